From an optimization exercise on the open Yosys and OpenROAD flow, aimed at small area; shortcuts taken in it are not production practice.
RTL that was checked went through simulation tests only; none was proved equivalent to the original.
Order is by start time. A run may have started before the one above it ended, and the first run may already hold edits.
The series may have gaps, and a smaller design here may also do less where the tests do not look.
For runs 1 to 3, 10 and 11, only the layout was checked, not whether the RTL still works.
No activity file was given, so power comes from the tool's default toggle rates.

### flow/design.v
module dly_signal (clk, indata, outdata);
parameter WIDTH = 1;
input clk;
input [WIDTH-1:0] indata;
output [WIDTH-1:0] outdata;
reg [WIDTH-1:0] outdata, next_outdata;
always @(posedge clk) outdata <= next_outdata;
always @*
begin
  next_outdata = indata;
end
endmodule
module pipeline_stall (clk, reset, datain, dataout);
parameter WIDTH = 1;
parameter DELAY = 1;
input clk, reset;
input [WIDTH-1:0] datain;
output [WIDTH-1:0] dataout;
reg [(WIDTH*DELAY)-1:0] dly_datain, next_dly_datain;
assign dataout = dly_datain[(WIDTH*DELAY)-1 : WIDTH*(DELAY-1)];
always @ (posedge clk or posedge reset)
begin
  if (reset)
    dly_datain <= 0;
  else dly_datain <= next_dly_datain;
end
always @*
begin
  next_dly_datain = {dly_datain, datain};
end
endmodule
module full_synchronizer (clk, reset, datain, dataout);
parameter WIDTH = 1;
input clk, reset;
input [WIDTH-1:0] datain;
output [WIDTH-1:0] dataout;
pipeline_stall #(WIDTH,2) sync (clk, reset, datain, dataout);
endmodule
module reset_sync (clk, hardreset, reset);
input clk, hardreset;
output reset;
reg [3:0] reset_reg, next_reset_reg;
assign reset = reset_reg[3];
always @ (posedge clk or posedge hardreset)
begin
  if (hardreset)
    reset_reg <= 4'hF;
  else reset_reg <= next_reset_reg;
end
always @*
begin
  next_reset_reg = {reset_reg,1'b0};
end
endmodule
module SRLC16E (A0,A1,A2,A3,CLK,CE,D,Q15,Q);
input A0,A1,A2,A3,CLK,CE,D;
output Q15,Q;
reg [15:0] mem;
wire [3:0] addr = {A3,A2,A1,A0};
assign Q15 = mem[15];
assign Q = mem[addr];
always @(posedge CLK)
begin
  if (CE) mem <= {mem[14:0],D};
end
endmodule
`timescale 1ns/100ps
module decoder(
  clock, execute, opcode,
  wrtrigmask, wrtrigval, wrtrigcfg, wrtrigedge,
  wrspeed, wrsize, wrfwd, wrbwd, wrFlags,
  wrTrigSelect, wrTrigChain,
  finish_now,
  arm_basic, arm_adv, resetCmd);
input clock;
input execute;
input [7:0] opcode;
output [3:0] wrtrigmask;
output [3:0] wrtrigval;
output [3:0] wrtrigcfg;
output [3:0] wrtrigedge;
output wrspeed;
output wrsize;
output wrfwd;
output wrbwd;
output wrFlags;
output wrTrigSelect;
output wrTrigChain;
output finish_now;
output arm_basic;
output arm_adv;
output resetCmd;
reg resetCmd, next_resetCmd;
reg arm_basic, next_arm_basic;
reg arm_adv, next_arm_adv;
reg [3:0] wrtrigmask, next_wrtrigmask;
reg [3:0] wrtrigval, next_wrtrigval;
reg [3:0] wrtrigcfg, next_wrtrigcfg;
reg [3:0] wrtrigedge, next_wrtrigedge;
reg wrspeed, next_wrspeed;
reg wrsize, next_wrsize;
reg wrfwd, next_wrfwd;
reg wrbwd, next_wrbwd;
reg wrFlags, next_wrFlags;
reg finish_now, next_finish_now;
reg wrTrigSelect, next_wrTrigSelect;
reg wrTrigChain, next_wrTrigChain;
always @(posedge clock) 
begin
  resetCmd <= next_resetCmd;
  arm_basic <= next_arm_basic;
  arm_adv <= next_arm_adv;
  wrtrigmask <= next_wrtrigmask;
  wrtrigval <= next_wrtrigval;
  wrtrigcfg <= next_wrtrigcfg;
  wrtrigedge <= next_wrtrigedge;
  wrspeed <= next_wrspeed;
  wrsize <= next_wrsize;
  wrfwd <= next_wrfwd;
  wrbwd <= next_wrbwd;
  wrFlags <= next_wrFlags;
  finish_now <= next_finish_now;
  wrTrigSelect <= next_wrTrigSelect;
  wrTrigChain <= next_wrTrigChain;
end
always @*
begin
  next_resetCmd = 1'b0;
  next_arm_basic = 1'b0;
  next_arm_adv = 1'b0;
  next_wrtrigmask = 4'b0000;
  next_wrtrigval = 4'b0000;
  next_wrtrigcfg = 4'b0000;
  next_wrtrigedge = 4'b0000;
  next_wrspeed = 1'b0;
  next_wrsize = 1'b0;
  next_wrfwd = 1'b0;
  next_wrbwd = 1'b0;
  next_wrFlags = 1'b0;
  next_finish_now = 1'b0;
  next_wrTrigSelect = 1'b0;
  next_wrTrigChain = 1'b0;
  if (execute)
    case(opcode)
      8'h00 : next_resetCmd = 1'b1;
      8'h01 : next_arm_basic = 1'b1;
      8'h02 :; 
      8'h03 :; 
      8'h04 :; 
      8'h05 : next_finish_now = 1'b1;
      8'h06 :; 
      8'h0F : next_arm_adv = 1'b1;
      8'h11 :; 
      8'h13 :; 
      8'h80 : next_wrspeed = 1'b1;
      8'h81 : next_wrsize = 1'b1;
      8'h82 : next_wrFlags = 1'b1;
      8'h83 : next_wrfwd = 1'b1;
      8'h84 : next_wrbwd = 1'b1;
      8'h9E : next_wrTrigSelect = 1'b1;
      8'h9F : next_wrTrigChain = 1'b1;
      8'hC0 : next_wrtrigmask[0] = 1'b1;
      8'hC1 : next_wrtrigval[0] = 1'b1;
      8'hC2 : next_wrtrigcfg[0] = 1'b1;
      8'hC3 : next_wrtrigedge[0] = 1'b1;
      8'hC4 : next_wrtrigmask[1] = 1'b1;
      8'hC5 : next_wrtrigval[1] = 1'b1;
      8'hC6 : next_wrtrigcfg[1] = 1'b1;
      8'hC7 : next_wrtrigedge[1] = 1'b1;
      8'hC8 : next_wrtrigmask[2] = 1'b1;
      8'hC9 : next_wrtrigval[2] = 1'b1;
      8'hCA : next_wrtrigcfg[2] = 1'b1;
      8'hCB : next_wrtrigedge[2] = 1'b1;
      8'hCC : next_wrtrigmask[3] = 1'b1;
      8'hCD : next_wrtrigval[3] = 1'b1;
      8'hCE : next_wrtrigcfg[3] = 1'b1;
      8'hCF : next_wrtrigedge[3] = 1'b1;
    endcase
end
endmodule
`timescale 1ns/100ps
module flags(
  clock, wrFlags, config_data,
  finish_now,
  flags_reg);
input clock;
input wrFlags;
input [31:0] config_data;
input finish_now;
output [31:0] flags_reg;
reg [31:0] flags_reg, next_flags_reg;
always @(posedge clock) 
begin
  flags_reg <= next_flags_reg;
end
always @*
begin
  next_flags_reg = (wrFlags) ? config_data : flags_reg;
  if (finish_now) next_flags_reg[8] = 1'b0;
end
endmodule
`timescale 1ns/100ps
module demux(clock, indata, indata180, outdata);
input clock;
input [15:0] indata;
input [15:0] indata180;
output [31:0] outdata;
reg [15:0] dly_indata180, next_dly_indata180;
assign outdata = {dly_indata180,indata};
always @(posedge clock) 
begin
  dly_indata180 <= next_dly_indata180;
end
always @*
begin
  next_dly_indata180 = indata180;
end
endmodule
`timescale 1ns/100ps
module filter (clock, indata, indata180, outdata);
input clock;
input [31:0] indata;
input [31:0] indata180;
output [31:0] outdata;
reg [31:0] dly_indata, next_dly_indata; 
reg [31:0] dly_indata180, next_dly_indata180; 
reg [31:0] outdata, next_outdata;
always @(posedge clock) 
begin
  outdata <= next_outdata;
  dly_indata <= next_dly_indata;
  dly_indata180 <= next_dly_indata180;
end
always @*
begin
  next_outdata = (outdata | dly_indata | indata) & dly_indata180;
  next_dly_indata = indata;
  next_dly_indata180 = indata180;
end
endmodule
`timescale 1ns/100ps
module sync (clock, reset, indata, intTestMode, numberScheme, filter_mode, demux_mode, falling_edge, outdata);
input clock;
input reset;
input [31:0] indata;
input intTestMode;
input numberScheme;
input filter_mode;
input demux_mode;
input falling_edge;
output [31:0] outdata;
dly_signal sampled_intTestMode_reg (clock, intTestMode, sampled_intTestMode);
dly_signal sampled_numberScheme_reg (clock, numberScheme, sampled_numberScheme);
wire [31:0] sync_indata, sync_indata180;
dly_signal #(32) inbuf_reg (clock, indata, sync_indata);
dly_signal #(32) inbuf180_reg (clock, indata, sync_indata180);
reg [7:0] testcount, next_testcount;
always @ (posedge clock) testcount <= next_testcount;
always @* begin next_testcount = reset ? 8'h00 : testcount+1'b1; end
wire [7:0] testcount1 = {
  testcount[0],testcount[1],testcount[2],testcount[3],
  testcount[4],testcount[5],testcount[6],testcount[7]};
wire [7:0] testcount2 = {
  testcount[3],testcount[2],testcount[1],testcount[0],
  testcount[4],testcount[5],testcount[6],testcount[7]};
wire [7:0] testcount3 = {
  testcount[3],testcount[2],testcount[1],testcount[0],
  testcount[7],testcount[6],testcount[5],testcount[4]};
wire [31:0] itm_count;
dly_signal #(32) sampled_testcount_reg (clock, {testcount3,testcount2,testcount1,testcount}, itm_count);
wire [31:0] itm_indata = (sampled_intTestMode) ? itm_count : sync_indata;
wire [31:0] itm_indata180 = (sampled_intTestMode) ? ~itm_count : sync_indata180;
wire [31:0] demuxL_indata; 
demux demuxL (
  .clock(clock),
  .indata(itm_indata[15:0]), 
  .indata180(itm_indata180[15:0]), 
  .outdata(demuxL_indata));
wire [31:0] demuxH_indata; 
demux demuxH (
  .clock(clock),
  .indata(itm_indata[31:16]), 
  .indata180(itm_indata180[31:16]), 
  .outdata(demuxH_indata));
wire [31:0] demux_indata = (sampled_numberScheme) ? {demuxH_indata[15:0],demuxH_indata[31:16]} : demuxL_indata;
wire [31:0] filtered_indata; 
filter filter (
  .clock(clock), 
  .indata(itm_indata),
  .indata180(itm_indata180),
  .outdata(filtered_indata));
reg [1:0] select, next_select;
reg [31:0] selectdata, next_selectdata;
reg [31:0] outdata;
always @(posedge clock) 
begin
  select <= next_select;
  selectdata <= next_selectdata;
end
always @*
begin
  if (demux_mode)	    
    next_select = 2'b10;
  else if (filter_mode)
    next_select = 2'b11;
  else next_select = {1'b0,falling_edge};
  case (select) 
    2'b00 : next_selectdata = itm_indata;
    2'b01 : next_selectdata = itm_indata180;
    2'b10 : next_selectdata = demux_indata;
    2'b11 : next_selectdata = filtered_indata;
  endcase
  outdata = (sampled_numberScheme) ? {selectdata[15:0],selectdata[31:16]} : selectdata;
end
endmodule
`timescale 1ns/100ps
module sampler (
  clock, extClock_mode, 
  wrDivider, config_data, 
  validIn, dataIn, 
  validOut, dataOut, ready50);
input clock; 			 
input extClock_mode;		 
input wrDivider; 		 
input [23:0] config_data; 	 
input validIn;			 
input [31:0] dataIn; 		 
output validOut; 		 
output [31:0] dataOut; 		 
output ready50;
parameter TRUE = 1'b1;
parameter FALSE = 1'b0;
reg validOut, next_validOut;
reg [31:0] dataOut, next_dataOut;
reg ready50, next_ready50;  
reg [23:0] divider, next_divider; 
reg [23:0] counter, next_counter;	 
wire counter_zero = ~|counter;
always @ (posedge clock) 
begin
  divider <= next_divider;
  counter <= next_counter;
  validOut <= next_validOut;
  dataOut <= next_dataOut;
end
always @*
begin
  next_divider = divider;
  next_counter = counter;
  next_validOut = FALSE;
  next_dataOut = dataOut;
  if (extClock_mode)
    begin
      next_validOut = validIn;
      next_dataOut = dataIn;
    end
  else if (validIn && counter_zero)
    begin
      next_validOut = TRUE;
      next_dataOut = dataIn;
    end
  if (wrDivider)
    begin
      next_divider = config_data[23:0];
      next_counter = next_divider;
      next_validOut = FALSE;  
    end
  else if (validIn) 
    if (counter_zero)
      next_counter = divider;
    else next_counter = counter-1'b1;
end
always @(posedge clock) 
begin
  ready50 <= next_ready50;
end
always @*
begin
  next_ready50 = ready50;
  if (wrDivider)
    next_ready50 = FALSE;  
  else if (counter_zero)
    next_ready50 = TRUE;
  else if (counter == divider[23:1])
    next_ready50 = FALSE;
end
endmodule
`timescale 1ns/100ps
module stage(
  clock, reset, dataIn, validIn,
  wrMask, wrValue, wrEdge, 
  wrConfig, config_data,
  arm, demux_mode, level,
  run, match);
parameter TRUE = 1'b1;
parameter FALSE = 1'b0;
input clock, reset;
input validIn;
input [31:0] dataIn;		 
input wrMask;			 
input wrValue;		 
input wrEdge;			 
input wrConfig;		 
input [31:0] config_data;	 
input arm;
input demux_mode;
input [1:0] level;
output run;
output match;
reg [31:0] dataIn_dlyd;
reg validIn_dlyd;
reg [31:0] maskRegister, next_maskRegister;
reg [31:0] valueRegister, next_valueRegister;
reg [31:0] edgeRegister, next_edgeRegister;
reg [27:0] configRegister, next_configRegister;
reg [15:0] counter, next_counter; 
reg [31:0] shiftRegister, next_shiftRegister;
reg match32Register, next_match32Register;
reg run, next_run;
reg match, next_match;
wire cfgStart = configRegister[27];
wire cfgSerial = configRegister[26];
wire [4:0] cfgChannel = configRegister[24:20];
wire [1:0] cfgLevel = configRegister[17:16];
wire [15:0] cfgDelay = configRegister[15:0];
always @ (posedge clock)
  if (wrConfig) begin
    dataIn_dlyd <= 0;
    validIn_dlyd <= 0;
  end else begin
    dataIn_dlyd <= validIn ? dataIn : dataIn_dlyd;
    validIn_dlyd <= validIn | validIn_dlyd;
  end
always @ (posedge clock or posedge reset)
  if (reset) begin
    maskRegister <= 0;
    valueRegister <= 0;
    edgeRegister <= 0;
    configRegister <= 0;
  end else begin
    maskRegister <= next_maskRegister;
    valueRegister <= next_valueRegister;
    edgeRegister <= next_edgeRegister;
    configRegister <= next_configRegister;
  end
always @*
begin
  next_maskRegister = (wrMask) ? config_data : maskRegister;
  next_valueRegister = (wrValue) ? config_data : valueRegister;
  next_edgeRegister = (wrEdge) ? config_data : edgeRegister;
  next_configRegister = (wrConfig) ? config_data[27:0] : configRegister;
end
wire [31:0] testValue = (cfgSerial) ? shiftRegister : dataIn;
wire [31:0] edgeMatch, bitMatch;
genvar i;
generate
  for(i = 0 ; i < 32 ; i = i + 1)
    begin
      assign edgeMatch[i] = validIn_dlyd & (valueRegister[i] ? (dataIn[i] & ~dataIn_dlyd[i]) : (~dataIn[i] & dataIn_dlyd[i]));
      assign bitMatch[i] = ~maskRegister[i] | ((edgeRegister[i] & ~cfgSerial) ? edgeMatch[i] : (~testValue[i] ^ valueRegister[i]));
    end
endgenerate
wire matchL16 = &bitMatch[15:0];
wire matchH16 = &bitMatch[31:16];
always @(posedge clock) 
begin
  match32Register <= next_match32Register;
end
always @*
begin
  if (demux_mode) 
    next_match32Register = matchL16 | matchH16;
  else next_match32Register = matchL16 & matchH16;
end
wire serialChannelL16 = dataIn[{1'b0,cfgChannel[3:0]}];
wire serialChannelH16 = dataIn[{1'b1,cfgChannel[3:0]}];
always @(posedge clock) 
begin
  shiftRegister <= next_shiftRegister;
end
always @*
begin
  next_shiftRegister = shiftRegister;
  if (validIn)
    if (demux_mode)  
      next_shiftRegister = {shiftRegister,serialChannelH16,serialChannelL16};
    else next_shiftRegister = {shiftRegister, (cfgChannel[4]) ? serialChannelH16 : serialChannelL16};
end
parameter [1:0]
  OFF = 2'h0,
  ARMED = 2'h1,
  MATCHED = 2'h2;
reg [1:0] state, next_state;
always @(posedge clock or posedge reset) 
begin
  if (reset) 
    begin
      state <= OFF;
      counter <= 0;
      match <= FALSE;
      run <= FALSE;
    end
  else 
    begin
      state <= next_state;
      counter <= next_counter;
      match <= next_match;
      run <= next_run;
    end
end
always @*
begin
  next_state = state;
  next_counter = counter;
  next_match = FALSE;
  next_run = FALSE;
  case (state)  
    OFF : 
      begin
        if (arm) next_state = ARMED;
      end
    ARMED : 
      begin
        next_counter = cfgDelay;
        if (match32Register && (level >= cfgLevel)) 
          next_state = MATCHED;
      end
    MATCHED : 
      begin
        if (validIn)
	  begin
            next_counter = counter-1'b1;
            if (~|counter)
	      begin
                next_run = cfgStart;
                next_match = ~cfgStart;
                next_state = OFF;
              end
	  end
      end
  endcase
end
endmodule
`timescale 1ns/100ps
module trigger(
  clock, reset, 
  dataIn, validIn, 
  wrMask, wrValue,
  wrConfig, wrEdge,
  config_data,
  arm, demux_mode, 
  capture, run);
input clock, reset;
input validIn;
input [31:0] dataIn;		 
input [3:0] wrMask;		 
input [3:0] wrValue;		 
input [3:0] wrConfig;		 
input [3:0] wrEdge;		 
input [31:0] config_data;	 
input arm;
input demux_mode;
output capture;			 
output run;			 
reg capture, next_capture;
reg [1:0] levelReg, next_levelReg;
wire [3:0] stageRun;
wire run = |stageRun;
wire [3:0] stageMatch;
stage stage0 (
  .clock(clock), .reset(reset), .dataIn(dataIn), .validIn(validIn), 
  .wrMask(wrMask[0]), .wrValue(wrValue[0]), .wrEdge(wrEdge[0]), 
  .wrConfig(wrConfig[0]), .config_data(config_data),
  .arm(arm), .level(levelReg), .demux_mode(demux_mode),
  .run(stageRun[0]), .match(stageMatch[0]));
stage stage1 (
  .clock(clock), .reset(reset), .dataIn(dataIn), .validIn(validIn), 
  .wrMask(wrMask[1]), .wrValue(wrValue[1]), .wrEdge(wrEdge[1]), 
  .wrConfig(wrConfig[1]), .config_data(config_data),
  .arm(arm), .level(levelReg), .demux_mode(demux_mode),
  .run(stageRun[1]), .match(stageMatch[1]));
stage stage2 (
  .clock(clock), .reset(reset), .dataIn(dataIn), .validIn(validIn), 
  .wrMask(wrMask[2]), .wrValue(wrValue[2]), .wrEdge(wrEdge[2]), 
  .wrConfig(wrConfig[2]), .config_data(config_data),
  .arm(arm), .level(levelReg), .demux_mode(demux_mode),
  .run(stageRun[2]), .match(stageMatch[2]));
stage stage3 (
  .clock(clock), .reset(reset), .dataIn(dataIn), .validIn(validIn), 
  .wrMask(wrMask[3]), .wrValue(wrValue[3]), .wrEdge(wrEdge[3]), 
  .wrConfig(wrConfig[3]), .config_data(config_data),
  .arm(arm), .level(levelReg), .demux_mode(demux_mode),
  .run(stageRun[3]), .match(stageMatch[3]));
always @(posedge clock or posedge reset) 
begin : P2
  if (reset) 
    begin
      capture <= 1'b0;
      levelReg <= 2'b00;
    end
  else 
    begin
      capture <= next_capture;
      levelReg <= next_levelReg;
    end
end
always @*
begin
  next_capture = arm | capture;
  next_levelReg = levelReg;
  if (|stageMatch) next_levelReg = levelReg + 1;
end
endmodule
module delay_fifo (
  clock, reset,
  validIn, dataIn,
  validOut, dataOut);
parameter DELAY = 3;	 
parameter WIDTH = 32;
input clock, reset;
input validIn;
input [WIDTH-1:0] dataIn;
output validOut;
output [WIDTH-1:0] dataOut;
wire [3:0] dly = DELAY-1;
SRLC16E s(.A0(dly[0]), .A1(dly[1]), .A2(dly[2]), .A3(dly[3]), .CLK(clock), .CE(1'b1), .D(validIn), .Q(validOut));
wire [WIDTH-1:0] dataOut;
genvar i;
generate
  for (i=0; i<WIDTH; i=i+1) 
    begin : shiftgen
      SRLC16E s(.A0(dly[0]), .A1(dly[1]), .A2(dly[2]), .A3(dly[3]), .CLK(clock), .CE(1'b1), .D(dataIn[i]), .Q(dataOut[i]));
    end
endgenerate
endmodule
`timescale 1ns/100ps
module data_align(
  clock, disabledGroups, 
  validIn, dataIn, 
  validOut, dataOut);
input clock;
input [3:0] disabledGroups;
input validIn;
input [31:0] dataIn;
output validOut;
output [31:0] dataOut;
reg [1:0] insel0, next_insel0;
reg [1:0] insel1, next_insel1;
reg insel2, next_insel2;
reg [31:0] dataOut, next_dataOut;
reg validOut, next_validOut;
always @ (posedge clock)
begin
  dataOut <= next_dataOut;
  validOut <= next_validOut;
end
always @*
begin
  next_dataOut = dataIn;
  next_validOut = validIn;
  case (insel0[1:0])
    2'h1 : next_dataOut[7:0] = dataIn[15:8];
    2'h2 : next_dataOut[7:0] = dataIn[23:16];
    2'h3 : next_dataOut[7:0] = dataIn[31:24];
  endcase
  case (insel1[1:0])
    2'h1 : next_dataOut[15:8] = dataIn[23:16];
    2'h2 : next_dataOut[15:8] = dataIn[31:24];
  endcase
  case (insel2)
    1'b1 : next_dataOut[23:16] = dataIn[31:24];
  endcase
end
always @(posedge clock) 
begin
  insel0 <= next_insel0;
  insel1 <= next_insel1;
  insel2 <= next_insel2;
end
always @*
begin
  next_insel0 = 2'h0;
  next_insel1 = 2'h0;
  next_insel2 = 1'b0;
  case (disabledGroups)
    4'b0001 : begin next_insel2 = 1'b1; next_insel1=2'h1; next_insel0=2'h1; end
    4'b0010 : begin next_insel2 = 1'b1; next_insel1=2'h1; end
    4'b0100 : begin next_insel2 = 1'b1; end
    4'b0011 : begin next_insel1=2'h2; next_insel0=2'h2; end
    4'b0101 : begin next_insel1=2'h2; next_insel0=2'h1; end
    4'b1001 : begin next_insel1=2'h1; next_insel0=2'h1; end
    4'b0110 : begin next_insel1=2'h2; end
    4'b1010 : begin next_insel1=2'h1; end
    4'b1100 : begin next_insel1=2'h0; end
    4'b0111 : next_insel0 = 2'h3;
    4'b1011 : next_insel0 = 2'h2;
    4'b1101 : next_insel0 = 2'h1;
  endcase
end
endmodule
`timescale 1ns/100ps
module rle_enc(
  clock, reset, 
  enable, arm, 
  rle_mode, demux_mode,
  disabledGroups, 
  dataIn, validIn, 
  dataOut, validOut);
input clock, reset;
input enable, arm;
input [1:0] rle_mode;
input demux_mode;
input [3:0] disabledGroups;
input [31:0] dataIn;
input validIn;
output [31:0] dataOut;
output validOut;
localparam TRUE = 1'b1;
localparam FALSE = 1'b0;
localparam RLE_COUNT = 1'b1;
reg active, next_active;
reg mask_flag, next_mask_flag;
reg [1:0] mode, next_mode;
reg [30:0] data_mask, next_data_mask;
reg [30:0] last_data, next_last_data;
reg last_valid, next_last_valid;
reg [31:0] dataOut, next_dataOut;
reg validOut, next_validOut;
reg [30:0] count, next_count;		 
reg [8:0] fieldcount, next_fieldcount;	 
reg [1:0] track, next_track;		 
wire [30:0] inc_count = count+1'b1;
wire count_zero = ~|count;
wire count_gt_one = track[1];
wire count_full = (count==data_mask);
reg demux_mismatch;
reg mismatch;
wire [30:0] masked_dataIn = dataIn & data_mask;
wire rle_repeat_mode = 0;  
always @ (posedge clock)
begin
  mode <= next_mode;
  data_mask <= next_data_mask;
end
always @*
begin
  next_mode = 2'h3;  
  case (disabledGroups)
    4'b1110,4'b1101,4'b1011,4'b0111 : next_mode = 2'h0;  
    4'b1100,4'b1010,4'b0110,4'b1001,4'b0101,4'b0011 : next_mode = 2'h1;  
    4'b1000,4'b0100,4'b0010,4'b0001 : next_mode = 2'h2;  
  endcase
  next_data_mask = demux_mode ? 32'h7FFF7FFF : 32'h7FFFFFFF;
  case (mode)
    2'h0 : next_data_mask = 32'h0000007F;
    2'h1 : next_data_mask = demux_mode ? 32'h00007F7F : 32'h00007FFF;
    2'h2 : next_data_mask = 32'h007FFFFF;
  endcase
end
always @ (posedge clock or posedge reset)
begin
  if (reset)
    begin
      active <= 0;
      mask_flag <= 0;
    end
  else 
    begin
      active <= next_active;
      mask_flag <= next_mask_flag;
    end
end
always @ (posedge clock)
begin
  count <= next_count;
  fieldcount <= next_fieldcount;
  track <= next_track;
  dataOut <= next_dataOut;
  validOut <= next_validOut;
  last_data <= next_last_data;
  last_valid <= next_last_valid;
end
always @*
begin
  next_active = active | (enable && arm);
  next_mask_flag = mask_flag | (enable && arm);  
  next_dataOut = (mask_flag) ? masked_dataIn : dataIn;
  next_validOut = validIn;
  next_last_data = (validIn) ? masked_dataIn : last_data; 
  next_last_valid = FALSE;
  next_count = count & {31{active}};
  next_fieldcount = fieldcount & {9{active}};
  next_track = track & {2{active}};
  mismatch = |(masked_dataIn^last_data);  
  if (demux_mode)
    begin
      case (mode)
        2'h0 : demux_mismatch = 0;  
        2'h1 : demux_mismatch = (dataIn[14:8] != dataIn[6:0]);
        2'h2 : demux_mismatch = 0;  
        2'h3 : demux_mismatch = (dataIn[30:16] != dataIn[14:0]);
      endcase
    end
  else
    demux_mismatch = 0;
  if (active)
    begin
      next_validOut = FALSE;
      next_last_valid = last_valid | validIn;
      if (validIn && last_valid)
        if (!enable || mismatch || demux_mismatch || count_full)  
          begin
	    next_active = enable;
            next_validOut = TRUE;
            next_dataOut = {RLE_COUNT,count};
            case (mode)
              2'h0 : next_dataOut = {RLE_COUNT,count[6:0]};
              2'h1 : next_dataOut = {RLE_COUNT,count[14:0]};
              2'h2 : next_dataOut = {RLE_COUNT,count[22:0]};
            endcase
            if (!count_gt_one) next_dataOut = last_data;
	    next_fieldcount = fieldcount+1'b1;  
	    next_count = (mismatch || demux_mismatch || ~rle_mode[1] || ~rle_mode[0] & fieldcount[8]) ? 0 : 1;
	    next_track = next_count[1:0];
          end
        else  
	  begin
            next_count = inc_count;
	    if (count_zero)  
	      begin
		next_fieldcount = 0;
		next_validOut = TRUE;
	      end
	    if (rle_repeat_mode && count_zero) next_count = 2;
	    next_track = {|track,1'b1};
	  end
    end
end
endmodule
`timescale 1ns/100ps
module controller(
  clock, reset, run,
  wrSize, wrFwd, wrBwd, config_data,
  validIn, dataIn, busy, arm, 
  send, memoryWrData, memoryRead, 
  memoryWrite, memoryLastWrite);
input clock;
input reset;
input run;
input wrSize;
input wrFwd;
input wrBwd;
input [31:0] config_data;
input validIn;
input [31:0] dataIn;
input busy;
input arm;
output send;
output [31:0] memoryWrData;
output memoryRead;
output memoryWrite;
output memoryLastWrite;
reg [25:0] fwd, next_fwd;  
reg [25:0] bwd, next_bwd;
reg send, next_send;
reg memoryRead, next_memoryRead;
reg memoryWrite, next_memoryWrite;
reg memoryLastWrite, next_memoryLastWrite;
reg [27:0] counter, next_counter; 
wire [27:0] counter_inc = counter+1'b1;
reg [31:0] memoryWrData, next_memoryWrData;
always @(posedge clock) 
begin
  memoryWrData <= next_memoryWrData;
end
always @*
begin
   next_memoryWrData = dataIn;
end
parameter [2:0]
  IDLE =     3'h0,
  SAMPLE =   3'h1,
  DELAY =    3'h2,
  READ =     3'h3,
  READWAIT = 3'h4;
reg [2:0] state, next_state; 
always @(posedge clock or posedge reset) 
begin
  if (reset)
    begin
      state <= IDLE;
      memoryWrite <= 1'b0;
      memoryLastWrite <= 1'b0;
      memoryRead <= 1'b0;
    end
  else 
    begin
      state <= next_state;
      memoryWrite <= next_memoryWrite;
      memoryLastWrite <= next_memoryLastWrite;
      memoryRead <= next_memoryRead;
    end
end
always @(posedge clock)
begin
  counter <= next_counter;
  send <= next_send;
end
always @*
begin
  next_state = state;
  next_counter = counter;
  next_memoryWrite = 1'b0;
  next_memoryLastWrite = 1'b0;
  next_memoryRead = 1'b0;
  next_send = 1'b0;
  case(state)
    IDLE :
      begin
        next_counter = 0;
        next_memoryWrite = 1;
	if (run) next_state = DELAY;
	else if (arm) next_state = SAMPLE;
      end
    SAMPLE : 
      begin
        next_counter = 0;
        next_memoryWrite = validIn;
        if (run) next_state = DELAY;
      end
    DELAY : 
      begin
	if (validIn)
	  begin
	    next_memoryWrite = 1'b1;
            next_counter = counter_inc;
            if (counter == {fwd,2'b11}) 	 
	      begin				 
		next_memoryLastWrite = 1'b1;	 
		next_counter = 0;
		next_state = READ;
	      end
	  end
      end
    READ : 
      begin
        next_memoryRead = 1'b1;
        next_send = 1'b1;
        if (counter == {bwd,2'b11}) 
	  begin
            next_counter = 0;
            next_state = IDLE;
          end
        else 
	  begin
            next_counter = counter_inc;
            next_state = READWAIT;
          end
      end
    READWAIT : 
      begin
        if (!busy && !send) next_state = READ;
      end
  endcase
end
always @(posedge clock) 
begin
  fwd <= next_fwd;
  bwd <= next_bwd;
end
always @*
begin
  next_fwd = fwd;
  next_bwd = bwd;
  if (wrSize) 
    begin
      next_fwd = {10'd0, config_data[31:16]};
      next_bwd = {10'd0, config_data[15:0]};
    end
  else if (wrFwd)
    next_fwd = config_data[25:0];
  else if (wrBwd)
    next_bwd = config_data[25:0];
end
endmodule
`timescale 1ns/100ps
module core(
  clock, extReset, 
  extTriggerIn, 
  opcode, config_data, execute, indata, outputBusy, 
  sampleReady50, outputSend, stableInput,
  memoryWrData, memoryRead, memoryWrite, memoryLastWrite,
  extTriggerOut, armLED, 
  triggerLED, wrFlags, extTestMode);
input clock;
input extReset;			 
input [7:0] opcode;		 
input [31:0] config_data;
input execute;			 
input [31:0] indata;		 
input outputBusy;
input extTriggerIn;
output sampleReady50;
output outputSend;
output [31:0] stableInput;
output [31:0] memoryWrData;
output memoryRead;
output memoryWrite;
output memoryLastWrite;
output extTriggerOut;
output armLED;
output triggerLED;
output wrFlags;
output extTestMode;
wire [31:0] syncedInput;
wire [3:0] wrtrigmask; 
wire [3:0] wrtrigval; 
wire [3:0] wrtrigcfg;
wire [3:0] wrtrigedge;
wire wrDivider; 
wire wrsize; 
wire wrfwd;
wire wrbwd;
wire sample_valid;
wire [31:0] sample_data; 
wire dly_sample_valid;
wire [31:0] dly_sample_data;
wire aligned_data_valid;
wire [31:0] aligned_data;
wire rle_data_valid; 
wire [31:0] rle_data;
wire arm_basic, arm_adv;
wire arm = arm_basic;		 
wire resetCmd;
wire reset = extReset | resetCmd;
reset_sync reset_sync_core (clock, reset, reset_core); 
wire [31:0] flags_reg;
wire demux_mode = flags_reg[0];                     
wire filter_mode = flags_reg[1];                    
wire [3:0] disabledGroups = flags_reg[5:2];         
wire extClock_mode = flags_reg[6];                  
wire falling_edge = flags_reg[7];                   
wire rleEnable = flags_reg[8];                      
wire numberScheme = flags_reg[9];                   
wire extTestMode = flags_reg[10] && !numberScheme;  
wire intTestMode = flags_reg[11];                   
wire [1:0] rle_mode = flags_reg[15:14];             
wire run_basic, run; 
dly_signal extTriggerIn_reg (clock, extTriggerIn, sampled_extTriggerIn);
dly_signal extTriggerOut_reg (clock, run, extTriggerOut);
assign run = sampled_extTriggerIn | run_basic;
reg armLED, next_armLED;
reg triggerLED, next_triggerLED;
always @(posedge clock or posedge extReset) 
begin
  if (extReset) begin
    triggerLED <= 0;
  end else begin
    triggerLED <= next_triggerLED;
  end
end
always @(posedge clock or posedge reset) 
begin
  if (reset) begin
    armLED <= 0;
  end else begin
    armLED <= next_armLED;
  end
end
always @*
begin
  next_armLED = armLED;
  next_triggerLED = triggerLED;
  if (arm) 
    begin
      next_armLED = 1'b1;
      next_triggerLED = 1'b0;
    end
  else if (run) 
    begin
      next_armLED = 1'b0;
      next_triggerLED = 1'b1;
    end
end
decoder decoder(
  .clock(clock),
  .execute(execute),
  .opcode(opcode),
  .wrtrigmask(wrtrigmask),
  .wrtrigval(wrtrigval),
  .wrtrigcfg(wrtrigcfg),
  .wrtrigedge(wrtrigedge),
  .wrspeed(wrDivider),
  .wrsize(wrsize),
  .wrfwd(wrfwd),
  .wrbwd(wrbwd),
  .wrFlags(wrFlags),
  .wrTrigSelect(wrTrigSelect),
  .wrTrigChain(wrTrigChain),
  .finish_now(finish_now),
  .arm_basic(arm_basic),
  .arm_adv(arm_adv),
  .resetCmd(resetCmd));
flags flags(
  .clock(clock),
  .wrFlags(wrFlags),
  .config_data(config_data),
  .finish_now(finish_now),
  .flags_reg(flags_reg));
sync sync(
  .clock(clock),
  .reset(reset_core),
  .indata(indata),
  .intTestMode(intTestMode),
  .numberScheme(numberScheme),
  .filter_mode(filter_mode),
  .demux_mode(demux_mode),
  .falling_edge(falling_edge),
  .outdata(syncedInput));
reg [31:0] stableInput;
reg stableValid;
always @(posedge clock) stableInput <= syncedInput;
always @(posedge clock or posedge reset_core)
begin
  if (reset_core) stableValid <= 1'b0;
  else stableValid <= 1'b1;
end
sampler sampler(
  .clock(clock),
  .extClock_mode(extClock_mode),
  .wrDivider(wrDivider),
  .config_data(config_data[23:0]),
  .validIn(stableValid),
  .dataIn(stableInput),
  .validOut(sample_valid),
  .dataOut(sample_data),
  .ready50(sampleReady50));
trigger trigger(
  .clock(clock),
  .reset(reset_core),
  .validIn(sample_valid),
  .dataIn(sample_data),
  .wrMask(wrtrigmask),
  .wrValue(wrtrigval),
  .wrConfig(wrtrigcfg),
  .wrEdge(wrtrigedge),
  .config_data(config_data),
  .arm(arm_basic),
  .demux_mode(demux_mode),
  .run(run_basic),
  .capture(capture_basic));
wire capture = capture_basic;
delay_fifo #(.DELAY(2)) delay_fifo (
  .clock(clock),
  .validIn(sample_valid),
  .dataIn(sample_data),
  .validOut(dly_sample_valid),
  .dataOut(dly_sample_data));
data_align data_align (
  .clock(clock),
  .disabledGroups(disabledGroups),
  .validIn(dly_sample_valid && capture),
  .dataIn(dly_sample_data),
  .validOut(aligned_data_valid),
  .dataOut(aligned_data));
rle_enc rle_enc (
  .clock(clock),
  .reset(reset_core),
  .enable(rleEnable),
  .arm(arm),
  .rle_mode(rle_mode),
  .demux_mode(demux_mode),
  .disabledGroups(disabledGroups),
  .validIn(aligned_data_valid),
  .dataIn(aligned_data),
  .validOut(rle_data_valid),
  .dataOut(rle_data));
pipeline_stall #(.DELAY(2)) dly_arm_reg (
  .clk(clock), 
  .reset(reset_core), 
  .datain(arm), 
  .dataout(dly_arm));
pipeline_stall #(.DELAY(1)) dly_run_reg (
  .clk(clock), 
  .reset(reset_core), 
  .datain(run), 
  .dataout(dly_run));
controller controller(
  .clock(clock),
  .reset(reset_core),
  .run(dly_run),
  .wrSize(wrsize),
  .wrFwd(wrfwd),
  .wrBwd(wrbwd),
  .config_data(config_data),
  .validIn(rle_data_valid),
  .dataIn(rle_data),
  .arm(dly_arm),
  .busy(outputBusy),
  .send(outputSend),
  .memoryWrData(memoryWrData),
  .memoryRead(memoryRead),
  .memoryWrite(memoryWrite),
  .memoryLastWrite(memoryLastWrite));
endmodule
### flow/run.sh
#!/bin/bash
# synth_recipe.tcl (not shown) runs the flow's synth.tcl, then flattens the netlist and writes it again
# the make line also repeats each setting of config.mk as NAME=value (left out here)
make -C /OpenROAD-flow-scripts/flow DESIGN_CONFIG=/design/flow/config.mk WORK_HOME=/design/flow/orfs CLKGATE_MAP_FILE= SYNTH_SCRIPT=/design/flow/synth_recipe.tcl finish
### flow/config.mk
export PLATFORM = sky130hd
export DESIGN_NAME = core
export DESIGN_NICKNAME = core
export VERILOG_FILES = /design/flow/design.v
export SDC_FILE = /design/flow/constraint.sdc
export NUM_CORES = 4
export LEC_CHECK = 0
export CAP_MARGIN = 20
export CORE_MARGIN = 2
export CORE_UTILIZATION = 40
export SLEW_MARGIN = 20
### flow/constraint.sdc
create_clock -name core_clock -period 6.0 [get_ports {clock}]
set_input_delay 1.2000 -clock core_clock [delete_from_list [all_inputs] [get_ports {clock}]]
set_output_delay 1.2000 -clock core_clock [all_outputs]
set_load 0.01 [all_outputs]
==> flow_summary.toml, run 1 <==
[critical_path]
worstPathRequired_ns = 4.80
crit_type = "reg -> out"
crit_slowest_cell = "dfxtp_1"
slowest_delay_ns = 0.79
arrival_ns = 2.50
crit_path_end_kind = "output pin"
cp_cell_sequence = "buf_4 -> clkdlybuf4s50_1"
crit_buf_inv = 2
path_max_fanout = 9
cp_top_family = "buffers and inverters"
cp-start-kind = "register"

[layout]
final_area_um2 = 73030
drive_gt1_share_pct = 19.71
syn2layout_area_growth_pct = 14.27
layout.nets = 5734
regMostFlops = "delay_fifo.shiftgen.s.mem"
largest_reg_flops = 64

[timing]
setup_viol = 0
max_freq_mhz = 270.1
rsz0062_at_grt = "false"
min_period_over_period_pct = 61.70
fin_setup_tns_ns = 0
final_hold_viol_count = 0
skew_ns = 0.05416
hold_slack_ns = 0.3194
drv_slew = 0
max-slew-margin-rel_pct = 23.28
post-route-min-period_ns = 3.702
fin_ws_ns = 2.298
worst_pin_slew_ns = 1.151

[power]
ir_drop_v = 0.0003199
powerDensity_nw_per_um2 = 340.4
p_total_mw = 24.86
p_leak_nw = 29.90

[global_route]
grt_overflow = 0
grt_pass1_wl_mm = 282.1
grt_util_all_layers_pct = 22.84
grt_start_max_net_pins = 163
antenna_found_initial = 11
grt_pass1_vias = 43180

[cts]
cts-root-buf = "clkbuf_16"
ctsLongestPathBuffers = 3
cts_hold_buffers = 0
postCtsResizedCells = 0
cts_tree = "done"
cts_made_buffers = 160
clk_latency_ns = 0.83
clk_pin_slew_ns = 0.06
cts_sinks = 1514
postCtsSetupBuffers = 0
htreeDepth = 4

[place]
gp_congestion = 0.8793
dp_slack_ns = 2.541
io_buffers = 150
place_hpwl_mm = 123.4
dpl_cell_area_um2 = 67440

[drt]
drt-pass1-iter-count = 6
final_antenna_net_count = 0
vias_per_cell = 5.695
drc = 0
drt-total-wl_mm = 188.5
via_count = 44580
first_iter_violations = 4677
wl_per_cell_um = 24.08

[die]
io_pins = 151
dieWidth_um = 403.7
core_um2 = 158600
die_h_um = 403.7
dieArea_um2 = 163000
start_util_pct = 40.31
row_count = 146

[logic_synthesis]
synth_nets = 5666
syn_area_per_cell_um2 = 11.52
yosysWarnings = 28
synth-async-reset-ratio_pct = 38.64
yosysTopAreaCellShare_pct = 22.75
synth_cell_type_count = 78
synth_edf_count = 312
yosysTopAreaCell = "dfrtp_1"
synth-seq-cells = 1514
synth_most_common_cell = "mux2_2"
synthCells = 5548
synth.area.top_cells = "dfrtp_1, dfxtp_1, edfxtp_1, mux2_2, nand2_1"
synth.cell_area_um2 = 63910
synthFlopType = "dfxtp_1"
synth_common_cells = "mux2_2, dfxtp_1, nand2_1"
ys_seq_area_share_pct = 56.90

[hold_path]
hold_class = "reg -> async"

[outcome]
status = "no timing/DRC/antenna violations"

[job]
cap_violations = 0
[where the power goes]
group / leakage, nW / internal (mW) / total, mW / switching [mW]
combinational: 11.1 / 1.19 / 2.74 / 1.55
sequential: 16.0 / 11.2 / 11.9 / 0.758
clock: 2.71 / 5.86 / 10.2 / 4.34
[final cells by class]
| cell class | instances | area [um2] |
|---|---|---|
| multi-input cells | 3628 | 26000 |
| flip-flops and latches | 1514 | 36390 |
| clock inverters | 58 | 698.2 |
| well taps | 2072 | 2592 |
| clock buffers | 242 | 4862 |
| inverters | 74 | 284.0 |
| repair buffers | 238 | 2197 |
| fillers | 14320 | 85530 |
| diodes | 3 | 7.507 |
[cell usage in the layout, fill, tap and decap left out, types with 24 or more instances in the layout]
cell type / Yosys / final
mux4_2: 53 / 53
nand3_1: 112 / 112
nand4_1: 56 / 56
nand2_1: 599 / 599
dfxtp_1: 617 / 604
a31oi_1: 141 / 141
buf_4: 2 / 84
a22oi_1: 74 / 74
o21ai_0: 333 / 333
inv_1: 73 / 71
clkbuf_8: 0 / 38
and3_1: 27 / 27
clkbuf_16: 0 / 168
xor2_1: 221 / 221
a211oi_1: 122 / 122
clkinv_2: 0 / 24
mux2i_1: 43 / 43
nand2b_1: 71 / 70
nor2b_1: 61 / 61
and2_1: 28 / 28
dfrtp_1: 581 / 581
or3_1: 26 / 26
nor3_1: 42 / 42
clkdlybuf4s50_1: 0 / 148
nor4_1: 27 / 27
ha_1: 41 / 40
mux2_2: 671 / 671
xnor2_1: 127 / 127
o31a_1: 36 / 36
nor2_1: 235 / 234
o211ai_1: 31 / 31
clkbuf_1: 264 / 36
a21oi_1: 248 / 246
edfxtp_1: 312 / 312
[worst reg2reg max path: stages, from the launching register on]
cell and delay (ns):
dfxtp_1 0.74, nand4_1 0.18, or4_1 0.59, a2111oi_2 0.40
nand4_2 0.29, o211ai_4 0.35, buf_4 0.57, o21ai_0 0.25
[kinds of logic after synthesis]
family | share of synthesized area (%)
AO/OA/AOI/OAI | 10.88
AND/OR/NAND/NOR | 9.714
adder cells (fa/ha/maj) | 0.8810
flip-flops | 56.90
XOR/XNOR | 4.769
other | 0.01175
buffers and inverters | 2.449
multiplexers | 14.40
[per-layer routing]
metal  part of all wire, %  global-route usage [%]
met4                   3.5                   7.921
met5                0.0048                       0
met3                   6.7                   4.091
met2                    45                   35.18
met1                    45                   32.35
[stage by stage]
stage          std cells  utilization (%)
6_report            7829            46.06
5_1_grt             7826            46.05
4_1_cts             7825            46.04
3_5_place_dp        7525            42.53
3_3_place_gp        7525            42.53
2_1_floorplan       5548                -
[path summary, 6_finish.rpt]
kind	start	slack, ns	cells after the start	to
max in group asynchronous	reset_sync_core.reset_reg[3]	3.95	2	trigger.stage1.maskRegister[20]
min in group core_clock	delay_fifo.shiftgen[9].s.mem[0]	0.32	0	delay_fifo.shiftgen[9].s.mem[1]
max	decoder.wrFlags	2.30	2	wrFlags
min	decoder.resetCmd	0.32	1	armLED
max reg2reg	rle_enc.mode[1]	2.46	7	rle_enc.dataOut[22]
min reg2reg	decoder.resetCmd	0.32	1	armLED
==> run 2, diff against run 1 <==
==> flow/design.v (replaced) <==
`timescale 1ns/100ps
module stage(
  clock, reset, dataIn, rise, fall, validIn,
  wrMask, wrValue, wrEdge, wrConfig, config_data,
  arm, demux_mode, level,
  run, match);
input clock, reset;
input validIn;
input [31:0] dataIn;
input [31:0] rise;		 
input [31:0] fall;		 
input wrMask, wrValue, wrEdge, wrConfig;
input [31:0] config_data;
input arm;
input demux_mode;
input [1:0] level;
output run;
output match;
reg [31:0] maskRegister, valueRegister, edgeRegister;
reg [27:0] configRegister;
reg mv, vv, ev, cv;
reg validIn_dlyd;
reg [15:0] counter;
reg [31:0] shiftRegister;
reg match32Register;
reg run, match;
reg [1:0] state;
always @(posedge clock) begin
  if (wrMask) maskRegister <= config_data;
  if (wrValue) valueRegister <= config_data;
  if (wrEdge) edgeRegister <= config_data;
  if (wrConfig) configRegister <= config_data[27:0];
end
always @(posedge clock or posedge reset)
  if (reset) begin
    mv <= 1'b0; vv <= 1'b0; ev <= 1'b0; cv <= 1'b0;
  end else begin
    mv <= mv | wrMask;
    vv <= vv | wrValue;
    ev <= ev | wrEdge;
    cv <= cv | wrConfig;
  end
wire cfgStart = configRegister[27] & cv;
wire cfgSerial = configRegister[26] & cv;
wire [4:0] cfgChannel = configRegister[24:20] & {5{cv}};
wire [1:0] cfgLevel = configRegister[17:16] & {2{cv}};
wire [15:0] cfgDelay = configRegister[15:0] & {16{cv}};
always @(posedge clock)
  validIn_dlyd <= ~wrConfig & (validIn | validIn_dlyd);
wire [31:0] value = valueRegister & {32{vv}};
wire [31:0] edgeSel = edgeRegister & {32{~cfgSerial & ev}};
wire [31:0] testValue = cfgSerial ? shiftRegister : dataIn;
wire [31:0] edgeMatch = {32{validIn_dlyd}} & ((value & rise) | (~value & fall));
wire [31:0] bitMatch = ~maskRegister | (edgeSel & edgeMatch) | (~edgeSel & ~(testValue ^ value));
wire matchL16 = ~mv | (&bitMatch[15:0]);
wire matchH16 = ~mv | (&bitMatch[31:16]);
always @(posedge clock)
  match32Register <= demux_mode ? (matchL16 | matchH16) : (matchL16 & matchH16);
wire serialChannelL16 = dataIn[{1'b0,cfgChannel[3:0]}];
wire serialChannelH16 = dataIn[{1'b1,cfgChannel[3:0]}];
always @(posedge clock)
  if (validIn)
    if (demux_mode)
      shiftRegister <= {shiftRegister[29:0],serialChannelH16,serialChannelL16};
    else shiftRegister <= {shiftRegister[30:0], (cfgChannel[4]) ? serialChannelH16 : serialChannelL16};
localparam [1:0] OFF = 2'h0, ARMED = 2'h1, MATCHED = 2'h2;
always @(posedge clock)
  if (state == ARMED) counter <= cfgDelay;
  else if (state == MATCHED && validIn) counter <= counter - 1'b1;
always @(posedge clock or posedge reset)
  if (reset) begin
    state <= OFF;
    match <= 1'b0;
    run <= 1'b0;
  end else begin
    match <= 1'b0;
    run <= 1'b0;
    case (state)
      OFF : if (arm) state <= ARMED;
      ARMED : if (match32Register && (level >= cfgLevel)) state <= MATCHED;
      MATCHED :
        if (validIn && ~|counter) begin
          run <= cfgStart;
          match <= ~cfgStart;
          state <= OFF;
        end
      default : ;
    endcase
  end
endmodule
`timescale 1ns/100ps
module core(
  clock, extReset,
  extTriggerIn,
  opcode, config_data, execute, indata, outputBusy,
  sampleReady50, outputSend, stableInput,
  memoryWrData, memoryRead, memoryWrite, memoryLastWrite,
  extTriggerOut, armLED,
  triggerLED, wrFlags, extTestMode);
input clock;
input extReset;
input [7:0] opcode;
input [31:0] config_data;
input execute;
input [31:0] indata;
input outputBusy;
input extTriggerIn;
output sampleReady50;
output outputSend;
output [31:0] stableInput;
output [31:0] memoryWrData;
output memoryRead;
output memoryWrite;
output memoryLastWrite;
output extTriggerOut;
output armLED;
output triggerLED;
output wrFlags;
output extTestMode;
reg resetCmd;
reg dec_trig;      
reg dec_long;      
reg dec_short;     
reg [3:0] dec_lo;
always @(posedge clock)
begin
  resetCmd <= execute & (opcode == 8'h00);
  dec_trig <= execute & (opcode[7:4] == 4'hC);
  dec_long <= execute & (opcode[7:3] == 5'b10000);
  dec_short <= execute & (opcode[7:3] == 5'b00000);
  dec_lo <= opcode[3:0];
end
wire arm_basic = dec_short & (dec_lo[2:0] == 3'd1);
wire finish_now = dec_short & (dec_lo[2:0] == 3'd5);
wire wrDivider = dec_long & (dec_lo[2:0] == 3'd0);
wire wrsize = dec_long & (dec_lo[2:0] == 3'd1);
assign wrFlags = dec_long & (dec_lo[2:0] == 3'd2);
wire wrfwd = dec_long & (dec_lo[2:0] == 3'd3);
wire wrbwd = dec_long & (dec_lo[2:0] == 3'd4);
wire [3:0] wrtrigmask, wrtrigval, wrtrigcfg, wrtrigedge;
genvar gs;
generate
  for (gs = 0; gs < 4; gs = gs + 1)
    begin : dec
      assign wrtrigmask[gs] = dec_trig & (dec_lo == 4*gs+0);
      assign wrtrigval[gs] = dec_trig & (dec_lo == 4*gs+1);
      assign wrtrigcfg[gs] = dec_trig & (dec_lo == 4*gs+2);
      assign wrtrigedge[gs] = dec_trig & (dec_lo == 4*gs+3);
    end
endgenerate
wire arm = arm_basic;
wire reset = extReset | resetCmd;
reg [3:0] reset_reg;
always @(posedge clock or posedge reset)
begin
  if (reset) reset_reg <= 4'hF;
  else reset_reg <= {reset_reg[2:0], 1'b0};
end
wire reset_core = reset_reg[3];
reg [15:0] flags_reg;
always @(posedge clock)
begin
  if (wrFlags) flags_reg <= config_data[15:0];
  if (finish_now) flags_reg[8] <= 1'b0;
end
wire demux_mode = flags_reg[0];
wire filter_mode = flags_reg[1];
wire [3:0] disabledGroups = flags_reg[5:2];
wire extClock_mode = flags_reg[6];
wire falling_edge = flags_reg[7];
wire rleEnable = flags_reg[8];
wire numberScheme = flags_reg[9];
assign extTestMode = flags_reg[10] && !numberScheme;
wire intTestMode = flags_reg[11];
wire [1:0] rle_mode = flags_reg[15:14];
wire run_basic, run;
reg sampled_extTriggerIn;
reg extTriggerOut;
always @(posedge clock)
begin
  sampled_extTriggerIn <= extTriggerIn;
  extTriggerOut <= run;
end
assign run = sampled_extTriggerIn | run_basic;
reg armLED, triggerLED;
always @(posedge clock or posedge extReset)
begin
  if (extReset) triggerLED <= 1'b0;
  else if (arm) triggerLED <= 1'b0;
  else if (run) triggerLED <= 1'b1;
end
always @(posedge clock or posedge reset)
begin
  if (reset) armLED <= 1'b0;
  else if (arm) armLED <= 1'b1;
  else if (run) armLED <= 1'b0;
end
reg sampled_intTestMode, sampled_numberScheme, dly_intTestMode;
reg [31:0] sync_indata, dly_sync_indata;
reg [7:0] testcount, cnt1, cnt2;
reg [31:0] filtered;
reg [1:0] select;
reg [31:0] selectdata;
wire [31:0] cnt1w = {cnt1[3],cnt1[2],cnt1[1],cnt1[0],cnt1[7],cnt1[6],cnt1[5],cnt1[4],
                     cnt1[3],cnt1[2],cnt1[1],cnt1[0],cnt1[4],cnt1[5],cnt1[6],cnt1[7],
                     cnt1[0],cnt1[1],cnt1[2],cnt1[3],cnt1[4],cnt1[5],cnt1[6],cnt1[7],
                     cnt1};
wire [31:0] cnt2w = {cnt2[3],cnt2[2],cnt2[1],cnt2[0],cnt2[7],cnt2[6],cnt2[5],cnt2[4],
                     cnt2[3],cnt2[2],cnt2[1],cnt2[0],cnt2[4],cnt2[5],cnt2[6],cnt2[7],
                     cnt2[0],cnt2[1],cnt2[2],cnt2[3],cnt2[4],cnt2[5],cnt2[6],cnt2[7],
                     cnt2};
wire [31:0] itm_indata = sampled_intTestMode ? cnt1w : sync_indata;
wire [31:0] itm_indata180 = sampled_intTestMode ? ~cnt1w : sync_indata;
wire [31:0] dly_itm180 = dly_intTestMode ? ~cnt2w : dly_sync_indata;
wire [31:0] demux_indata = sampled_numberScheme ?
  {itm_indata[31:16], dly_itm180[31:16]} : {dly_itm180[15:0], itm_indata[15:0]};
always @(posedge clock)
begin
  sampled_intTestMode <= intTestMode;
  sampled_numberScheme <= numberScheme;
  dly_intTestMode <= sampled_intTestMode;
  sync_indata <= indata;
  dly_sync_indata <= sync_indata;
  testcount <= reset_core ? 8'h00 : testcount + 1'b1;
  cnt1 <= testcount;
  cnt2 <= cnt1;
  filtered <= dly_intTestMode ? ((filtered | itm_indata) & ~cnt2w) : dly_sync_indata;
  if (demux_mode) select <= 2'b10;
  else if (filter_mode) select <= 2'b11;
  else select <= {1'b0, falling_edge};
  case (select)
    2'b00 : selectdata <= itm_indata;
    2'b01 : selectdata <= itm_indata180;
    2'b10 : selectdata <= demux_indata;
    2'b11 : selectdata <= filtered;
  endcase
end
wire [31:0] syncedInput = sampled_numberScheme ? {selectdata[15:0],selectdata[31:16]} : selectdata;
reg [31:0] stableInput;
reg stableValid;
always @(posedge clock) stableInput <= syncedInput;
always @(posedge clock or posedge reset_core)
begin
  if (reset_core) stableValid <= 1'b0;
  else stableValid <= 1'b1;
end
reg sample_valid;
reg [31:0] sample_data;
reg sampleReady50;
reg [23:0] divider;
reg [23:0] scounter;
wire scounter_zero = ~|scounter;
always @(posedge clock)
begin
  if (wrDivider) begin
    divider <= config_data[23:0];
    scounter <= config_data[23:0];
  end else if (stableValid) begin
    if (scounter_zero) scounter <= divider;
    else scounter <= scounter - 1'b1;
  end
  sample_valid <= ~wrDivider & (extClock_mode ? stableValid : (stableValid & scounter_zero));
  if (extClock_mode | (stableValid & scounter_zero)) sample_data <= stableInput;
  if (wrDivider) sampleReady50 <= 1'b0;
  else if (scounter_zero) sampleReady50 <= 1'b1;
  else if (scounter == {1'b0, divider[23:1]}) sampleReady50 <= 1'b0;
end
reg [31:0] last_sample;
always @(posedge clock) if (sample_valid) last_sample <= sample_data;
wire [31:0] rise = sample_data & ~last_sample;
wire [31:0] fall = ~sample_data & last_sample;
reg capture;
reg [1:0] levelReg;
wire [3:0] stageRun, stageMatch;
assign run_basic = |stageRun;
generate
  for (gs = 0; gs < 4; gs = gs + 1)
    begin : st
      stage stage (
        .clock(clock), .reset(reset_core), .dataIn(sample_data),
        .rise(rise), .fall(fall), .validIn(sample_valid),
        .wrMask(wrtrigmask[gs]), .wrValue(wrtrigval[gs]), .wrEdge(wrtrigedge[gs]),
        .wrConfig(wrtrigcfg[gs]), .config_data(config_data),
        .arm(arm_basic), .level(levelReg), .demux_mode(demux_mode),
        .run(stageRun[gs]), .match(stageMatch[gs]));
    end
endgenerate
always @(posedge clock or posedge reset_core)
begin
  if (reset_core) begin
    capture <= 1'b0;
    levelReg <= 2'b00;
  end else begin
    capture <= arm | capture;
    if (|stageMatch) levelReg <= levelReg + 1'b1;
  end
end
reg [1:0] dly_valid;
reg [31:0] dly_data1, dly_data2;
always @(posedge clock)
begin
  dly_valid <= {dly_valid[0], sample_valid};
  dly_data1 <= sample_data;
  dly_data2 <= dly_data1;
end
reg [1:0] insel0, insel1;
reg insel2;
reg [31:0] aligned_data;
reg aligned_data_valid;
always @(posedge clock)
begin
  aligned_data_valid <= dly_valid[1] & capture;
  aligned_data[31:24] <= dly_data2[31:24];
  aligned_data[23:16] <= insel2 ? dly_data2[31:24] : dly_data2[23:16];
  case (insel1)
    2'h1 : aligned_data[15:8] <= dly_data2[23:16];
    2'h2 : aligned_data[15:8] <= dly_data2[31:24];
    default : aligned_data[15:8] <= dly_data2[15:8];
  endcase
  case (insel0)
    2'h1 : aligned_data[7:0] <= dly_data2[15:8];
    2'h2 : aligned_data[7:0] <= dly_data2[23:16];
    2'h3 : aligned_data[7:0] <= dly_data2[31:24];
    default : aligned_data[7:0] <= dly_data2[7:0];
  endcase
  insel0 <= 2'h0;
  insel1 <= 2'h0;
  insel2 <= 1'b0;
  case (disabledGroups)
    4'b0001 : begin insel2 <= 1'b1; insel1 <= 2'h1; insel0 <= 2'h1; end
    4'b0010 : begin insel2 <= 1'b1; insel1 <= 2'h1; end
    4'b0100 : begin insel2 <= 1'b1; end
    4'b0011 : begin insel1 <= 2'h2; insel0 <= 2'h2; end
    4'b0101 : begin insel1 <= 2'h2; insel0 <= 2'h1; end
    4'b1001 : begin insel1 <= 2'h1; insel0 <= 2'h1; end
    4'b0110 : begin insel1 <= 2'h2; end
    4'b1010 : begin insel1 <= 2'h1; end
    4'b0111 : insel0 <= 2'h3;
    4'b1011 : insel0 <= 2'h2;
    4'b1101 : insel0 <= 2'h1;
    default : ;
  endcase
end
reg [1:0] rmode;
reg [30:0] data_mask;
reg ractive, mask_flag;
reg [30:0] last_data;
reg last_valid;
reg [31:0] rle_data;
reg rle_data_valid;
reg [30:0] count;
reg [8:0] fieldcount;
reg [1:0] track;
wire count_zero = ~|count;
wire count_gt_one = track[1];
wire count_full = (count == data_mask);
wire [30:0] masked_dataIn = aligned_data[30:0] & data_mask;
wire mismatch = |(masked_dataIn ^ last_data);
wire demux_mismatch = demux_mode & (
  (rmode == 2'h1) ? (aligned_data[14:8] != aligned_data[6:0]) :
  (rmode == 2'h3) ? (aligned_data[30:16] != aligned_data[14:0]) : 1'b0);
always @(posedge clock)
begin
  rmode <= 2'h3;
  case (disabledGroups)
    4'b1110,4'b1101,4'b1011,4'b0111 : rmode <= 2'h0;
    4'b1100,4'b1010,4'b0110,4'b1001,4'b0101,4'b0011 : rmode <= 2'h1;
    4'b1000,4'b0100,4'b0010,4'b0001 : rmode <= 2'h2;
    default : ;
  endcase
  case (rmode)
    2'h0 : data_mask <= 31'h0000007F;
    2'h1 : data_mask <= demux_mode ? 31'h00007F7F : 31'h00007FFF;
    2'h2 : data_mask <= 31'h007FFFFF;
    default : data_mask <= demux_mode ? 31'h7FFF7FFF : 31'h7FFFFFFF;
  endcase
end
wire rle_emit = ractive & aligned_data_valid & last_valid &
                (~rleEnable | mismatch | demux_mismatch | count_full);
wire rle_inc = ractive & aligned_data_valid & last_valid & ~rle_emit;
always @(posedge clock or posedge reset_core)
begin
  if (reset_core) begin
    ractive <= 1'b0;
    mask_flag <= 1'b0;
  end else begin
    if (rle_emit) ractive <= rleEnable;
    else ractive <= ractive | (rleEnable & arm);
    mask_flag <= mask_flag | (rleEnable & arm);
  end
end
always @(posedge clock)
begin
  if (aligned_data_valid) last_data <= masked_dataIn;
  last_valid <= ractive & (last_valid | aligned_data_valid);
  if (rle_emit) begin
    if (!count_gt_one) rle_data <= {1'b0, last_data};
    else case (rmode)
      2'h0 : rle_data <= {24'd0, 1'b1, count[6:0]};
      2'h1 : rle_data <= {16'd0, 1'b1, count[14:0]};
      2'h2 : rle_data <= {8'd0, 1'b1, count[22:0]};
      default : rle_data <= {1'b1, count};
    endcase
  end else
    rle_data <= mask_flag ? {1'b0, masked_dataIn} : aligned_data;
  rle_data_valid <= ractive ? (rle_emit | (rle_inc & count_zero)) : aligned_data_valid;
  if (!ractive) begin
    count <= 31'd0;
    fieldcount <= 9'd0;
    track <= 2'd0;
  end else if (rle_emit) begin
    fieldcount <= fieldcount + 1'b1;
    if (mismatch || demux_mismatch || ~rle_mode[1] || (~rle_mode[0] & fieldcount[8])) begin
      count <= 31'd0;
      track <= 2'd0;
    end else begin
      count <= 31'd1;
      track <= 2'd1;
    end
  end else if (rle_inc) begin
    count <= count + 1'b1;
    if (count_zero) fieldcount <= 9'd0;
    track <= {|track, 1'b1};
  end
end
reg [1:0] dly_arm_reg;
reg dly_run;
always @(posedge clock or posedge reset_core)
begin
  if (reset_core) begin
    dly_arm_reg <= 2'b00;
    dly_run <= 1'b0;
  end else begin
    dly_arm_reg <= {dly_arm_reg[0], arm};
    dly_run <= run;
  end
end
wire dly_arm = dly_arm_reg[1];
reg [25:0] fwd, bwd;
reg outputSend;
reg memoryRead, memoryWrite, memoryLastWrite;
reg [27:0] ccounter;
reg [31:0] memoryWrData;
reg [2:0] state;
localparam [2:0] IDLE = 3'h0, SAMPLE = 3'h1, DELAY = 3'h2, READ = 3'h3, READWAIT = 3'h4;
always @(posedge clock) memoryWrData <= rle_data;
always @(posedge clock)
begin
  if (wrsize) begin
    fwd <= {10'd0, config_data[31:16]};
    bwd <= {10'd0, config_data[15:0]};
  end else if (wrfwd)
    fwd <= config_data[25:0];
  else if (wrbwd)
    bwd <= config_data[25:0];
end
always @(posedge clock or posedge reset_core)
begin
  if (reset_core) begin
    state <= IDLE;
    memoryWrite <= 1'b0;
    memoryLastWrite <= 1'b0;
    memoryRead <= 1'b0;
  end else begin
    memoryWrite <= 1'b0;
    memoryLastWrite <= 1'b0;
    memoryRead <= 1'b0;
    case (state)
      IDLE : begin
        memoryWrite <= 1'b1;
        if (dly_run) state <= DELAY;
        else if (dly_arm) state <= SAMPLE;
      end
      SAMPLE : begin
        memoryWrite <= rle_data_valid;
        if (dly_run) state <= DELAY;
      end
      DELAY :
        if (rle_data_valid) begin
          memoryWrite <= 1'b1;
          if (ccounter == {fwd,2'b11}) begin
            memoryLastWrite <= 1'b1;
            state <= READ;
          end
        end
      READ : begin
        memoryRead <= 1'b1;
        if (ccounter == {bwd,2'b11}) state <= IDLE;
        else state <= READWAIT;
      end
      READWAIT :
        if (!outputBusy && !outputSend) state <= READ;
      default : ;
    endcase
  end
end
always @(posedge clock)
begin
  outputSend <= (state == READ);
  case (state)
    IDLE, SAMPLE : ccounter <= 28'd0;
    DELAY :
      if (rle_data_valid) begin
        if (ccounter == {fwd,2'b11}) ccounter <= 28'd0;
        else ccounter <= ccounter + 1'b1;
      end
    READ :
      if (ccounter == {bwd,2'b11}) ccounter <= 28'd0;
      else ccounter <= ccounter + 1'b1;
    default : ;
  endcase
end
endmodule
--- a/flow/config.mk
+++ b/flow/config.mk
@@ -10,2 +10,3 @@
 export CORE_UTILIZATION = 40
+export CTS_BUF_LIST = sky130_fd_sc_hd__clkbuf_4
 export SLEW_MARGIN = 20
==> flow_summary.toml, run 2 <==
[outcome]
status = "no timing/DRC/antenna violations"

[hold_path]
hold_class = "reg -> reg"

[cts]
cts_made_buffers = 379
htreeDepth = 5
clk_pin_slew_ns = 0.06
cts-root-buf = "clkbuf_4"
postCtsResizedCells = 0
postCtsSetupBuffers = 0
cts_tree = "done"
ctsLongestPathBuffers = 4
clk_latency_ns = 1.37
cts_sinks = 1395
cts_hold_buffers = 1

[drt]
first_iter_violations = 4495
drt-pass1-iter-count = 6
via_count = 43260
vias_per_cell = 5.597
wl_per_cell_um = 24.65
final_antenna_net_count = 0
drt-total-wl_mm = 190.5
drc = 0

[layout]
mostFrequentLayoutCell = "edfxtp_1"
drive_gt1_share_pct = 17.76
regArea_um2 = 37140
layout.cells.non_filler = 7730
final_cell_mix = "edfxtp_1, clkbuf_4, nand2_1"
multi_input_area_um2 = 22210
syn2layout_area_growth_pct = 14.27
nFillCells = 13850
final_core_util_pct = 46.18
layout.nets = 5534

[critical_path]
crit_type = "reg -> out"
path_max_fanout = 16
crit_path_end_kind = "output pin"
crit_slowest_cell = "dfxtp_1"
worstPathRequired_ns = 4.80
crit_buf_inv = 1
slowest_delay_ns = 0.68
arrival_ns = 3.27
cp_cell_sequence = "nand2b_1 -> nor2_2 -> clkdlybuf4s50_1"
cp_top_family = "simple AND/OR/NAND/NOR gates"
cp-start-kind = "register"

[die]
dieArea_um2 = 155000
dieWidth_um = 393.7
row_count = 142
core_um2 = 150300
start_util_pct = 40.41
io_pins = 151
die_h_um = 393.7

[logic_synthesis]
synthCells = 5054
synth_edf_count = 892
synth_cell_type_count = 93
ys_seq_area_share_pct = 61.13
synth.area.top_cells = "edfxtp_1, dfxtp_1, xnor2_1, mux2_2, nand2_1"
synth-async-reset-ratio_pct = 3.799
yosysTopAreaCellShare_pct = 44.10
synthFlopType = "edfxtp_1"
yosysTopAreaCell = "edfxtp_1"
syn_area_per_cell_um2 = 12.02
synth.cell_area_um2 = 60740
yosysWarnings = 2
synth_common_cells = "edfxtp_1, nand2_1, dfxtp_1"
synth_most_common_cell = "edfxtp_1"
synth-seq-cells = 1395
synth_nets = 5168

[place]
gp_congestion = 0.9424
place_inst = 7051
io_buffers = 150
place_hpwl_mm = 122.4

[timing]
final_hold_viol_count = 0
hold_slack_ns = 0.2620
skew_ns = 0.1362
fin_setup_tns_ns = 0
max_freq_mhz = 223.6
drv_slew = 0
rsz0062_at_grt = "false"
min_period_over_period_pct = 74.53
post-route-min-period_ns = 4.472
setup_viol = 0
worst_pin_slew_ns = 1.152
max-slew-margin-rel_pct = 23.04

[global_route]
grt_pass1_wl_mm = 277.2
grt_start_max_net_pins = 104
antenna_found_initial = 13
grt_pass1_vias = 42350
grt_util_all_layers_pct = 23.98
grt_overflow = 0

[power]
p_leak_nw = 24.94
ir_drop_v = 0.0001724
powerDensity_nw_per_um2 = 319.9

[job]
cap_violations = 0
run 2: cell count changes after synthesis, sizes merged, moves of 107 or more:
cell	change
dfrtp	-532
mux2i	+107
mux2	-487
dfxtp	-167
xnor2	+144
edfxtp	+580
run 2: cells by family (layout without fill, tap and decap cells):
group	count (synthesis)	in the layout	synth area share (%)
adders and majority gates	40	40	0.8117
buffers and inverters	377	1027	2.530
xor gates and xnor gates	428	428	6.172
muxes	367	367	7.070
other	2	12	0.01237
DFF	1395	1395	61.13
AOI/OAI and AO/OA	993	993	10.48
and+or+nand+nor	1452	1452	11.80
run 2: per-layer routing:
layer  up-vias  share of wire [%]  track usage [%]
met5         -              0.012                0
met4         4                4.7            11.88
met3       432                8.8            5.556
met2      2112                 45            37.28
met1     21180                 41            31.45
li1      19540                  -                -
run 2: final cells by class:
class                      count  share of cell area, %
sequential                  1395                  53.52
multi-input combinational   3282                  32.00
clock buffer                 569                  6.155
tap                         2016                  3.634
timing repair buffer         260                  3.494
clock inverter                96                 0.6129
inverter                     102                 0.5534
antenna                       10                0.03605
run 2: worst reg2reg max path, stage by stage (launching register included):
cell,delay [ns]
dfrtp_1,0.33
buf_4,0.41
a21boi_2,0.68
and2_1,0.55
a31oi_1,0.15
or4_1,0.52
nor3_1,0.66
o2111ai_1,0.27
o211ai_1,0.16
run 2: final timing paths:
check,from,endpoint,slack (ns),depth (start not counted)
worst max-delay path,dec_lo[1],wrFlags,1.53,3
worst min-delay path,rle_data[6],memoryWrData[6],0.26,0
worst max register to register,st[2].stage.ev,st[2].stage.match32Register,2.21,8
worst min register to register,rle_data[6],memoryWrData[6],0.26,0
max in group asynchronous,extReset,reset_reg[3],4.53,3
min in group asynchronous,resetCmd,armLED,0.34,1
run 2: per-stage QoR:
stage	worst slack, ns	power, mW	cell area, um2
2_1_floorplan	0.9073	13.16	60740
3_3_place_gp	2.155	13.95	64520
3_5_place_dp	2.028	14.04	64580
4_1_cts	1.404	22.41	69290
5_1_grt	1.353	23.26	69400
6_report	1.528	22.20	69410
run 2: where the power goes:
part	internal [mW]	switching [mW]	leakage [nW]
combinational	0.942	1.38	9.47
clock	4.39	3.94	2.83
sequential	10.9	0.606	12.6
total	16.3	5.93	24.9
==> run 3, diff against run 2 <==
--- a/flow/design.v
+++ b/flow/design.v
@@ -52,4 +52,5 @@
 wire [31:0] testValue = cfgSerial ? shiftRegister : dataIn;
-wire [31:0] edgeMatch = {32{validIn_dlyd}} & ((value & rise) | (~value & fall));
-wire [31:0] bitMatch = ~maskRegister | (edgeSel & edgeMatch) | (~edgeSel & ~(testValue ^ value));
+wire [31:0] eq = ~(testValue ^ value);
+wire [31:0] prevOk = {32{validIn_dlyd}} & (rise ^ value);
+wire [31:0] bitMatch = ~maskRegister | (eq & (~edgeSel | prevOk));
 wire matchL16 = ~mv | (&bitMatch[15:0]);
@@ -280,3 +281,3 @@
         .clock(clock), .reset(reset_core), .dataIn(sample_data),
-        .rise(rise), .fall(fall), .validIn(sample_valid),
+        .rise(last_sample), .fall(fall), .validIn(sample_valid),
         .wrMask(wrtrigmask[gs]), .wrValue(wrtrigval[gs]), .wrEdge(wrtrigedge[gs]),
==> flow/flow/run.sh (new file) <==
#!/bin/bash
set -e
cp standard.sh flow_standard_copy.sh.txt
cat >> config.mk <<'EOF'
export CTS_ARGS = -sink_clustering_enable -repair_clock_nets -dont_use_dummy_load -buf_list sky130_fd_sc_hd__clkbuf_8 -sink_clustering_size 15 -sink_clustering_max_diameter 50
export BUFFER_PORTS_ARGS = -buffer_cell sky130_fd_sc_hd__buf_1
EOF
bash standard.sh > standard.log 2>&1
==> flow/standard.sh (new file) <==
#!/bin/bash
# synth_recipe.tcl (not shown) runs the flow's synth.tcl, then flattens the netlist and writes it again
# the make line also repeats each setting of config.mk as NAME=value (left out here)
make -C /OpenROAD-flow-scripts/flow DESIGN_CONFIG=/design/flow/config.mk WORK_HOME=/design/flow/orfs CLKGATE_MAP_FILE= SYNTH_SCRIPT=/design/flow/synth_recipe.tcl "${@:-finish}"
--- a/flow/config.mk
+++ b/flow/config.mk
@@ -10,3 +10,4 @@
 export CORE_UTILIZATION = 40
-export CTS_BUF_LIST = sky130_fd_sc_hd__clkbuf_4
 export SLEW_MARGIN = 20
+export CTS_ARGS = -sink_clustering_enable -repair_clock_nets -dont_use_dummy_load -buf_list sky130_fd_sc_hd__clkbuf_8 -sink_clustering_size 15 -sink_clustering_max_diameter 50
+export BUFFER_PORTS_ARGS = -buffer_cell sky130_fd_sc_hd__buf_1
removed: flow/run.sh
==> flow_summary.toml, run 3 <==
[drt]
drt-pass1-iter-count = 6
via_count = 39350
dr.max_layer_used = "met4"
vias_per_cell = 5.657
final_antenna_net_count = 0
drc = 0
wl_met3_mm = 12.59
drt-total-wl_mm = 173.7
first_iter_violations = 4094
met2_length_mm = 81.16
wl_met1_mm = 74.03
wl_per_cell_um = 24.97

[place]
dpl_cell_area_um2 = 62540
place_hpwl_mm = 112.0
dp_slack_ns = 2.176
gp_congestion = 0.9064
io_buffers = 150

[critical_path]
slowest_delay_ns = 0.73
cp_top_family = "simple AND/OR/NAND/NOR gates"
cp_cell_sequence = "nand2b_1 -> nor2_2 -> buf_4 -> buf_1"
arrival_ns = 3.19
crit_buf_inv = 2
cp-start-kind = "register"
crit_slowest_cell = "nor2_2"
crit_path_end_kind = "output pin"
crit_type = "reg -> out"
worstPathRequired_ns = 4.80
path_max_fanout = 16

[layout]
drive_gt1_share_pct = 10.60
final_cell_mix = "edfxtp_1, nand2_1, dfxtp_1"
final_area_um2 = 64620
mostFrequentLayoutCell = "edfxtp_1"
nFillCells = 13600
layout.nets = 5137
syn2layout_area_growth_pct = 8.375

[die]
dieArea_um2 = 152200
dieWidth_um = 390.1
start_util_pct = 40.33
io_pins = 151
die_h_um = 390.1
core_um2 = 147800
row_count = 141

[timing]
hold_slack_ns = 0.1351
max_freq_mhz = 227.8
min_period_over_period_pct = 73.17
max-slew-margin-rel_pct = 21.72
fin_setup_tns_ns = 0
drv_slew = 0
worst_pin_slew_ns = 1.174
post-route-min-period_ns = 4.390
fin_ws_ns = 1.610
rsz0062_at_grt = "false"
setup_viol = 0
final_hold_viol_count = 0
skew_ns = 0.09236

[logic_synthesis]
synth_edf_count = 892
synth-async-reset-ratio_pct = 3.799
synth_most_common_cell = "edfxtp_1"
yosysWarnings = 2
synth.cell_area_um2 = 59630
ys_seq_area_share_pct = 62.26
synthCells = 4882
synthFlopType = "edfxtp_1"
yosysTopAreaCellShare_pct = 44.92
syn_area_per_cell_um2 = 12.21
yosysTopAreaCell = "edfxtp_1"
synth_nets = 4996
synth.area.top_cells = "edfxtp_1, dfxtp_1, mux2i_1, nand2_1, xnor2_1"
synth_common_cells = "edfxtp_1, nand2_1, dfxtp_1"
synth_cell_type_count = 77
synth-seq-cells = 1395

[cts]
clk_latency_ns = 0.91
postCtsResizedCells = 0
htreeDepth = 4
postCtsSetupBuffers = 0
clk_pin_slew_ns = 0.07
ctsLongestPathBuffers = 3
cts_made_buffers = 148
cts_hold_buffers = 0
cts_tree = "done"
cts_sinks = 1395
cts-root-buf = "clkbuf_8"

[job]
cap_violations = 0

[global_route]
grt_util_all_layers_pct = 22.39
antenna_found_initial = 9
grt_overflow = 0
grt_start_max_net_pins = 129
grt_pass1_wl_mm = 251.8
grt_pass1_vias = 37630

[power]
powerDensity_nw_per_um2 = 291.5
p_total_mw = 18.84
p_leak_nw = 23.23
ir_drop_v = 0.0002409

[outcome]
status = "no timing/DRC/antenna violations"

[hold_path]
hold_class = "in -> async"
[run 3: cell types whose count changed in the layout (fill, tap and decap cells not counted), sizes merged, moves of 90 or more]
cell and delta:
buf +123, clkbuf -417, clkdlybuf4s50 -145, mux2i +141, nand2 +106, nor2 -90
o21ai -93
[run 3: worst paths after layout]
check                                from                          end  slack [ns]  depth (start not counted)
hold reg to reg                  resetCmd                       armLED        0.27                          1
max in group asynchronous    reset_reg[3]               st[2].stage.vv        4.51                          2
hold / removal                   extReset                   triggerLED        0.14                          2
min in group core_clock      rle_data[17]             memoryWrData[17]        0.29                          0
setup / recovery                dec_lo[1]                      wrFlags        1.61                          4
setup reg to reg           st[2].stage.cv  st[2].stage.match32Register        2.04                          7
[run 3: cell type report]
type                    count  area (um2)  share of cell area (%)
flip-flops and latches   1395       37150                   57.48
multi-input cells        3149       21320                   33.00
well taps                1930        2415                   3.737
clock buffers             148        2037                   3.152
repair buffers            241        1358                   2.101
inverters                  88       331.6                  0.5131
diodes                      5       12.51                 0.01936
[run 3: routing by layer]
| metal | track usage [%] | vias to the layer above |
|---|---|---|
| met3 | 3.718 | 287 |
| met1 | 30.41 | 19540 |
| met4 | 8.066 | 0 |
| met5 | 0 | - |
| li1 | - | 17960 |
| met2 | 36.14 | 1563 |
[run 3: worst reg2reg max path: stages (launching register included)]
cell       delay, ns
dfrtp_1         0.91
nand2_2         0.84
mux2i_1         0.50
mux2i_1         0.12
a2111oi_0       0.52
nand4_1         0.36
o41ai_1         0.42
a21bo_2         0.17
[run 3: cells by family after synthesis]
family | share of synthesized area [%]
other | 0.01259
AND/OR/NAND/NOR | 12.68
adder cells (fa/ha/maj) | 0.7932
multiplexers | 9.342
XOR/XNOR | 5.317
flip-flops | 62.26
AO/OA/AOI/OAI | 7.407
buffers and inverters | 2.189
[run 3: per-stage QoR]
stage | utilization, % | std cells
after floorplan | - | 4882
after global placement | 42.23 | 6798
after detailed placement | 42.30 | 6802
after CTS | 43.68 | 6950
after global routing | 43.70 | 6952
final | 43.71 | 6956
[run 3: power breakdown]
group	internal [mW]	leakage, nW	switching, mW
Clock	2.19	1.06	3.10
Combinational	0.816	9.54	1.22
Sequential	10.9	12.6	0.589
==> run 4, diff against run 3 <==
--- a/flow/design.v
+++ b/flow/design.v
@@ -199,4 +199,6 @@
 reg sampled_intTestMode, sampled_numberScheme, dly_intTestMode;
-reg [31:0] sync_indata, dly_sync_indata;
-reg [7:0] testcount, cnt1, cnt2;
+reg [31:0] sync_indata;
+reg [31:0] dly_itm180;
+reg cnt_clear;
+reg [7:0] cnt1;
 reg [31:0] filtered;
@@ -208,9 +210,4 @@
                      cnt1};
-wire [31:0] cnt2w = {cnt2[3],cnt2[2],cnt2[1],cnt2[0],cnt2[7],cnt2[6],cnt2[5],cnt2[4],
-                     cnt2[3],cnt2[2],cnt2[1],cnt2[0],cnt2[4],cnt2[5],cnt2[6],cnt2[7],
-                     cnt2[0],cnt2[1],cnt2[2],cnt2[3],cnt2[4],cnt2[5],cnt2[6],cnt2[7],
-                     cnt2};
 wire [31:0] itm_indata = sampled_intTestMode ? cnt1w : sync_indata;
 wire [31:0] itm_indata180 = sampled_intTestMode ? ~cnt1w : sync_indata;
-wire [31:0] dly_itm180 = dly_intTestMode ? ~cnt2w : dly_sync_indata;
 wire [31:0] demux_indata = sampled_numberScheme ?
@@ -223,7 +220,6 @@
   sync_indata <= indata;
-  dly_sync_indata <= sync_indata;
-  testcount <= reset_core ? 8'h00 : testcount + 1'b1;
-  cnt1 <= testcount;
-  cnt2 <= cnt1;
-  filtered <= dly_intTestMode ? ((filtered | itm_indata) & ~cnt2w) : dly_sync_indata;
+  dly_itm180 <= itm_indata180;
+  cnt_clear <= reset_core;
+  cnt1 <= cnt_clear ? 8'h00 : cnt1 + 1'b1;
+  filtered <= dly_itm180 & (filtered | itm_indata | {32{~dly_intTestMode}});
   if (demux_mode) select <= 2'b10;
==> flow_summary.toml, run 4 <==
[power]
powerDensity_nw_per_um2 = 277.4
switchingPower_mw = 4.379
swShare_pct = 24.72
intPower_mw = 13.34
ir_drop_v = 0.0001775
p_seq_share_pct = 62.3
pwr-share-comb_pct = 8.9
pwr-share-clk_pct = 28.8
p_leak_nw = 22.71

[critical_path]
arrival_ns = 2.72
crit_slowest_cell = "dfxtp_1"
path_max_fanout = 16
cp-start-kind = "register"
crit_type = "reg -> out"
cp_cell_sequence = "nand2b_1 -> nor2_2 -> buf_4 -> buf_1"
crit_path_end_kind = "output pin"
worstPathRequired_ns = 4.80
rr_worst_depth = 8
slowest_delay_ns = 0.76

[logic_synthesis]
synth-async-reset-ratio_pct = 3.841
synth-seq-cells = 1380
synth_cell_type_count = 88
syn_area_per_cell_um2 = 12.38
synth_top_family_by_area = "simple AND/OR/NAND/NOR gates"
synth_nets = 4888
synthCells = 4774
synth_edf_count = 892
ys_seq_area_share_pct = 62.31
synth_mux_area_share_pct = 9.402
synth.area.top_cells = "edfxtp_1, dfxtp_1, mux2i_1, nand2_1, mux2_2"
synth_most_common_cell = "edfxtp_1"
synthFlopType = "edfxtp_1"
synth_common_cells = "edfxtp_1, nand2_1, dfxtp_1"
yosysTopAreaCell = "edfxtp_1"
synth_xor_area_share_pct = 5.566
synth_fa_ha_area_share_pct = 0.8172
synth_compound_area_share_pct = 7.399
synth.cell_area_um2 = 59100
yosys.area_share.simple_pct = 12.28
yosysWarnings = 2
yosysTopAreaCellShare_pct = 45.32

[layout]
syn2layout_area_growth_pct = 8.068
multi_input_area_um2 = 21100
final_cell_mix = "edfxtp_1, nand2_1, dfxtp_1"
regArea_um2 = 36840
layout.nets = 5009
nFillCells = 13630
drive_gt1_share_pct = 11.32
layout.cells.non_filler = 6830
mostFrequentLayoutCell = "edfxtp_1"

[timing]
drv_slew = 0
min_period_over_period_pct = 65.38
skew_ns = 0.1269
post-route-min-period_ns = 3.923
hold_slack_ns = 0.1245
max-slew-margin-rel_pct = 23.51
worst_pin_slew_ns = 1.147
setup_viol = 0
rsz0062_at_grt = "false"
max_freq_mhz = 254.9
fin_setup_tns_ns = 0
final_hold_viol_count = 0

[global_route]
grt_pass1_wl_mm = 243.8
grt_pass1_vias = 36680
grt_overflow = 0
grt_util_all_layers_pct = 21.76
antenna_found_initial = 12
grt_start_max_net_pins = 132

[cts]
cts_sinks = 1380
postCtsResizedCells = 0
clk_pin_slew_ns = 0.09
cts_tree = "done"
htreeDepth = 4
cts_hold_buffers = 0
cts-root-buf = "clkbuf_8"
clk_latency_ns = 0.93
cts_made_buffers = 139
ctsLongestPathBuffers = 3
postCtsSetupBuffers = 0

[drt]
final_antenna_net_count = 0
drt-pass1-iter-count = 6
via_count = 38290
drt-total-wl_mm = 167.6
drc = 0
wl_per_cell_um = 24.54
first_iter_violations = 3372
vias_per_cell = 5.606

[hold_path]
hold_class = "in -> async"

[outcome]
status = "no timing/DRC/antenna violations"

[place]
gp_congestion = 0.8616
place_hpwl_mm = 111.2
io_buffers = 150
place_inst = 6682

[die]
io_pins = 151
dieArea_um2 = 150800
row_count = 141
die_h_um = 388.4
core_um2 = 147100
start_util_pct = 40.17
dieWidth_um = 388.4

[job]
cap_violations = 0
run 4: cell count changes after synthesis, sizes merged, moves of 20 or more:
cell / delta
nand2: -31
nand2b: -26
mux2i: -34
and3: -36
buf: +25
a21oi: -49
nor2: +48
clkbuf: -31
nor3: +27
o21ai: -35
xor2: +25
nand3: -20
run 4: path summary, 6_finish.rpt:
kind	startpoint	end	slack (ns)
worst max register to register	st[1].stage.cv	st[1].stage.match32Register	2.21
worst max-delay path	dec_lo[1]	wrFlags	2.08
worst min register to register	reset_reg[3]	st[1].stage.ev	0.30
min in group core_clock	rle_data[17]	memoryWrData[17]	0.32
max in group asynchronous	reset_reg[3]	st[3].stage.vv	4.68
worst min-delay path	extReset	triggerLED	0.12
run 4: layout make-up:
class / count / area share [%]
antenna: 7 / 0.02743
clock buffer: 139 / 2.995
sequential: 1380 / 57.68
inverter: 92 / 0.5426
tap: 1930 / 3.781
multi-input combinational: 3058 / 33.04
timing repair buffer: 224 / 1.932
run 4: critical path, delay by kind of cell, from the launching register on:
kind / cells / cell delay (ns)
buffers and inverters: 2 / 0.51
flip-flops: 1 / 0.76
AND/OR/NAND/NOR: 2 / 0.54
run 4: routing by layer:
layer  track usage [%]  up-vias  part of all wire [%]
li1                  -    17540                     -
met2             35.98     1412                    48
met3             3.833      276                   7.0
met1             28.92    19050                    42
met5                 0        -                 0.018
met4             7.202        4                   3.2
run 4: through the flow:
step / util, % / power, mW / cell area (um2) / worst slack (ns)
floorplan: - / 12.24 / 59100 / 0.9073
CTS: 43.37 / 17.85 / 63820 / 2.003
global route: 43.41 / 18.40 / 63870 / 1.894
detailed placement: 42.07 / 12.82 / 61900 / 2.224
finish: 43.41 / 17.72 / 63870 / 2.077
global placement: 42.02 / 12.77 / 61820 / 2.347
run 4: logic make-up after synthesis:
group	after synthesis
buffers and inverters	336
other	2
multiplexers	490
flip-flops	1380
AND/OR/NAND/NOR	1479
AO/OA/AOI/OAI	675
adder cells (fa/ha/maj)	39
XOR/XNOR	373
run 4: power by group through the flow:
stage	Clock (mW)	Sequential, mW	Combinational (mW)
floorplan	0	11.1	1.14
global placement	0	11.2	1.54
detailed placement	0	11.2	1.57
CTS	5.23	11.0	1.58
global route	5.55	11.1	1.76
finish	5.10	11.0	1.57
==> run 5, diff against run 4 <==
==> flow/flow/run.sh (replaced) <==
#!/bin/bash
set -e
cat >> config.mk <<'EOF'
export CTS_ARGS = -sink_clustering_enable -repair_clock_nets -dont_use_dummy_load -buf_list sky130_fd_sc_hd__clkbuf_8 -sink_clustering_size 16 -sink_clustering_max_diameter 60
export BUFFER_PORTS_ARGS = -buffer_cell sky130_fd_sc_hd__buf_1
EOF
rm -rf scripts_local
cp -r "$FLOW_HOME/scripts" scripts_local
cp flow/abc_speed.script scripts_local/abc_speed.script
bash standard.sh SCRIPTS_DIR="$PWD/scripts_local" > standard.log 2>&1
==> flow/flow/abc_speed.script (new file) <==
&get -n
&st
&dch
&nf -p -R 1000
&st
&syn2
&if -g -K 6
&synch2
&nf -p -R 1000
&st
&syn2
&if -g -K 6
&synch2
&nf -p -R 1000
&st
&syn2
&if -g -K 6
&synch2
&nf -p -R 1000
&st
&syn2
&if -g -K 6
&synch2
&nf -p -R 1000
&st
&syn2
&if -g -K 6
&synch2
&nf -p -R 1000
&put
topo
dnsize -c
stime -c
==> flow/config.mk (replaced) <==
export PLATFORM = sky130hd
export DESIGN_NAME = core
export DESIGN_NICKNAME = core
export VERILOG_FILES = /design/flow/design.v
export SDC_FILE = /design/flow/constraint.sdc
export NUM_CORES = 4
export LEC_CHECK = 0
export CAP_MARGIN = 20
export CORE_MARGIN = 2
export CORE_UTILIZATION = 65
export SLEW_MARGIN = 20
export CTS_ARGS = -sink_clustering_enable -repair_clock_nets -dont_use_dummy_load -buf_list sky130_fd_sc_hd__clkbuf_8 -sink_clustering_size 16 -sink_clustering_max_diameter 60
export BUFFER_PORTS_ARGS = -buffer_cell sky130_fd_sc_hd__buf_1
==> flow_summary.toml, run 5 <==
[critical_path]
reg2reg_slack_ns = 2.11
crit_type = "reg -> out"
startpoint = "dec_lo[1]"
worstPathRequired_ns = 4.80
rr_endpoint = "fieldcount[5]"
crit_path_end = "wrFlags"
cp-start-kind = "register"
crit_path_end_kind = "output pin"
timing.rr.start = "data_mask[29]"
arrival_ns = 2.82
path_max_fanout = 16
rr_worst_depth = 13

[global_route]
antenna_found_initial = 10
grt_pass1_wl_mm = 221.9
grt_util_all_layers_pct = 33.62
grt_overflow = 0
grt_pass1_vias = 35000
grt_start_max_net_pins = 138

[drt]
wl_per_cell_um = 25.97
via_count = 36790
drt-total-wl_mm = 151.6
first_iter_violations = 4332
final_antenna_net_count = 0
drc = 0
vias_per_cell = 6.302
drt-pass1-iter-count = 6

[cts]
postCtsSetupBuffers = 0
clk_pin_slew_ns = 0.10
cts_made_buffers = 109
clk_latency_ns = 0.81
cts-root-buf = "clkbuf_8"
cts_sinks = 1380
htreeDepth = 3
ctsLongestPathBuffers = 3
postCtsResizedCells = 0
cts_hold_buffers = 0
cts_tree = "done"

[timing]
skew_ns = 0.06736
rsz0062_at_grt = "false"
worst_pin_slew_ns = 1.040
post-route-min-period_ns = 4.023
max_freq_mhz = 248.6
drv_slew = 0
fin_setup_tns_ns = 0
setup_viol = 0
max-slew-margin-rel_pct = 30.69
final_hold_viol_count = 0
min_period_over_period_pct = 67.05

[place]
place_inst = 5720
place_hpwl_mm = 97.76
gp_congestion = 0.9258
dpl_cell_area_um2 = 59410
io_buffers = 150

[logic_synthesis]
yosysTopAreaCellShare_pct = 47.27
synth.area.top_cells = "edfxtp_1, dfxtp_1, xnor2_1, nand2_1, xor2_1"
synthFlopType = "edfxtp_1"
syn_area_per_cell_um2 = 13.06
synth_common_cells = "edfxtp_1, nand2_1, dfxtp_1"
synth-seq-cells = 1380
synth_cell_type_count = 61
yosysTopAreaCell = "edfxtp_1"
synth-async-reset-ratio_pct = 3.841
synthCells = 4338
yosysWarnings = 2
synth.cell_area_um2 = 56670
synth_nets = 4452
synth_edf_count = 892
ys_seq_area_share_pct = 64.99
synth_most_common_cell = "edfxtp_1"

[power]
swShare_pct = 24.56
switchingPower_mw = 4.189
pwr-share-comb_pct = 9.2
ir_drop_v = 0.0002466
intPower_mw = 12.87
powerDensity_nw_per_um2 = 279.4
p_seq_share_pct = 64.7
p_total_mw = 17.05
pwr-share-clk_pct = 26.2
p_leak_nw = 21.29

[layout]
syn2layout_area_growth_pct = 7.715
layout.cells.non_filler = 5838
mostFrequentLayoutCell = "edfxtp_1"
drive_gt1_share_pct = 5.686
layout.nets = 4794
final_area_um2 = 61040
final_cell_mix = "edfxtp_1, nand2_1, dfxtp_1"

[die]
row_count = 108
core_um2 = 86620
die_h_um = 299.3
dieArea_um2 = 89560
start_util_pct = 65.42
io_pins = 151
dieWidth_um = 299.3

[outcome]
status = "no timing/DRC/antenna violations"

[job]
cap_violations = 0

[hold_path]
hold_class = "reg -> async"
-- run 5: changes by cell type in the layout (fill, tap and decap cells not counted), sizes merged, moves of 40 or more --
| cell | before | now |
|---|---|---|
| inv | 90 | 2 |
| clkbuf | 156 | 112 |
| nand4b | 42 | 1 |
| clkinv | 2 | 52 |
| o2111ai | 44 | 0 |
| nand2 | 608 | 558 |
| mux2i | 257 | 145 |
| xor2 | 144 | 239 |
| xnor2 | 229 | 274 |
| o21ai | 218 | 260 |
| and2 | 78 | 38 |
-- run 5: area by class of cell --
type / instances / area, um2
Sequential cell: 1380 / 36830
Antenna cell: 5 / 12.51
Multi-Input combinational cell: 2903 / 19770
Clock buffer: 109 / 1500
Fill cell: 6320 / 25580
Timing Repair Buffer: 232 / 1277
Tap cell: 1155 / 1445
Inverter: 54 / 202.7
-- run 5: cell families after synthesis --
logic type	share of synthesized area (%)
flops	64.99
simple gates	10.66
compound gates	7.631
xor+xnor	7.929
mux	7.490
buf+inv	0.3643
fa+ha+maj	0.9229
other cells	0.01325
-- run 5: routing by layer --
metal / vias to the layer above / routed length (um) / GRT usage (%)
li1: 16610 / - / -
met1: 18010 / 62130 / 47.92
met2: 1805 / 67710 / 50.90
met3: 360 / 14520 / 6.335
met4: 2 / 7230 / 14.95
met5: - / 13 / 0
-- run 5: worst min path at each step --
stage / endpoint / slack, ns / depth (start not counted)
final: armLED / 0.23 / 1
after CTS: triggerLED / 0.20 / 2
after global placement: armLED / 0.23 / 1
after detailed placement: armLED / 0.23 / 1
after global routing: triggerLED / 0.23 / 2
after floorplan: armLED / 0.15 / 1
-- run 5: power by group through the flow --
stage	Sequential (mW)	Combinational (mW)	Clock, mW
final	11.0	1.56	4.46
after global routing	11.1	1.74	4.83
after CTS	11.0	1.56	4.53
after detailed placement	11.2	1.55	0
after global placement	11.2	1.50	0
after floorplan	11.1	1.06	0
-- run 5: per-stage QoR --
step	utilization (%)	setup WS [ns]	hold slack, ns
2_1_floorplan	-	0.07900	0.1546
3_3_place_gp	68.58	2.304	0.2321
3_5_place_dp	68.59	2.193	0.2339
4_1_cts	70.32	2.008	0.2045
5_1_grt	70.46	1.699	0.2264
6_report	70.47	1.977	0.2300
-- run 5: worst max-delay path, stage by stage, from the launching register on --
cell and delay [ns]:
dfxtp_1 0.78, nand2b_1 0.33, nor2_2 0.70, buf_1 0.21
==> run 6, diff against run 5 <==
--- a/flow/design.v
+++ b/flow/design.v
@@ -212,4 +212,16 @@
 wire [31:0] itm_indata180 = sampled_intTestMode ? ~cnt1w : sync_indata;
-wire [31:0] demux_indata = sampled_numberScheme ?
-  {itm_indata[31:16], dly_itm180[31:16]} : {dly_itm180[15:0], itm_indata[15:0]};
+wire s00 = (select == 2'b00), s01 = (select == 2'b01);
+wire s10 = (select == 2'b10), s11 = (select == 2'b11);
+wire s0x = ~select[1];
+wire dN = s10 & sampled_numberScheme, dL = s10 & ~sampled_numberScheme;
+wire T = sampled_intTestMode;
+wire aLo = ~T & (s0x | dL);      
+wire aHi = ~T & (s0x | dN);      
+wire [31:0] cLo = {32{T}} & (({32{s00}} & cnt1w) | ({32{s01}} & ~cnt1w) | ({32{dL}} & cnt1w));
+wire [31:0] cHi = {32{T}} & (({32{s00}} & cnt1w) | ({32{s01}} & ~cnt1w) | ({32{dN}} & cnt1w));
+wire [31:0] next_selectdata;
+assign next_selectdata[15:0] = ({16{aLo}} & sync_indata[15:0]) | cLo[15:0] |
+                               ({16{dN}} & dly_itm180[31:16]) | ({16{s11}} & filtered[15:0]);
+assign next_selectdata[31:16] = ({16{aHi}} & sync_indata[31:16]) | cHi[31:16] |
+                                ({16{dL}} & dly_itm180[15:0]) | ({16{s11}} & filtered[31:16]);
 always @(posedge clock)
@@ -227,8 +239,3 @@
   else select <= {1'b0, falling_edge};
-  case (select)
-    2'b00 : selectdata <= itm_indata;
-    2'b01 : selectdata <= itm_indata180;
-    2'b10 : selectdata <= demux_indata;
-    2'b11 : selectdata <= filtered;
-  endcase
+  selectdata <= next_selectdata;
 end
--- a/flow/flow/abc_speed.script
+++ b/flow/flow/abc_speed.script
@@ -30,2 +30,7 @@
 &put
+&get -n
+&st
+&dch
+&nf -p -R 1000 -a
+&put
 topo
==> flow_summary.toml, run 6 <==
[critical_path]
crit_buf_inv = 1
cp_top_family = "simple AND/OR/NAND/NOR gates"
arrival_ns = 4.32
crit_type = "reg -> reg"
rr_worst_depth = 11
slowest_delay_ns = 0.66
worstPathRequired_ns = 6.69
cp.depth = 11
crit_path_end_kind = "register"
crit_slowest_cell = "dfxtp_1"
cp_cell_sequence = "and2_0 -> xnor2_1 -> nand2_1 -> a2111oi_0 -> nand4_1 -> nor4_1 -> nor2b_1 -> nand2b_2 -> buf_4 -> a221oi_1 -> a21oi_1"
reg2reg_slack_ns = 2.37
path_max_fanout = 40
cp-start-kind = "register"

[logic_synthesis]
synthCells = 4314
synth.area.top_cells = "edfxtp_1, dfxtp_1, nand2_1, xnor2_1, mux2_1"
ys_seq_area_share_pct = 65.62
synth_nets = 4428
yosysTopAreaCell = "edfxtp_1"
yosysWarnings = 2
synthFlopType = "edfxtp_1"
yosysTopAreaCellShare_pct = 47.73
syn_area_per_cell_um2 = 13.01
synth-seq-cells = 1380
synth.cell_area_um2 = 56120
synth_edf_count = 892
synth_most_common_cell = "edfxtp_1"
synth_cell_type_count = 61
synth-async-reset-ratio_pct = 3.841
synth_common_cells = "edfxtp_1, nand2_1, dfxtp_1"

[place]
dpl_cell_area_um2 = 58770
dp_slack_ns = 2.012
io_buffers = 150
place_inst = 5673
gp_congestion = 0.9324
place_hpwl_mm = 98.74

[global_route]
grt_pass1_wl_mm = 222.1
grt_pass1_vias = 34810
grt_overflow = 0
grt_start_max_net_pins = 163
antenna_found_initial = 10
grt_util_all_layers_pct = 33.75

[drt]
drt-pass1-iter-count = 7
vias_per_cell = 6.365
first_iter_violations = 4999
via_count = 36840
final_antenna_net_count = 0
drc = 0
wl_per_cell_um = 26.02
drt-total-wl_mm = 150.6

[power]
switchingPower_mw = 4.446
pwr-share-comb_pct = 10.4
p_leak_nw = 21.14
swShare_pct = 25.46
ir_drop_v = 0.0002355
p_total_mw = 17.46
powerDensity_nw_per_um2 = 289.2
p_seq_share_pct = 64.3
pwr-share-clk_pct = 25.2
intPower_mw = 13.01

[outcome]
status = "no timing/DRC/antenna violations"

[layout]
layout.cells.non_filler = 5788
syn2layout_area_growth_pct = 7.587
mostFrequentLayoutCell = "edfxtp_1"
final_core_util_pct = 70.69
final_area_um2 = 60380
layout.nets = 4756
drive_gt1_share_pct = 5.345
final_cell_mix = "edfxtp_1, nand2_1, dfxtp_1"

[timing]
fin_setup_tns_ns = 0
worst_pin_slew_ns = 1.174
fin_ws_ns = 2.371
skew_ns = 0.06165
hold_slack_ns = 0.2468
final_hold_viol_count = 0
max_freq_mhz = 275.6
max-slew-margin-rel_pct = 21.74
post-route-min-period_ns = 3.629
setup_viol = 0
drv_slew = 0
min_period_over_period_pct = 60.48
rsz0062_at_grt = "false"

[cts]
cts_made_buffers = 106
htreeDepth = 3
clk_latency_ns = 0.80
cts_tree = "done"
clk_pin_slew_ns = 0.10
postCtsResizedCells = 0
postCtsSetupBuffers = 0
cts_sinks = 1380
cts-root-buf = "clkbuf_8"
cts_hold_buffers = 0
ctsLongestPathBuffers = 3

[die]
dieArea_um2 = 88710
start_util_pct = 65.70
dieWidth_um = 297.8
core_um2 = 85410
row_count = 107
die_h_um = 297.8
io_pins = 151

[job]
cap_violations = 0

[hold_path]
hold_class = "reg -> async"
-- run 6: cell count changes after synthesis, sizes merged, moves of 24 or more --
cell    change
a221oi     +25
clkinv     +24
nand2      +32
nand2b     -27
nor2       +33
nor2b      -28
nor3       +30
o21ai      -57
xnor2      -31
-- run 6: cell type report --
class / instances / area (um2)
Multi-Input combinational cell: 2855 / 19120
Clock buffer: 106 / 1459
Sequential cell: 1380 / 36830
Tap cell: 1144 / 1431
Inverter: 78 / 292.8
Timing Repair Buffer: 221 / 1231
Fill cell: 6152 / 25040
Antenna cell: 4 / 10.01
-- run 6: layer usage --
layer  GRT usage, %  vias to the layer above  wire length (um)
met1          49.67                    18120             62190
met4          10.96                        4              5498
met3          5.819                      310             15120
met5              0                        -                27
met2          51.60                     1893             67780
li1               -                    16510                 -
-- run 6: final timing paths --
path	startpoint	end
setup / recovery	data_mask[29]	rle_data[21]
hold / removal	resetCmd	armLED
setup reg to reg	data_mask[29]	rle_data[21]
hold reg to reg	resetCmd	armLED
max in group asynchronous	reset_reg[3]	state[0]
min in group core_clock	dly_data1[30]	dly_data2[30]
-- run 6: cell families (layout without fill, tap and decap cells) --
| group | after synthesis | in the layout | share of synthesized area, % |
|---|---|---|---|
| other | 2 | 6 | 0.01338 |
| and+or+nand+nor | 1292 | 1292 | 10.51 |
| buffers and inverters | 79 | 405 | 0.5284 |
| DFF | 1380 | 1380 | 65.62 |
| muxes | 352 | 352 | 7.212 |
| xor gates and xnor gates | 464 | 464 | 7.241 |
| AOI/OAI and AO/OA | 708 | 708 | 8.046 |
| adders and majority gates | 37 | 37 | 0.8249 |
-- run 6: power by group through the flow --
stage | sequential, mW | combinational, mW | clock, mW
after CTS | 11.2 | 1.81 | 4.47
after floorplan | 11.3 | 1.25 | 0
after detailed placement | 11.4 | 1.80 | 0
after global routing | 11.3 | 2.05 | 4.79
final | 11.2 | 1.82 | 4.41
after global placement | 11.4 | 1.75 | 0
==> run 7, diff against run 6 <==
--- a/flow/design.v
+++ b/flow/design.v
@@ -53,3 +53,3 @@
 wire [31:0] eq = ~(testValue ^ value);
-wire [31:0] prevOk = {32{validIn_dlyd}} & (rise ^ value);
+wire [31:0] prevOk = {32{validIn_dlyd}} & rise;
 wire [31:0] bitMatch = ~maskRegister | (eq & (~edgeSel | prevOk));
@@ -284,3 +284,3 @@
         .clock(clock), .reset(reset_core), .dataIn(sample_data),
-        .rise(last_sample), .fall(fall), .validIn(sample_valid),
+        .rise(sample_data ^ last_sample), .fall(fall), .validIn(sample_valid),
         .wrMask(wrtrigmask[gs]), .wrValue(wrtrigval[gs]), .wrEdge(wrtrigedge[gs]),
==> flow_summary.toml, run 7 <==
[critical_path]
cp-start-kind = "register"
crit_buf_inv = 0
rr_worst_depth = 14
rr_endpoint = "fieldcount[5]"
worstPathRequired_ns = 6.72
crit_type = "reg -> reg"
cp.depth = 14
startpoint = "aligned_data[14]"
crit_path_end = "fieldcount[5]"
reg2reg_slack_ns = 1.58
slowest_delay_ns = 1.00
crit_slowest_cell = "a21oi_1"
crit_path_end_kind = "register"
timing.rr.start = "aligned_data[14]"
path_max_fanout = 30
cp_cell_sequence = "xor2_1 -> nor4_1 -> nand3_1 -> o311ai_0 -> a21oi_1 -> nor3_1 -> nand4_1 -> or3_1 -> or2_0 -> nand2_1 -> nand2_1 -> a21oi_1 -> o21ai_0 -> o21ai_0"
arrival_ns = 5.14
cp_top_family = "simple AND/OR/NAND/NOR gates"

[logic_synthesis]
synth_common_cells = "edfxtp_1, nand2_1, dfxtp_1"
yosysWarnings = 2
syn_area_per_cell_um2 = 13.20
synth.area.top_cells = "edfxtp_1, dfxtp_1, xor2_1, mux2_1, nand2_1"
synth-seq-cells = 1380
synthFlopType = "edfxtp_1"
synth_most_common_cell = "edfxtp_1"
synth_nets = 4325
synth.cell_area_um2 = 55580
synthCells = 4211
yosysTopAreaCellShare_pct = 48.20
yosysTopAreaCell = "edfxtp_1"
synth-async-reset-ratio_pct = 3.841
ys_seq_area_share_pct = 66.26
synth_edf_count = 892
synth_cell_type_count = 65

[job]
cap_violations = 0

[layout]
drive_gt1_share_pct = 6.073
layout.nets = 4677
syn2layout_area_growth_pct = 7.936
layout.cells.non_filler = 5714
mostFrequentLayoutCell = "edfxtp_1"
multi_input_area_um2 = 18600
regArea_um2 = 36830
final_cell_mix = "edfxtp_1, nand2_1, dfxtp_1"
nFillCells = 6090

[place]
io_buffers = 150
gp_congestion = 0.9423
place_inst = 5598
place_hpwl_mm = 99.08

[timing]
fin_setup_tns_ns = 0
final_hold_viol_count = 0
min_period_over_period_pct = 73.74
drv_slew = 0
max_freq_mhz = 226.0
rsz0062_at_grt = "false"
worst_pin_slew_ns = 1.174
max-slew-margin-rel_pct = 21.10
skew_ns = 0.09285
setup_viol = 0
post-route-min-period_ns = 4.424

[drt]
via_count = 36820
drt-total-wl_mm = 152.4
wl_per_cell_um = 26.67
drc = 0
final_antenna_net_count = 0
vias_per_cell = 6.444
drt-pass1-iter-count = 8
first_iter_violations = 5002

[cts]
postCtsResizedCells = 0
cts_sinks = 1380
clk_pin_slew_ns = 0.10
cts_made_buffers = 104
cts_tree = "done"
clk_latency_ns = 0.81
ctsLongestPathBuffers = 3
htreeDepth = 3
cts_hold_buffers = 0
cts-root-buf = "clkbuf_8"
postCtsSetupBuffers = 0

[power]
powerDensity_nw_per_um2 = 278.6
p_total_mw = 16.71
ir_drop_v = 0.0002209
p_leak_nw = 20.92

[die]
start_util_pct = 65.37
dieWidth_um = 296.4
row_count = 107
dieArea_um2 = 87860
io_pins = 151
die_h_um = 296.4
core_um2 = 85010

[global_route]
grt_overflow = 0
grt_pass1_wl_mm = 222.4
antenna_found_initial = 7
grt_pass1_vias = 34550
grt_util_all_layers_pct = 34.75
grt_start_max_net_pins = 127

[hold_path]
hold_class = "reg -> async"

[outcome]
status = "no timing/DRC/antenna violations"
## run 7: cell count changes after synthesis, sizes merged, moves of 12 or more
cell,change
nor3,+14
a31oi,-33
xnor2,-122
nand2,-82
nand3,+37
and2,+12
xor2,+23
a22oi,+14
a21oi,-33
## run 7: worst reg2reg max path, cell delays in order, from the launching register on
cell,delay (ns)
dfxtp_1,0.50
xor2_1,0.11
nor4_1,0.29
nand3_1,0.11
o311ai_0,0.28
a21oi_1,0.09
nor3_1,0.20
nand4_1,0.12
or3_1,0.34
or2_0,0.32
nand2_1,0.10
nand2_1,0.58
a21oi_1,1.00
o21ai_0,0.21
o21ai_0,0.11
## run 7: how the worst min path moves through the flow
stage | slack [ns] | from | endpoint | cells past startpoint
final | 0.21 | resetCmd | armLED | 1
after CTS | 0.21 | extReset | triggerLED | 2
after detailed placement | 0.25 | resetCmd | armLED | 1
after floorplan | 0.15 | resetCmd | armLED | 1
after global routing | 0.23 | extReset | triggerLED | 2
after global placement | 0.24 | resetCmd | armLED | 1
## run 7: final cells by class
| class | instances | area share, % |
|---|---|---|
| clock buffers | 104 | 2.386 |
| repair buffers | 247 | 2.336 |
| inverters | 71 | 0.4464 |
| multi-input cells | 2759 | 31.01 |
| well taps | 1144 | 2.386 |
| diodes | 9 | 0.03754 |
| flip-flops and latches | 1380 | 61.40 |
## run 7: stage by stage
step | util, % | setup WS [ns] | area [um2] | hold WS, ns
floorplan | - | 0.07791 | 55580 | 0.1546
global placement | 68.70 | 1.664 | 58410 | 0.2358
detailed placement | 68.75 | 1.630 | 58440 | 0.2491
CTS | 70.43 | 1.662 | 59870 | 0.2099
global route | 70.54 | 1.237 | 59970 | 0.2311
finish | 70.56 | 1.576 | 59990 | 0.2104
## run 7: cell families after synthesis
| family | synth area share (%) |
|---|---|
| compound gates | 8.510 |
| buf+inv | 0.4863 |
| fa+ha+maj | 0.8330 |
| simple gates | 10.87 |
| xor+xnor | 5.752 |
| flops | 66.26 |
| mux | 7.272 |
| other cells | 0.01351 |
## run 7: routing by layer
| metal | wire length, um | GRT usage [%] | vias up |
|---|---|---|---|
| met5 | 13 | 0 | - |
| met4 | 6372 | 13.41 | 2 |
| met3 | 14920 | 5.723 | 380 |
| met2 | 68600 | 53.41 | 2001 |
| met1 | 62470 | 50.17 | 18000 |
| li1 | - | - | 16440 |
## run 7: where the power goes
group          internal, mW  leakage (nW)  switching, mW
clock                  1.55         0.748           2.81
sequential             10.6          12.4          0.312
combinational         0.532          7.76          0.907
==> run 8, diff against run 7 <==
--- a/flow/design.v
+++ b/flow/design.v
@@ -449,2 +449,3 @@
 localparam [2:0] IDLE = 3'h0, SAMPLE = 3'h1, DELAY = 3'h2, READ = 3'h3, READWAIT = 3'h4;
+wire ccounter_hit = (ccounter == {(state == READ) ? bwd : fwd, 2'b11});
 always @(posedge clock) memoryWrData <= rle_data;
@@ -484,3 +485,3 @@
           memoryWrite <= 1'b1;
-          if (ccounter == {fwd,2'b11}) begin
+          if (ccounter_hit) begin
             memoryLastWrite <= 1'b1;
@@ -491,3 +492,3 @@
         memoryRead <= 1'b1;
-        if (ccounter == {bwd,2'b11}) state <= IDLE;
+        if (ccounter_hit) state <= IDLE;
         else state <= READWAIT;
@@ -507,3 +508,3 @@
       if (rle_data_valid) begin
-        if (ccounter == {fwd,2'b11}) ccounter <= 28'd0;
+        if (ccounter_hit) ccounter <= 28'd0;
         else ccounter <= ccounter + 1'b1;
@@ -511,3 +512,3 @@
     READ :
-      if (ccounter == {bwd,2'b11}) ccounter <= 28'd0;
+      if (ccounter_hit) ccounter <= 28'd0;
       else ccounter <= ccounter + 1'b1;
==> flow/flow/abc_speed.script (replaced) <==
&get -n
&st
&dch
&nf -p -R 1000 -a
&st
&syn2
&if -g -K 6
&synch2
&nf -p -R 1000 -a
&st
&dch
&nf -p -R 1000 -a
&put
topo
dnsize -c
stime -c
==> flow_summary.toml, run 8 <==
[drt]
final_antenna_net_count = 0
first_iter_violations = 4635
drt-total-wl_mm = 149.1
drt-pass1-iter-count = 7
drc = 0
vias_per_cell = 6.305
via_count = 36760
wl_per_cell_um = 25.58

[timing]
skew_ns = 0.07451
max-slew-margin-rel_pct = 21.87
fin_ws_ns = 1.594
max_freq_mhz = 227.0
post-route-min-period_ns = 4.406
fin_setup_tns_ns = 0
min_period_over_period_pct = 73.44
rsz0062_at_grt = "false"
final_hold_viol_count = 0
worst_pin_slew_ns = 1.169
setup_viol = 0
drv_slew = 0

[cts]
clk_latency_ns = 0.77
cts_made_buffers = 104
cts_tree = "done"
ctsLongestPathBuffers = 3
htreeDepth = 3
cts-root-buf = "clkbuf_8"
cts_sinks = 1380
postCtsSetupBuffers = 0
cts_hold_buffers = 0
clk_pin_slew_ns = 0.09
postCtsResizedCells = 0

[critical_path]
path_max_fanout = 45
crit_path_end_kind = "register"
worstPathRequired_ns = 6.64
crit_type = "reg -> reg"
arrival_ns = 5.05
cp-start-kind = "register"

[place]
gp_congestion = 0.9236
dp_slack_ns = 1.728
io_buffers = 150
place_hpwl_mm = 95.15

[global_route]
grt_overflow = 0
grt_pass1_vias = 34240
grt_start_max_net_pins = 73
grt_util_all_layers_pct = 33.79
antenna_found_initial = 10
grt_pass1_wl_mm = 217.3

[logic_synthesis]
yosysTopAreaCell = "edfxtp_1"
synth_common_cells = "edfxtp_1, nand2_1, dfxtp_1"
synth-async-reset-ratio_pct = 3.841
syn_area_per_cell_um2 = 12.85
synth.cell_area_um2 = 55490
ys_seq_area_share_pct = 66.36
synthCells = 4317
synth_nets = 4431
synth_edf_count = 892
synthFlopType = "edfxtp_1"
synth.area.top_cells = "edfxtp_1, dfxtp_1, nand2_1, xor2_1, mux2_1"
synth_most_common_cell = "edfxtp_1"
synth_cell_type_count = 62
yosysTopAreaCellShare_pct = 48.27
yosysWarnings = 2
synth-seq-cells = 1380

[outcome]
status = "no timing/DRC/antenna violations"

[power]
powerDensity_nw_per_um2 = 280.1
p_leak_nw = 20.90
ir_drop_v = 0.0002575

[die]
start_util_pct = 65.38
dieArea_um2 = 87720
io_pins = 151
dieWidth_um = 296.2
row_count = 107
die_h_um = 296.2
core_um2 = 84880

[layout]
regArea_um2 = 36830
nFillCells = 6084
final_cell_mix = "edfxtp_1, nand2_1, dfxtp_1"
syn2layout_area_growth_pct = 8.255
multi_input_area_um2 = 18510
layout.nets = 4800
mostFrequentLayoutCell = "edfxtp_1"
drive_gt1_share_pct = 5.871

[hold_path]
hold_class = "in -> async"

[job]
cap_violations = 0
-- run 8: cell count changes in the layout (fill, tap and decap cells not counted), moves of 21 or more --
| cell | delta |
|---|---|
| a21oi_1 | +119 |
| a221oi_1 | -26 |
| a222oi_1 | -21 |
| a22oi_1 | -44 |
| a31oi_1 | -22 |
| mux2i_1 | +37 |
| nand2_1 | +73 |
| nand3_1 | -51 |
| o21ai_0 | +105 |
-- run 8: per-layer routing --
layer	part of all wire (%)	track usage [%]	vias up
met5	0.0087	0	-
met4	3.6	11.67	2
met3	10	5.966	308
met2	45	51.91	1945
met1	41	49.02	17920
li1	-	-	16590
-- run 8: stage by stage --
step	hold WS (ns)	instances	total power, mW	util (%)	cell area [um2]
6_report	0.3089	5831	16.82	70.77	60070
2_1_floorplan	0.1546	4317	12.06	-	55490
4_1_cts	0.2432	5821	16.86	70.54	59870
3_5_place_dp	0.3121	5717	12.65	68.85	58440
5_1_grt	0.2955	5829	17.42	70.77	60070
3_3_place_gp	0.3096	5716	12.58	68.82	58410
-- run 8: power by group --
part           switching, mW  internal (mW)  leakage [nW]
Sequential             0.335           10.6          12.5
Combinational          0.949          0.553          7.66
Clock                   2.83           1.55         0.748
-- run 8: path summary, 6_finish.rpt --
kind                                       endpoint          start  slack (ns)  cells after the start
max in group asynchronous           memoryLastWrite   reset_reg[3]        4.57                      2
worst min register to register  sampled_intTestMode  flags_reg[11]        0.31                      0
min in group core_clock         sampled_intTestMode  flags_reg[11]        0.31                      0
worst min-delay path                     triggerLED       extReset        0.31                      2
worst max register to register        fieldcount[7]  data_mask[14]        1.59                     13
worst max-delay path                  fieldcount[7]  data_mask[14]        1.59                     13
-- run 8: cells by family after synthesis --
| group | count (synthesis) | share of synthesized area, % |
|---|---|---|
| AO/OA/AOI/OAI | 809 | 8.602 |
| buffers and inverters | 75 | 0.5073 |
| multiplexers | 373 | 7.463 |
| flip-flops | 1380 | 66.36 |
| adder cells (fa/ha/maj) | 41 | 0.9064 |
| AND/OR/NAND/NOR | 1298 | 10.79 |
| XOR/XNOR | 339 | 5.351 |
| other | 2 | 0.01353 |
-- run 8: critical path: stages (launching register included) --
cell	delay, ns
dfxtp_1	0.54
nand2_1	0.17
a221oi_1	0.39
o2111ai_1	0.18
nor3_1	0.27
nand3_1	0.12
nor4b_1	0.72
nor2b_1	0.30
nor2_1	0.11
nand2_2	0.39
buf_4	0.49
and3_1	0.41
nand2_1	0.10
o21ai_0	0.09
-- run 8: area by class of cell --
| type | count | share of cell area, % |
|---|---|---|
| diodes | 3 | 0.01250 |
| clock buffers | 104 | 2.383 |
| inverters | 74 | 0.4624 |
| multi-input cells | 2862 | 30.82 |
| flip-flops and latches | 1380 | 61.31 |
| well taps | 1144 | 2.383 |
| repair buffers | 264 | 2.631 |
==> run 9, diff against run 8 <==
--- a/flow/design.v
+++ b/flow/design.v
@@ -61,11 +61,17 @@
 wire serialChannelH16 = dataIn[{1'b1,cfgChannel[3:0]}];
-always @(posedge clock)
-  if (validIn)
-    if (demux_mode)
-      shiftRegister <= {shiftRegister[29:0],serialChannelH16,serialChannelL16};
-    else shiftRegister <= {shiftRegister[30:0], (cfgChannel[4]) ? serialChannelH16 : serialChannelL16};
+wire shHold = ~validIn;
+wire shTwo = validIn & demux_mode;
+wire shOne = validIn & ~demux_mode;
+always @(posedge clock)
+  shiftRegister <= ({32{shHold}} & shiftRegister) |
+                   ({32{shTwo}} & {shiftRegister[29:0], serialChannelH16, serialChannelL16}) |
+                   ({32{shOne}} & {shiftRegister[30:0], (cfgChannel[4]) ? serialChannelH16 : serialChannelL16});
 localparam [1:0] OFF = 2'h0, ARMED = 2'h1, MATCHED = 2'h2;
+wire [15:0] borrow = {~|counter[14:0], ~|counter[13:0], ~|counter[12:0], ~|counter[11:0],
+                      ~|counter[10:0], ~|counter[9:0], ~|counter[8:0], ~|counter[7:0],
+                      ~|counter[6:0], ~|counter[5:0], ~|counter[4:0], ~|counter[3:0],
+                      ~|counter[2:0], ~|counter[1:0], ~counter[0], 1'b1};
+wire countDown = (state == MATCHED) & validIn;
 always @(posedge clock)
-  if (state == ARMED) counter <= cfgDelay;
-  else if (state == MATCHED && validIn) counter <= counter - 1'b1;
+  counter <= (state == ARMED) ? cfgDelay : counter ^ (borrow & {16{countDown}});
 always @(posedge clock or posedge reset)
@@ -256,11 +262,15 @@
 wire scounter_zero = ~|scounter;
+reg [23:0] sborrow;
+integer k;
+always @*
+begin
+  sborrow[0] = 1'b1;
+  for (k = 1; k < 24; k = k + 1) sborrow[k] = sborrow[k-1] & ~scounter[k-1];
+end
 always @(posedge clock)
 begin
-  if (wrDivider) begin
-    divider <= config_data[23:0];
-    scounter <= config_data[23:0];
-  end else if (stableValid) begin
-    if (scounter_zero) scounter <= divider;
-    else scounter <= scounter - 1'b1;
-  end
+  if (wrDivider) divider <= config_data[23:0];
+  if (wrDivider) scounter <= config_data[23:0];
+  else if (stableValid & scounter_zero) scounter <= divider;
+  else scounter <= scounter ^ (sborrow & {24{stableValid}});
   sample_valid <= ~wrDivider & (extClock_mode ? stableValid : (stableValid & scounter_zero));
@@ -384,2 +394,13 @@
 wire rle_inc = ractive & aligned_data_valid & last_valid & ~rle_emit;
+wire rle_keep1 = ~(mismatch | demux_mismatch | ~rle_mode[1] | (~rle_mode[0] & fieldcount[8]));
+reg [30:0] ccarry;
+reg [8:0] fcarry;
+integer kr;
+always @*
+begin
+  ccarry[0] = 1'b1;
+  for (kr = 1; kr < 31; kr = kr + 1) ccarry[kr] = ccarry[kr-1] & count[kr-1];
+  fcarry[0] = 1'b1;
+  for (kr = 1; kr < 9; kr = kr + 1) fcarry[kr] = fcarry[kr-1] & fieldcount[kr-1];
+end
 always @(posedge clock or posedge reset_core)
@@ -410,20 +431,8 @@
   rle_data_valid <= ractive ? (rle_emit | (rle_inc & count_zero)) : aligned_data_valid;
-  if (!ractive) begin
-    count <= 31'd0;
-    fieldcount <= 9'd0;
-    track <= 2'd0;
-  end else if (rle_emit) begin
-    fieldcount <= fieldcount + 1'b1;
-    if (mismatch || demux_mismatch || ~rle_mode[1] || (~rle_mode[0] & fieldcount[8])) begin
-      count <= 31'd0;
-      track <= 2'd0;
-    end else begin
-      count <= 31'd1;
-      track <= 2'd1;
-    end
-  end else if (rle_inc) begin
-    count <= count + 1'b1;
-    if (count_zero) fieldcount <= 9'd0;
-    track <= {|track, 1'b1};
-  end
+  if (!ractive) track <= 2'd0;
+  else if (rle_emit) track <= {1'b0, rle_keep1};
+  else if (rle_inc) track <= {|track, 1'b1};
+  if (~ractive | rle_emit) count <= {30'd0, rle_emit & rle_keep1};
+  else count <= count ^ (ccarry & {31{rle_inc}});
+  fieldcount <= {9{~(~ractive | (rle_inc & count_zero))}} & (fieldcount ^ (fcarry & {9{rle_emit}}));
 end
@@ -501,2 +510,11 @@
 end
+wire cc_en = ((state == DELAY) & rle_data_valid) | (state == READ);
+wire cc_clr = (state == IDLE) | (state == SAMPLE) | (cc_en & ccounter_hit);
+reg [27:0] cccarry;
+integer kc;
+always @*
+begin
+  cccarry[0] = 1'b1;
+  for (kc = 1; kc < 28; kc = kc + 1) cccarry[kc] = cccarry[kc-1] & ccounter[kc-1];
+end
 always @(posedge clock)
@@ -504,14 +522,3 @@
   outputSend <= (state == READ);
-  case (state)
-    IDLE, SAMPLE : ccounter <= 28'd0;
-    DELAY :
-      if (rle_data_valid) begin
-        if (ccounter_hit) ccounter <= 28'd0;
-        else ccounter <= ccounter + 1'b1;
-      end
-    READ :
-      if (ccounter_hit) ccounter <= 28'd0;
-      else ccounter <= ccounter + 1'b1;
-    default : ;
-  endcase
+  ccounter <= {28{~cc_clr}} & (ccounter ^ (cccarry & {28{cc_en}}));
 end
==> flow_summary.toml, run 9 <==
[place]
dpl_cell_area_um2 = 55900
place_hpwl_mm = 96.19
io_buffers = 150
gp_congestion = 0.9049
place_inst = 5884

[cts]
cts-root-buf = "clkbuf_8"
cts_made_buffers = 104
clk_pin_slew_ns = 0.09
clk_latency_ns = 0.75
cts_tree = "done"
ctsLongestPathBuffers = 3
cts_sinks = 1380
postCtsResizedCells = 0
postCtsSetupBuffers = 0
cts_hold_buffers = 0
htreeDepth = 3

[layout]
final_cell_mix = "nand2_1, dfxtp_1, edfxtp_1"
mostFrequentLayoutCell = "nand2_1"
multi_input_area_um2 = 18740
drive_gt1_share_pct = 4.948
syn2layout_area_growth_pct = 7.907
final_area_um2 = 57410
layout.cells.non_filler = 5993
layout.nets = 5045
regArea_um2 = 34390
nFillCells = 5910
final_core_util_pct = 71.04

[power]
switchingPower_mw = 3.820
powerDensity_nw_per_um2 = 278.0
intPower_mw = 12.14
p_total_mw = 15.96
swShare_pct = 23.93
pwr-share-clk_pct = 27.2
pwr-share-comb_pct = 7.1
p_seq_share_pct = 65.7
ir_drop_v = 0.0002256
p_leak_nw = 20.89

[timing]
setup_viol = 0
final_hold_viol_count = 0
post-route-min-period_ns = 4.419
worst_pin_slew_ns = 1.140
drv_slew = 0
max-slew-margin-rel_pct = 24.02
min_period_over_period_pct = 73.66
skew_ns = 0.05278
max_freq_mhz = 226.3
rsz0062_at_grt = "false"

[die]
core_um2 = 80810
dieWidth_um = 290.1
start_util_pct = 65.84
dieArea_um2 = 84150
row_count = 104
io_pins = 151
die_h_um = 290.1

[logic_synthesis]
synth.cell_area_um2 = 53200
yosysTopAreaCell = "edfxtp_1"
yosysTopAreaCellShare_pct = 36.58
synth.area.top_cells = "edfxtp_1, dfxtp_1, nand2_1, xor2_1, mux2i_1"
synthCells = 4588
ys_seq_area_share_pct = 64.63
synth_edf_count = 648
synth_common_cells = "nand2_1, dfxtp_1, edfxtp_1"
synth_nets = 4700
synth_cell_type_count = 61
syn_area_per_cell_um2 = 11.60
synth-async-reset-ratio_pct = 3.841
synth-seq-cells = 1380
yosysWarnings = 2
synthFlopType = "dfxtp_1"
synth_most_common_cell = "nand2_1"

[critical_path]
arrival_ns = 5.03
reg2reg_slack_ns = 1.58
crit_path_end = "ccounter[17]"
cp-start-kind = "register"
crit_type = "reg -> reg"
startpoint = "state[1]"
rr_worst_depth = 12
worstPathRequired_ns = 6.61
path_max_fanout = 28
rr_endpoint = "ccounter[17]"
crit_path_end_kind = "register"
timing.rr.start = "state[1]"

[drt]
first_iter_violations = 4289
drt-total-wl_mm = 144.3
wl_per_cell_um = 24.08
via_count = 37240
drt-pass1-iter-count = 6
final_antenna_net_count = 0
drc = 0
vias_per_cell = 6.214

[global_route]
met1_usage_pct = 46.02
met2_usage_pct = 55.19
busiest_layer = "met2"
grt_pass1_vias = 35370
use_met3_pct = 4.971
grt_util_all_layers_pct = 33.85
grt_start_max_net_pins = 203
antenna_found_initial = 6
grt_overflow = 0
grt_pass1_wl_mm = 216.2

[job]
cap_violations = 0

[outcome]
status = "no timing/DRC/antenna violations"

[hold_path]
hold_class = "in -> async"
-- run 9: changes by cell type after synthesis, moves of 119 or more --
cell,change
nor2_1,+127
nand2_1,+189
edfxtp_1,-244
mux2_1,-120
dfxtp_1,+244
a31oi_1,+119
-- run 9: critical path, stage by stage (launching register included) --
cell	delay [ns]
dfrtp_1	0.50
nor2b_1	0.20
nand2_1	0.52
clkinv_1	0.92
mux2i_1	0.47
xor2_1	0.19
nand3_1	0.09
a2111oi_0	0.43
nand4_1	0.20
nor2_1	0.14
o21ai_0	0.15
o21ai_4	0.30
nor3_1	0.14
-- run 9: worst min path at each step --
stage | from | slack (ns) | end | depth (start not counted)
2_1_floorplan | resetCmd | 0.15 | armLED | 1
6_report | extReset | 0.28 | triggerLED | 2
3_5_place_dp | resetCmd | 0.30 | armLED | 1
5_1_grt | extReset | 0.27 | triggerLED | 2
4_1_cts | extReset | 0.21 | triggerLED | 2
3_3_place_gp | resetCmd | 0.29 | armLED | 1
-- run 9: routing by layer --
| metal | up-vias | wire length (um) |
|---|---|---|
| li1 | 17230 | - |
| met5 | - | 0 |
| met2 | 1678 | 67700 |
| met3 | 294 | 11840 |
| met4 | 0 | 6177 |
| met1 | 18040 | 58610 |
-- run 9: layout make-up --
class                   instances  area share (%)
well taps                    1060           2.310
inverters                      55          0.3640
diodes                          2        0.008718
clock buffers                 104           2.493
repair buffers                240           2.280
flip-flops and latches       1380           59.90
multi-input cells            3152           32.64
-- run 9: kinds of logic after synthesis --
group	after synthesis	synth area share (%)
compound gates	935	10.39
xor+xnor	303	4.988
fa+ha+maj	39	0.8984
buf+inv	56	0.3951
flops	1380	64.63
mux	249	5.052
other cells	2	0.01412
simple gates	1624	13.63
-- run 9: power groups by stage --
stage,clock network (mW),logic (mW),registers (mW)
2_1_floorplan,0,0.715,10.6
3_3_place_gp,0,1.09,10.7
3_5_place_dp,0,1.13,10.7
4_1_cts,4.41,1.13,10.5
5_1_grt,4.72,1.26,10.5
6_report,4.34,1.14,10.5
-- run 9: stage by stage --
step,setup TNS (ns),hold WS [ns],worst slack [ns]
floorplan,-1.717,0.1546,-0.2879
global placement,0,0.2861,1.672
detailed placement,0,0.2996,1.529
CTS,0,0.2141,1.539
global route,0,0.2730,1.244
finish,0,0.2770,1.581
==> run 10, diff against run 9 <==
--- a/flow/design.v
+++ b/flow/design.v
@@ -317,3 +317,2 @@
   dly_data1 <= sample_data;
-  dly_data2 <= dly_data1;
 end
@@ -323,2 +322,22 @@
 reg aligned_data_valid;
+always @*
+begin
+  insel0 = 2'h0;
+  insel1 = 2'h0;
+  insel2 = 1'b0;
+  case (disabledGroups)
+    4'b0001 : begin insel2 = 1'b1; insel1 = 2'h1; insel0 = 2'h1; end
+    4'b0010 : begin insel2 = 1'b1; insel1 = 2'h1; end
+    4'b0100 : begin insel2 = 1'b1; end
+    4'b0011 : begin insel1 = 2'h2; insel0 = 2'h2; end
+    4'b0101 : begin insel1 = 2'h2; insel0 = 2'h1; end
+    4'b1001 : begin insel1 = 2'h1; insel0 = 2'h1; end
+    4'b0110 : begin insel1 = 2'h2; end
+    4'b1010 : begin insel1 = 2'h1; end
+    4'b0111 : insel0 = 2'h3;
+    4'b1011 : insel0 = 2'h2;
+    4'b1101 : insel0 = 2'h1;
+    default : ;
+  endcase
+end
 always @(posedge clock)
@@ -326,31 +345,15 @@
   aligned_data_valid <= dly_valid[1] & capture;
-  aligned_data[31:24] <= dly_data2[31:24];
-  aligned_data[23:16] <= insel2 ? dly_data2[31:24] : dly_data2[23:16];
+  aligned_data <= dly_data2;
+  dly_data2[31:24] <= dly_data1[31:24];
+  dly_data2[23:16] <= insel2 ? dly_data1[31:24] : dly_data1[23:16];
   case (insel1)
-    2'h1 : aligned_data[15:8] <= dly_data2[23:16];
-    2'h2 : aligned_data[15:8] <= dly_data2[31:24];
-    default : aligned_data[15:8] <= dly_data2[15:8];
+    2'h1 : dly_data2[15:8] <= dly_data1[23:16];
+    2'h2 : dly_data2[15:8] <= dly_data1[31:24];
+    default : dly_data2[15:8] <= dly_data1[15:8];
   endcase
   case (insel0)
-    2'h1 : aligned_data[7:0] <= dly_data2[15:8];
-    2'h2 : aligned_data[7:0] <= dly_data2[23:16];
-    2'h3 : aligned_data[7:0] <= dly_data2[31:24];
-    default : aligned_data[7:0] <= dly_data2[7:0];
-  endcase
-  insel0 <= 2'h0;
-  insel1 <= 2'h0;
-  insel2 <= 1'b0;
-  case (disabledGroups)
-    4'b0001 : begin insel2 <= 1'b1; insel1 <= 2'h1; insel0 <= 2'h1; end
-    4'b0010 : begin insel2 <= 1'b1; insel1 <= 2'h1; end
-    4'b0100 : begin insel2 <= 1'b1; end
-    4'b0011 : begin insel1 <= 2'h2; insel0 <= 2'h2; end
-    4'b0101 : begin insel1 <= 2'h2; insel0 <= 2'h1; end
-    4'b1001 : begin insel1 <= 2'h1; insel0 <= 2'h1; end
-    4'b0110 : begin insel1 <= 2'h2; end
-    4'b1010 : begin insel1 <= 2'h1; end
-    4'b0111 : insel0 <= 2'h3;
-    4'b1011 : insel0 <= 2'h2;
-    4'b1101 : insel0 <= 2'h1;
-    default : ;
+    2'h1 : dly_data2[7:0] <= dly_data1[15:8];
+    2'h2 : dly_data2[7:0] <= dly_data1[23:16];
+    2'h3 : dly_data2[7:0] <= dly_data1[31:24];
+    default : dly_data2[7:0] <= dly_data1[7:0];
   endcase
==> flow_summary.toml, run 10 <==
[outcome]
status = "no timing/DRC/antenna violations"

[power]
p_leak_nw = 21.02
ir_drop_v = 0.0002901
p_total_mw = 15.71
powerDensity_nw_per_um2 = 271.7

[timing]
final_hold_viol_count = 0
skew_ns = 0.06187
max_freq_mhz = 217.6
drv_slew = 0
min_period_over_period_pct = 76.59
fin_ws_ns = 1.405
post-route-min-period_ns = 4.595
hold_slack_ns = 0.1930
rsz0062_at_grt = "false"
max-slew-margin-rel_pct = 22.07
fin_setup_tns_ns = 0
setup_viol = 0
worst_pin_slew_ns = 1.166

[global_route]
grt_start_max_net_pins = 91
grt_util_all_layers_pct = 34.49
grt_pass1_vias = 35770
grt_pass1_wl_mm = 219.4
antenna_found_initial = 6
grt_overflow = 0

[critical_path]
worstPathRequired_ns = 6.63
crit_path_end_kind = "register"
cp-start-kind = "register"
path_max_fanout = 28
crit_type = "reg -> reg"
arrival_ns = 5.22

[logic_synthesis]
synth_edf_count = 648
synth.area.top_cells = "edfxtp_1, dfxtp_1, nand2_1, xor2_1, mux2i_1"
syn_area_per_cell_um2 = 11.49
synth_most_common_cell = "nand2_1"
synth-async-reset-ratio_pct = 3.841
synthCells = 4652
synth_mux_area_share_pct = 5.034
synth_top_family_by_area = "simple AND/OR/NAND/NOR gates"
synth_fa_ha_area_share_pct = 0.9642
ys_seq_area_share_pct = 64.31
yosysTopAreaCellShare_pct = 36.40
synth-seq-cells = 1380
synth_compound_area_share_pct = 10.60
yosys.area_share.simple_pct = 13.74
yosysWarnings = 2
synthFlopType = "dfxtp_1"
synth_xor_area_share_pct = 4.784
synth.cell_area_um2 = 53460
synth_cell_type_count = 64
synth_nets = 4767
yosysTopAreaCell = "edfxtp_1"
synth_common_cells = "nand2_1, dfxtp_1, edfxtp_1"

[cts]
htreeDepth = 3
clk_pin_slew_ns = 0.10
cts_hold_buffers = 0
ctsLongestPathBuffers = 3
cts_sinks = 1380
cts_tree = "done"
postCtsResizedCells = 0
clk_latency_ns = 0.76
cts_made_buffers = 103
cts-root-buf = "clkbuf_8"
postCtsSetupBuffers = 0

[job]
cap_violations = 0

[drt]
final_antenna_net_count = 0
drc = 0
wl_per_cell_um = 24.20
first_iter_violations = 4806
vias_per_cell = 6.207
via_count = 37740
drt-total-wl_mm = 147.1
drt-pass1-iter-count = 6

[die]
dieWidth_um = 290.8
core_um2 = 81720
io_pins = 151
dieArea_um2 = 84560
start_util_pct = 65.42
die_h_um = 290.8
row_count = 105

[layout]
final_cell_mix = "nand2_1, dfxtp_1, edfxtp_1"
nFillCells = 6046
final_core_util_pct = 70.75
final_area_um2 = 57810
mostFrequentLayoutCell = "nand2_1"
layout.cells.non_filler = 6080
syn2layout_area_growth_pct = 8.135
multi_input_area_um2 = 18940
layout.nets = 5124
drive_gt1_share_pct = 5.452
regArea_um2 = 34390

[hold_path]
hold_class = "reg -> async"

[place]
place_hpwl_mm = 96.00
dpl_cell_area_um2 = 56300
place_inst = 5971
dp_slack_ns = 1.300
gp_congestion = 0.8992
io_buffers = 150
run 10: kinds of logic after synthesis:
family	Yosys count
buf+inv	79
other cells	2
fa+ha+maj	42
simple gates	1645
flops	1380
compound gates	963
mux	249
xor+xnor	292
run 10: path summary, 6_finish.rpt:
kind	from	to	slack, ns	depth (start not counted)
max	state[1]	ccounter[21]	1.40	13
min	resetCmd	armLED	0.19	1
max reg2reg	state[1]	ccounter[21]	1.40	13
min reg2reg	resetCmd	armLED	0.19	1
max in group asynchronous	reset_reg[3]	st[3].stage.mv	4.72	2
min in group core_clock	rle_data[23]	memoryWrData[23]	0.32	0
run 10: critical path, cell delays in order (launching register included):
cell	delay (ns)
dfrtp_1	0.49
nor2b_1	0.18
nand2_1	0.44
clkinv_1	0.61
buf_4	0.38
mux2i_1	0.26
o22ai_1	0.12
nor3_1	0.22
nand4_1	0.12
nor4_1	0.58
nand2b_1	0.21
o22ai_4	0.61
o21bai_1	0.21
a21oi_1	0.05
run 10: area by class of cell:
type | instances | area share (%)
Timing Repair Buffer | 253 | 2.456
Clock buffer | 103 | 2.452
Inverter | 78 | 0.5129
Multi-Input combinational cell | 3193 | 32.77
Sequential cell | 1380 | 59.48
Antenna cell | 3 | 0.01299
Tap cell | 1070 | 2.316
run 10: where the power goes:
group	internal (mW)	switching, mW	total, mW
sequential	10.1	0.273	10.4
combinational	0.367	0.623	0.989
clock	1.53	2.79	4.32
total	12.0	3.69	15.7
run 10: routing by layer:
metal	track usage (%)	vias to the layer above	part of all wire, %
met1	48.03	18220	40
met5	0	-	0.0088
met2	55.00	1805	46
met3	5.904	290	9.7
li1	-	17420	-
met4	12.40	2	3.8
==> run 11, diff against run 10 <==
==> flow/flow/run.sh (replaced) <==
#!/bin/bash
set -e
cat >> config.mk <<'EOF'
export CTS_ARGS = -sink_clustering_enable -repair_clock_nets -dont_use_dummy_load -buf_list sky130_fd_sc_hd__clkbuf_4 -sink_clustering_size 10 -sink_clustering_max_diameter 40
export BUFFER_PORTS_ARGS = -buffer_cell sky130_fd_sc_hd__buf_1
EOF
rm -rf scripts_local
cp -r "$FLOW_HOME/scripts" scripts_local
cp flow/abc_speed.script scripts_local/abc_speed.script
bash standard.sh SCRIPTS_DIR="$PWD/scripts_local" > standard.log 2>&1
--- a/flow/config.mk
+++ b/flow/config.mk
@@ -11,3 +11,3 @@
 export SLEW_MARGIN = 20
-export CTS_ARGS = -sink_clustering_enable -repair_clock_nets -dont_use_dummy_load -buf_list sky130_fd_sc_hd__clkbuf_8 -sink_clustering_size 16 -sink_clustering_max_diameter 60
+export CTS_ARGS = -sink_clustering_enable -repair_clock_nets -dont_use_dummy_load -buf_list sky130_fd_sc_hd__clkbuf_4 -sink_clustering_size 10 -sink_clustering_max_diameter 40
 export BUFFER_PORTS_ARGS = -buffer_cell sky130_fd_sc_hd__buf_1
==> flow_summary.toml, run 11 <==
[cts]
htreeDepth = 4
postCtsResizedCells = 0
cts_tree = "done"
clk_pin_slew_ns = 0.11
cts_sinks = 1380
cts_made_buffers = 171
postCtsSetupBuffers = 0
clk_latency_ns = 1.14
cts_hold_buffers = 1
ctsLongestPathBuffers = 3
cts-root-buf = "clkbuf_4"

[logic_synthesis]
synth_nets = 4767
synth_mux_area_share_pct = 5.034
yosys.area_share.simple_pct = 13.74
synthFlopType = "dfxtp_1"
synth_common_cells = "nand2_1, dfxtp_1, edfxtp_1"
synthCells = 4652
ys_seq_area_share_pct = 64.31
synth_most_common_cell = "nand2_1"
synth_compound_area_share_pct = 10.60
synth.area.top_cells = "edfxtp_1, dfxtp_1, nand2_1, xor2_1, mux2i_1"
synth_top_family_by_area = "simple AND/OR/NAND/NOR gates"
syn_area_per_cell_um2 = 11.49
synth-async-reset-ratio_pct = 3.841
yosysWarnings = 2
synth_xor_area_share_pct = 4.784
yosysTopAreaCellShare_pct = 36.40
synth_cell_type_count = 64
synth_edf_count = 648
synth-seq-cells = 1380
synth_fa_ha_area_share_pct = 0.9642
yosysTopAreaCell = "edfxtp_1"
synth.cell_area_um2 = 53460

[power]
powerDensity_nw_per_um2 = 269.4
p_leak_nw = 21.08
p_total_mw = 15.55
ir_drop_v = 0.0001973

[timing]
min_period_over_period_pct = 77.14
skew_ns = 0.1239
max_freq_mhz = 216.1
hold_slack_ns = 0.1750
worst_pin_slew_ns = 1.250
final_hold_viol_count = 0
rsz0062_at_grt = "false"
drv_slew = 0
max-slew-margin-rel_pct = 16.35
setup_viol = 0
post-route-min-period_ns = 4.628
fin_ws_ns = 1.372

[critical_path]
slowest_delay_ns = 0.61
cp-start-kind = "register"
crit_type = "reg -> reg"
arrival_ns = 5.60
crit_path_end_kind = "register"
crit_slowest_cell = "clkinv_1"
reg2reg_slack_ns = 1.37
path_max_fanout = 28
timing.rr.start = "state[1]"
cp_top_family = "simple AND/OR/NAND/NOR gates"
rr_worst_depth = 13
cp_cell_sequence = "nor2b_1 -> nand2_1 -> clkinv_1 -> buf_4 -> mux2i_1 -> o22ai_1 -> nor3_1 -> nand4_1 -> nor4_1 -> nand2b_1 -> o22ai_4 -> o21bai_1 -> a21oi_1"
rr_endpoint = "ccounter[21]"
crit_buf_inv = 2
worstPathRequired_ns = 6.97

[layout]
final_core_util_pct = 70.62
final_cell_mix = "nand2_1, dfxtp_1, edfxtp_1"
layout.nets = 5193
mostFrequentLayoutCell = "nand2_1"
syn2layout_area_growth_pct = 7.946
drive_gt1_share_pct = 6.718

[drt]
wl_per_cell_um = 24.09
drc = 0
vias_per_cell = 6.210
drt-pass1-iter-count = 6
final_antenna_net_count = 0
via_count = 38240
drt-total-wl_mm = 148.4
first_iter_violations = 4744

[place]
io_buffers = 150
dp_slack_ns = 1.300
gp_congestion = 0.8992
place_hpwl_mm = 96.00

[hold_path]
min_path_cells = 1
hold-path-endpoint = "sync_indata[1]"
hold_class = "in -> reg"
min_from = "indata[1]"

[die]
die_h_um = 290.8
io_pins = 151
start_util_pct = 65.42
core_um2 = 81720
dieWidth_um = 290.8
row_count = 105
dieArea_um2 = 84560

[global_route]
grt_overflow = 0
grt_pass1_wl_mm = 220.9
grt_start_max_net_pins = 91
grt_pass1_vias = 36310
antenna_found_initial = 5
grt_util_all_layers_pct = 34.88

[outcome]
status = "no timing/DRC/antenna violations"

[job]
cap_violations = 0
-- run 11: cell counts after synthesis --
Identical to the previous run, type by type.
-- run 11: logic make-up (layout without fill, tap and decap cells) --
family	count (synthesis)	count (layout)
adders and majority gates	42	42
xor gates and xnor gates	292	292
AOI/OAI and AO/OA	963	963
other	2	14
buffers and inverters	79	503
muxes	249	249
and+or+nand+nor	1645	1645
DFF	1380	1380
-- run 11: cell type report --
class | instances | area, um2
Fill cell | 6081 | 24010
Timing Repair Buffer | 254 | 1430
Inverter | 78 | 296.5
Sequential cell | 1380 | 34390
Tap cell | 1070 | 1339
Multi-Input combinational cell | 3193 | 18940
Antenna cell | 12 | 30.03
Clock buffer | 171 | 1284
-- run 11: per-stage QoR --
step           TNS (ns)  std cells  cell area [um2]
2_1_floorplan   -102.52       4652            53490
5_1_grt               0       6147            57680
4_1_cts               0       6143            57590
3_5_place_dp          0       5971            56300
6_report              0       6158            57710
3_3_place_gp          0       5970            56280
-- run 11: per-layer routing --
layer  GRT usage (%)  up-vias  wire length, um
li1                -    17630                -
met1           47.90    18380            60000
met2           54.70     1870            67820
met3           7.074      355            14500
met4           14.31        2             6031
met5               0        -               10
-- run 11: worst max-delay path by stage --
stage	from	cells past startpoint	endpoint	slack, ns
floorplan	flags_reg[0]	11	fieldcount[8]	-1.86
global placement	state[1]	13	ccounter[21]	1.40
detailed placement	state[1]	13	ccounter[21]	1.30
CTS	state[1]	13	ccounter[21]	1.27
global route	state[1]	13	ccounter[21]	1.01
finish	state[1]	13	ccounter[21]	1.37
-- run 11: worst register-to-register path, delay by kind of cell, from the launching register on --
kind | cells | cell delay [ns]
AO/OA/AOI/OAI | 4 | 0.99
buffers and inverters | 2 | 0.99
flip-flops | 1 | 0.49
multiplexers | 1 | 0.26
AND/OR/NAND/NOR | 6 | 1.77
-- run 11: where the power goes --
part	switching, mW	total (mW)	internal [mW]
registers	0.273	10.4	10.1
clock network	2.86	4.17	1.31
logic	0.622	0.989	0.367
==> run 12, diff against run 11 <==
==> flow/design.v: back to that of run 9 <==
==> flow/flow/run.sh (replaced) <==
#!/bin/bash
set -e
cat >> config.mk <<'EOF'
export CTS_ARGS = -sink_clustering_enable -repair_clock_nets -dont_use_dummy_load -buf_list sky130_fd_sc_hd__clkbuf_8 -sink_clustering_size 16 -sink_clustering_max_diameter 60
export BUFFER_PORTS_ARGS = -buffer_cell sky130_fd_sc_hd__buf_1
EOF
rm -rf scripts_local
cp -r "$FLOW_HOME/scripts" scripts_local
cp flow/abc_speed.script scripts_local/abc_speed.script
bash standard.sh SCRIPTS_DIR="$PWD/scripts_local" > standard.log 2>&1
==> flow/flow/abc_speed.script (replaced) <==
strash
dc2
dch -f
amap -m
topo
stime -c
--- a/flow/config.mk
+++ b/flow/config.mk
@@ -11,3 +11,3 @@
 export SLEW_MARGIN = 20
-export CTS_ARGS = -sink_clustering_enable -repair_clock_nets -dont_use_dummy_load -buf_list sky130_fd_sc_hd__clkbuf_4 -sink_clustering_size 10 -sink_clustering_max_diameter 40
+export CTS_ARGS = -sink_clustering_enable -repair_clock_nets -dont_use_dummy_load -buf_list sky130_fd_sc_hd__clkbuf_8 -sink_clustering_size 16 -sink_clustering_max_diameter 60
 export BUFFER_PORTS_ARGS = -buffer_cell sky130_fd_sc_hd__buf_1
==> flow_summary.toml, run 12 <==
[global_route]
grt_pass1_wl_mm = 225.7
grt_overflow = 0
antenna_found_initial = 4
grt_pass1_vias = 36600
grt_start_max_net_pins = 96
grt_util_all_layers_pct = 36.31

[place]
place_inst = 6031
io_buffers = 150
dpl_cell_area_um2 = 55970
gp_congestion = 0.9437
place_hpwl_mm = 102.1

[logic_synthesis]
synth_nets = 4774
synth-seq-cells = 1380
synthCells = 4662
synth_edf_count = 648
ys_seq_area_share_pct = 65.25
yosysTopAreaCellShare_pct = 36.93
syn_area_per_cell_um2 = 11.30
synth.cell_area_um2 = 52690
synth_common_cells = "dfxtp_1, edfxtp_1, clkinv_1"
synth.area.top_cells = "edfxtp_1, dfxtp_1, clkinv_1, o22ai_1, nor2_1"
synth_cell_type_count = 55
yosysTopAreaCell = "edfxtp_1"
synth_most_common_cell = "dfxtp_1"
yosysWarnings = 2
synthFlopType = "dfxtp_1"
synth-async-reset-ratio_pct = 3.841

[drt]
vias_per_cell = 6.523
drc = 0
wl_per_cell_um = 24.93
drt-pass1-iter-count = 9
drt-total-wl_mm = 153.2
final_antenna_net_count = 0
via_count = 40090
first_iter_violations = 5800

[critical_path]
slowest_delay_ns = 0.43
crit_slowest_cell = "edfxtp_1"
worstPathRequired_ns = 6.68
crit_type = "reg -> reg"
timing.rr.start = "last_data[5]"
cp_top_family = "simple AND/OR/NAND/NOR gates"
arrival_ns = 6.46
crit_buf_inv = 3
crit_path_end_kind = "register"
cp-start-kind = "register"
startpoint = "last_data[5]"
path_max_fanout = 3
cpMostUsedCell = "nor2_2"

[power]
pwr-share-comb_pct = 6.2
p_seq_share_pct = 65.7
powerDensity_nw_per_um2 = 269.8
pwr-share-clk_pct = 28.1
switchingPower_mw = 3.643
p_total_mw = 15.55
swShare_pct = 23.43
intPower_mw = 11.91
p_leak_nw = 20.33
ir_drop_v = 0.0002413

[cts]
htreeDepth = 3
cts-root-buf = "clkbuf_8"
cts_hold_buffers = 0
clk_latency_ns = 0.77
cts_made_buffers = 104
cts_tree = "done"
clk_pin_slew_ns = 0.11
cts_sinks = 1380
ctsLongestPathBuffers = 3

[timing]
max_freq_mhz = 173.0
worst_pin_slew_ns = 1.306
hold_slack_ns = 0.2340
drv_slew = 0
setup_viol = 0
min_period_over_period_pct = 96.33
rsz0062_at_grt = "true"
final_hold_viol_count = 0
post-route-min-period_ns = 5.780
skew_ns = 0.05275
max-slew-margin-rel_pct = 12.00

[layout]
final_area_um2 = 57630
layout.cells.non_filler = 6146
drive_gt1_share_pct = 6.806
final_core_util_pct = 71.66
final_cell_mix = "dfxtp_1, edfxtp_1, clkinv_1"
syn2layout_area_growth_pct = 9.367
layout.nets = 5198
nFillCells = 5851
mostFrequentLayoutCell = "dfxtp_1"

[die]
row_count = 104
io_pins = 151
die_h_um = 288.7
start_util_pct = 65.52
core_um2 = 80420
dieWidth_um = 288.7
dieArea_um2 = 83360

[hold_path]
hold_class = "reg -> async"

[job]
cap_violations = 0

[outcome]
status = "no timing/DRC/antenna violations"
-- run 12: power by group through the flow --
stage                     logic (mW)  registers [mW]  clock network (mW)
after floorplan                0.556            10.4                   0
after global placement         0.917            10.4                   0
after detailed placement       0.943            10.4                   0
after CTS                      0.947            10.2                4.39
after global routing            1.06            10.2                4.72
final                          0.967            10.2                4.37
-- run 12: cells by family (layout without fill, tap and decap cells) --
family | after synthesis | in the layout | share of synthesized area (%)
xor gates and xnor gates | 4 | 4 | 0.06650
DFF | 1380 | 1380 | 65.25
and+or+nand+nor | 1034 | 1034 | 8.446
buffers and inverters | 632 | 1054 | 4.502
other | 2 | 4 | 0.01425
AOI/OAI and AO/OA | 1575 | 1575 | 20.89
adders and majority gates | 35 | 35 | 0.8311
-- run 12: path summary, 6_finish.rpt --
kind / to / slack (ns) / cells past startpoint
setup / recovery: count[30] / 0.22 / 38
hold / removal: armLED / 0.23 / 1
setup reg to reg: count[30] / 0.22 / 38
hold reg to reg: armLED / 0.23 / 1
max in group asynchronous: st[0].stage.state[0] / 4.70 / 2
min in group core_clock: dly_valid[1] / 0.31 / 0
-- run 12: timing repair --
item	4_1_cts	5_1_grt
gates resized for setup	2	35
pin swaps	0	24
setup buffers	0	7
setup endpoints to repair	2	6
-- run 12: worst register-to-register path: cells and delay by family (launching register included) --
family	cells	cell delay, ns
buffers and inverters	3	0.30
AO/OA/AOI/OAI	5	1.28
flip-flops	1	0.43
AND/OR/NAND/NOR	30	3.73
-- run 12: per-layer routing --
layer,share of wire [%],up-vias,GRT usage (%),routed length (um)
li1,-,18360,-,-
met1,40,19060,51.78,60870
met2,44,2303,54.93,67490
met3,11,367,6.777,17610
met4,4.7,2,15.55,7229
met5,0.0098,-,0,15
-- run 12: area by class of cell --
| class | count | area, um2 | area share, % |
|---|---|---|---|
| multi-input combinational | 2650 | 16190 | 28.09 |
| clock buffer | 104 | 1431 | 2.484 |
| antenna | 2 | 5.005 | 0.008685 |
| inverter | 631 | 2374 | 4.119 |
| timing repair buffer | 319 | 1919 | 3.331 |
| tap | 1060 | 1326 | 2.301 |
| sequential | 1380 | 34390 | 59.67 |
-- run 12: stage by stage --
stage | setup WS [ns] | setup TNS [ns]
final | 0.2205 | 0
after global routing | -0.2453 | -0.7166
after CTS | 0.008798 | 0
after detailed placement | -0.05162 | -0.05162
after global placement | 0.1045 | 0
after floorplan | 0.02377 | 0
==> run 13, diff against run 12 <==
==> flow/flow/run.sh (replaced) <==
#!/bin/bash
set -e
cat >> config.mk <<'EOF'
export CTS_ARGS = -sink_clustering_enable -repair_clock_nets -dont_use_dummy_load -buf_list sky130_fd_sc_hd__clkbuf_4 -sink_clustering_size 10 -sink_clustering_max_diameter 40
export BUFFER_PORTS_ARGS = -buffer_cell sky130_fd_sc_hd__buf_1
EOF
rm -rf scripts_local
cp -r "$FLOW_HOME/scripts" scripts_local
cp flow/abc_speed.script scripts_local/abc_speed.script
bash standard.sh SCRIPTS_DIR="$PWD/scripts_local" > standard.log 2>&1
==> flow/flow/abc_speed.script (replaced) <==
&get -n
&st
&dch
&nf -p -R 1000 -a
&st
&syn2
&if -g -K 6
&synch2
&nf -p -R 1000 -a
&st
&dch
&nf -p -R 1000 -a
&put
topo
dnsize -c
stime -c
==> flow/config.mk (replaced) <==
export PLATFORM = sky130hd
export DESIGN_NAME = core
export DESIGN_NICKNAME = core
export VERILOG_FILES = /design/flow/design.v
export SDC_FILE = /design/flow/constraint.sdc
export NUM_CORES = 4
export LEC_CHECK = 0
export CAP_MARGIN = 20
export CORE_MARGIN = 2
export CORE_UTILIZATION = 78
export SLEW_MARGIN = 20
export CTS_ARGS = -sink_clustering_enable -repair_clock_nets -dont_use_dummy_load -buf_list sky130_fd_sc_hd__clkbuf_4 -sink_clustering_size 10 -sink_clustering_max_diameter 40
export BUFFER_PORTS_ARGS = -buffer_cell sky130_fd_sc_hd__buf_1
==> flow_summary.toml, run 13 <==
[die]
core_um2 = 67400
die_h_um = 265.2
start_util_pct = 78.94
dieWidth_um = 265.2
dieArea_um2 = 70310
io_pins = 151
row_count = 95

[global_route]
grt_pass1_wl_mm = 218.5
grt_overflow = 0
grt_start_max_net_pins = 200
grt_util_all_layers_pct = 41.82
antenna_found_initial = 9
grt_pass1_vias = 37220

[place]
gp_congestion = 0.9658
place_hpwl_mm = 96.30
io_buffers = 150
place_inst = 5691
dp_slack_ns = 1.847

[timing]
min_period_over_period_pct = 69.37
max-slew-margin-rel_pct = 20.11
post-route-min-period_ns = 4.162
final_hold_viol_count = 0
drv_slew = 0
fin_ws_ns = 1.838
worst_pin_slew_ns = 1.194
skew_ns = 0.08392
max_freq_mhz = 240.3
setup_viol = 0
fin_setup_tns_ns = 0
rsz0062_at_grt = "false"

[drt]
via_count = 39370
vias_per_cell = 6.712
final_antenna_net_count = 0
first_iter_violations = 6160
wl_per_cell_um = 25.11
drt-total-wl_mm = 147.3
drt-pass1-iter-count = 9
drc = 0

[job]
cap_violations = 0

[outcome]
status = "no timing/DRC/antenna violations"

[critical_path]
timing.rr.start = "data_mask[29]"
crit_path_end_kind = "register"
rr_endpoint = "count[28]"
crit_type = "reg -> reg"
reg2reg_slack_ns = 1.84
cp-start-kind = "register"
rr_worst_depth = 13
worstPathRequired_ns = 6.88
path_max_fanout = 13
arrival_ns = 5.04

[logic_synthesis]
synth_mux_area_share_pct = 5.052
synthFlopType = "dfxtp_1"
synth.area.top_cells = "edfxtp_1, dfxtp_1, nand2_1, xor2_1, mux2i_1"
synth.cell_area_um2 = 53200
synth_edf_count = 648
yosysTopAreaCell = "edfxtp_1"
synth_compound_area_share_pct = 10.39
synth_fa_ha_area_share_pct = 0.8984
yosysTopAreaCellShare_pct = 36.58
yosysWarnings = 2
synth_most_common_cell = "nand2_1"
synth-async-reset-ratio_pct = 3.841
synthCells = 4588
synth_common_cells = "nand2_1, dfxtp_1, edfxtp_1"
synth_cell_type_count = 61
yosys.area_share.simple_pct = 13.63
synth-seq-cells = 1380
synth_top_family_by_area = "simple AND/OR/NAND/NOR gates"
syn_area_per_cell_um2 = 11.60
synth_xor_area_share_pct = 4.988
ys_seq_area_share_pct = 64.63
synth_nets = 4700

[layout]
layout.cells.non_filler = 5866
nFillCells = 3730
layout.nets = 5103
drive_gt1_share_pct = 6.133
final_cell_mix = "nand2_1, dfxtp_1, edfxtp_1"
mostFrequentLayoutCell = "nand2_1"
syn2layout_area_growth_pct = 7.037

[cts]
cts_sinks = 1380
cts_made_buffers = 168
htreeDepth = 4
postCtsResizedCells = 0
clk_pin_slew_ns = 0.10
clk_latency_ns = 1.06
ctsLongestPathBuffers = 3
cts_tree = "done"
cts-root-buf = "clkbuf_4"

[power]
powerDensity_nw_per_um2 = 277.1
ir_drop_v = 0.0002331
p_leak_nw = 20.90

[hold_path]
hold_class = "reg -> async"
## run 13: area by class of cell
cell class | count | area (um2) | share of cell area, %
well taps | 873 | 1092 | 1.918
flip-flops and latches | 1380 | 34390 | 60.39
inverters | 55 | 209.0 | 0.3669
repair buffers | 234 | 1255 | 2.204
clock buffers | 168 | 1261 | 2.215
multi-input cells | 3152 | 18730 | 32.89
diodes | 4 | 10.01 | 0.01758
## run 13: routing by layer
| metal | up-vias | part of all wire, % | global-route usage, % |
|---|---|---|---|
| li1 | 17410 | - | - |
| met4 | 2 | 6.1 | 24.34 |
| met1 | 18480 | 36 | 56.51 |
| met2 | 2963 | 44 | 62.99 |
| met3 | 514 | 14 | 9.628 |
| met5 | - | 0.036 | 0 |
## run 13: critical path, stage by stage, from the launching register on
cell,delay (ns)
dfxtp_1,0.61
nand2_1,0.18
a2111oi_0,0.43
nand4_1,0.16
nor3_1,0.14
and4_1,0.20
o311ai_0,0.20
nand3b_1,0.30
nor3_1,0.86
and4_1,0.43
and3_1,0.24
nand2_1,0.09
xor2_1,0.15
nor2_1,0.06
## run 13: how the worst max path moves through the flow
stage                             start                            to  slack [ns]
final                     data_mask[29]                     count[28]        1.84
after global routing      data_mask[29]                     count[28]        1.40
after CTS                 data_mask[29]                     count[28]        1.83
after detailed placement  data_mask[29]                     count[28]        1.85
after global placement    data_mask[29]                     count[28]        1.98
after floorplan            flags_reg[0]  st[2].stage.shiftRegister[0]       -0.29
## run 13: cells by family after synthesis
family          after synthesis
xor+xnor                    303
fa+ha+maj                    39
compound gates              935
buf+inv                      56
mux                         249
flops                      1380
simple gates               1624
other cells                   2
## run 13: timing repair
item	in CTS	in global routing
buffers inserted	0	0
endpoints found under the hold margin	1	0
hold buffers	1	0
## run 13: power by group
part / leakage, nW / switching, mW / internal (mW) / total [mW]
clock: 0.773 / 2.83 / 1.29 / 4.12
combinational: 7.92 / 0.725 / 0.445 / 1.17
sequential: 12.2 / 0.342 / 10.1 / 10.5
## run 13: through the flow
step                      hold WS (ns)  utilization (%)  cell area (um2)  total power [mW]
after global placement          0.1912            82.51            55610             11.76
after global routing            0.1930            84.49            56940             16.25
final                           0.1689            84.49            56940             15.78
after detailed placement        0.1923            82.51            55610             11.83
after floorplan                 0.1546                -            53200             11.33
after CTS                       0.1697            84.40            56880             15.72
==> run 14, diff against run 13 <==
--- a/flow/design.v
+++ b/flow/design.v
@@ -462,9 +462,6 @@
 begin
-  if (wrsize) begin
-    fwd <= {10'd0, config_data[31:16]};
-    bwd <= {10'd0, config_data[15:0]};
-  end else if (wrfwd)
-    fwd <= config_data[25:0];
-  else if (wrbwd)
-    bwd <= config_data[25:0];
+  fwd <= ({26{~(wrsize | wrfwd)}} & fwd) | ({26{wrsize}} & {10'd0, config_data[31:16]}) |
+         ({26{wrfwd}} & config_data[25:0]);
+  if (wrsize | wrbwd) bwd[15:0] <= config_data[15:0];
+  bwd[25:16] <= ({10{~(wrsize | wrbwd)}} & bwd[25:16]) | ({10{wrbwd}} & config_data[25:16]);
 end
==> flow/flow/run.sh (replaced) <==
#!/bin/bash
set -e
cat >> config.mk <<'EOF'
export CTS_ARGS = -sink_clustering_enable -repair_clock_nets -dont_use_dummy_load -buf_list sky130_fd_sc_hd__clkbuf_8 -sink_clustering_size 16 -sink_clustering_max_diameter 60
export BUFFER_PORTS_ARGS = -buffer_cell sky130_fd_sc_hd__buf_1
EOF
rm -rf scripts_local
cp -r "$FLOW_HOME/scripts" scripts_local
cp flow/abc_speed.script scripts_local/abc_speed.script
bash standard.sh SCRIPTS_DIR="$PWD/scripts_local" > standard.log 2>&1
--- a/flow/config.mk
+++ b/flow/config.mk
@@ -11,3 +11,3 @@
 export SLEW_MARGIN = 20
-export CTS_ARGS = -sink_clustering_enable -repair_clock_nets -dont_use_dummy_load -buf_list sky130_fd_sc_hd__clkbuf_4 -sink_clustering_size 10 -sink_clustering_max_diameter 40
+export CTS_ARGS = -sink_clustering_enable -repair_clock_nets -dont_use_dummy_load -buf_list sky130_fd_sc_hd__clkbuf_8 -sink_clustering_size 16 -sink_clustering_max_diameter 60
 export BUFFER_PORTS_ARGS = -buffer_cell sky130_fd_sc_hd__buf_1
==> flow_summary.toml, run 14 <==
[critical_path]
worstPathRequired_ns = 6.63
crit_path_end_kind = "register"
arrival_ns = 4.99
crit_slowest_cell = "nor2b_4"
crit_type = "reg -> reg"
cp_cell_sequence = "nand2b_1 -> nor2b_4 -> mux2i_1 -> xor2_1 -> nand4_1 -> nor3_1 -> nand3_1 -> or4_1 -> nor2_1 -> o21ai_0 -> o21ai_1 -> buf_4 -> nor3_1"
cp-start-kind = "register"
cpMostUsedCell = "nor3_1"
slowest_delay_ns = 0.82
reg2reg_slack_ns = 1.64
path_max_fanout = 30

[logic_synthesis]
synth_most_common_cell = "nand2_1"
yosysTopAreaCellShare_pct = 35.80
synth.area.top_cells = "edfxtp_1, dfxtp_1, nand2_1, xor2_1, mux2i_1"
syn_area_per_cell_um2 = 11.54
synth_common_cells = "nand2_1, dfxtp_1, edfxtp_1"
synthCells = 4595
synth_nets = 4707
synth.cell_area_um2 = 53010
synth_cell_type_count = 61
synth-async-reset-ratio_pct = 3.841
synth_edf_count = 632
synth-seq-cells = 1380
yosysTopAreaCell = "edfxtp_1"
synthFlopType = "dfxtp_1"
yosysWarnings = 2
ys_seq_area_share_pct = 64.56

[die]
dieArea_um2 = 70060
core_um2 = 67280
die_h_um = 264.7
io_pins = 151
start_util_pct = 78.79
row_count = 95
dieWidth_um = 264.7

[layout]
drive_gt1_share_pct = 4.847
final_area_um2 = 56920
mostFrequentLayoutCell = "nand2_1"
syn2layout_area_growth_pct = 7.384
final_core_util_pct = 84.60
layout.cells.non_filler = 5805
layout.nets = 5045
final_cell_mix = "nand2_1, dfxtp_1, edfxtp_1"

[drt]
vias_per_cell = 6.791
via_count = 39420
final_antenna_net_count = 0
drc = 0
first_iter_violations = 5904
wl_per_cell_um = 25.74
drt-total-wl_mm = 149.4
drt-pass1-iter-count = 9

[outcome]
status = "no timing/DRC/antenna violations"

[place]
gp_congestion = 0.9451
dpl_cell_area_um2 = 55440
io_buffers = 150
place_inst = 5701
dp_slack_ns = 1.742
place_hpwl_mm = 97.92

[timing]
skew_ns = 0.04948
fin_ws_ns = 1.637
post-route-min-period_ns = 4.363
worst_pin_slew_ns = 1.167
drv_slew = 0
setup_viol = 0
rsz0062_at_grt = "false"
max_freq_mhz = 229.2
max-slew-margin-rel_pct = 22.21
min_period_over_period_pct = 72.72
final_hold_viol_count = 0

[power]
ir_drop_v = 0.0002549
switchingPower_mw = 3.815
pwr-share-comb_pct = 7.1
swShare_pct = 24.10
p_leak_nw = 20.65
pwr-share-clk_pct = 26.7
intPower_mw = 12.02
powerDensity_nw_per_um2 = 278.2
p_seq_share_pct = 66.2

[global_route]
grt_start_max_net_pins = 93
met2_usage_pct = 64.97
met1_usage_pct = 56.82
grt_pass1_vias = 37950
antenna_found_initial = 5
use_met3_pct = 9.438
busiest_layer = "met2"
grt_util_all_layers_pct = 42.28
grt_pass1_wl_mm = 223.2
grt_overflow = 0

[hold_path]
hold_class = "reg -> async"

[cts]
postCtsResizedCells = 0
cts_hold_buffers = 0
clk_pin_slew_ns = 0.10
htreeDepth = 3
cts_sinks = 1380
cts_tree = "done"
cts-root-buf = "clkbuf_8"
postCtsSetupBuffers = 0
clk_latency_ns = 0.78
cts_made_buffers = 98
ctsLongestPathBuffers = 3

[job]
cap_violations = 0
run 14: changes by cell type after synthesis, moves of 9 or more:
cell and change:
a21o_1 -9, a222oi_1 +16, a22o_1 +11, clkinv_1 +25, dfxtp_1 +16, edfxtp_1 -16, mux2_1 -16, nand2_1 +13
nand2b_1 -11, nand3_1 +14, nor2_1 -22, nor3_1 -18, o21a_1 -9, o21ai_0 +12
run 14: worst paths after layout:
kind / endpoint / startpoint / cells after the start
hold / removal: armLED / resetCmd / 1
hold reg to reg: armLED / resetCmd / 1
min in group core_clock: dly_data2[2] / dly_data1[2] / 0
setup reg to reg: ccounter[2] / state[2] / 13
setup / recovery: ccounter[2] / state[2] / 13
max in group asynchronous: st[3].stage.vv / reset_reg[3] / 2
run 14: stage by stage:
step | hold slack (ns) | TNS, ns | power, mW
after floorplan | 0.1546 | -1.450 | 11.27
after global placement | 0.2055 | 0 | 11.68
after global routing | 0.2668 | 0 | 16.24
after detailed placement | 0.2140 | 0 | 11.76
final | 0.2355 | 0 | 15.83
after CTS | 0.2434 | 0 | 15.76
run 14: logic make-up after synthesis:
| logic type | count (synthesis) | share of synthesized area (%) |
|---|---|---|
| other | 2 | 0.01417 |
| and+or+nand+nor | 1602 | 13.47 |
| xor gates and xnor gates | 301 | 4.974 |
| DFF | 1380 | 64.56 |
| muxes | 229 | 4.655 |
| adders and majority gates | 39 | 0.9017 |
| buffers and inverters | 81 | 0.5736 |
| AOI/OAI and AO/OA | 961 | 10.85 |
run 14: power groups by stage:
stage	clock network, mW	registers (mW)	logic [mW]
after floorplan	0	10.6	0.703
after global placement	0	10.7	1.03
after detailed placement	0	10.7	1.09
after CTS	4.20	10.5	1.10
after global routing	4.51	10.5	1.22
final	4.23	10.5	1.13
run 14: worst max-delay path: cells and delay by family (launching register included):
family	cells	cell delay, ns
AND/OR/NAND/NOR	8	2.27
buffers and inverters	1	0.36
AO/OA/AOI/OAI	2	0.64
XOR/XNOR	1	0.16
flip-flops	1	0.47
multiplexers	1	0.31
run 14: final cells by class:
| cell class | instances | area [um2] |
|---|---|---|
| sequential | 1380 | 34230 |
| timing repair buffer | 239 | 1326 |
| clock buffer | 98 | 1349 |
| tap | 873 | 1092 |
| fill | 3620 | 10360 |
| inverter | 80 | 302.8 |
| multi-input combinational | 3134 | 18620 |
| antenna | 1 | 2.502 |
run 14: metal layers:
layer  routed length [um]  vias to the layer above
met3                20160                      604
met5                   25                        -
li1                     -                    17220
met2                66720                     2821
met4                 9160                        4
met1                53330                    18770
==> run 15, diff against run 14 <==
--- a/flow/flow/run.sh
+++ b/flow/flow/run.sh
@@ -5,2 +5,3 @@
 export BUFFER_PORTS_ARGS = -buffer_cell sky130_fd_sc_hd__buf_1
+export RECOVER_POWER = 100
 EOF
--- a/flow/config.mk
+++ b/flow/config.mk
@@ -13 +13,2 @@
 export BUFFER_PORTS_ARGS = -buffer_cell sky130_fd_sc_hd__buf_1
+export RECOVER_POWER = 100
==> flow_summary.toml, run 15 <==
[power]
p_seq_share_pct = 66.3
pwr-share-clk_pct = 26.7
powerDensity_nw_per_um2 = 279.9
swShare_pct = 24.08
switchingPower_mw = 3.810
p_leak_nw = 20.37
intPower_mw = 12.01
ir_drop_v = 0.0002559
pwr-share-comb_pct = 7.0

[logic_synthesis]
synth_cell_type_count = 61
yosysTopAreaCell = "edfxtp_1"
synth-async-reset-ratio_pct = 3.841
ys_seq_area_share_pct = 64.56
yosysTopAreaCellShare_pct = 35.80
synth_edf_count = 632
synth.cell_area_um2 = 53010
synth_common_cells = "nand2_1, dfxtp_1, edfxtp_1"
yosysWarnings = 2
synth-seq-cells = 1380
synth.area.top_cells = "edfxtp_1, dfxtp_1, nand2_1, xor2_1, mux2i_1"
synthFlopType = "dfxtp_1"
synth_most_common_cell = "nand2_1"
syn_area_per_cell_um2 = 11.54
synthCells = 4595
synth_nets = 4707

[cts]
htreeDepth = 3
clk_latency_ns = 0.78
postCtsSetupBuffers = 0
cts_tree = "done"
ctsLongestPathBuffers = 3
cts_made_buffers = 98
cts-root-buf = "clkbuf_8"
cts_hold_buffers = 0
clk_pin_slew_ns = 0.10
cts_sinks = 1380
postCtsResizedCells = 0

[timing]
max_freq_mhz = 198.1
skew_ns = 0.04786
post-route-min-period_ns = 5.047
drv_slew = 1361
max-slew-margin-rel_pct = -185.9
rsz0062_at_grt = "false"
setup_viol = 0
fin_ws_ns = 0.9530
min_period_over_period_pct = 84.12
final_hold_viol_count = 0
worst_pin_slew_ns = 4.288

[drt]
drt-total-wl_mm = 149.2
drt-pass1-iter-count = 10
first_iter_violations = 5628
vias_per_cell = 6.789
wl_per_cell_um = 25.71
final_antenna_net_count = 0
drc = 0
via_count = 39410

[critical_path]
rr_worst_depth = 4
cp-start-kind = "register"
crit_path_end_kind = "register"
rr_endpoint = "st[2].stage.shiftRegister[19]"
crit_type = "reg -> reg"
reg2reg_slack_ns = 0.95
worstPathRequired_ns = 6.69
timing.rr.start = "flags_reg[0]"
arrival_ns = 5.74
path_max_fanout = 87

[place]
io_buffers = 150
gp_congestion = 0.9451
place_hpwl_mm = 97.92
dp_slack_ns = 1.742

[die]
row_count = 95
dieArea_um2 = 70060
start_util_pct = 78.79
dieWidth_um = 264.7
die_h_um = 264.7
core_um2 = 67280
io_pins = 151

[layout]
layout.nets = 5045
final_core_util_pct = 84.02
syn2layout_area_growth_pct = 6.635
drive_gt1_share_pct = 3.204
mostFrequentLayoutCell = "nand2_1"
final_cell_mix = "nand2_1, dfxtp_1, edfxtp_1"

[outcome]
so.violations = "capacitance limit, slew limit"
status = "failed layout checks"

[global_route]
grt_pass1_vias = 37950
grt_overflow = 0
antenna_found_initial = 6
grt_util_all_layers_pct = 42.28
grt_start_max_net_pins = 93
grt_pass1_wl_mm = 223.2

[job]
cap_violations = 46

[hold_path]
hold_class = "reg -> async"
==> run 15: cell counts after synthesis <==
Identical to the previous run, type by type.
==> run 15: how the worst max path moves through the flow <==
stage / startpoint / endpoint / slack (ns) / cells after the start
2_1_floorplan: flags_reg[0] / st[1].stage.shiftRegister[0] / -0.25 / 4
3_3_place_gp: state[2] / ccounter[26] / 1.85 / 13
3_5_place_dp: state[2] / ccounter[3] / 1.74 / 13
4_1_cts: state[2] / ccounter[3] / 1.71 / 13
5_1_grt: flags_reg[0] / st[1].stage.shiftRegister[17] / 0.86 / 4
6_report: flags_reg[0] / st[2].stage.shiftRegister[19] / 0.95 / 4
==> run 15: logic make-up (layout without fill, tap and decap cells) <==
family	count (synthesis)	count (layout)	synth area share, %
muxes	229	229	4.655
buffers and inverters	81	417	0.5736
other	2	3	0.01417
AOI/OAI and AO/OA	961	961	10.85
adders and majority gates	39	39	0.9017
and+or+nand+nor	1602	1602	13.47
xor gates and xnor gates	301	301	4.974
DFF	1380	1380	64.56
==> run 15: metrics by stage <==
stage	hold WS (ns)	power [mW]	setup TNS (ns)	area, um2	cells
after floorplan	0.1546	11.27	-1.450	53010	4595
after global placement	0.2055	11.68	0	55440	5701
after detailed placement	0.2140	11.76	0	55440	5701
after CTS	0.2434	15.76	0	56790	5799
after global routing	0.2668	16.23	0	56520	5805
final	0.2351	15.82	0	56520	5805
==> run 15: per-layer routing <==
metal  wire length, um  up-vias  GRT usage, %  share of wire [%]
met1             52540    18640         56.82                 35
met2             66690     2936         64.97                 45
met3             20410      604         9.438                 14
met4              9565        4         23.04                6.4
met5                27        -             0              0.018
li1                  -    17230             -                  -
==> run 15: cell type report <==
class / instances / area [um2]
inverter: 80 / 302.8
antenna: 1 / 2.502
multi-input combinational: 3134 / 18560
timing repair buffer: 239 / 988.4
fill: 3732 / 10750
sequential: 1380 / 34230
clock buffer: 98 / 1349
tap: 873 / 1092
==> run 15: power groups by stage <==
| stage | Clock, mW | Sequential [mW] | Combinational, mW |
|---|---|---|---|
| after floorplan | 0 | 10.6 | 0.703 |
| after detailed placement | 0 | 10.7 | 1.09 |
| after CTS | 4.20 | 10.5 | 1.10 |
| after global placement | 0 | 10.7 | 1.03 |
| after global routing | 4.51 | 10.5 | 1.21 |
| final | 4.22 | 10.5 | 1.12 |
==> run 15: critical path, cell delays in order (launching register included) <==
cell and delay (ns):
edfxtp_1 0.48, buf_4 0.52, clkbuf_1 3.04, nand2_1 0.53
a31oi_1 0.33

==> re-timing with driven ports <==
The flow's constraints put no driver on any port. The routed layouts listed below were extracted and timed again, unchanged, in two steps.
Step 1: set_driving_cell puts a clkbuf_16 on clock and a buf_2 on each other input, an assumption about the parent block.
Step 2 adds t to the input delays and takes it off the output delays; t is the mean of the earliest and latest rising clock arrival at the registers after step 1. Input paths then give back, and output paths get back, about the clock's delay inside the block.
Three values: ideal ports, drivers, drivers and shift; two values: the first two.
| run | shift t [ns] | setup slack, ns | hold WS [ns] | worst setup path at the end | cell pins on the clock port's net |
|---|---|---|---|---|---|
| run 1 | 0.877 | 2.298 / 2.219 / 2.457 | 0.319 / 0.319 / 0.319 | register to register | 1 |
| run 2 | 1.369 | 1.528 / 1.461 / 2.209 | 0.262 / 0.262 / 0.262 | register to register | 1 |
| run 3 | 0.949 | 1.610 / 1.535 / 2.035 | 0.135 / 0.084 / 0.274 | register to register | 1 |
| run 4 | 0.934 | 2.077 / 1.999 / 2.214 | 0.124 / 0.066 / 0.299 | register to register | 1 |
| run 5 | 0.843 | 1.977 / 1.908 / 2.110 | 0.230 / 0.210 / 0.230 | register to register | 1 |
| run 6 | 0.839 | 2.371 / 2.371 / 2.371 | 0.247 / 0.208 / 0.247 | register to register | 1 |
| run 7 | 0.837 | 1.576 / 1.576 / 1.576 | 0.210 / 0.195 / 0.210 | register to register | 1 |
| run 8 | 0.806 | 1.594 / 1.594 / 1.594 | 0.309 / 0.258 / 0.309 | register to register | 1 |
| run 9 | 0.803 | 1.581 / 1.581 / 1.581 | 0.277 / 0.227 / 0.288 | register to register | 1 |
| run 10 | 0.796 | 1.405 / 1.405 / 1.405 | 0.193 / 0.193 / 0.193 | register to register | 1 |
| run 11 | 1.146 | 1.372 / 1.372 / 1.372 | 0.175 / 0.124 / 0.193 | register to register | 1 |
| run 12 | 0.821 | 0.220 / 0.220 / 0.220 | 0.234 / 0.230 / 0.234 | register to register | 1 |
| run 13 | 1.067 | 1.838 / 1.838 / 1.838 | 0.169 / 0.169 / 0.169 | register to register | 1 |
| run 14 | 0.820 | 1.637 / 1.637 / 1.637 | 0.235 / 0.235 / 0.235 | register to register | 1 |
| run 15 | 0.819 | 0.953 / 0.953 / 0.953 | 0.235 / 0.235 / 0.235 | register to register | 1 |
